Background: an optimization exercise with open tools, aiming at small area and a short achievable clock period. Do not read the settings as production practice.
Where RTL was checked, it was by simulation tests only, not by an equivalence proof against the original.
The runs stand in the order in which they began. Some may have run side by side, so a run need not build on the results above it, and the first need not be the original design.
The series may have gaps, and a smaller design here may also do less where the tests do not look.
The RTL of run 3 was laid out without a check of its function.
Power figures rest on the tool's default switching activity, not on a simulated workload.

==> design/flow/design.v <==
typedef logic [32-1:0] addr_t;
typedef logic [32-1:0] instr_t;
typedef logic [32-1:0] imm_t;
typedef logic [32-1:0] word_t;
typedef logic [32-1:0] reg_data_t;
typedef logic [$clog2(32)-1:0] arf_id_t;
typedef logic [$clog2(16)-1:0] rob_id_t;
typedef logic [$clog2(4)-1:0] st_buf_id_t;
typedef logic [64-1:0] block_data_t;
typedef logic [$clog2((2**(32-$clog2(64 / 8))))-1:0] main_mem_block_addr_t;
typedef logic [$clog2(64 / 8)-1:0] main_mem_block_offset_t;
typedef logic [(32 - $clog2(64/8) - $clog2(64))-1:0] dcache_tag_t;
typedef logic [$clog2(64)-1:0] dcache_index_t;
typedef logic [$clog2(64/8)-1:0] dcache_offset_t;
typedef enum bit {ICACHE = 1'b0, DCACHE = 1'b1} cache_type_t;
typedef enum bit {READ = 1'b0, WRITE = 1'b1} req_type_t;
typedef enum bit [1:0] {BYTE = 2'b00, HALFWORD = 2'b01, WORD = 2'b10} req_width_t;
typedef struct packed {
    dcache_tag_t tag;
    dcache_index_t index;
    dcache_offset_t offset;
} dcache_addr_t;
typedef struct packed {
    logic valid;
    req_type_t req_type;
    logic [1:0] wmask;
} dcache_tag_array_req_t;
typedef logic [$clog2(64/8)-1:0] icache_offset_t;
typedef logic [$clog2(64)-1:0] icache_index_t;
typedef logic [(32 - $clog2(64/8) - $clog2(64))-1:0] icache_tag_t;
typedef struct packed {
    instr_t instr;
    addr_t pc;
    logic is_cond_br;
    logic br_dir_pred;
    addr_t br_target_pred;
} ififo_entry_t;
typedef struct packed {
    logic dst_valid;
    arf_id_t dst_arf_id;
    addr_t pc_npc;  
    logic br_mispred;
    logic reg_ready;
    logic is_executed;
    reg_data_t reg_data;
} rob_entry_t;
typedef struct packed {
    logic dst_valid;
    arf_id_t dst_arf_id;
    addr_t pc;
} rob_dispatch_data_t;
typedef struct packed {
    logic src1_valid;  
    rob_id_t src1_rob_id;
    logic src1_ready;  
    reg_data_t src1_data;
    logic src2_valid;
    rob_id_t src2_rob_id;
    logic src2_ready;
    reg_data_t src2_data;
    logic dst_valid;
    rob_id_t instr_rob_id;
    imm_t imm;
    addr_t pc;
    logic [2:0] funct3;  
    logic is_r_type;
    logic is_i_type;
    logic is_u_type;  
    logic is_b_type;
    logic is_j_type;  
    logic is_sub;  
    logic is_sra_srai;  
    logic is_lui;  
    logic is_jalr;  
    logic br_dir_pred;  
    addr_t br_target_pred;
} iiq_entry_t;
typedef struct packed {
    logic ld_st;  
    rob_id_t base_addr_rob_id;
    logic base_addr_ready;
    addr_t base_addr;
    imm_t imm;
    rob_id_t st_data_rob_id;
    logic st_data_ready;
    reg_data_t st_data;
    rob_id_t instr_rob_id;
    logic [1:0] width;  
    logic ld_sign;  
    logic [$clog2(4)-1:0] st_buf_id;  
} lsq_entry_t;
typedef struct packed {
    logic ld_st;  
    rob_id_t base_addr_rob_id;
    logic base_addr_ready;
    addr_t base_addr;
    imm_t imm;
    rob_id_t st_data_rob_id;
    logic st_data_ready;
    reg_data_t st_data;
    rob_id_t instr_rob_id;
    req_width_t width;
    logic ld_sign;  
} lsq_simple_entry_t;
typedef struct packed {
    logic entry_valid;
    reg_data_t src1_data;
    reg_data_t src2_data;
    rob_id_t instr_rob_id;  
    imm_t imm;
    addr_t pc;
    logic [2:0] funct3;  
    logic is_r_type;
    logic is_i_type;
    logic is_u_type;  
    logic is_b_type;
    logic is_j_type;  
    logic is_sub;  
    logic is_sra_srai;  
    logic is_lui;  
    logic is_jalr;  
    logic br_dir_pred;  
} iiq_issue_data_t;
typedef struct packed {
    addr_t eff_addr;
    logic [1:0] ld_width;
    logic is_dcache_initiated;  
    rob_id_t instr_rob_id;
    reg_data_t ld_data;  
} ld_buf_entry_t;
typedef struct packed {
    addr_t eff_addr;
    reg_data_t st_data;
    logic [2:0] st_width;
} st_buf_entry_t;
typedef struct packed {
    logic valid;
    logic rd_wr;  
    addr_t addr;
    logic [1:0] width;
    reg_data_t data;  
} lsu_dcache_req_t;
typedef struct packed {
    logic valid;
    reg_data_t data;
} dcache_lsu_resp_t;  
typedef struct packed {
    logic valid;
    addr_t addr;
} ifu_icache_req_t;
typedef struct packed {
    logic valid;
    instr_t instr;
} icache_ifu_resp_t;
typedef struct packed {
    logic valid;
    logic rd_wr;
    main_mem_block_addr_t addr;
    block_data_t data;
} dcache_main_mem_req_t;
typedef struct packed {
    logic valid;
    main_mem_block_addr_t addr;
    block_data_t data;
} icache_main_mem_req_t;
typedef struct packed {
    logic valid;
    logic i_d;  
    main_mem_block_addr_t addr;
    block_data_t data;
} main_mem_req_t;
typedef struct packed {
    logic valid;
    logic i_d;  
    block_data_t data;
} main_mem_resp_t;
typedef struct packed {
    logic valid;
    block_data_t data;
} main_mem_dcache_resp_t;
typedef struct packed {
    logic valid;
    block_data_t data;
} main_mem_icache_resp_t;
typedef enum {POSEDGE, NEGEDGE} edge_t;
typedef logic [6:0] opcode_t;
typedef logic [2:0] funct3_t;
typedef logic [6:0] funct7_t;
module INV_X1 (input wire A, output wire ZN);
    assign ZN = ~A;
endmodule
module AND2_X1 (input wire A1, input wire A2, output wire ZN);
    assign ZN = A1 & A2;
endmodule
module AND3_X1 (input wire A1, input wire A2, input wire A3, output wire ZN);
    assign ZN = A1 & A2 & A3;
endmodule
module AND4_X1 (input wire A1, input wire A2, input wire A3, input wire A4, output wire ZN);
    assign ZN = A1 & A2 & A3 & A4;
endmodule
module OR2_X1 (input wire A1, input wire A2, output wire ZN);
    assign ZN = A1 | A2;
endmodule
module OR3_X1 (input wire A1, input wire A2, input wire A3, output wire ZN);
    assign ZN = A1 | A2 | A3;
endmodule
module OR4_X1 (input wire A1, input wire A2, input wire A3, input wire A4, output wire ZN);
    assign ZN = A1 | A2 | A3 | A4;
endmodule
module XOR2_X1 (input wire A, input wire B, output wire Z);
    assign Z = A ^ B;
endmodule
module XNOR2_X1 (input wire A, input wire B, output wire ZN);
    assign ZN = ~(A ^ B);
endmodule
module FA_X1 (input wire A, input wire B, input wire CI, output wire S, output wire CO);
    assign S = A ^ B ^ CI;
    assign CO = (A & B) | (A & CI) | (B & CI);
endmodule
module ff1 #(
    parameter WIDTH = 8
) (
    input wire [WIDTH-1:0] a,
    output reg [WIDTH-1:0] y
);
    assign y[0] = a[0];
    for (genvar i = 1; i < WIDTH; i++) begin
        assign y[i] = ~|a[i-1:0] & a[i];
    end
endmodule
module unsigned_cmp #(
    parameter WIDTH
) (
    input wire [WIDTH-1:0] a,
    input wire [WIDTH-1:0] b,
    output wire eq,
    output wire lt,
    output wire ge
);
    assign eq = (a == b);
    assign lt = (a < b);
    assign ge = (a >= b);
endmodule
module reg_ #(
    parameter WIDTH = 1
) (
    input wire clk,
    input wire rst_aL,
    input wire we,
    input wire [WIDTH-1:0] din,
    output wire [WIDTH-1:0] dout,
    input wire flush,
    input wire init,
    input wire [WIDTH-1:0] init_state
);
    logic [WIDTH-1:0] reg_r;
    always_ff @(posedge clk or negedge rst_aL) begin
        if (!rst_aL) begin
            reg_r <= 0;
        end else if (flush) begin
            reg_r <= 0;
        end else if (we) begin
            reg_r <= din;
        end
    end
    assign dout = reg_r;
endmodule
module adder #(
    parameter WIDTH
) (
    input wire [WIDTH-1:0] a,
    input wire [WIDTH-1:0] b,
    output wire [WIDTH-1:0] sum
);
    wire [WIDTH-2:0] C;
    wire cout;  
    for (genvar i = 0; i < WIDTH; i = i + 1) begin : fa_gen
        if (i == 0) begin
            FA_X1 fa_first (.A(a[0]), .B(b[0]), .CI(1'b0), .S(sum[0]), .CO(C[0]));
        end else if (i < WIDTH-1) begin
            FA_X1 fa_middle (.A(a[i]), .B(b[i]), .CI(C[i-1]), .S(sum[i]), .CO(C[i]));
        end else begin
            FA_X1 fa_last (.A(a[WIDTH-1]), .B(b[WIDTH-1]), .CI(C[WIDTH-2]), .S(sum[WIDTH-1]), .CO(cout));
        end
    end
endmodule
module up_down_counter #(
    parameter WIDTH = 1
) (
    input wire clk,
    input wire rst_aL,
    input wire inc,
    input wire dec,
    output wire [WIDTH-1:0] count,
    input wire flush,
    input wire init,
    input wire [WIDTH-1:0] init_state
);
    wire [WIDTH-1:0] next_count;
    reg_ #(.WIDTH(WIDTH)) ctr (
        .flush(flush),
        .clk(clk),
        .rst_aL(rst_aL),
        .we(inc ^ dec),  
        .din(next_count),
        .dout(count),
        .init(init),
        .init_state(init_state)
    );
    wire [WIDTH-1:0] one = 'b1;
    wire [WIDTH-1:0] minus_one = {WIDTH{1'b1}};
    wire [WIDTH-1:0] b = inc ? one : minus_one;  
    adder #(.WIDTH(WIDTH)) inc_adder (
        .a(count),
        .b(b),
        .sum(next_count)
    );
endmodule
module onehot_mux #(
    parameter WIDTH,
    parameter N_INS
) (
    input wire clk,
    input wire [N_INS-1:0] [WIDTH-1:0] ins,
    input wire [N_INS-1:0] sel,
    output logic [WIDTH-1:0] out  
);
    always_comb begin
        out = {WIDTH{1'b0}};
        for (int i = N_INS-1; i >= 0; i--) begin
            if (sel[i]) begin
                out = ins[i];
            end
        end
    end
endmodule
module dec_ #(
    parameter IN_WIDTH = 1,
    localparam OUT_WIDTH = 2**IN_WIDTH
) (
    input wire [IN_WIDTH-1:0] in,
    output wire [OUT_WIDTH-1:0] out
);
    assign out = 1 << in;
endmodule
module and8 (
    input wire [7:0] a,
    output wire y
);
    wire and0;
    wire and1;
    AND4_X1 _and0(.A1(a[0]), .A2(a[1]), .A3(a[2]), .A4(a[3]), .ZN(and0));
    AND4_X1 _and1(.A1(a[4]), .A2(a[5]), .A3(a[6]), .A4(a[7]), .ZN(and1));
    AND2_X1 _and_y(.A1(and0), .A2(and1), .ZN(y));
endmodule
module and16 (
    input wire [15:0] a,
    output wire y
);
    wire and0;
    wire and1;
    and8 _and0(.a(a[7:0]), .y(and0));
    and8 _and1(.a(a[15:8]), .y(and1));
    AND2_X1 _and_y(.A1(and0), .A2(and1), .ZN(y));
endmodule
module and32 (
    input wire [31:0] a,
    output wire y
);
    wire and0;
    wire and1;
    and16 _and0(.a(a[15:0]), .y(and0));
    and16 _and1(.a(a[31:16]), .y(and1));
    AND2_X1 _and_y(.A1(and0), .A2(and1), .ZN(y));
endmodule
module and_ #(
    parameter N_INS
) (
    input wire [N_INS-1:0] a,
    output wire y
);
    case (N_INS)
        2: AND2_X1 and_gate (
            .A1(a[0]),
            .A2(a[1]),
            .ZN(y)
        );
        3: AND3_X1 and_gate (
            .A1(a[0]),
            .A2(a[1]),
            .A3(a[2]),
            .ZN(y)
        );
        4: AND4_X1 and_gate (
            .A1(a[0]),
            .A2(a[1]),
            .A3(a[2]),
            .A4(a[3]),
            .ZN(y)
        );
        5: and8 and_gate (
            .a({a, 3'b111}),
            .y(y)
        );
        6: and8 and_gate (
            .a({a, 2'b11}),
            .y(y)
        );
        7: and8 and_gate (
            .a({a, 1'b1}),
            .y(y)
        );
        8: and8 and_gate (
            .a(a),
            .y(y)
        );
        9: and16 and_gate (
            .a({a, 7'b1111111}),
            .y(y)
        );
        10: and16 and_gate (
            .a({a, 6'b111111}),
            .y(y)
        );
        11: and16 and_gate (
            .a({a, 5'b11111}),
            .y(y)
        );
        12: and16 and_gate (
            .a({a, 4'b1111}),
            .y(y)
        );
        13: and16 and_gate (
            .a({a, 3'b111}),
            .y(y)
        );
        14: and16 and_gate (
            .a({a, 2'b11}),
            .y(y)
        );
        15: and16 and_gate (
            .a({a, 1'b1}),
            .y(y)
        );
        16: and16 and_gate (
            .a(a),
            .y(y)
        );
        17: and32 and_gate (
            .a({a, 15'b111111111111111}),
            .y(y)
        );
        18: and32 and_gate (
            .a({a, 14'b11111111111111}),
            .y(y)
        );
        19: and32 and_gate (
            .a({a, 13'b1111111111111}),
            .y(y)
        );
        20: and32 and_gate (
            .a({a, 12'b111111111111}),
            .y(y)
        );
        21: and32 and_gate (
            .a({a, 11'b11111111111}),
            .y(y)
        );
        22: and32 and_gate (
            .a({a, 10'b1111111111}),
            .y(y)
        );
        23: and32 and_gate (
            .a({a, 9'b111111111}),
            .y(y)
        );
        24: and32 and_gate (
            .a({a, 8'b11111111}),
            .y(y)
        );
        25: and32 and_gate (
            .a({a, 7'b1111111}),
            .y(y)
        );
        26: and32 and_gate (
            .a({a, 6'b111111}),
            .y(y)
        );
        27: and32 and_gate (
            .a({a, 5'b11111}),
            .y(y)
        );
        28: and32 and_gate (
            .a({a, 4'b1111}),
            .y(y)
        );
        29: and32 and_gate (
            .a({a, 3'b111}),
            .y(y)
        );
        30: and32 and_gate (
            .a({a, 2'b11}),
            .y(y)
        );
        31: and32 and_gate (
            .a({a, 1'b1}),
            .y(y)
        );
        32: and32 and_gate (
            .a(a),
            .y(y)
        );
        default: begin
            assign y = 1'b0;
        end
    endcase
endmodule
module or8 (
    input wire [7:0] a,
    output wire y
);
    wire or0;
    wire or1;
    OR4_X1 _or0(.A1(a[0]), .A2(a[1]), .A3(a[2]), .A4(a[3]), .ZN(or0));
    OR4_X1 _or1(.A1(a[4]), .A2(a[5]), .A3(a[6]), .A4(a[7]), .ZN(or1));
    OR2_X1 _or_y(.A1(or0), .A2(or1), .ZN(y));
endmodule
module or16 (
    input wire [15:0] a,
    output wire y
);
    wire or0;
    wire or1;
    or8 _or0(.a(a[7:0]), .y(or0));
    or8 _or1(.a(a[15:8]), .y(or1));
    OR2_X1 _or_y(.A1(or0), .A2(or1), .ZN(y));
endmodule
module or32 (
    input wire [31:0] a,
    output wire y
);
    wire or0;
    wire or1;
    or16 _or0(.a(a[15:0]), .y(or0));
    or16 _or1(.a(a[31:16]), .y(or1));
    OR2_X1 _or_y(.A1(or0), .A2(or1), .ZN(y));
endmodule
module or_ #(
    parameter N_INS
) (
    input wire [N_INS-1:0] a,
    output wire y
);
    case (N_INS)
        2: OR2_X1 _or (
            .A1(a[0]),
            .A2(a[1]),
            .ZN(y)
        );
        3: OR3_X1 _or (
            .A1(a[0]),
            .A2(a[1]),
            .A3(a[2]),
            .ZN(y)
        );
        4: OR4_X1 _or (
            .A1(a[0]),
            .A2(a[1]),
            .A3(a[2]),
            .A4(a[3]),
            .ZN(y)
        );
        5: or8 _or (
            .a({a, 3'b000}),
            .y(y)
        );
        6: or8 _or (
            .a({a, 2'b00}),
            .y(y)
        );
        7: or8 _or (
            .a({a, 1'b0}),
            .y(y)
        );
        8: or8 _or (
            .a(a),
            .y(y)
        );
        9: or16 _or (
            .a({a, 7'b0000_000}),
            .y(y)
        );
        10: or16 _or (
            .a({a, 6'b0000_00}),
            .y(y)
        );
        11: or16 _or (
            .a({a, 5'b0000_0}),
            .y(y)
        );
        12: or16 _or (
            .a({a, 4'b0000}),
            .y(y)
        );
        13: or16 _or (
            .a({a, 3'b000}),
            .y(y)
        );
        14: or16 _or (
            .a({a, 2'b00}),
            .y(y)
        );
        15: or16 _or (
            .a({a, 1'b0}),
            .y(y)
        );
        16: or16 _or (
            .a(a),
            .y(y)
        );
        17: or32 _or (
            .a({a, 15'b0000_0000_0000_000}),
            .y(y)
        );
        18: or32 _or (
            .a({a, 14'b0000_0000_0000_00}),
            .y(y)
        );
        19: or32 _or (
            .a({a, 13'b0000_0000_0000_0}),
            .y(y)
        );
        20: or32 _or (
            .a({a, 12'b0000_0000_0000}),
            .y(y)
        );
        21: or32 _or (
            .a({a, 11'b0000_0000_000}),
            .y(y)
        );
        22: or32 _or (
            .a({a, 10'b0000_0000_00}),
            .y(y)
        );
        23: or32 _or (
            .a({a, 9'b0000_0000_0}),
            .y(y)
        );
        24: or32 _or (
            .a({a, 8'b0000_0000}),
            .y(y)
        );
        25: or32 _or (
            .a({a, 7'b0000_000}),
            .y(y)
        );
        26: or32 _or (
            .a({a, 6'b0000_00}),
            .y(y)
        );
        27: or32 _or (
            .a({a, 5'b0000_0}),
            .y(y)
        );
        28: or32 _or (
            .a({a, 4'b0000}),
            .y(y)
        );
        29: or32 _or (
            .a({a, 3'b000}),
            .y(y)
        );
        30: or32 _or (
            .a({a, 2'b00}),
            .y(y)
        );
        31: or32 _or (
            .a({a, 1'b0}),
            .y(y)
        );
        32: or32 _or (
            .a(a),
            .y(y)
        );
        default: begin
            assign y = 1'b0;
        end
    endcase
endmodule
module extend_first1 #(
    parameter WIDTH = 1
) (
    input wire [WIDTH-1:0] a,
    output wire [WIDTH-1:0] y
);
    assign y[0] = a[0];
    for (genvar i = 1; i < WIDTH; i++) begin
        or_ #(.N_INS(2)) or_gate (
            .a({a[i], y[i-1]}),
            .y(y[i])
        );
    end
endmodule
module shift_queue #(
    parameter N_ENTRIES = 8,
    parameter ENTRY_WIDTH = 190,
    localparam PTR_WIDTH = $clog2(N_ENTRIES),
    localparam CTR_WIDTH = PTR_WIDTH + 1
) (
    input wire clk,
    input wire rst_aL,
    output wire enq_ready,
    input wire enq_valid,
    input wire [ENTRY_WIDTH-1:0] enq_data,
    input wire deq_ready,
    input wire [N_ENTRIES-1:0] deq_sel_onehot,  
    output wire deq_valid,
    output wire [ENTRY_WIDTH-1:0] deq_data,
    input wire [N_ENTRIES-1:0] wr_en,
    input wire [N_ENTRIES-1:0] [ENTRY_WIDTH-1:0] wr_data,
    output wire [N_ENTRIES-1:0] [ENTRY_WIDTH-1:0] entry_douts,
    output wire [CTR_WIDTH-1:0] enq_ctr_dout,
    input wire flush,
    input wire init,
    input wire [N_ENTRIES-1:0] [ENTRY_WIDTH-1:0] init_entry_reg_state,
    input wire [CTR_WIDTH-1:0] init_enq_up_down_counter_state,
    output wire [N_ENTRIES-1:0] [ENTRY_WIDTH-1:0] current_entry_reg_state,
    output wire [CTR_WIDTH-1:0] current_enq_up_down_counter_state
);
    wire [CTR_WIDTH-1:0] enq_ctr;  
    wire [PTR_WIDTH-1:0] enq_ptr = enq_ctr[PTR_WIDTH-1:0];  
    wire queue_full = enq_ctr[PTR_WIDTH];  
    wire enq;
    and_ #(.N_INS(2)) enq_and (
        .a({enq_ready, enq_valid}),
        .y(enq)
    );
    wire deq;
    and_ #(.N_INS(2)) deq_and (
        .a({deq_ready, deq_valid}),
        .y(deq)
    );
    wire [N_ENTRIES-1:0] shift_we_pre;
    extend_first1 #(.WIDTH(N_ENTRIES)) shift_we_pre_extf1 (
        .a(deq_sel_onehot),
        .y(shift_we_pre)
    );
    wire [N_ENTRIES-1:0] shift_we;
    for (genvar i = 0; i < N_ENTRIES; i++) begin
        and_ #(.N_INS(2)) shift_we_and (
            .a({shift_we_pre[i], deq}),
            .y(shift_we[i])
        );
    end
    wire [N_ENTRIES:0] enq_we_ext_pre;
    wire [2**CTR_WIDTH-1:0] enq_ctr_decoder_out;
    dec_ #(.IN_WIDTH(CTR_WIDTH)) enq_ctr_decoder (
        .in(enq_ctr),
        .out(enq_ctr_decoder_out)
    );
    assign enq_we_ext_pre = enq_ctr_decoder_out[N_ENTRIES:0];  
    wire [N_ENTRIES:0] enq_we_ext;
    for (genvar i = 0; i <= N_ENTRIES; i++) begin
        and_ #(.N_INS(2)) enq_we_and (
            .a({enq_we_ext_pre[i], enq}),
            .y(enq_we_ext[i])
        );
    end
    wire [N_ENTRIES:0] wr_en_ext = {1'b0, wr_en};  
    wire [N_ENTRIES-1:0] shift_we_not;
    wire [N_ENTRIES:0] enq_we_ext_not;
    wire [N_ENTRIES:0] wr_en_ext_not;
    for (genvar i = 0; i < N_ENTRIES; i++) begin
        INV_X1 shift_we_inv (
            .A(shift_we[i]),
            .ZN(shift_we_not[i])
        );
        INV_X1 enq_we_ext_inv (
            .A(enq_we_ext[i]),
            .ZN(enq_we_ext_not[i])
        );
        INV_X1 wr_en_ext_inv (
            .A(wr_en_ext[i]),
            .ZN(wr_en_ext_not[i])
        );
    end
    INV_X1 enq_we_ext_last_inv (
        .A(enq_we_ext[N_ENTRIES]),
        .ZN(enq_we_ext_not[N_ENTRIES])
    );
    INV_X1 wr_en_ext_last_inv (
        .A(wr_en_ext[N_ENTRIES]),
        .ZN(wr_en_ext_not[N_ENTRIES])
    );
    wire [N_ENTRIES-1:0] sel_data_behind;  
    for (genvar i = 0; i < N_ENTRIES; i++) begin
        and_ #(.N_INS(3)) sel_data_behind_and (
            .a({shift_we[i], enq_we_ext_not[i+1], wr_en_ext_not[i+1]}),
            .y(sel_data_behind[i])
        );
    end
    wire [N_ENTRIES-1:0] sel_enq_data_pre_from_this;  
    wire [N_ENTRIES-1:0] sel_enq_data_pre_from_behind;  
    wire [N_ENTRIES-1:0] sel_enq_data;  
    for (genvar i = 0; i < N_ENTRIES; i++) begin
        and_ #(.N_INS(2)) sel_enq_data_pre_from_this_and (
            .a({enq_we_ext[i], shift_we_not[i]}),
            .y(sel_enq_data_pre_from_this[i])
        );
        and_ #(.N_INS(2)) sel_enq_data_pre_from_behind_and (
            .a({enq_we_ext[i+1], shift_we[i]}),
            .y(sel_enq_data_pre_from_behind[i])
        );
        or_ #(.N_INS(2)) sel_enq_data_or (
            .a({sel_enq_data_pre_from_this[i], sel_enq_data_pre_from_behind[i]}),
            .y(sel_enq_data[i])
        );
    end
    wire [N_ENTRIES-1:0] sel_wr_data;  
    for (genvar i = 0; i < N_ENTRIES; i++) begin
        and_ #(.N_INS(2)) sel_wr_data_and (
            .a({wr_en_ext[i], shift_we_not[i]}),
            .y(sel_wr_data[i])
        );
    end
    wire [N_ENTRIES-1:0] sel_wr_data_behind;  
    for (genvar i = 0; i < N_ENTRIES; i++) begin
        and_ #(.N_INS(2)) sel_wr_data_behind_and (
            .a({wr_en_ext[i+1], shift_we[i]}),
            .y(sel_wr_data_behind[i])
        );
    end
    wire [N_ENTRIES-1:0] [ENTRY_WIDTH-1:0] entry_din;
    for (genvar i = 0; i < N_ENTRIES-1; i++) begin
        onehot_mux #(.WIDTH(ENTRY_WIDTH), .N_INS(4)) entry_din_mux (
            .clk(clk),
            .ins({entry_douts[i+1], enq_data, wr_data[i], wr_data[i+1]}),
            .sel({sel_data_behind[i], sel_enq_data[i], sel_wr_data[i], sel_wr_data_behind[i]}),
            .out(entry_din[i])
        );
    end
    onehot_mux #(.WIDTH(ENTRY_WIDTH), .N_INS(4)) entry_din_last_mux (
        .clk(clk),
        .ins({{ENTRY_WIDTH{1'b0}}, enq_data, wr_data[N_ENTRIES-1], {ENTRY_WIDTH{1'b0}}}),
        .sel({sel_data_behind[N_ENTRIES-1], sel_enq_data[N_ENTRIES-1], sel_wr_data[N_ENTRIES-1], sel_wr_data_behind[N_ENTRIES-1]}),
        .out(entry_din[N_ENTRIES-1])
    );
    wire [N_ENTRIES-1:0] entry_we;
    for (genvar i = 0; i < N_ENTRIES; i++) begin
        or_ #(.N_INS(4)) entry_we_or (
            .a({sel_data_behind[i], sel_enq_data[i], sel_wr_data[i], sel_wr_data_behind[i]}),
            .y(entry_we[i])
        );
    end
    wire enq_ctr_inc;
    wire enq_ctr_dec;
    wire enq_not;
    wire deq_not;
    INV_X1 enq_inv (
        .A(enq),
        .ZN(enq_not)
    );
    INV_X1 deq_inv (
        .A(deq),
        .ZN(deq_not)
    );
    and_ #(.N_INS(2)) enq_ctr_inc_and (
        .a({enq, deq_not}),
        .y(enq_ctr_inc)
    );
    and_ #(.N_INS(2)) enq_ctr_dec_and (
        .a({enq_not, deq}),
        .y(enq_ctr_dec)
    );
    wire queue_not_full;
    INV_X1 inv (
        .A(queue_full),
        .ZN(queue_not_full)
    );
    or_ #(.N_INS(2)) enq_ready_or (
        .a({queue_not_full, deq}),
        .y(enq_ready)
    );
    or_ #(.N_INS(N_ENTRIES)) deq_valid_or (
        .a(deq_sel_onehot),
        .y(deq_valid)
    );
    onehot_mux #(.WIDTH(ENTRY_WIDTH), .N_INS(N_ENTRIES)) deq_data_mux (
        .clk(clk),
        .sel(deq_sel_onehot),
        .ins(entry_douts),
        .out(deq_data)
    );
    up_down_counter #(.WIDTH(CTR_WIDTH)) enq_up_down_counter (  
        .clk(clk),
        .rst_aL(rst_aL),
        .inc(enq_ctr_inc),
        .dec(enq_ctr_dec),
        .count(enq_ctr),
        .flush(flush),
        .init(init),
        .init_state(init_enq_up_down_counter_state)
    );
    assign enq_ctr_dout = enq_ctr;
    for (genvar i = 0; i < N_ENTRIES; i++) begin : queue
        reg_ #(.WIDTH(ENTRY_WIDTH)) entry_reg (  
            .flush(flush),
            .clk(clk),
            .rst_aL(rst_aL),
            .we(entry_we[i]),
            .din(entry_din[i]),
            .dout(entry_douts[i]),
            .init(init),
            .init_state(init_entry_reg_state[i])
        );
    end
    assign current_entry_reg_state = entry_douts;
    assign current_enq_up_down_counter_state = enq_ctr;
endmodule
module inv (
    input wire a,
    output wire y
);
    INV_X1 _inv (
        .A(a),
        .ZN(y)
    );
endmodule
module nor_ #(
    parameter N_INS
) (
    input wire [N_INS-1:0] a,
    output wire y
);
    wire or_y;
    or_ #(.N_INS(N_INS)) _or (
        .a(a),
        .y(or_y)
    );
    inv _inv (
        .a(or_y),
        .y(y)
    );
endmodule
module integer_issue (
    input wire clk,
    input wire init,
    input wire rst_aL,
    output wire dispatch_ready,
    input wire dispatch_valid,
    input wire iiq_entry_t dispatch_data,
    output wire issue_valid,
    output wire rob_id_t issue_rob_id,
    output wire iiq_issue_data_t issue_data,
    input wire alu_broadcast_valid,
    input wire rob_id_t alu_broadcast_rob_id,
    input wire reg_data_t alu_broadcast_reg_data,
    input wire ld_broadcast_valid,
    input wire rob_id_t ld_broadcast_rob_id,  
    input wire reg_data_t ld_broadcast_reg_data,
    input wire fetch_redirect_valid
);
    wire [8-1:0] [190-1:0] entries;
    wire [8-1:0] scheduled_entry_idx_onehot;
    wire iiq_entry_t scheduled_entry;
    wire [8-1:0] entries_wr_en;
    wire [8-1:0] [190-1:0] entries_wr_data;
    localparam int unsigned CTR_WIDTH = $clog2(8) + 1;
    wire [CTR_WIDTH-1:0] enq_ctr;
    shift_queue #(
        .N_ENTRIES(8),
        .ENTRY_WIDTH(190)
    ) iiq (
        .clk(clk),
        .init(init),
        .rst_aL(rst_aL),
        .enq_ready(dispatch_ready),
        .enq_valid(dispatch_valid),
        .enq_data(dispatch_data),
        .deq_ready(1'b1),  
        .deq_sel_onehot(scheduled_entry_idx_onehot),  
        .deq_valid(issue_valid),
        .deq_data(scheduled_entry),
        .wr_en(entries_wr_en),
        .wr_data(entries_wr_data),
        .entry_douts(entries),
        .enq_ctr_dout(enq_ctr),
        .flush(fetch_redirect_valid),
        .init_entry_reg_state('0),
        .init_enq_up_down_counter_state('0),
        .current_enq_up_down_counter_state(),
        .current_entry_reg_state()
    );
    wire [8-1:0] entries_valid;
    wire [8-1:0] entries_ready;
    for (genvar i = 0; i < 8; i++) begin
        wire iiq_entry_t entry_i = entries[i];
        unsigned_cmp #(
            .WIDTH(CTR_WIDTH)
        ) entries_valid_cmp (
            .a(i[CTR_WIDTH-1:0]),
            .b(enq_ctr),
            .eq(),
            .lt(entries_valid[i]),
            .ge()
        );
        wire entries_src1_valid_and_ready;
        and_ #(
            .N_INS(2)
        ) entries_src1_valid_and_ready_and (
            .a({entry_i.src1_valid, entry_i.src1_ready}),
            .y(entries_src1_valid_and_ready)
        );
        wire entries_src1_not_valid;
        inv entries_src1_not_valid_inv (
            .a(entry_i.src1_valid),
            .y(entries_src1_not_valid)
        );
        wire src1_ok;
        or_ #(
            .N_INS(2)
        ) src1_ok_or (
            .a({entries_src1_not_valid, entries_src1_valid_and_ready}),
            .y(src1_ok)
        );
        wire entries_src2_valid_and_ready;
        and_ #(
            .N_INS(2)
        ) entries_src2_valid_and_ready_and (
            .a({entry_i.src2_valid, entry_i.src2_ready}),
            .y(entries_src2_valid_and_ready)
        );
        wire entries_src2_not_valid;
        inv entries_src2_not_valid_inv (
            .a(entry_i.src2_valid),
            .y(entries_src2_not_valid)
        );
        wire src2_ok;
        or_ #(
            .N_INS(2)
        ) src2_ok_or (
            .a({entries_src2_not_valid, entries_src2_valid_and_ready}),
            .y(src2_ok)
        );
        and_ #(
            .N_INS(3)
        ) entries_ready_and (
            .a({entries_valid[i], src1_ok, src2_ok}),
            .y(entries_ready[i])
        );
    end
    ff1 #(
        .WIDTH(8)
    ) issue_scheduler (
        .a(entries_ready),
        .y(scheduled_entry_idx_onehot)
    );
    wire [8-1:0] entries_src1_iiq_wakeup;  
    wire [8-1:0] entries_src1_iiq_wakeup_ok;
    wire [8-1:0] entries_src2_iiq_wakeup;
    wire [8-1:0] entries_src2_iiq_wakeup_ok;
    wire [8-1:0] entries_src1_alu_capture;
    wire [8-1:0] entries_src1_alu_capture_ok;
    wire [8-1:0] entries_src2_alu_capture;
    wire [8-1:0] entries_src2_alu_capture_ok;
    wire [8-1:0] entries_src1_ld_capture;
    wire [8-1:0] entries_src1_ld_capture_ok;
    wire [8-1:0] entries_src2_ld_capture;
    wire [8-1:0] entries_src2_ld_capture_ok;
    for (genvar i = 0; i < 8; i++) begin
        wire iiq_entry_t entry_i = entries[i];
        unsigned_cmp #(
            .WIDTH($clog2(16))
        ) entries_src1_int_wakeup_cmp (
            .a(scheduled_entry.src1_rob_id),
            .b(entry_i.src1_rob_id),
            .eq(entries_src1_iiq_wakeup[i]),
            .ge(),
            .lt()
        );
        wire entries_src1_not_ready;
        inv entries_src1_not_ready_inv (
            .a(entry_i.src1_ready),
            .y(entries_src1_not_ready)
        );
        and_ #(
            .N_INS(5)
        ) entries_src1_iiq_wakeup_ok_and (
            .a({issue_valid, entries_valid[i], entry_i.src1_valid, entries_src1_not_ready, entries_src1_iiq_wakeup[i]}),
            .y(entries_src1_iiq_wakeup_ok[i])
        );
        unsigned_cmp #(
            .WIDTH($clog2(16))
        ) entries_src2_int_wakeup_cmp (
            .a(scheduled_entry.src2_rob_id),
            .b(entry_i.src2_rob_id),
            .eq(entries_src2_iiq_wakeup[i]),
            .ge(),
            .lt()
        );
        wire entries_src2_not_ready;
        inv entries_src2_not_ready_inv (
            .a(entry_i.src2_ready),
            .y(entries_src2_not_ready)
        );
        and_ #(
            .N_INS(5)
        ) entries_src2_iiq_wakeup_ok_and (
            .a({issue_valid, entries_valid[i], entry_i.src2_valid, entries_src2_not_ready, entries_src2_iiq_wakeup[i]}),
            .y(entries_src2_iiq_wakeup_ok[i])
        );
        unsigned_cmp #(
            .WIDTH($clog2(16))
        ) entries_src1_alu_capture_cmp (
            .a(alu_broadcast_rob_id),
            .b(entry_i.src1_rob_id),
            .eq(entries_src1_alu_capture[i]),
            .ge(),
            .lt()
        );
        and_ #(
            .N_INS(5)
        ) entries_src1_alu_capture_ok_and (
            .a({
                alu_broadcast_valid,
                entries_valid[i],
                entry_i.src1_valid,
                entry_i.src1_ready,
                entries_src1_alu_capture[i]
            }),
            .y(entries_src1_alu_capture_ok[i])
        );
        unsigned_cmp #(
            .WIDTH($clog2(16))
        ) entries_src2_alu_capture_cmp (
            .a(alu_broadcast_rob_id),
            .b(entry_i.src2_rob_id),
            .eq(entries_src2_alu_capture[i]),
            .ge(),
            .lt()
        );
        and_ #(
            .N_INS(5)
        ) entries_src2_alu_capture_ok_and (
            .a({
                alu_broadcast_valid,
                entries_valid[i],
                entry_i.src2_valid,
                entry_i.src2_ready,
                entries_src2_alu_capture[i]
            }),
            .y(entries_src2_alu_capture_ok[i])
        );
        unsigned_cmp #(
            .WIDTH($clog2(16))
        ) entries_src1_ld_capture_cmp (
            .a(ld_broadcast_rob_id),
            .b(entry_i.src1_rob_id),
            .eq(entries_src1_ld_capture[i]),
            .ge(),
            .lt()
        );
        and_ #(
            .N_INS(5)
        ) entries_src1_ld_capture_ok_and (
            .a({
                ld_broadcast_valid,
                entries_valid[i],
                entry_i.src1_valid,
                entries_src1_not_ready,
                entries_src1_ld_capture[i]
            }),
            .y(entries_src1_ld_capture_ok[i])
        );
        unsigned_cmp #(
            .WIDTH($clog2(16))
        ) entries_src2_ld_capture_cmp (
            .a(ld_broadcast_rob_id),
            .b(entry_i.src2_rob_id),
            .eq(entries_src2_ld_capture[i]),
            .ge(),
            .lt()
        );
        and_ #(
            .N_INS(5)
        ) entries_src2_ld_capture_ok_and (
            .a({
                ld_broadcast_valid,
                entries_valid[i],
                entry_i.src2_valid,
                entries_src2_not_ready,
                entries_src2_ld_capture[i]
            }),
            .y(entries_src2_ld_capture_ok[i])
        );
    end
    for (genvar i = 0; i < 8; i++) begin
        wire iiq_entry_t entry_i = entries[i];
        or_ #(
            .N_INS(6)
        ) entries_wr_en_or (
            .a({
                entries_src1_iiq_wakeup_ok[i],
                entries_src2_iiq_wakeup_ok[i],
                entries_src1_alu_capture_ok[i],
                entries_src2_alu_capture_ok[i],
                entries_src1_ld_capture_ok[i],
                entries_src2_ld_capture_ok[i]
            }),
            .y(entries_wr_en[i])
        );
    end
    for (genvar i = 0; i < 8; i++) begin
        wire iiq_entry_t entry_i = entries[i];
        wire entries_wr_src1_ready;
        or_ #(
            .N_INS(3)
        ) entries_wr_src1_ready_or (
            .a({entries_src1_iiq_wakeup_ok[i], entries_src1_ld_capture_ok[i], entry_i.src1_ready}),
            .y(entries_wr_src1_ready)
        );
        wire sel_src1_data;
        nor_ #(
            .N_INS(2)
        ) sel_src1_data_nor (
            .a({entries_src1_alu_capture_ok[i], entries_src1_ld_capture_ok[i]}),
            .y(sel_src1_data)
        );
        wire reg_data_t entries_wr_src1_data;
        onehot_mux #(
            .WIDTH(32),
            .N_INS(3)
        ) entries_wr_src1_data_mux (
            .clk(clk),
            .ins({alu_broadcast_reg_data,         ld_broadcast_reg_data,         entry_i.src1_data}),
            .sel({entries_src1_alu_capture_ok[i], entries_src1_ld_capture_ok[i], sel_src1_data}),
            .out(entries_wr_src1_data)
        );
        wire entries_wr_src2_ready;
        or_ #(
            .N_INS(3)
        ) entries_wr_src2_ready_or (
            .a({entries_src2_iiq_wakeup_ok[i], entries_src2_ld_capture_ok[i], entry_i.src2_ready}),
            .y(entries_wr_src2_ready)
        );
        wire sel_src2_data;
        nor_ #(
            .N_INS(2)
        ) sel_src2_data_nor (
            .a({entries_src2_alu_capture_ok[i], entries_src2_ld_capture_ok[i]}),
            .y(sel_src2_data)
        );
        wire reg_data_t entries_wr_src2_data;
        onehot_mux #(
            .WIDTH(32),
            .N_INS(3)
        ) entries_wr_src2_data_mux (
            .clk(clk),
            .ins({alu_broadcast_reg_data,         ld_broadcast_reg_data,         entry_i.src2_data}),
            .sel({entries_src2_alu_capture_ok[i], entries_src2_ld_capture_ok[i], sel_src2_data}),
            .out(entries_wr_src2_data)
        );
        assign entries_wr_data[i] = {
        entry_i.src1_valid,
        entry_i.src1_rob_id,
        entries_wr_src1_ready,
        entries_wr_src1_data,
        entry_i.src2_valid,
        entry_i.src2_rob_id,
        entries_wr_src2_ready,
        entries_wr_src2_data,
        entry_i.dst_valid,
        entry_i.instr_rob_id,
        entry_i.imm,
        entry_i.pc,
        entry_i.funct3,
        entry_i.is_r_type,
        entry_i.is_i_type,
        entry_i.is_u_type,
        entry_i.is_b_type,
        entry_i.is_j_type,
        entry_i.is_sub,
        entry_i.is_sra_srai,
        entry_i.is_lui,
        entry_i.is_jalr,
        entry_i.br_dir_pred,
        entry_i.br_target_pred
    };
    end
    wire src1_alu_broadcast_match;
    wire src1_ld_broadcast_match;
    wire src2_alu_broadcast_match;
    wire src2_ld_broadcast_match;
    unsigned_cmp #(
        .WIDTH($clog2(16))
    ) src1_alu_broadcast_cmp (
        .a(alu_broadcast_rob_id),
        .b(scheduled_entry.src1_rob_id),
        .eq(src1_alu_broadcast_match),
        .ge(),
        .lt()
    );
    unsigned_cmp #(
        .WIDTH($clog2(16))
    ) src1_ld_broadcast_cmp (
        .a(ld_broadcast_rob_id),
        .b(scheduled_entry.src1_rob_id),
        .eq(src1_ld_broadcast_match),
        .ge(),
        .lt()
    );
    unsigned_cmp #(
        .WIDTH($clog2(16))
    ) src2_alu_broadcast_cmp (
        .a(alu_broadcast_rob_id),
        .b(scheduled_entry.src2_rob_id),
        .eq(src2_alu_broadcast_match),
        .ge(),
        .lt()
    );
    unsigned_cmp #(
        .WIDTH($clog2(16))
    ) src2_ld_broadcast_cmp (
        .a(ld_broadcast_rob_id),
        .b(scheduled_entry.src2_rob_id),
        .eq(src2_ld_broadcast_match),
        .ge(),
        .lt()
    );
    wire src1_alu_broadcast_bypass;
    wire src1_ld_broadcast_bypass;
    wire src2_alu_broadcast_bypass;
    wire src2_ld_broadcast_bypass;
    and_ #(
        .N_INS(2)
    ) src1_alu_broadcast_bypass_and (
        .a({alu_broadcast_valid, src1_alu_broadcast_match}),
        .y(src1_alu_broadcast_bypass)
    );
    and_ #(
        .N_INS(2)
    ) src1_ld_broadcast_bypass_and (
        .a({ld_broadcast_valid, src1_ld_broadcast_match}),
        .y(src1_ld_broadcast_bypass)
    );
    and_ #(
        .N_INS(2)
    ) src2_alu_broadcast_bypass_and (
        .a({alu_broadcast_valid, src2_alu_broadcast_match}),
        .y(src2_alu_broadcast_bypass)
    );
    and_ #(
        .N_INS(2)
    ) src2_ld_broadcast_bypass_and (
        .a({ld_broadcast_valid, src2_ld_broadcast_match}),
        .y(src2_ld_broadcast_bypass)
    );
    wire sel_iiq_src1_data;
    wire sel_iiq_src2_data;
    nor_ #(
        .N_INS(2)
    ) sel_iiq_src1_data_nor (
        .a({src1_alu_broadcast_bypass, src1_ld_broadcast_bypass}),
        .y(sel_iiq_src1_data)
    );
    nor_ #(
        .N_INS(2)
    ) sel_iiq_src2_data_nor (
        .a({src2_alu_broadcast_bypass, src2_ld_broadcast_bypass}),
        .y(sel_iiq_src2_data)
    );
    wire reg_data_t integer_issue_buffer_din_src1_data;
    wire reg_data_t integer_issue_buffer_din_src2_data;
    onehot_mux #(
        .WIDTH(32),
        .N_INS(3)
    ) integer_issue_buffer_din_src1_data_mux (
        .clk(clk),
        .ins({alu_broadcast_reg_data,         ld_broadcast_reg_data,         scheduled_entry.src1_data}),
        .sel({src1_alu_broadcast_bypass,      src1_ld_broadcast_bypass,      sel_iiq_src1_data}),
        .out(integer_issue_buffer_din_src1_data)
    );
    onehot_mux #(
        .WIDTH(32),
        .N_INS(3)
    ) integer_issue_buffer_din_src2_data_mux (
        .clk(clk),
        .ins({alu_broadcast_reg_data,         ld_broadcast_reg_data,         scheduled_entry.src2_data}),
        .sel({src2_alu_broadcast_bypass,      src2_ld_broadcast_bypass,      sel_iiq_src2_data}),
        .out(integer_issue_buffer_din_src2_data)
    );
    wire iiq_issue_data_t integer_issue_buffer_din;
    assign integer_issue_buffer_din = {
        issue_valid,
        integer_issue_buffer_din_src1_data,
        integer_issue_buffer_din_src2_data,
        scheduled_entry.instr_rob_id,
        scheduled_entry.imm,
        scheduled_entry.pc,
        scheduled_entry.funct3,
        scheduled_entry.is_r_type,
        scheduled_entry.is_i_type,
        scheduled_entry.is_u_type,
        scheduled_entry.is_b_type,
        scheduled_entry.is_j_type,
        scheduled_entry.is_sub,
        scheduled_entry.is_sra_srai,
        scheduled_entry.is_lui,
        scheduled_entry.is_jalr,
        scheduled_entry.br_dir_pred
    };
    reg_ #(.WIDTH(146))
    integer_issue_buffer (
        .clk(clk),
        .init(init),
        .rst_aL(rst_aL),
        .we(1'b1),
        .din(integer_issue_buffer_din),
        .dout(issue_data),
        .flush(fetch_redirect_valid),
        .init_state('0)
    );
    assign issue_rob_id = scheduled_entry.instr_rob_id;
endmodule
module signed_cmp #(
    parameter WIDTH
) (
    input wire [WIDTH-1:0] a,
    input wire [WIDTH-1:0] b,
    output wire eq,
    output wire lt,
    output wire ge
);
    assign eq = ($signed(a) == $signed(b));
    assign lt = ($signed(a) < $signed(b));
    assign ge = ($signed(a) >= $signed(b));
endmodule
module bitwise_and #(
    parameter WIDTH = 1
) (
    input wire [WIDTH-1:0] a,
    input wire [WIDTH-1:0] b,
    output wire [WIDTH-1:0] y
);
    for (genvar i = 0; i < WIDTH; i++) begin
        and_ #(.N_INS(2)) and_i (
            .a({a[i], b[i]}),
            .y(y[i])
        );
    end
endmodule
module bitwise_or #(
    parameter WIDTH = 1
) (
    input wire [WIDTH-1:0] a,
    input wire [WIDTH-1:0] b,
    output wire [WIDTH-1:0] y
);
    for (genvar i = 0; i < WIDTH; i++) begin
        or_ #(.N_INS(2)) or_i (
            .a({a[i], b[i]}),
            .y(y[i])
        );
    end
endmodule
module xor_ #(
    parameter N_INS
) (
    input wire [N_INS-1:0] a,
    output wire y
);
    assign y = ^a;
endmodule
module bitwise_xor #(
    parameter WIDTH
) (
    input wire [WIDTH-1:0] a,
    input wire [WIDTH-1:0] b,
    output wire [WIDTH-1:0] y
);
    for (genvar i = 0; i < WIDTH; i++) begin
        xor_ #(.N_INS(2)) xor_i (
            .a({a[i], b[i]}),
            .y(y[i])
        );
    end
endmodule
module mux_ #(
    parameter WIDTH,
    parameter N_INS,
    localparam SEL_WIDTH = $clog2(N_INS)
) (
    input wire [N_INS-1:0][WIDTH-1:0] ins,
    input wire [SEL_WIDTH-1:0] sel,
    output wire [WIDTH-1:0] out
);
    wire [SEL_WIDTH-1:0] inv_sel;
    for (genvar i = 0; i < SEL_WIDTH; i = i + 1) begin
        INV_X1 inv(
            .A(sel[i]),
            .ZN(inv_sel[i])
        );
    end
    wire [N_INS-1:0][WIDTH-1:0] gated_ins;
    genvar i,j,k;
    generate
        for (i = 0; i < WIDTH; i = i + 1) begin
            wire [N_INS-1:0] gated_ins_i;
            for(j = 0; j < N_INS; j = j + 1) begin
                wire [(SEL_WIDTH+1)-1:0] and_in;
                assign and_in[0] = ins[j][i];
                for(k = 0; k < SEL_WIDTH; k = k + 1) begin
                    assign and_in[k+1] = (j & (1'b1 << k)) ? sel[k] : inv_sel[k];
                end
                and_ #(.N_INS(SEL_WIDTH+1)) and_gate(
                    .a(and_in),
                    .y(gated_ins[j][i])
                );
                assign gated_ins_i[j] = gated_ins[j][i];
            end
            or_ #(.N_INS(N_INS)) or_gate(.a(gated_ins_i), .y(out[i]));
        end
    endgenerate
endmodule
module bitwise_inv #(
    parameter WIDTH
) (
    input wire [WIDTH-1:0] a,
    output wire [WIDTH-1:0] y
);
    for (genvar i = 0; i < WIDTH; i = i + 1) begin
        inv _inv (
            .a(a[i]),
            .y(y[i])
        );
    end
endmodule
module integer_execute (
    input wire clk,
    input wire rst_aL,
    input wire iiq_issue_data_t iiq_issue_data,
    output wire rob_id_t instr_rob_id_out,  
    output wire execute_valid,  
    output wire alu_broadcast_valid,
    output wire reg_data_t dst,
    output wire npc_wb_valid,  
    output wire npc_mispred,  
    output wire addr_t npc  
);
    wire entry_valid = iiq_issue_data.entry_valid;
    wire reg_data_t src1 = iiq_issue_data.src1_data;
    wire reg_data_t src2 = iiq_issue_data.src2_data;
    wire rob_id_t instr_rob_id_in = iiq_issue_data.instr_rob_id;
    wire imm_t imm = iiq_issue_data.imm;
    wire addr_t pc = iiq_issue_data.pc;
    wire funct3_t funct3 = iiq_issue_data.funct3;  
    wire is_r_type = iiq_issue_data.is_r_type;
    wire is_i_type = iiq_issue_data.is_i_type;
    wire is_u_type = iiq_issue_data.is_u_type;  
    wire is_b_type = iiq_issue_data.is_b_type;
    wire is_j_type = iiq_issue_data.is_j_type;  
    wire is_sub = iiq_issue_data.is_sub;  
    wire is_sra_srai = iiq_issue_data.is_sra_srai;  
    wire is_lui = iiq_issue_data.is_lui;  
    wire is_jalr = iiq_issue_data.is_jalr;  
    wire br_dir_pred = iiq_issue_data.br_dir_pred;  
    wire word_t main_adder_op1 = (is_r_type || is_i_type) ?
                                    src1 :
                                    (is_lui) ?
                                        32'b0:
                                        pc;
    wire word_t inv_src2;
    bitwise_inv #(
        .WIDTH(32)
    ) src2_inv (
        .a(src2),
        .y(inv_src2)
    );
    wire word_t minus_src2;
    adder #(
        .WIDTH(32)
    ) minus_src2_adder (
        .a(inv_src2),
        .b(32'b1),
        .sum(minus_src2)
    );
    wire word_t main_adder_op2 = (!is_r_type) ?
                                    imm :
                                    is_sub ?
                                        minus_src2 :
                                        src2;
    wire word_t main_adder_sum;
    adder #(
        .WIDTH(32)
    ) main_adder (
        .a(main_adder_op1),
        .b(main_adder_op2),
        .sum(main_adder_sum)
    );
    wire addr_t pc_plus_4;
    adder #(
        .WIDTH(32)
    ) pc_plus_4_adder (
        .a(pc),
        .b(32'd4),
        .sum(pc_plus_4)
    );
    wire word_t cmp_op1 = src1;
    wire word_t cmp_op2;
    mux_ #(
        .WIDTH(32),
        .N_INS(2)
    ) cmp_op2_mux (
        .ins({imm, src2}),
        .sel(is_i_type),
        .out(cmp_op2)
    );
    wire unsigned_cmp_eq_w;
    wire unsigned_cmp_lt_w;
    wire unsigned_cmp_ge_w;
    wire word_t unsigned_cmp_eq;
    wire word_t unsigned_cmp_lt;
    wire word_t unsigned_cmp_ge;
    wire word_t signed_cmp_eq;
    wire word_t signed_cmp_lt;
    wire word_t signed_cmp_ge;
    unsigned_cmp #(
        .WIDTH(32)
    ) unsigned_cmp (
        .a(cmp_op1),
        .b(cmp_op2),
        .eq(unsigned_cmp_eq_w),
        .lt(unsigned_cmp_lt_w),
        .ge(unsigned_cmp_ge_w)
    );
    assign unsigned_cmp_eq = {31'b0, unsigned_cmp_eq_w};
    assign unsigned_cmp_lt = {31'b0, unsigned_cmp_lt_w};
    assign unsigned_cmp_ge = {31'b0, unsigned_cmp_ge_w};
    signed_cmp #(
        .WIDTH(32)
    ) signed_cmp (
        .a(cmp_op1),
        .b(cmp_op2),
        .eq(),
        .lt(),
        .ge()
    );
    assign signed_cmp_eq = {31'b0, unsigned_cmp_eq_w};
    assign signed_cmp_lt = {31'b0, unsigned_cmp_lt_w};
    assign signed_cmp_ge = {31'b0, unsigned_cmp_ge_w};
    wire word_t and_op1 = src1;
    wire word_t and_op2;
    mux_ #(
        .WIDTH(32),
        .N_INS(2)
    ) and_op2_mux (
        .ins({imm, src2}),
        .sel(is_i_type),
        .out(and_op2)
    );
    wire word_t and_out;
    bitwise_and #(
        .WIDTH(32)
    ) _bitwise_and (
        .a(and_op1),
        .b(and_op2),
        .y(and_out)
    );
    wire word_t or_op1 = src1;
    wire word_t or_op2;
    mux_ #(
        .WIDTH(32),
        .N_INS(2)
    ) or_op2_mux (
        .ins({imm, src2}),
        .sel(is_i_type),
        .out(or_op2)
    );
    wire word_t or_out;
    bitwise_or #(
        .WIDTH(32)
    ) _bitwise_or (
        .a(or_op1),
        .b(or_op2),
        .y(or_out)
    );
    wire word_t xor_op1 = src1;
    wire word_t xor_op2;
    mux_ #(
        .WIDTH(32),
        .N_INS(2)
    ) xor_op2_mux (
        .ins({imm, src2}),
        .sel(is_i_type),
        .out(xor_op2)
    );
    wire word_t xor_out;
    bitwise_xor #(
        .WIDTH(32)
    ) _bitwise_xor (
        .a(xor_op1),
        .b(xor_op2),
        .y(xor_out)
    );
    wire word_t sll_op1 = src1;
    wire [4:0] sll_op2;
    mux_ #(
        .WIDTH(5),
        .N_INS(2)
    ) sll_op2_mux (
        .ins({imm[4:0], src2[4:0]}),
        .sel(is_i_type),
        .out(sll_op2)
    );
    wire word_t sll_out = sll_op1 << sll_op2;
    wire word_t srl_op1 = src1;
    wire [4:0] srl_op2;
    mux_ #(
        .WIDTH(5),
        .N_INS(2)
    ) srl_op2_mux (
        .ins({imm[4:0], src2[4:0]}),
        .sel(is_i_type),
        .out(srl_op2)
    );
    wire word_t srl_out = srl_op1 >> srl_op2;
    wire word_t sra_op1 = src1;
    wire [4:0] sra_op2;
    mux_ #(
        .WIDTH(5),
        .N_INS(2)
    ) sra_op2_mux (
        .ins({imm[4:0], src2[4:0]}),
        .sel(is_i_type),
        .out(sra_op2)
    );
    wire word_t sra_out = sra_op1 >>> sra_op2;
    assign instr_rob_id_out = instr_rob_id_in;
    assign execute_valid = entry_valid;
    wire dst_valid;
    inv dst_valid_inv (
        .a(is_b_type),
        .y(dst_valid)
    );
    and_ #(
        .N_INS(2)
    ) alu_broadcast_valid_and (
        .a({entry_valid, dst_valid}),
        .y(alu_broadcast_valid)
    );
    wire funct3_nor;
    nor_ #(
        .N_INS(3)
    ) _funct3_nor (
        .a(funct3),
        .y(funct3_nor)
    );
    wire sel_main_adder_sum;
    or_ #(
        .N_INS(2)
    ) sel_main_adder_sum_or (
        .a({is_u_type, funct3_nor}),
        .y(sel_main_adder_sum)
    );
    wire not_funct3_2;
    wire not_funct3_1;
    wire not_funct3_0;
    inv not_funct3_2_inv (
        .a(funct3[2]),
        .y(not_funct3_2)
    );
    inv not_funct3_1_inv (
        .a(funct3[1]),
        .y(not_funct3_1)
    );
    inv not_funct3_0_inv (
        .a(funct3[0]),
        .y(not_funct3_0)
    );
    wire sel_sll_out;
    and_ #(
        .N_INS(3)
    ) sel_sll_out_and (
        .a({not_funct3_2, not_funct3_1, funct3[0]}),
        .y(sel_sll_out)
    );
    wire not_is_sra_srai;
    inv not_is_sra_srai_inv (
        .a(is_sra_srai),
        .y(not_is_sra_srai)
    );
    wire sel_srl_out;
    and_ #(
        .N_INS(4)
    ) sel_srl_out_and (
        .a({funct3[2], not_funct3_1, funct3[0], not_is_sra_srai}),
        .y(sel_srl_out)
    );
    wire sel_sra_out;
    and_ #(
        .N_INS(4)
    ) sel_sra_out_and (
        .a({funct3[2], not_funct3_1, funct3[0], is_sra_srai}),
        .y(sel_sra_out)
    );
    wire sel_unsigned_cmp_lt;
    and_ #(
        .N_INS(3)
    ) sel_unsigned_cmp_lt_and (
        .a({not_funct3_2, funct3[1], funct3[0]}),
        .y(sel_unsigned_cmp_lt)
    );
    wire sel_signed_cmp_lt;
    and_ #(
        .N_INS(3)
    ) sel_signed_cmp_lt_and (
        .a({not_funct3_2, funct3[1], not_funct3_0}),
        .y(sel_signed_cmp_lt)
    );
    wire sel_and_out;
    and_ #(
        .N_INS(3)
    ) sel_and_out_and (
        .a(funct3),
        .y(sel_and_out)
    );
    wire sel_or_out;
    and_ #(
        .N_INS(3)
    ) sel_or_out_and (
        .a({funct3[2], funct3[1], not_funct3_0}),
        .y(sel_or_out)
    );
    wire sel_xor_out;
    and_ #(
        .N_INS(3)
    ) sel_xor_out_and (
        .a({funct3[2], not_funct3_1, not_funct3_0}),
        .y(sel_xor_out)
    );
    wire sel_pc_plus_4;
    or_ #(
        .N_INS(2)
    ) sel_pc_plus_4_or (
        .a({is_j_type, is_jalr}),
        .y(sel_pc_plus_4)
    );
    onehot_mux #(
        .WIDTH(32),
        .N_INS(10)
    ) dst_mux (
        .clk(clk),
        .ins({
            main_adder_sum,
            sll_out,
            srl_out,
            sra_out,
            unsigned_cmp_lt,
            signed_cmp_lt,
            and_out,
            or_out,
            xor_out,
            pc_plus_4
        }),
        .sel({
            sel_main_adder_sum,
            sel_sll_out,
            sel_srl_out,
            sel_sra_out,
            sel_unsigned_cmp_lt,
            sel_signed_cmp_lt,
            sel_and_out,
            sel_or_out,
            sel_xor_out,
            sel_pc_plus_4
        }),
        .out(dst)
    );
    wire sel_beq_taken;
    nor_ #(
        .N_INS(3)
    ) sel_beq_taken_nor (
        .a(funct3),
        .y(sel_beq_taken)
    );
    wire sel_bne_taken;
    and_ #(
        .N_INS(3)
    ) sel_bne_taken_and (
        .a({not_funct3_2, not_funct3_1, funct3[0]}),
        .y(sel_bne_taken)
    );
    wire sel_blt_taken;
    and_ #(
        .N_INS(3)
    ) sel_blt_taken_and (
        .a({funct3[2], not_funct3_1, not_funct3_0}),
        .y(sel_blt_taken)
    );
    wire sel_bge_taken;
    and_ #(
        .N_INS(3)
    ) sel_bge_taken_and (
        .a({funct3[2], not_funct3_1, funct3[0]}),
        .y(sel_bge_taken)
    );
    wire sel_bltu_taken;
    and_ #(
        .N_INS(3)
    ) sel_bltu_taken_and (
        .a({funct3[2], funct3[1], not_funct3_0}),
        .y(sel_bltu_taken)
    );
    wire sel_bgeu_taken;
    and_ #(
        .N_INS(3)
    ) sel_bgeu_taken_and (
        .a(funct3),
        .y(sel_bgeu_taken)
    );
    wire unsigned_cmp_eq_or;
    wire unsigned_cmp_eq_nor;
    wire signed_cmp_lt_or;
    wire signed_cmp_ge_or;
    wire unsigned_cmp_lt_or;
    wire unsigned_cmp_ge_or;
    or_ #(
        .N_INS(32)
    ) _unsigned_cmp_eq_or (
        .a(unsigned_cmp_eq),
        .y(unsigned_cmp_eq_or)
    );
    nor_ #(
        .N_INS(32)
    ) _unsigned_cmp_eq_nor (
        .a(unsigned_cmp_eq),
        .y(unsigned_cmp_eq_nor)
    );
    or_ #(
        .N_INS(32)
    ) _signed_cmp_lt_or (
        .a(signed_cmp_lt),
        .y(signed_cmp_lt_or)
    );
    or_ #(
        .N_INS(32)
    ) _signed_cmp_ge_or (
        .a(signed_cmp_ge),
        .y(signed_cmp_ge_or)
    );
    or_ #(
        .N_INS(32)
    ) _unsigned_cmp_lt_or (
        .a(unsigned_cmp_lt),
        .y(unsigned_cmp_lt_or)
    );
    or_ #(
        .N_INS(32)
    ) _unsigned_cmp_ge_or (
        .a(unsigned_cmp_ge),
        .y(unsigned_cmp_ge_or)
    );
    wire br_taken;
    onehot_mux #(
        .WIDTH(1),
        .N_INS(6)
    ) br_taken_mux (
        .clk(clk),
        .ins({
            unsigned_cmp_eq_or,
            unsigned_cmp_eq_nor,
            signed_cmp_lt_or,
            signed_cmp_ge_or,
            unsigned_cmp_lt_or,
            unsigned_cmp_ge_or
        }),
        .sel({
            sel_beq_taken,
            sel_bne_taken,
            sel_blt_taken,
            sel_bge_taken,
            sel_bltu_taken,
            sel_bgeu_taken
        }),
        .out(br_taken)
    );
    or_ #(
        .N_INS(2)
    ) npc_wb_valid_or (
        .a({is_b_type, is_jalr}),
        .y(npc_wb_valid)
    );
    mux_ #(
        .WIDTH(1),
        .N_INS(2)
    ) npc_0_mux (
        .ins({1'b0, main_adder_sum[0]}),
        .sel(is_jalr),
        .out(npc[0])
    );
    assign npc[31:1] = main_adder_sum[31:1];
    wire br_dir_pred_xor_br_taken;
    xor_ #(
        .N_INS(2)
    ) _br_dir_pred_xor_br_taken (
        .a({br_dir_pred, br_taken}),
        .y(br_dir_pred_xor_br_taken)
    );
    or_ #(
        .N_INS(2)
    ) npc_mispred_or (
        .a({br_dir_pred_xor_br_taken, is_jalr}),
        .y(npc_mispred)
    );
endmodule
module int_backend (
    input  wire        clk,
    input  wire        rst_aL,
    input  wire        flush,
    output wire        dispatch_ready,
    input  wire        dispatch_valid,
    input  wire [190-1:0] dispatch_data,
    input  wire        ld_broadcast_valid,
    input  wire [$clog2(16)-1:0] ld_broadcast_rob_id,
    input  wire [32-1:0] ld_broadcast_reg_data,
    output wire        issue_valid,
    output wire [$clog2(16)-1:0] issue_rob_id,
    output wire        execute_valid,
    output wire        alu_broadcast_valid,
    output wire [$clog2(16)-1:0] alu_broadcast_rob_id,
    output wire [32-1:0] alu_broadcast_reg_data,
    output wire        alu_npc_wb_valid,
    output wire        alu_npc_mispred,
    output wire [32-1:0] alu_npc
);
    iiq_issue_data_t iiq_issue_data;
    rob_id_t         iiq_issue_rob_id;
    rob_id_t         alu_rob_id;
    reg_data_t       alu_dst;
    addr_t           npc;
    wire             alu_bc_valid;
    wire [190-1:0] dispatch_entry = {dispatch_data[189:114], 1'b0,
                                                  dispatch_data[112:32], 32'b0};
    integer_issue _integer_issue (
        .clk(clk),
        .init(1'b0),
        .rst_aL(rst_aL),
        .fetch_redirect_valid(flush),
        .dispatch_ready(dispatch_ready),
        .dispatch_valid(dispatch_valid),
        .dispatch_data(dispatch_entry),
        .issue_valid(issue_valid),
        .issue_rob_id(iiq_issue_rob_id),
        .issue_data(iiq_issue_data),
        .alu_broadcast_valid(alu_bc_valid),
        .alu_broadcast_rob_id(alu_rob_id),
        .alu_broadcast_reg_data(alu_dst),
        .ld_broadcast_valid(ld_broadcast_valid),
        .ld_broadcast_rob_id(ld_broadcast_rob_id),
        .ld_broadcast_reg_data(ld_broadcast_reg_data)
    );
    integer_execute _integer_execute (
        .clk(clk),
        .rst_aL(rst_aL),
        .iiq_issue_data(iiq_issue_data),
        .instr_rob_id_out(alu_rob_id),
        .execute_valid(execute_valid),
        .alu_broadcast_valid(alu_bc_valid),
        .dst(alu_dst),
        .npc_wb_valid(alu_npc_wb_valid),
        .npc_mispred(alu_npc_mispred),
        .npc(npc)
    );
    assign issue_rob_id           = iiq_issue_rob_id;
    assign alu_broadcast_valid    = alu_bc_valid;
    assign alu_broadcast_rob_id   = alu_rob_id;
    assign alu_broadcast_reg_data = alu_dst;
    assign alu_npc                = npc;
endmodule
==> design/flow/run.sh <==
#!/bin/bash
# synth_recipe.tcl (not shown) runs the flow's synth.tcl, then flattens the netlist and writes it again
# the make line also repeats each setting of config.mk as NAME=value (left out here)
make -C /OpenROAD-flow-scripts/flow DESIGN_CONFIG=/design/flow/config.mk WORK_HOME=/design/flow/orfs CLKGATE_MAP_FILE= SYNTH_SCRIPT=/design/flow/synth_recipe.tcl finish
==> design/flow/config.mk <==
export PLATFORM = sky130hd
export DESIGN_NAME = int_backend
export DESIGN_NICKNAME = int_backend
export VERILOG_FILES = /design/flow/design.v
export SDC_FILE = /design/flow/constraint.sdc
export NUM_CORES = 4
export LEC_CHECK = 0
export CAP_MARGIN = 20
export CELL_PAD_IN_SITES_DETAIL_PLACEMENT = 2
export CELL_PAD_IN_SITES_GLOBAL_PLACEMENT = 4
export CORE_MARGIN = 2
export CORE_UTILIZATION = 20
export GPL_ROUTABILITY_DRIVEN = 1
export PLACE_DENSITY = 0.35
export SLEW_MARGIN = 20
==> design/flow/constraint.sdc <==
create_clock -name core_clock -period 24.0 [get_ports {clk}]
set_input_delay 4.8000 -clock core_clock [delete_from_list [all_inputs] [get_ports {clk}]]
set_output_delay 4.8000 -clock core_clock [all_outputs]
set_load 0.01 [all_outputs]
==> impl_metrics.json, run 1 <==
{
  "status": "complete, no violations",
  "synth_top_family_by_area": "compound AO/OA/AOI/OAI gates",
  "yosysSeqAreaShare": 0.365,
  "global_route.usage.met2": 0.515,
  "synth_ff_type": "dfrtp_1",
  "synthAdderAreaFrac": 0.0272,
  "use_met1": 0.466,
  "antenna_found_initial": 129,
  "die_y_um": 696,
  "slowest_delay_ns": 0.76,
  "synth_xor_area_frac": 0.0154,
  "instances_no_fill": 17800,
  "finalSetupViolations": 0,
  "clkLatencyLatePin_ns": 0.97,
  "yosys.area_share.simple": 0.107,
  "grt_pass1_vias": 114000,
  "grt_pass1_wl_mm": 1110,
  "p_per_area_nw_per_um2": 158,
  "fin_worst_skew_ns": 0.101,
  "placed_cells": 17300,
  "critical_path_class": "flip-flop to primary output",
  "cts_resized": 0,
  "setup_tns_ns": 0,
  "via_count": 109000,
  "synth_edf_count": 0,
  "worst_path_most_repeated_cell": "fa_1",
  "met3_usage": 0.0609,
  "hpwl_mm": 518,
  "syn-num-nets": 12100,
  "clkSinkCount": 1397,
  "critical_path.endpoint_type": "primary output",
  "min_period_ns": 23.14,
  "portBuffers": 274,
  "ant_nets": 0,
  "cts_buffers": 210,
  "vias_per_cell": 6.15,
  "area_delta_synth_final_pct": 17.6,
  "worst_pin_slew_ns": 1.28,
  "p_leak_nw": 41.9,
  "hold_class": "flip-flop to flip-flop",
  "top_usage_layer": "met2",
  "wirelength_mm": 837,
  "async_flop_share": 1.00,
  "dr.pass1.iters": 8,
  "start_util": 0.201,
  "worst_path_dominant_cell_family": "adder cells",
  "postSynthAreaPerCell_um2": 8.17,
  "post_cts_buffers": 0,
  "arrival_ns": 18.34,
  "yosysUniqueCellTypes": 101,
  "place.gp.congestion": 0.874,
  "die_width_um": 696,
  "layout-drive-gt1-share": 0.0958,
  "cap_viol_max_count": 0,
  "crit_fanout": 34,
  "synth_cells": 11700,
  "dieArea_um2": 485000,
  "rows": 254,
  "critPathSlowestCell": "a22oi_2",
  "grt_overflow_total": 0,
  "grt_use_total": 0.335,
  "clock_path_buffers": 4,
  "grt_max_degree": 132,
  "start_kind": "flip-flop",
  "finalHoldViolations": 0,
  "routedWlPerCell_um": 47.1,
  "clk_pin_slew_ns": 0.06,
  "slew_violations": 0,
  "peakVddDrop_v": 0.000166,
  "synthMuxAreaShare": 0.0233,
  "synth_compound_area_frac": 0.390,
  "ctsHoldBuffers": 0,
  "drt_iter0_markers": 12100,
  "clock.fmax_mhz": 43.2,
  "netlist_area_um2": 95800,
  "relSlewSlack": 0.142,
  "fin_crit_sh": 0.964,
  "boundaryPins": 309,
  "cts_tree": "built",
  "drc_errors": 0,
  "ys_ff_latch": 1397,
  "core_um2": 478000,
  "ys_warn_count": 16,
  "ctsRootBufferMaster": "clkbuf_16",
  "rsz0062_at_grt": "no",
  "crit_buf_inv": 5,
  "cp.required_ns": 19.20,
  "fin_util": 0.236,
  "final_net_count": 11600,
  "htreeDepth": 4
}
-- final cells by class --
type,count,area [um^2]
fill,54000,365000
inverter,192,726
clock inverter,37,404
sequential,1397,35000
multi-input combinational,8576,55200
clock buffer,334,6400
timing repair buffer,757,6820
antenna,76,190
tap,6400,8010
-- Yosys cell counts (35+ instances only) --
master	count	area, um^2
a21oi_1	1542	7720
nand2_1	1413	5300
dfrtp_1	1397	35000
clkbuf_1	1155	4340
o21ai_0	956	4780
a22oi_1	870	6530
nor2_1	585	2200
o22ai_1	477	2980
a221o_1	352	3520
a221oi_1	320	2800
buf_1	231	867
inv_1	188	706
ha_1	157	1960
mux2i_1	142	1420
a211oi_1	129	968
a22o_1	128	1120
a222oi_1	127	1270
nor3_1	118	591
buf_2	108	541
xnor2_1	97	850
o31ai_1	89	668
a311oi_1	86	753
o221ai_1	72	631
xor2_1	71	622
nand3_1	67	335
nand2b_1	66	413
a21o_1	51	383
buf_4	49	368
o21a_1	45	338
a31oi_1	42	263
o211ai_1	37	278
a32oi_1	35	307
-- tightest hold or removal path: cells and delay by family, from the launching register on --
family          cells  cell delay [ns]
flops               1             0.34
compound gates      1             0.05
simple gates        1             0.05
-- final timing paths --
| kind | slack (ns) | to | cells after the start | start |
|---|---|---|---|---|
| setup / recovery | 0.86 | alu_broadcast_reg_data[30] | 42 | _integer_issue.integer_issue_buffer.reg_r[9] |
| hold / removal | 0.48 | _integer_issue.iiq.queue[0].entry_reg.reg_r[175] | 2 | _integer_issue.iiq.queue[0].entry_reg.reg_r[175] |
| setup reg to reg | 5.91 | _integer_issue.iiq.queue[1].entry_reg.reg_r[144] | 44 | _integer_issue.integer_issue_buffer.reg_r[9] |
| hold reg to reg | 0.48 | _integer_issue.iiq.queue[0].entry_reg.reg_r[175] | 2 | _integer_issue.iiq.queue[0].entry_reg.reg_r[175] |
| max in group asynchronous | 16.37 | _integer_issue.iiq.queue[4].entry_reg.reg_r[100] | 5 | rst_aL |
| min in group asynchronous | 3.79 | _integer_issue.iiq.queue[7].entry_reg.reg_r[130] | 1 | rst_aL |
-- kinds of logic after synthesis --
family,count (synthesis)
adder cells (fa/ha/maj),189
XOR/XNOR,168
multiplexers,187
AO/OA/AOI/OAI,5576
flip-flops,1397
AND/OR/NAND/NOR,2456
buffers and inverters,1745
-- where the power goes --
| part | switching [mW] | internal [mW] | total (mW) |
|---|---|---|---|
| sequential | 0.401 | 2.66 | 3.06 |
| combinational | 8.99 | 2.52 | 11.5 |
| clock | 1.39 | 1.86 | 3.25 |
-- routing by layer --
metal | routed length, um | vias up
li1 | - | 43300
met1 | 382000 | 59800
met2 | 366000 | 4889
met3 | 55400 | 1225
met4 | 32800 | 46
met5 | 644 | -
-- flip-flops by register name (all words and copies together) (netlist names) --
signal	flops
_integer_issue.iiq.enq_up_down_counter.ctr.reg_r	4
_integer_issue.integer_issue_buffer.reg_r	145
_integer_issue.iiq.queue.entry_reg.reg_r	1248
-- metrics by stage --
step / power [mW] / cell area [um^2] / hold slack, ns / setup slack (ns)
2_1_floorplan: 7.60 / 95800 / 0.443 / 2.73
3_3_place_gp: 14.4 / 106000 / 0.460 / 1.61
3_5_place_dp: 14.5 / 106000 / 0.469 / 1.70
4_1_cts: 17.8 / 112000 / 0.484 / 0.645
5_1_grt: 18.2 / 113000 / 0.513 / 0.199
6_report: 17.8 / 113000 / 0.485 / 0.865
-- cells in the final DEF (no fill, tap or decap), types with 76 or more instances in the layout --
cell type        instances
o21ai_0                954
a21oi_1               1530
ha_1                   157
clkbuf_16              212
buf_4                  447
inv_1                  186
diode_2                 76
o22ai_1                475
a22oi_1                869
a221oi_1               314
mux2i_1                139
a311oi_1                86
a22o_1                 128
o31ai_1                 87
nand2_1               1402
clkdlybuf4s50_1        267
xnor2_1                 97
dfrtp_1               1392
nor3_1                  95
a221o_1                352
a211oi_1               123
nor2_1                 558
a222oi_1               127
==> run 2, diff against run 1 <==
--- a/design/flow/design.v
+++ b/design/flow/design.v
@@ -2020,60 +2020,244 @@
     output wire        dispatch_ready,
     input  wire        dispatch_valid,
-    input  wire [190-1:0] dispatch_data,
+    input  wire [189:0] dispatch_data,
     input  wire        ld_broadcast_valid,
-    input  wire [$clog2(16)-1:0] ld_broadcast_rob_id,
-    input  wire [32-1:0] ld_broadcast_reg_data,
+    input  wire [3:0]  ld_broadcast_rob_id,
+    input  wire [31:0] ld_broadcast_reg_data,
     output wire        issue_valid,
-    output wire [$clog2(16)-1:0] issue_rob_id,
+    output wire [3:0]  issue_rob_id,
     output wire        execute_valid,
     output wire        alu_broadcast_valid,
-    output wire [$clog2(16)-1:0] alu_broadcast_rob_id,
-    output wire [32-1:0] alu_broadcast_reg_data,
+    output wire [3:0]  alu_broadcast_rob_id,
+    output wire [31:0] alu_broadcast_reg_data,
     output wire        alu_npc_wb_valid,
     output wire        alu_npc_mispred,
-    output wire [32-1:0] alu_npc
+    output wire [31:0] alu_npc
 );
-    iiq_issue_data_t iiq_issue_data;
-    rob_id_t         iiq_issue_rob_id;
-    rob_id_t         alu_rob_id;
-    reg_data_t       alu_dst;
-    addr_t           npc;
-    wire             alu_bc_valid;
-    wire [190-1:0] dispatch_entry = {dispatch_data[189:114], 1'b0,
-                                                  dispatch_data[112:32], 32'b0};
-    integer_issue _integer_issue (
-        .clk(clk),
-        .init(1'b0),
-        .rst_aL(rst_aL),
-        .fetch_redirect_valid(flush),
-        .dispatch_ready(dispatch_ready),
-        .dispatch_valid(dispatch_valid),
-        .dispatch_data(dispatch_entry),
-        .issue_valid(issue_valid),
-        .issue_rob_id(iiq_issue_rob_id),
-        .issue_data(iiq_issue_data),
-        .alu_broadcast_valid(alu_bc_valid),
-        .alu_broadcast_rob_id(alu_rob_id),
-        .alu_broadcast_reg_data(alu_dst),
-        .ld_broadcast_valid(ld_broadcast_valid),
-        .ld_broadcast_rob_id(ld_broadcast_rob_id),
-        .ld_broadcast_reg_data(ld_broadcast_reg_data)
-    );
-    integer_execute _integer_execute (
-        .clk(clk),
-        .rst_aL(rst_aL),
-        .iiq_issue_data(iiq_issue_data),
-        .instr_rob_id_out(alu_rob_id),
-        .execute_valid(execute_valid),
-        .alu_broadcast_valid(alu_bc_valid),
-        .dst(alu_dst),
-        .npc_wb_valid(alu_npc_wb_valid),
-        .npc_mispred(alu_npc_mispred),
-        .npc(npc)
-    );
-    assign issue_rob_id           = iiq_issue_rob_id;
-    assign alu_broadcast_valid    = alu_bc_valid;
-    assign alu_broadcast_rob_id   = alu_rob_id;
-    assign alu_broadcast_reg_data = alu_dst;
-    assign alu_npc                = npc;
+    localparam N = 8;
+    wire        d_s1v   = dispatch_data[189];
+    wire [3:0]  d_s1id  = dispatch_data[188:185];
+    wire        d_s1r   = dispatch_data[184];
+    wire [31:0] d_s1d   = dispatch_data[183:152];
+    wire        d_s2v   = dispatch_data[151];
+    wire [3:0]  d_s2id  = dispatch_data[150:147];
+    wire        d_s2r   = dispatch_data[146];
+    wire [31:0] d_s2d   = dispatch_data[145:114];
+    wire [3:0]  d_rob   = dispatch_data[112:109];
+    wire [31:0] d_imm   = dispatch_data[108:77];
+    wire [31:0] d_pc    = dispatch_data[76:45];
+    wire [2:0]  d_f3    = dispatch_data[44:42];
+    wire [7:0]  d_fl    = {dispatch_data[41],    
+                           dispatch_data[40],    
+                           dispatch_data[38],    
+                           dispatch_data[37],    
+                           dispatch_data[36],    
+                           dispatch_data[34],    
+                           dispatch_data[33],    
+                           dispatch_data[32]};   
+    reg [N-1:0]  valid;
+    reg [N-1:0]          s1v;
+    reg [N-1:0] [3:0]    s1id;
+    reg [N-1:0]          s1r;
+    reg [N-1:0] [31:0]   s1d;
+    reg [N-1:0]          s2v;
+    reg [N-1:0] [3:0]    s2id;
+    reg [N-1:0]          s2r;
+    reg [N-1:0] [31:0]   s2d;
+    reg [N-1:0] [3:0]    rob;
+    reg [N-1:0] [31:0]   imm;
+    reg [N-1:0] [31:0]   pc;
+    reg [N-1:0] [2:0]    f3;
+    reg [N-1:0] [7:0]    fl;
+    reg [N*N-1:0] older;
+    reg          ex_valid_q;
+    reg          bc_valid_q;
+    reg [3:0]    rob_q;
+    reg [31:0]   dst_q;
+    reg          wb_valid_q;
+    reg          mispred_q;
+    reg [31:0]   npc_q;
+    wire [N-1:0] rdy;
+    for (genvar s = 0; s < N; s++) begin : g_rdy
+        assign rdy[s] = valid[s] & (~s1v[s] | s1r[s]) & (~s2v[s] | s2r[s]);
+    end
+    wire [N-1:0] sel;
+    for (genvar s = 0; s < N; s++) begin : g_sel
+        wire [N-1:0] blk;
+        for (genvar o = 0; o < N; o++) begin : g_o
+            if (o < s)      assign blk[o] = rdy[o] & older[o*N+s];
+            else if (o > s) assign blk[o] = rdy[o] & ~older[s*N+o];
+            else            assign blk[o] = 1'b0;
+        end
+        assign sel[s] = rdy[s] & ~|blk;
+    end
+    assign issue_valid = |rdy;
+    reg        q_s1v, q_s2v;
+    reg [3:0]  q_s1id, q_s2id, q_rob;
+    reg [31:0] q_s1d, q_s2d, q_imm, q_pc;
+    reg [2:0]  q_f3;
+    reg [7:0]  q_fl;
+    always_comb begin
+        q_s1v = 1'b0; q_s1id = 4'b0; q_s1d = 32'b0;
+        q_s2v = 1'b0; q_s2id = 4'b0; q_s2d = 32'b0;
+        q_rob = 4'b0; q_imm = 32'b0; q_pc = 32'b0; q_f3 = 3'b0; q_fl = 8'b0;
+        for (int s = 0; s < N; s++) begin
+            q_s1id = q_s1id | ({4{sel[s]}}  & s1id[s]);
+            q_s1d  = q_s1d  | ({32{sel[s]}} & s1d[s]);
+            q_s2id = q_s2id | ({4{sel[s]}}  & s2id[s]);
+            q_s2d  = q_s2d  | ({32{sel[s]}} & s2d[s]);
+            q_rob  = q_rob  | ({4{sel[s]}}  & rob[s]);
+            q_imm  = q_imm  | ({32{sel[s]}} & imm[s]);
+            q_pc   = q_pc   | ({32{sel[s]}} & pc[s]);
+            q_f3   = q_f3   | ({3{sel[s]}}  & f3[s]);
+            q_fl   = q_fl   | ({8{sel[s]}}  & fl[s]);
+        end
+    end
+    assign issue_rob_id = q_rob;
+    wire full = &valid;
+    assign dispatch_ready = ~full | issue_valid;
+    wire enq = dispatch_valid & dispatch_ready;
+    wire [N-1:0] free = ~valid;
+    wire [N-1:0] free_first;
+    for (genvar s = 0; s < N; s++) begin : g_ff
+        if (s == 0) assign free_first[s] = free[0];
+        else        assign free_first[s] = free[s] & ~|free[s-1:0];
+    end
+    wire [N-1:0] tgt = full ? sel : free_first;
+    wire        alu_bc_v  = bc_valid_q;
+    wire [3:0]  alu_bc_id = rob_q;
+    wire [31:0] alu_bc_d  = dst_q;
+    always_ff @(posedge clk or negedge rst_aL) begin
+        if (!rst_aL) begin
+            valid <= '0;
+        end else if (flush) begin
+            valid <= '0;
+        end else begin
+            valid <= (valid & ~sel) | (tgt & {N{enq}});
+        end
+    end
+    for (genvar s = 0; s < N; s++) begin : g_slot
+        wire wake1 = issue_valid & s1v[s] & ~s1r[s] & (q_s1id == s1id[s]);
+        wire wake2 = issue_valid & s2v[s] & ~s2r[s] & (q_s2id == s2id[s]);
+        wire ld1   = ld_broadcast_valid & s1v[s] & ~s1r[s] & (ld_broadcast_rob_id == s1id[s]);
+        wire ld2   = ld_broadcast_valid & s2v[s] & ~s2r[s] & (ld_broadcast_rob_id == s2id[s]);
+        wire alu1  = alu_bc_v & s1v[s] & s1r[s] & (alu_bc_id == s1id[s]);
+        wire alu2  = alu_bc_v & s2v[s] & s2r[s] & (alu_bc_id == s2id[s]);
+        always_ff @(posedge clk) begin
+            if (tgt[s]) begin
+                s1v[s]  <= d_s1v;
+                s1id[s] <= d_s1id;
+                s1r[s]  <= d_s1r;
+                s1d[s]  <= d_s1d;
+                s2v[s]  <= d_s2v;
+                s2id[s] <= d_s2id;
+                s2r[s]  <= d_s2r;
+                s2d[s]  <= d_s2d;
+                rob[s]  <= d_rob;
+                imm[s]  <= d_imm;
+                pc[s]   <= d_pc;
+                f3[s]   <= d_f3;
+                fl[s]   <= d_fl;
+            end else begin
+                if (wake1 | ld1) s1r[s] <= 1'b1;
+                if (wake2 | ld2) s2r[s] <= 1'b1;
+                if (ld1)       s1d[s] <= ld_broadcast_reg_data;
+                else if (alu1) s1d[s] <= alu_bc_d;
+                if (ld2)       s2d[s] <= ld_broadcast_reg_data;
+                else if (alu2) s2d[s] <= alu_bc_d;
+            end
+        end
+        for (genvar o = s + 1; o < N; o++) begin : g_age
+            always_ff @(posedge clk) begin
+                if (tgt[s])      older[s*N+o] <= 1'b0;
+                else if (tgt[o]) older[s*N+o] <= 1'b1;
+            end
+        end
+    end
+    wire b1_ld  = ld_broadcast_valid & (ld_broadcast_rob_id == q_s1id);
+    wire b1_alu = alu_bc_v & (alu_bc_id == q_s1id);
+    wire b2_ld  = ld_broadcast_valid & (ld_broadcast_rob_id == q_s2id);
+    wire b2_alu = alu_bc_v & (alu_bc_id == q_s2id);
+    wire [31:0] src1 = b1_ld ? ld_broadcast_reg_data : b1_alu ? alu_bc_d : q_s1d;
+    wire [31:0] src2 = b2_ld ? ld_broadcast_reg_data : b2_alu ? alu_bc_d : q_s2d;
+    wire is_r    = q_fl[7];
+    wire is_i    = q_fl[6];
+    wire is_b    = q_fl[5];
+    wire is_j    = q_fl[4];
+    wire is_sub  = q_fl[3];
+    wire is_lui  = q_fl[2];
+    wire is_jalr = q_fl[1];
+    wire bdp     = q_fl[0];
+    wire [31:0] op1  = (is_r | is_i) ? src1 : is_lui ? 32'b0 : q_pc;
+    wire        cin  = is_r & is_sub;
+    wire [31:0] op2  = ~is_r ? q_imm : is_sub ? ~src2 : src2;
+    wire [32:0] sum_x = {op1, 1'b1} + {op2, cin};
+    wire [31:0] sum  = sum_x[32:1];
+    wire [31:0] pc4  = q_pc + 32'd4;
+    wire [31:0] opb  = is_i ? q_imm : src2;
+    wire        eq   = (src1 == opb);
+    wire        lt   = (src1 < opb);
+    wire [31:0] sll  = src1 << opb[4:0];
+    wire [31:0] srl  = src1 >> opb[4:0];
+    reg [31:0] res;
+    always_comb begin
+        case (q_f3)
+            3'd0: res = sum;
+            3'd1: res = sll;
+            3'd2: res = {31'b0, lt};
+            3'd3: res = {31'b0, lt};
+            3'd4: res = src1 ^ opb;
+            3'd5: res = srl;
+            3'd6: res = src1 | opb;
+            default: res = src1 & opb;
+        endcase
+    end
+    wire [31:0] dst = (is_j | is_jalr) ? pc4 : res;
+    reg br_taken;
+    always_comb begin
+        case (q_f3)
+            3'd0: br_taken = eq;
+            3'd1: br_taken = ~eq;
+            3'd4: br_taken = lt;
+            3'd5: br_taken = ~lt;
+            3'd6: br_taken = lt;
+            3'd7: br_taken = ~lt;
+            default: br_taken = 1'b0;
+        endcase
+    end
+    wire mispred = (bdp ^ br_taken) | is_jalr;
+    wire [31:0] npc = {sum[31:1], sum[0] & ~is_jalr};
+    always_ff @(posedge clk or negedge rst_aL) begin
+        if (!rst_aL) begin
+            ex_valid_q <= 1'b0;
+            bc_valid_q <= 1'b0;
+            rob_q      <= 4'b0;
+            dst_q      <= 32'b0;
+            wb_valid_q <= 1'b0;
+            mispred_q  <= 1'b1;
+            npc_q      <= 32'b0;
+        end else if (flush) begin
+            ex_valid_q <= 1'b0;
+            bc_valid_q <= 1'b0;
+            rob_q      <= 4'b0;
+            dst_q      <= 32'b0;
+            wb_valid_q <= 1'b0;
+            mispred_q  <= 1'b1;
+            npc_q      <= 32'b0;
+        end else begin
+            ex_valid_q <= issue_valid;
+            bc_valid_q <= issue_valid & ~is_b;
+            rob_q      <= q_rob;
+            dst_q      <= dst;
+            wb_valid_q <= is_b | is_jalr;
+            mispred_q  <= mispred;
+            npc_q      <= npc;
+        end
+    end
+    assign execute_valid          = ex_valid_q;
+    assign alu_broadcast_valid    = bc_valid_q;
+    assign alu_broadcast_rob_id   = rob_q;
+    assign alu_broadcast_reg_data = dst_q;
+    assign alu_npc_wb_valid       = wb_valid_q;
+    assign alu_npc_mispred        = mispred_q;
+    assign alu_npc                = npc_q;
 endmodule
==> impl_metrics.json, run 2 <==
{
  "status": "complete, no violations",
  "grt_pass1_wl_mm": 621,
  "combPwrFrac": 0.244,
  "clock_path_buffers": 4,
  "grt_pass1_vias": 63900,
  "dr.pass1.iters": 5,
  "slew_violations": 0,
  "p_clk_frac": 0.379,
  "worstRegToRegCells": 35,
  "yosysUniqueCellTypes": 120,
  "cts_resized": 0,
  "synth.area.top_cells": "edfxtp_1 (50%), mux2i_1 (8.1%), a22oi_1 (5.0%)",
  "rsz0062_at_grt": "no",
  "wirelength_mm": 465,
  "arrival_ns": 13.67,
  "crit_fanout": 27,
  "worst_pin_slew_ns": 1.29,
  "cp.required_ns": 24.70,
  "final_net_count": 7220,
  "postSynthAreaPerCell_um2": 11.0,
  "core_um2": 372000,
  "power_frac_seq": 0.377,
  "start_kind": "input port",
  "synth_ff_type": "edfxtp_1",
  "swShare": 0.345,
  "portBuffers": 273,
  "synth_common_cells": "edfxtp_1 (1240), o21ai_0 (695), nand2_1 (691), mux2i_1 (605), a22oi_1 (492)",
  "worst-r2r-setup-slack_ns": 12.53,
  "critical_path.endpoint_type": "flip-flop",
  "clkLatencyLatePin_ns": 0.91,
  "layout_setup_ws_ns": 11.03,
  "ctsHoldBuffers": 0,
  "area_delta_synth_final_pct": 19.9,
  "p_sw_mw": 2.52,
  "start_util": 0.201,
  "vias_per_cell": 4.95,
  "place.gp.congestion": 0.857,
  "htreeDepth": 4,
  "peakVddDrop_v": 0.0000523,
  "synth_cells": 6755,
  "fin_crit_sh": 0.540,
  "grt_max_degree": 94,
  "antenna_found_initial": 105,
  "endpoint": "dst_q[24]",
  "async_flop_share": 0.0593,
  "drc_errors": 0,
  "ctsRootBufferMaster": "clkbuf_16",
  "p_per_area_nw_per_um2": 81.9,
  "finalSetupViolations": 0,
  "timing.rr.start": "s2r[1]",
  "grt_overflow_total": 0,
  "yosysSeqAreaShare": 0.534,
  "ys_ff_latch": 1348,
  "boundaryPins": 309,
  "relSlewSlack": 0.137,
  "reg2reg_to": "dst_q[24]",
  "dieArea_um2": 377000,
  "cap_viol_max_count": 0,
  "ys_warn_count": 1,
  "final_cell_mix": "edfxtp_1 (1240), o21ai_0 (693), nand2_1 (690)",
  "fin_worst_skew_ns": 0.0648,
  "min_period_ns": 12.97,
  "setup_tns_ns": 0,
  "clock.fmax_mhz": 77.1,
  "syn-num-nets": 7116,
  "clk_pin_slew_ns": 0.06,
  "finalHoldViolations": 0,
  "post_cts_buffers": 0,
  "synth_edf_count": 1240,
  "yosys.area.top_type": "edfxtp_1",
  "layout-drive-gt1-share": 0.107,
  "p_int_mw": 4.79,
  "netlist_area_um2": 74500,
  "hold_class": "flip-flop to flip-flop",
  "cts_tree": "built",
  "final_common_cell": "edfxtp_1",
  "die_y_um": 614,
  "drt_iter0_markers": 4010,
  "clkSinkCount": 1348,
  "critical_path_class": "input port to flip-flop",
  "rows": 224,
  "synthMostInstantiatedCell": "edfxtp_1",
  "dp_slack_ns": 9.90,
  "cp-startpoint": "ld_broadcast_rob_id[2]",
  "p_leak_nw": 32.6,
  "netlist.area_leader.share": 0.500,
  "cts_buffers": 189,
  "routedWlPerCell_um": 38.7,
  "hpwl_mm": 313,
  "die_width_um": 614,
  "fill_cells": 40800,
  "grt_use_total": 0.240,
  "via_count": 59500,
  "ant_nets": 0
}
-- run 2: cell types whose count changed after synthesis, sizes merged, moves of 468 or more --
cell	previous run	this run
dfrtp	1397	79
clkbuf	1161	459
nand2	1414	691
mux2i	142	610
a21oi	1543	175
edfxtp	0	1240
-- run 2: power by group through the flow --
stage	Sequential [mW]	Clock (mW)	Combinational (mW)
floorplan	2.79	0	0.852
global placement	2.80	0	1.79
detailed placement	2.81	0	1.80
CTS	2.76	2.88	1.81
global route	2.76	2.95	1.90
finish	2.76	2.77	1.78
-- run 2: worst min path at each step --
stage          startpoint  slack (ns)        end  depth (start not counted)
6_report        older[15]        0.50  older[15]                          2
5_1_grt          older[3]        0.53   older[3]                          2
4_1_cts          older[3]        0.51   older[3]                          2
3_5_place_dp    older[13]        0.49  older[13]                          2
3_3_place_gp    older[11]        0.48  older[11]                          2
2_1_floorplan   older[46]        0.44  older[46]                          2
-- run 2: cells by family (layout without fill, tap and decap cells) --
logic type      count (synthesis)  after routing  synth area share
mux                           626            626            0.0848
xor+xnor                      282            282            0.0335
buf+inv                       805           1060            0.0462
simple gates                 1719           1719             0.114
other cells                     0             36                 0
compound gates               1845           1845             0.165
flops                        1348           1348             0.534
fa+ha+maj                     130            130            0.0219
-- run 2: routing by layer --
layer | up-vias | wire, um | track usage
met5 | - | 68 | 0
met1 | 32200 | 214000 | 0.326
met3 | 417 | 14400 | 0.0210
met2 | 1145 | 226000 | 0.415
met4 | 10 | 10600 | 0.0509
li1 | 25800 | - | -
-- run 2: layout make-up --
type | count | area [um^2] | area share
multi-input combinational | 4602 | 31600 | 0.354
inverter | 128 | 533 | 0.00597
clock buffer | 245 | 5030 | 0.0563
tap | 4972 | 6220 | 0.0696
antenna | 36 | 90.1 | 0.00101
sequential | 1348 | 39800 | 0.446
clock inverter | 97 | 816 | 0.00913
timing repair buffer | 590 | 5220 | 0.0584
-- run 2: per-stage QoR --
stage | hold slack, ns | utilization | cell area, um^2 | power [mW] | instances
4_1_cts | 0.506 | 0.240 | 89300 | 7.44 | 12000
5_1_grt | 0.529 | 0.240 | 89300 | 7.61 | 12000
3_5_place_dp | 0.491 | 0.224 | 83400 | 4.61 | 11600
6_report | 0.500 | 0.240 | 89300 | 7.31 | 12000
2_1_floorplan | 0.439 | - | 74500 | 3.65 | 6755
3_3_place_gp | 0.478 | 0.224 | 83400 | 4.59 | 11600
-- run 2: critical path: stages --
cell and delay (ns):
clkdlybuf4s50_1 0.45, buf_4 0.40, inv_1 0.24, nand3_1 0.12, a211o_1 0.18, buf_4 0.39
or3_2 0.55, buf_4 0.47, mux2i_2 0.25, buf_4 0.27, o21ai_0 0.13, ha_1 0.40
a21o_1 0.21, a21o_1 0.21, a21o_1 0.18, a21o_1 0.17, a21oi_1 0.15, nor2_1 0.07
a211oi_1 0.45, o21bai_1 0.18, o21ai_0 0.69, a21oi_1 0.16, buf_4 0.22, o31ai_1 0.49
mux2i_1 0.62, o211ai_1 0.19, nor4bb_1 0.72, o22ai_1 0.18
==> run 3, diff against run 2 <==
--- a/design/flow/design.v
+++ b/design/flow/design.v
@@ -2070,26 +2070,10 @@
     reg [N-1:0] [7:0]    fl;
     reg [N*N-1:0] older;
-    reg          ex_valid_q;
-    reg          bc_valid_q;
+    reg          ex_valid_q, bc_valid_q, wb_valid_q;
     reg [3:0]    rob_q;
-    reg [31:0]   dst_q;
-    reg          wb_valid_q;
-    reg          mispred_q;
-    reg [31:0]   npc_q;
-    wire [N-1:0] rdy;
-    for (genvar s = 0; s < N; s++) begin : g_rdy
-        assign rdy[s] = valid[s] & (~s1v[s] | s1r[s]) & (~s2v[s] | s2r[s]);
-    end
-    wire [N-1:0] sel;
-    for (genvar s = 0; s < N; s++) begin : g_sel
-        wire [N-1:0] blk;
-        for (genvar o = 0; o < N; o++) begin : g_o
-            if (o < s)      assign blk[o] = rdy[o] & older[o*N+s];
-            else if (o > s) assign blk[o] = rdy[o] & ~older[s*N+o];
-            else            assign blk[o] = 1'b0;
-        end
-        assign sel[s] = rdy[s] & ~|blk;
-    end
-    assign issue_valid = |rdy;
+    wire [31:0]  dst;
+    reg  [N-1:0] sel;           
+    reg          issue_valid_q;
+    assign issue_valid = issue_valid_q;
     reg        q_s1v, q_s2v;
     reg [3:0]  q_s1id, q_s2id, q_rob;
@@ -2126,14 +2110,8 @@
     wire        alu_bc_v  = bc_valid_q;
     wire [3:0]  alu_bc_id = rob_q;
-    wire [31:0] alu_bc_d  = dst_q;
-    always_ff @(posedge clk or negedge rst_aL) begin
-        if (!rst_aL) begin
-            valid <= '0;
-        end else if (flush) begin
-            valid <= '0;
-        end else begin
-            valid <= (valid & ~sel) | (tgt & {N{enq}});
-        end
-    end
+    wire [31:0] alu_bc_d  = dst;
+    wire [N-1:0] valid_d = flush ? {N{1'b0}} : ((valid & ~sel) | (tgt & {N{enq}}));
+    wire [N-1:0] s1v_d, s1r_d, s2v_d, s2r_d;
+    wire [N*N-1:0] older_d;
     for (genvar s = 0; s < N; s++) begin : g_slot
         wire wake1 = issue_valid & s1v[s] & ~s1r[s] & (q_s1id == s1id[s]);
@@ -2143,13 +2121,17 @@
         wire alu1  = alu_bc_v & s1v[s] & s1r[s] & (alu_bc_id == s1id[s]);
         wire alu2  = alu_bc_v & s2v[s] & s2r[s] & (alu_bc_id == s2id[s]);
+        assign s1v_d[s] = tgt[s] ? d_s1v : s1v[s];
+        assign s2v_d[s] = tgt[s] ? d_s2v : s2v[s];
+        assign s1r_d[s] = tgt[s] ? d_s1r : (s1r[s] | wake1 | ld1);
+        assign s2r_d[s] = tgt[s] ? d_s2r : (s2r[s] | wake2 | ld2);
         always_ff @(posedge clk) begin
+            s1v[s] <= s1v_d[s];
+            s2v[s] <= s2v_d[s];
+            s1r[s] <= s1r_d[s];
+            s2r[s] <= s2r_d[s];
             if (tgt[s]) begin
-                s1v[s]  <= d_s1v;
                 s1id[s] <= d_s1id;
-                s1r[s]  <= d_s1r;
                 s1d[s]  <= d_s1d;
-                s2v[s]  <= d_s2v;
                 s2id[s] <= d_s2id;
-                s2r[s]  <= d_s2r;
                 s2d[s]  <= d_s2d;
                 rob[s]  <= d_rob;
@@ -2159,6 +2141,4 @@
                 fl[s]   <= d_fl;
             end else begin
-                if (wake1 | ld1) s1r[s] <= 1'b1;
-                if (wake2 | ld2) s2r[s] <= 1'b1;
                 if (ld1)       s1d[s] <= ld_broadcast_reg_data;
                 else if (alu1) s1d[s] <= alu_bc_d;
@@ -2168,8 +2148,31 @@
         end
         for (genvar o = s + 1; o < N; o++) begin : g_age
-            always_ff @(posedge clk) begin
-                if (tgt[s])      older[s*N+o] <= 1'b0;
-                else if (tgt[o]) older[s*N+o] <= 1'b1;
-            end
+            assign older_d[s*N+o] = tgt[s] ? 1'b0 : tgt[o] ? 1'b1 : older[s*N+o];
+            always_ff @(posedge clk) older[s*N+o] <= older_d[s*N+o];
+        end
+    end
+    wire [N-1:0] rdy_d;
+    for (genvar s = 0; s < N; s++) begin : g_rdy
+        assign rdy_d[s] = valid_d[s] & (~s1v_d[s] | s1r_d[s]) & (~s2v_d[s] | s2r_d[s]);
+    end
+    wire [N-1:0] sel_d;
+    for (genvar s = 0; s < N; s++) begin : g_sel
+        wire [N-1:0] blk;
+        for (genvar o = 0; o < N; o++) begin : g_o
+            if (o < s)      assign blk[o] = rdy_d[o] & older_d[o*N+s];
+            else if (o > s) assign blk[o] = rdy_d[o] & ~older_d[s*N+o];
+            else            assign blk[o] = 1'b0;
+        end
+        assign sel_d[s] = rdy_d[s] & ~|blk;
+    end
+    always_ff @(posedge clk or negedge rst_aL) begin
+        if (!rst_aL) begin
+            valid         <= '0;
+            sel           <= '0;
+            issue_valid_q <= 1'b0;
+        end else begin
+            valid         <= valid_d;
+            sel           <= sel_d;
+            issue_valid_q <= |rdy_d;
         end
     end
@@ -2193,4 +2196,5 @@
     wire [32:0] sum_x = {op1, 1'b1} + {op2, cin};
     wire [31:0] sum  = sum_x[32:1];
+    wire        pc4sel = is_j | is_jalr;
     wire [31:0] pc4  = q_pc + 32'd4;
     wire [31:0] opb  = is_i ? q_imm : src2;
@@ -2199,18 +2203,18 @@
     wire [31:0] sll  = src1 << opb[4:0];
     wire [31:0] srl  = src1 >> opb[4:0];
-    reg [31:0] res;
+    reg [31:0] m_d;
     always_comb begin
-        case (q_f3)
-            3'd0: res = sum;
-            3'd1: res = sll;
-            3'd2: res = {31'b0, lt};
-            3'd3: res = {31'b0, lt};
-            3'd4: res = src1 ^ opb;
-            3'd5: res = srl;
-            3'd6: res = src1 | opb;
-            default: res = src1 & opb;
+        if (pc4sel) m_d = pc4;
+        else case (q_f3)
+            3'd1:    m_d = sll;
+            3'd2:    m_d = {31'b0, lt};
+            3'd3:    m_d = {31'b0, lt};
+            3'd4:    m_d = src1 ^ opb;
+            3'd5:    m_d = srl;
+            3'd6:    m_d = src1 | opb;
+            default: m_d = src1 & opb;    
         endcase
     end
-    wire [31:0] dst = (is_j | is_jalr) ? pc4 : res;
+    wire use_sum = ~pc4sel & (q_f3 == 3'd0);
     reg br_taken;
     always_comb begin
@@ -2226,38 +2230,46 @@
     end
     wire mispred = (bdp ^ br_taken) | is_jalr;
-    wire [31:0] npc = {sum[31:1], sum[0] & ~is_jalr};
+    reg [31:0] sum_q, m_q;
+    reg        use_sum_q, jalr_q, mispred_q;
     always_ff @(posedge clk or negedge rst_aL) begin
         if (!rst_aL) begin
             ex_valid_q <= 1'b0;
             bc_valid_q <= 1'b0;
-            rob_q      <= 4'b0;
-            dst_q      <= 32'b0;
             wb_valid_q <= 1'b0;
+            rob_q      <= 4'b0;
+            sum_q      <= 32'b0;
+            m_q        <= 32'b0;
+            use_sum_q  <= 1'b1;
+            jalr_q     <= 1'b0;
             mispred_q  <= 1'b1;
-            npc_q      <= 32'b0;
         end else if (flush) begin
             ex_valid_q <= 1'b0;
             bc_valid_q <= 1'b0;
-            rob_q      <= 4'b0;
-            dst_q      <= 32'b0;
             wb_valid_q <= 1'b0;
+            rob_q      <= 4'b0;
+            sum_q      <= 32'b0;
+            m_q        <= 32'b0;
+            use_sum_q  <= 1'b1;
+            jalr_q     <= 1'b0;
             mispred_q  <= 1'b1;
-            npc_q      <= 32'b0;
         end else begin
             ex_valid_q <= issue_valid;
             bc_valid_q <= issue_valid & ~is_b;
-            rob_q      <= q_rob;
-            dst_q      <= dst;
             wb_valid_q <= is_b | is_jalr;
+            rob_q      <= q_rob;
+            sum_q      <= sum;
+            m_q        <= m_d;
+            use_sum_q  <= use_sum;
+            jalr_q     <= is_jalr;
             mispred_q  <= mispred;
-            npc_q      <= npc;
         end
     end
+    assign dst = use_sum_q ? sum_q : m_q;
     assign execute_valid          = ex_valid_q;
     assign alu_broadcast_valid    = bc_valid_q;
     assign alu_broadcast_rob_id   = rob_q;
-    assign alu_broadcast_reg_data = dst_q;
+    assign alu_broadcast_reg_data = dst;
     assign alu_npc_wb_valid       = wb_valid_q;
     assign alu_npc_mispred        = mispred_q;
-    assign alu_npc                = npc_q;
+    assign alu_npc                = {sum_q[31:1], sum_q[0] & ~jalr_q};
 endmodule
==> design/flow/flow/run.sh (new file) <==
#!/bin/bash
# The standard layout (standard.sh: standard synthesis and ORFS), with
# two changes to how the layout is made:
#  - timing repair aims past the clock (setup over-fix margin), so the tools
#    size and buffer the design for speed instead of stopping at 24 ns;
#  - the port buffers are plain buffer cells instead of delay cells.
# The SDC (clock period, I/O delays, loads) is the standard flow's, unchanged.
# Each tool's full log is under orfs/logs/; make's output is in make_standard.log.
set -euo pipefail
export SETUP_SLACK_MARGIN=17
export BUFFER_PORTS_ARGS="-buffer_cell sky130_fd_sc_hd__buf_2"
bash standard.sh > make_standard.log 2>&1
==> design/flow/standard.sh (new file) <==
#!/bin/bash
# synth_recipe.tcl (not shown) runs the flow's synth.tcl, then flattens the netlist and writes it again
# the make line also repeats each setting of config.mk as NAME=value (left out here)
make -C /OpenROAD-flow-scripts/flow DESIGN_CONFIG=/design/flow/config.mk WORK_HOME=/design/flow/orfs CLKGATE_MAP_FILE= SYNTH_SCRIPT=/design/flow/synth_recipe.tcl "${@:-finish}"
==> design/flow/config.mk (replaced) <==
export PLATFORM = sky130hd
export DESIGN_NAME = int_backend
export DESIGN_NICKNAME = int_backend
export VERILOG_FILES = /design/flow/design.v
export SDC_FILE = /design/flow/constraint.sdc
export NUM_CORES = 4
export LEC_CHECK = 0
export CAP_MARGIN = 20
export CELL_PAD_IN_SITES_DETAIL_PLACEMENT = 1
export CELL_PAD_IN_SITES_GLOBAL_PLACEMENT = 2
export CORE_MARGIN = 2
export CORE_UTILIZATION = 40
export CTS_BUF_LIST = sky130_fd_sc_hd__clkbuf_8
export CTS_CLUSTER_SIZE = 24
export GPL_ROUTABILITY_DRIVEN = 1
export GPL_TIMING_DRIVEN = 1
export PLACE_DENSITY = 0.55
export SLEW_MARGIN = 20
removed: design/flow/run.sh
==> impl_metrics.json, run 3 <==
{
  "slew_violations": 0,
  "start_kind": "input port",
  "dieArea_um2": 185000,
  "final_common_cell": "edfxtp_1",
  "cp_cell_sequence": "buf_16, xor2_4, nor4_4, buf_6, nand2_8, buf_12, buf_16, buf_4, buf_4, a21oi_2, mux2_2, ha_1, nor4_1, nand2_1, nor3_2, and4_1, nand2_1, a32oi_2, xnor2_1, nand3b_1",
  "ctsRootBufferMaster": "clkbuf_8",
  "hp-start": "older[37]",
  "die_width_um": 430,
  "netlist.area_leader.share": 0.499,
  "dr.pass1.iters": 5,
  "setup_tns_ns": 0,
  "synth_edf_count": 1208,
  "grt_overflow_total": 0,
  "grt_use_total": 0.387,
  "finalHoldViolations": 0,
  "peakVddDrop_v": 0.0000577,
  "synth_xor_area_frac": 0.0350,
  "postSynthAreaPerCell_um2": 10.2,
  "critPathSlowestCell": "and4_1",
  "timing.rr.start": "sel[3]",
  "routedWlPerCell_um": 37.8,
  "fin_util": 0.490,
  "clock_path_buffers": 3,
  "power_frac_seq": 0.384,
  "drt_iter0_markers": 7277,
  "p_int_mw": 4.67,
  "ys_warn_count": 1,
  "worstHoldPathCells": 2,
  "worst-r2r-setup-slack_ns": 16.14,
  "clock.fmax_mhz": 120,
  "async_flop_share": 0.0670,
  "placedInstanceArea_um2": 76200,
  "synth.area.top_cells": "edfxtp_1 (50%), o21ai_0 (7.4%), a22oi_1 (5.6%)",
  "cp.required_ns": 24.94,
  "hold_class": "flip-flop to flip-flop",
  "boundaryPins": 309,
  "layout_setup_ws_ns": 15.64,
  "grt_pass1_wl_mm": 505,
  "rows": 156,
  "yosysSeqAreaShare": 0.547,
  "syn-num-nets": 7489,
  "cts_buffers": 239,
  "drc_errors": 0,
  "portBuffers": 273,
  "yosys.area.top_type": "edfxtp_1",
  "rsz0062_at_grt": "yes",
  "area_delta_synth_final_pct": 21.8,
  "slowest_delay_ns": 0.49,
  "fill_cells": 19300,
  "hpwl_mm": 216,
  "cts_tree": "built",
  "relSlewSlack": 0.104,
  "arrival_ns": 9.30,
  "netlist_area_um2": 72700,
  "fin_crit_sh": 0.348,
  "htreeDepth": 4,
  "synthMuxAreaShare": 0.0358,
  "layout-drive-gt1-share": 0.217,
  "reg2reg_to": "mispred_q",
  "min_period_ns": 8.36,
  "final_net_count": 7866,
  "grt_pass1_vias": 62500,
  "grt_max_degree": 132,
  "die_y_um": 430,
  "vias_per_cell": 6.41,
  "placed_cells": 9229,
  "via_count": 64800,
  "wirelength_mm": 381,
  "final_cell_mix": "edfxtp_1 (1208), nand2_1 (1051), o21ai_0 (1047)",
  "cap_viol_max_count": 0,
  "ys_ff_latch": 1359,
  "swShare": 0.364,
  "p_leak_nw": 34.0,
  "ant_nets": 0,
  "instances_no_fill": 10100,
  "hold_slack_ns": 0.506,
  "synth_cells": 7128,
  "worst_pin_slew_ns": 1.34,
  "status": "complete, no violations",
  "clk_pin_slew_ns": 0.06,
  "synth_ff_type": "edfxtp_1",
  "critical_path.endpoint_type": "flip-flop",
  "p_per_area_nw_per_um2": 82.9,
  "fin_worst_skew_ns": 0.0987,
  "yosysUniqueCellTypes": 93,
  "finalSetupViolations": 0,
  "crit_fanout": 7,
  "synth_compound_area_frac": 0.194,
  "synth_common_cells": "edfxtp_1 (1208), o21ai_0 (1072), nand2_1 (1065), a22oi_1 (541), clkbuf_1 (450)",
  "critical_path_class": "input port to flip-flop",
  "synthAdderAreaFrac": 0.0225,
  "core_um2": 181000,
  "place.gp.congestion": 0.990,
  "p_sw_mw": 2.67,
  "antenna_found_initial": 72,
  "design_area_um2": 88500,
  "combPwrFrac": 0.325,
  "yosys.area_share.simple": 0.114,
  "p_total_mw": 7.34,
  "clkLatencyLatePin_ns": 1.06,
  "synthMostInstantiatedCell": "edfxtp_1",
  "start_util": 0.402,
  "worstRegToRegCells": 20,
  "dp_slack_ns": 12.86,
  "worstHoldEndpoint": "older[37]",
  "synth_top_family_by_area": "compound AO/OA/AOI/OAI gates",
  "clkSinkCount": 1359,
  "p_clk_frac": 0.292,
  "ctsHoldBuffers": 0
}
run 3: cell types whose count changed in the layout (fill, tap and decap cells not counted), sizes merged, moves of 43 or more:
cell           change
nor2             +133
nand3             -79
nor3              -43
nand4             +67
a22oi             +49
buf              +486
o21ai            +384
mux2i            -414
and4              -62
a21oi            +125
inv              +111
clkdlybuf4s50    -264
nand2            +374
run 3: kinds of logic (layout without fill, tap and decap cells):
family | after synthesis | count (layout)
fa+ha+maj | 130 | 130
buf+inv | 867 | 1431
mux | 251 | 251
xor+xnor | 290 | 290
simple gates | 1930 | 1940
flops | 1359 | 1359
compound gates | 2301 | 2301
other cells | 0 | 33
run 3: power groups by stage:
stage | clock [mW] | sequential [mW] | combinational, mW
6_report | 2.14 | 2.82 | 2.39
3_3_place_gp | 0 | 2.85 | 1.75
2_1_floorplan | 0 | 2.82 | 1.07
5_1_grt | 2.27 | 2.82 | 2.50
4_1_cts | 2.17 | 2.80 | 2.15
3_5_place_dp | 0 | 2.86 | 1.78
run 3: per-layer routing:
layer  GRT usage  routed length (um)
met1       0.508              152000
met2       0.609              172000
met5           0                 336
met4       0.201               23900
met3      0.0751               33600
run 3: cell type report:
cell class                 instances  area (um^2)  share of cell area
timing repair buffer             830         7730              0.0873
clock buffer                     250         3440              0.0389
multi-input combinational       4912        32500               0.367
tap                             2370         2970              0.0335
clock inverter                   188         1230              0.0139
sequential                      1359        39800               0.449
antenna                           33         82.6            0.000933
timing repair inverter             2         22.5            0.000254
inverter                         161          800             0.00903
run 3: how the worst max path moves through the flow:
| stage | to | depth (start not counted) | startpoint | slack, ns |
|---|---|---|---|---|
| after CTS | sum_q[31] | 24 | ld_broadcast_rob_id[2] | 15.76 |
| after global routing | sum_q[31] | 24 | ld_broadcast_rob_id[2] | 15.62 |
| after floorplan | sum_q[31] | 23 | ld_broadcast_rob_id[3] | 15.37 |
| after detailed placement | mispred_q | 23 | ld_broadcast_rob_id[1] | 12.86 |
| final | mispred_q | 20 | ld_broadcast_rob_id[2] | 15.64 |
| after global placement | sum_q[30] | 22 | ld_broadcast_rob_id[3] | 12.92 |
run 3: timing repair:
action / CTS / global route
buffers inserted: 255 / 110
cloned: 26 / 13
pin swaps: 99 / 97
resized for setup: 515 / 243
setup endpoints to repair: 157 / 187
run 3: worst max-delay path: cells and delay by family:
kind / cells / cell delay, ns
simple gates: 8 / 2.00
mux: 1 / 0.29
compound gates: 2 / 0.65
xor+xnor: 2 / 0.34
fa+ha+maj: 1 / 0.27
buf+inv: 6 / 0.91
==> run 4, diff against run 3 <==
--- a/design/flow/design.v
+++ b/design/flow/design.v
@@ -2166,4 +2166,13 @@
         assign sel_d[s] = rdy_d[s] & ~|blk;
     end
+    wire         bc_valid_d = ~flush & issue_valid & ~q_fl[5];
+    wire [N-1:0] eqa1, eqa2;
+    for (genvar s = 0; s < N; s++) begin : g_eqa
+        wire [3:0] id1_d = tgt[s] ? d_s1id : s1id[s];
+        wire [3:0] id2_d = tgt[s] ? d_s2id : s2id[s];
+        assign eqa1[s] = (id1_d == q_rob);
+        assign eqa2[s] = (id2_d == q_rob);
+    end
+    reg b1_alu_q, b2_alu_q;
     always_ff @(posedge clk or negedge rst_aL) begin
         if (!rst_aL) begin
@@ -2171,14 +2180,18 @@
             sel           <= '0;
             issue_valid_q <= 1'b0;
+            b1_alu_q      <= 1'b0;
+            b2_alu_q      <= 1'b0;
         end else begin
             valid         <= valid_d;
             sel           <= sel_d;
             issue_valid_q <= |rdy_d;
+            b1_alu_q      <= bc_valid_d & |(sel_d & eqa1);
+            b2_alu_q      <= bc_valid_d & |(sel_d & eqa2);
         end
     end
     wire b1_ld  = ld_broadcast_valid & (ld_broadcast_rob_id == q_s1id);
-    wire b1_alu = alu_bc_v & (alu_bc_id == q_s1id);
+    wire b1_alu = b1_alu_q;
     wire b2_ld  = ld_broadcast_valid & (ld_broadcast_rob_id == q_s2id);
-    wire b2_alu = alu_bc_v & (alu_bc_id == q_s2id);
+    wire b2_alu = b2_alu_q;
     wire [31:0] src1 = b1_ld ? ld_broadcast_reg_data : b1_alu ? alu_bc_d : q_s1d;
     wire [31:0] src2 = b2_ld ? ld_broadcast_reg_data : b2_alu ? alu_bc_d : q_s2d;
@@ -2194,11 +2207,16 @@
     wire        cin  = is_r & is_sub;
     wire [31:0] op2  = ~is_r ? q_imm : is_sub ? ~src2 : src2;
-    wire [32:0] sum_x = {op1, 1'b1} + {op2, cin};
-    wire [31:0] sum  = sum_x[32:1];
+    wire [17:0] lo_x  = {1'b0, op1[15:0], 1'b1} + {1'b0, op2[15:0], cin};
+    wire [16:0] lo    = lo_x[17:1];
+    wire [15:0] hi0   = op1[31:16] + op2[31:16];
+    wire [16:0] hi1_x = {op1[31:16], 1'b1} + {op2[31:16], 1'b1};
+    wire [15:0] hi1   = hi1_x[16:1];
     wire        pc4sel = is_j | is_jalr;
     wire [31:0] pc4  = q_pc + 32'd4;
     wire [31:0] opb  = is_i ? q_imm : src2;
-    wire        eq   = (src1 == opb);
-    wire        lt   = (src1 < opb);
+    wire        eq_hi = (src1[31:16] == opb[31:16]);
+    wire        eq_lo = (src1[15:0]  == opb[15:0]);
+    wire        lt_hi = (src1[31:16] <  opb[31:16]);
+    wire        lt_lo = (src1[15:0]  <  opb[15:0]);
     wire [31:0] sll  = src1 << opb[4:0];
     wire [31:0] srl  = src1 >> opb[4:0];
@@ -2208,28 +2226,24 @@
         else case (q_f3)
             3'd1:    m_d = sll;
-            3'd2:    m_d = {31'b0, lt};
-            3'd3:    m_d = {31'b0, lt};
             3'd4:    m_d = src1 ^ opb;
             3'd5:    m_d = srl;
             3'd6:    m_d = src1 | opb;
-            default: m_d = src1 & opb;    
+            3'd7:    m_d = src1 & opb;
+            default: m_d = 32'b0;         
         endcase
     end
     wire use_sum = ~pc4sel & (q_f3 == 3'd0);
-    reg br_taken;
-    always_comb begin
-        case (q_f3)
-            3'd0: br_taken = eq;
-            3'd1: br_taken = ~eq;
-            3'd4: br_taken = lt;
-            3'd5: br_taken = ~lt;
-            3'd6: br_taken = lt;
-            3'd7: br_taken = ~lt;
-            default: br_taken = 1'b0;
-        endcase
-    end
-    wire mispred = (bdp ^ br_taken) | is_jalr;
-    reg [31:0] sum_q, m_q;
-    reg        use_sum_q, jalr_q, mispred_q;
+    wire use_lt  = ~pc4sel & (q_f3[2:1] == 2'b01);
+    wire f3_none = (q_f3[2:1] == 2'b01);
+    wire mp_one  = is_jalr | (f3_none & bdp);
+    wire mp_zero = ~is_jalr & f3_none & ~bdp;
+    wire mp_inv  = bdp ^ ((q_f3 == 3'd1) | (q_f3 == 3'd5) | (q_f3 == 3'd7));
+    wire mp_eq   = ~q_f3[2];
+    reg [15:0] lo_q, hi0_q, hi1_q;
+    reg        c16_q;
+    reg [31:0] m_q;
+    reg        use_sum_q, use_lt_q, jalr_q;
+    reg        eq_hi_q, eq_lo_q, lt_hi_q, lt_lo_q;
+    reg        mp_one_q, mp_zero_q, mp_inv_q, mp_eq_q;
     always_ff @(posedge clk or negedge rst_aL) begin
         if (!rst_aL) begin
@@ -2238,9 +2252,20 @@
             wb_valid_q <= 1'b0;
             rob_q      <= 4'b0;
-            sum_q      <= 32'b0;
+            lo_q       <= 16'd0;
+            c16_q      <= 1'b0;
+            hi0_q      <= 16'd0;
+            hi1_q      <= 16'd1;
             m_q        <= 32'b0;
             use_sum_q  <= 1'b1;
+            use_lt_q   <= 1'b0;
             jalr_q     <= 1'b0;
-            mispred_q  <= 1'b1;
+            eq_hi_q    <= 1'b1;
+            eq_lo_q    <= 1'b1;
+            lt_hi_q    <= 1'b0;
+            lt_lo_q    <= 1'b0;
+            mp_one_q   <= 1'b0;
+            mp_zero_q  <= 1'b0;
+            mp_inv_q   <= 1'b0;
+            mp_eq_q    <= 1'b1;
         end else if (flush) begin
             ex_valid_q <= 1'b0;
@@ -2248,9 +2273,20 @@
             wb_valid_q <= 1'b0;
             rob_q      <= 4'b0;
-            sum_q      <= 32'b0;
+            lo_q       <= 16'd0;
+            c16_q      <= 1'b0;
+            hi0_q      <= 16'd0;
+            hi1_q      <= 16'd1;
             m_q        <= 32'b0;
             use_sum_q  <= 1'b1;
+            use_lt_q   <= 1'b0;
             jalr_q     <= 1'b0;
-            mispred_q  <= 1'b1;
+            eq_hi_q    <= 1'b1;
+            eq_lo_q    <= 1'b1;
+            lt_hi_q    <= 1'b0;
+            lt_lo_q    <= 1'b0;
+            mp_one_q   <= 1'b0;
+            mp_zero_q  <= 1'b0;
+            mp_inv_q   <= 1'b0;
+            mp_eq_q    <= 1'b1;
         end else begin
             ex_valid_q <= issue_valid;
@@ -2258,12 +2294,26 @@
             wb_valid_q <= is_b | is_jalr;
             rob_q      <= q_rob;
-            sum_q      <= sum;
+            lo_q       <= lo[15:0];
+            c16_q      <= lo[16];
+            hi0_q      <= hi0;
+            hi1_q      <= hi1;
             m_q        <= m_d;
             use_sum_q  <= use_sum;
+            use_lt_q   <= use_lt;
             jalr_q     <= is_jalr;
-            mispred_q  <= mispred;
+            eq_hi_q    <= eq_hi;
+            eq_lo_q    <= eq_lo;
+            lt_hi_q    <= lt_hi;
+            lt_lo_q    <= lt_lo;
+            mp_one_q   <= mp_one;
+            mp_zero_q  <= mp_zero;
+            mp_inv_q   <= mp_inv;
+            mp_eq_q    <= mp_eq;
         end
     end
-    assign dst = use_sum_q ? sum_q : m_q;
+    wire [31:0] sum = {c16_q ? hi1_q : hi0_q, lo_q};
+    wire eq = eq_hi_q & eq_lo_q;
+    wire lt = lt_hi_q | (eq_hi_q & lt_lo_q);
+    assign dst = use_sum_q ? sum : {m_q[31:1], m_q[0] | (use_lt_q & lt)};
     assign execute_valid          = ex_valid_q;
     assign alu_broadcast_valid    = bc_valid_q;
@@ -2271,5 +2321,5 @@
     assign alu_broadcast_reg_data = dst;
     assign alu_npc_wb_valid       = wb_valid_q;
-    assign alu_npc_mispred        = mispred_q;
-    assign alu_npc                = {sum_q[31:1], sum_q[0] & ~jalr_q};
+    assign alu_npc_mispred        = mp_one_q | (~mp_zero_q & (mp_inv_q ^ (mp_eq_q ? eq : lt)));
+    assign alu_npc                = {sum[31:1], sum[0] & ~jalr_q};
 endmodule
==> design/flow/flow/run.sh (replaced) <==
#!/bin/bash
# The standard layout (standard.sh: the standard flow's synthesis script and ORFS),
# with three changes to how the layout is made:
#  - synthesis leaves adders to Yosys's parallel-prefix mapping and abc
#    instead of extracting full/half-adder cells (ADDER_MAP_FILE empty);
#    registers, their names and cell types are unchanged;
#  - timing repair aims past the clock (setup over-fix margin), so the tools
#    size and buffer the design for speed instead of stopping at 24 ns;
#  - the port buffers are plain buffer cells instead of delay cells.
# The SDC (clock period, I/O delays, loads) is the standard flow's, unchanged.
# Each tool's full log is under orfs/logs/; make's output is in make_standard.log.
set -euo pipefail
export ADDER_MAP_FILE=
export SETUP_SLACK_MARGIN=17
export BUFFER_PORTS_ARGS="-buffer_cell sky130_fd_sc_hd__buf_2"
bash standard.sh > make_standard.log 2>&1
--- a/design/flow/config.mk
+++ b/design/flow/config.mk
@@ -11,8 +11,10 @@
 export CORE_MARGIN = 2
 export CORE_UTILIZATION = 40
-export CTS_BUF_LIST = sky130_fd_sc_hd__clkbuf_8
-export CTS_CLUSTER_SIZE = 24
+export CTS_BUF_LIST = sky130_fd_sc_hd__clkbuf_16
+export CTS_CLUSTER_DIAMETER = 50
+export CTS_CLUSTER_SIZE = 16
 export GPL_ROUTABILITY_DRIVEN = 1
 export GPL_TIMING_DRIVEN = 1
 export PLACE_DENSITY = 0.55
 export SLEW_MARGIN = 20
+export TNS_END_PERCENT = 3
==> impl_metrics.json, run 4 <==
{
  "worst_path_dominant_cell_family": "compound AO/OA/AOI/OAI gates",
  "grt_max_degree": 144,
  "fin_util": 0.459,
  "worst_path_most_repeated_cell": "buf_12",
  "yosys.area.top_type": "edfxtp_1",
  "synthMostInstantiatedCell": "edfxtp_1",
  "hold_class": "flip-flop to flip-flop",
  "worstRegToRegCells": 16,
  "dr.pass1.iters": 8,
  "peakVddDrop_v": 0.0000585,
  "timing.rr.start": "sel[2]",
  "start_kind": "input port",
  "final_cell_mix": "edfxtp_1 (1144), nand2_1 (1033), o21ai_0 (671)",
  "via_count": 62100,
  "hpwl_mm": 214,
  "drt_iter0_markers": 6105,
  "rows": 159,
  "core_um2": 187000,
  "status": "complete, no violations",
  "vias_per_cell": 6.27,
  "synth_top_family_by_area": "compound AO/OA/AOI/OAI gates",
  "synth.area.top_cells": "edfxtp_1 (46%), a22oi_1 (6.2%), mux2i_1 (5.5%)",
  "grt_pass1_wl_mm": 488,
  "place.gp.congestion": 0.925,
  "die_width_um": 438,
  "area_delta_synth_final_pct": 14.1,
  "clock_path_buffers": 3,
  "cp.depth": 17,
  "crit_fanout": 8,
  "worst_pin_slew_ns": 1.13,
  "synth_edf_count": 1144,
  "crit_buf_inv": 6,
  "fin_crit_sh": 0.323,
  "synth_compound_area_frac": 0.173,
  "p_leak_nw": 33.0,
  "clk_pin_slew_ns": 0.05,
  "yosysSeqAreaShare": 0.528,
  "reg2reg_to": "lo_q[13]",
  "grt_use_total": 0.357,
  "min_period_ns": 7.75,
  "cp-startpoint": "ld_broadcast_rob_id[2]",
  "ctsRootBufferMaster": "clkbuf_16",
  "portBuffers": 273,
  "synthAdderAreaFrac": 0.00427,
  "start_util": 0.402,
  "finalSetupViolations": 0,
  "fin_worst_skew_ns": 0.0372,
  "finalHoldViolations": 0,
  "yosys.area_share.simple": 0.127,
  "relSlewSlack": 0.245,
  "ys_ff_latch": 1386,
  "critical_path_class": "input port to flip-flop",
  "final_common_cell": "edfxtp_1",
  "routedWlPerCell_um": 35.2,
  "rsz0062_at_grt": "yes",
  "slew_violations": 0,
  "postSynthAreaPerCell_um2": 10.3,
  "cap_viol_max_count": 0,
  "endpoint": "m_q[25]",
  "grt_overflow_total": 0,
  "p_per_area_nw_per_um2": 84.4,
  "critical_path.endpoint_type": "flip-flop",
  "netlist.area_leader.share": 0.456,
  "ctsHoldBuffers": 0,
  "drc_errors": 0,
  "instances_no_fill": 9907,
  "setup_tns_ns": 0,
  "synth_common_cells": "edfxtp_1 (1144), nand2_1 (1036), o21ai_0 (681), a22oi_1 (623), nor2_1 (496)",
  "final_net_count": 7477,
  "ant_nets": 0,
  "critPathSlowestCell": "or3_4",
  "htreeDepth": 4,
  "arrival_ns": 8.42,
  "cp.required_ns": 24.66,
  "yosysUniqueCellTypes": 116,
  "placed_cells": 9501,
  "dieArea_um2": 192000,
  "clkLatencyLatePin_ns": 0.86,
  "cp_cell_sequence": "buf_12, buf_12, or3_4, a211oi_4, buf_12, buf_16, nand2_8, mux2i_4, buf_12, buf_4, mux2i_1, mux2i_2, mux2i_1, a22oi_1, nor2_1, o21ai_0, o221ai_1",
  "async_flop_share": 0.0851,
  "cts_buffers": 170,
  "grt_pass1_vias": 61900,
  "clkSinkCount": 1386,
  "synth_cells": 7325,
  "netlist_area_um2": 75300,
  "design_area_um2": 85900,
  "die_y_um": 438,
  "boundaryPins": 309,
  "placedInstanceArea_um2": 78100,
  "hold_slack_ns": 0.512,
  "slowest_delay_ns": 0.41,
  "synth_xor_area_frac": 0.0447,
  "synth_ff_type": "edfxtp_1",
  "antenna_found_initial": 74,
  "wirelength_mm": 349,
  "syn-num-nets": 7556,
  "clock.fmax_mhz": 129,
  "ys_warn_count": 1,
  "worst-r2r-setup-slack_ns": 17.93,
  "synthMuxAreaShare": 0.0687,
  "layout-drive-gt1-share": 0.163,
  "cts_tree": "built"
}
[run 4: cell types whose count changed after synthesis, moves of 82 or more]
cell | previous run | this run
a22oi_1 | 541 | 623
ha_1 | 129 | 0
mux2i_1 | 193 | 416
nor2_1 | 394 | 496
o21ai_0 | 1072 | 681
xor2_1 | 108 | 193
[run 4: worst min-delay path by stage]
stage              start  slack [ns]         to  cells past startpoint
6_report        older[1]        0.51   older[1]                      2
2_1_floorplan  older[39]        0.46  older[39]                      2
4_1_cts         older[7]        0.51   older[7]                      2
3_5_place_dp    older[5]        0.49   older[5]                      2
5_1_grt         older[6]        0.53   older[6]                      2
3_3_place_gp    older[5]        0.49   older[5]                      2
[run 4: area by class of cell]
| cell class | count | area [um^2] |
|---|---|---|
| Fill cell | 20200 | 101000 |
| Sequential cell | 1386 | 39800 |
| Multi-Input combinational cell | 5066 | 32700 |
| Clock buffer | 171 | 4280 |
| Timing Repair Buffer | 530 | 4010 |
| Tap cell | 2495 | 3120 |
| Clock inverter | 144 | 1530 |
| Inverter | 92 | 400 |
| Antenna cell | 23 | 57.6 |
[run 4: stage by stage]
stage / setup slack [ns] / power, mW
finish: 16.25 / 7.25
global route: 16.24 / 7.49
CTS: 16.41 / 7.24
detailed placement: 14.27 / 4.47
global placement: 14.18 / 4.44
floorplan: 16.36 / 3.86
[run 4: what timing repair did]
item,CTS,global route
gates cloned,9,0
gates resized for setup,198,25
setup endpoints to repair,145,124
buffers inserted,52,6
pin swaps,27,3
[run 4: worst register-to-register path: cells and delay by family (launching register included)]
family                     cells  cell delay [ns]
buffers and inverters          4             1.46
adders and majority gates      2             0.73
and+or+nand+nor                4             1.78
DFF                            1             0.66
AOI/OAI and AO/OA              5             1.03
muxes                          1             0.31
[run 4: metal layers]
layer | GRT usage | up-vias | wire, um
met5 | 0 | - | 208
met4 | 0.141 | 30 | 14200
met3 | 0.0545 | 624 | 23900
met2 | 0.573 | 2451 | 162000
met1 | 0.485 | 32200 | 149000
li1 | - | 26800 | -
[run 4: where the power goes]
| part | internal, mW | leakage [nW] | switching [mW] |
|---|---|---|---|
| clock network | 1.53 | 2.84 | 1.16 |
| logic | 0.555 | 17.0 | 1.17 |
| registers | 2.77 | 13.2 | 0.0797 |
| total | 4.85 | 33.0 | 2.41 |
[run 4: cells by family after synthesis]
logic type | Yosys count
and+or+nand+nor | 2132
AOI/OAI and AO/OA | 2020
DFF | 1386
buffers and inverters | 877
muxes | 503
xor gates and xnor gates | 377
adders and majority gates | 30
==> run 5, diff against run 4 <==
--- a/design/flow/config.mk
+++ b/design/flow/config.mk
@@ -11,10 +11,9 @@
 export CORE_MARGIN = 2
 export CORE_UTILIZATION = 40
-export CTS_BUF_LIST = sky130_fd_sc_hd__clkbuf_16
-export CTS_CLUSTER_DIAMETER = 50
-export CTS_CLUSTER_SIZE = 16
+export CTS_BUF_LIST = sky130_fd_sc_hd__clkbuf_8
+export CTS_CLUSTER_SIZE = 24
 export GPL_ROUTABILITY_DRIVEN = 1
 export GPL_TIMING_DRIVEN = 1
 export PLACE_DENSITY = 0.55
 export SLEW_MARGIN = 20
-export TNS_END_PERCENT = 3
+export TNS_END_PERCENT = 10
==> impl_metrics.json, run 5 <==
{
  "final_common_cell": "edfxtp_1",
  "worst_pin_slew_ns": 1.17,
  "cp_cell_sequence": "buf_12, buf_12, or3_4, buf_6, a211o_4, buf_4, or3_1, nand2_2, mux2i_1, mux2i_1, mux2i_1, mux2i_1, o32ai_1, a21oi_1, o21ai_0",
  "start_kind": "input port",
  "synth_ff_type": "edfxtp_1",
  "slowest_delay_ns": 0.45,
  "boundaryPins": 309,
  "clkSinkCount": 1386,
  "hpwl_mm": 212,
  "yosys.area.top_type": "edfxtp_1",
  "ctsHoldBuffers": 0,
  "finalHoldViolations": 0,
  "placedInstanceArea_um2": 78100,
  "ys_ff_latch": 1386,
  "synth_common_cells": "edfxtp_1 (1144), nand2_1 (1036), o21ai_0 (681), a22oi_1 (623), nor2_1 (496)",
  "netlist.area_leader.share": 0.456,
  "postSynthAreaPerCell_um2": 10.3,
  "grt_pass1_wl_mm": 505,
  "finalSetupViolations": 0,
  "slew_violations": 0,
  "setup_tns_ns": 0,
  "yosysSeqAreaShare": 0.528,
  "crit_fanout": 8,
  "arrival_ns": 8.58,
  "clkLatencyLatePin_ns": 1.06,
  "cts_tree": "built",
  "dr.pass1.iters": 6,
  "clock.fmax_mhz": 130,
  "antenna_found_initial": 78,
  "worst_path_dominant_cell_family": "compound AO/OA/AOI/OAI gates",
  "final_net_count": 7683,
  "critical_path_class": "input port to flip-flop",
  "worst_path_most_repeated_cell": "mux2i_1",
  "routedWlPerCell_um": 35.9,
  "final_cell_mix": "edfxtp_1 (1144), nand2_1 (1032), o21ai_0 (663)",
  "multiInputGateArea_um2": 33100,
  "critPathSlowestCell": "a211o_4",
  "min_period_ns": 7.71,
  "relSlewSlack": 0.220,
  "p_leak_nw": 34.1,
  "place.gp.congestion": 0.923,
  "clk_pin_slew_ns": 0.06,
  "status": "complete, no violations",
  "portBuffers": 273,
  "ys_warn_count": 1,
  "synth_edf_count": 1144,
  "peakVddDrop_v": 0.0000487,
  "core_um2": 187000,
  "p_per_area_nw_per_um2": 78.5,
  "wirelength_mm": 365,
  "die_width_um": 438,
  "grt_pass1_vias": 63300,
  "rows": 159,
  "area_delta_synth_final_pct": 15.7,
  "die_y_um": 438,
  "cts_buffers": 240,
  "rsz0062_at_grt": "yes",
  "synth.area.top_cells": "edfxtp_1 (46%), a22oi_1 (6.2%), mux2i_1 (5.5%)",
  "via_count": 64300,
  "synth_cells": 7325,
  "cap_viol_max_count": 0,
  "cp.required_ns": 24.87,
  "layout.area.seq_um2": 39800,
  "fin_worst_skew_ns": 0.0730,
  "grt_overflow_total": 0,
  "ant_nets": 0,
  "crit_buf_inv": 4,
  "fill_cells": 20400,
  "dieArea_um2": 192000,
  "grt_use_total": 0.370,
  "design_area_um2": 87100,
  "start_util": 0.402,
  "fin_crit_sh": 0.321,
  "grt_max_degree": 144,
  "synthMostInstantiatedCell": "edfxtp_1",
  "critical_path.endpoint_type": "flip-flop",
  "drc_errors": 0,
  "vias_per_cell": 6.32,
  "async_flop_share": 0.0851,
  "yosysUniqueCellTypes": 116,
  "drt_iter0_markers": 6791,
  "netlist_area_um2": 75300,
  "clock_path_buffers": 3,
  "htreeDepth": 4,
  "hold_class": "flip-flop to flip-flop",
  "layout-drive-gt1-share": 0.181,
  "syn-num-nets": 7556,
  "ctsRootBufferMaster": "clkbuf_8"
}
-- run 5: cell count changes in the layout (fill, tap and decap cells not counted), sizes merged --
| cell | change |
|---|---|
| a211o | +2 |
| buf | +128 |
| bufbuf | +3 |
| bufinv | -14 |
| clkbuf | +90 |
| clkinv | +5 |
| clkinvlp | -20 |
| diode | +4 |
| inv | +72 |
| nand2 | -2 |
-- run 5: per-layer routing --
layer | up-vias | wire (um) | GRT usage | part of all wire
li1 | 27200 | - | - | -
met4 | 26 | 15300 | 0.158 | 0.042
met3 | 687 | 30600 | 0.0689 | 0.084
met5 | - | 165 | 0 | 0.00045
met2 | 2995 | 167000 | 0.584 | 0.46
met1 | 33400 | 151000 | 0.499 | 0.42
-- run 5: final timing paths --
path	from	to	slack (ns)	cells past startpoint
min in group asynchronous	rst_aL	hi1_q[15]	3.72	1
setup reg to reg	sel[3]	m_q[12]	17.95	20
max in group asynchronous	rst_aL	sel[7]	18.67	2
setup / recovery	ld_broadcast_rob_id[2]	m_q[12]	16.29	15
hold / removal	older[6]	older[6]	0.51	2
hold reg to reg	older[6]	older[6]	0.51	2
-- run 5: cell type report --
cell class / count / area share
diodes: 27 / 0.000775
clock buffers: 256 / 0.0404
clock inverters: 187 / 0.0110
inverters: 92 / 0.00478
multi-input cells: 5066 / 0.380
flip-flops and latches: 1386 / 0.457
well taps: 2495 / 0.0358
repair buffers: 666 / 0.0697
-- run 5: tightest hold or removal path, stage by stage (launching register included) --
cell and delay, ns:
dfxtp_1 0.30, nor2_1 0.09, nor2_1 0.07
-- run 5: per-stage QoR --
stage | instances | setup WS [ns] | utilization | total power, mW | hold slack, ns
6_report | 10200 | 16.29 | 0.465 | 6.84 | 0.506
5_1_grt | 10200 | 16.40 | 0.465 | 7.08 | 0.527
4_1_cts | 10100 | 16.37 | 0.460 | 6.76 | 0.505
3_5_place_dp | 9491 | 14.04 | 0.417 | 4.47 | 0.494
3_3_place_gp | 9491 | 14.08 | 0.417 | 4.43 | 0.492
2_1_floorplan | 7325 | 16.36 | - | 3.86 | 0.462
-- run 5: timing repair --
action / in CTS / in global routing
buffers inserted: 143 / 49
pin swaps: 52 / 14
setup endpoints to repair: 146 / 126
cloned: 17 / 4
gates resized for setup: 397 / 62
-- run 5: power by group --
group / total [mW] / internal, mW / switching, mW
Sequential: 2.84 / 2.77 / 0.0742
Clock: 2.08 / 1.03 / 1.06
Combinational: 1.91 / 0.664 / 1.25
-- run 5: kinds of logic after synthesis --
family / count (synthesis) / share of synthesized area
adder cells (fa/ha/maj): 30 / 0.00427
flip-flops: 1386 / 0.528
XOR/XNOR: 377 / 0.0447
multiplexers: 503 / 0.0687
AO/OA/AOI/OAI: 2020 / 0.173
AND/OR/NAND/NOR: 2132 / 0.127
buffers and inverters: 877 / 0.0544
==> run 6, diff against run 5 <==
--- a/design/flow/design.v
+++ b/design/flow/design.v
@@ -2219,6 +2219,6 @@
     wire        lt_hi = (src1[31:16] <  opb[31:16]);
     wire        lt_lo = (src1[15:0]  <  opb[15:0]);
-    wire [31:0] sll  = src1 << opb[4:0];
-    wire [31:0] srl  = src1 >> opb[4:0];
+    wire [31:0] sll  = src1 << {opb[4:1], 1'b0};
+    wire [31:0] srl  = src1 >> {opb[4:1], 1'b0};
     reg [31:0] m_d;
     always_comb begin
@@ -2235,4 +2235,9 @@
     wire use_sum = ~pc4sel & (q_f3 == 3'd0);
     wire use_lt  = ~pc4sel & (q_f3[2:1] == 2'b01);
+    wire pk_hi1  = use_sum & lo[16];                          
+    wire pk_hi0  = use_sum & ~lo[16];                         
+    wire pk_l1   = ~pc4sel & (q_f3 == 3'd1) & opb[0];         
+    wire pk_r1   = ~pc4sel & (q_f3 == 3'd5) & opb[0];         
+    wire pk_m    = ~use_sum & ~pk_l1 & ~pk_r1;                
     wire f3_none = (q_f3[2:1] == 2'b01);
     wire mp_one  = is_jalr | (f3_none & bdp);
@@ -2244,4 +2249,5 @@
     reg [31:0] m_q;
     reg        use_sum_q, use_lt_q, jalr_q;
+    reg        pk_hi1_q, pk_hi0_q, pk_l1_q, pk_r1_q, pk_m_q;
     reg        eq_hi_q, eq_lo_q, lt_hi_q, lt_lo_q;
     reg        mp_one_q, mp_zero_q, mp_inv_q, mp_eq_q;
@@ -2259,4 +2265,9 @@
             use_sum_q  <= 1'b1;
             use_lt_q   <= 1'b0;
+            pk_hi1_q   <= 1'b0;
+            pk_hi0_q   <= 1'b1;
+            pk_l1_q    <= 1'b0;
+            pk_r1_q    <= 1'b0;
+            pk_m_q     <= 1'b0;
             jalr_q     <= 1'b0;
             eq_hi_q    <= 1'b1;
@@ -2280,4 +2291,9 @@
             use_sum_q  <= 1'b1;
             use_lt_q   <= 1'b0;
+            pk_hi1_q   <= 1'b0;
+            pk_hi0_q   <= 1'b1;
+            pk_l1_q    <= 1'b0;
+            pk_r1_q    <= 1'b0;
+            pk_m_q     <= 1'b0;
             jalr_q     <= 1'b0;
             eq_hi_q    <= 1'b1;
@@ -2301,4 +2317,9 @@
             use_sum_q  <= use_sum;
             use_lt_q   <= use_lt;
+            pk_hi1_q   <= pk_hi1;
+            pk_hi0_q   <= pk_hi0;
+            pk_l1_q    <= pk_l1;
+            pk_r1_q    <= pk_r1;
+            pk_m_q     <= pk_m;
             jalr_q     <= is_jalr;
             eq_hi_q    <= eq_hi;
@@ -2315,5 +2336,11 @@
     wire eq = eq_hi_q & eq_lo_q;
     wire lt = lt_hi_q | (eq_hi_q & lt_lo_q);
-    assign dst = use_sum_q ? sum : {m_q[31:1], m_q[0] | (use_lt_q & lt)};
+    wire [15:0] hi_pick = ({16{pk_hi1_q}} & hi1_q) | ({16{pk_hi0_q}} & hi0_q);
+    wire [31:0] sum_pick = {hi_pick, {16{use_sum_q}} & lo_q};
+    assign dst = sum_pick
+               | ({32{pk_l1_q}} & {m_q[30:0], 1'b0})
+               | ({32{pk_r1_q}} & {1'b0, m_q[31:1]})
+               | ({32{pk_m_q}}  & m_q)
+               | {31'b0, use_lt_q & lt};
     assign execute_valid          = ex_valid_q;
     assign alu_broadcast_valid    = bc_valid_q;
==> design/flow/flow/run.sh (replaced) <==
#!/bin/bash
# The standard layout (standard.sh: the standard flow's synthesis script and ORFS),
# with these changes to how the layout is made:
#  - synthesis leaves adders to Yosys's parallel-prefix mapping and abc
#    instead of extracting full/half-adder cells (ADDER_MAP_FILE empty);
#    registers, their names and cell types are unchanged;
#  - timing repair aims past the clock (setup over-fix margin), so the tools
#    size and buffer the design for speed instead of stopping at 24 ns;
#  - the port buffers are plain buffer cells instead of delay cells;
#  - clock tree: larger sink clusters on clkbuf_8, no dummy loads.
# The SDC (clock period, I/O delays, loads) is the standard flow's, unchanged.
# Each tool's full log is under orfs/logs/; make's output is in make_standard.log.
set -euo pipefail
export ADDER_MAP_FILE=
export SETUP_SLACK_MARGIN=17
export BUFFER_PORTS_ARGS="-buffer_cell sky130_fd_sc_hd__buf_2"
export CTS_ARGS="-sink_clustering_enable -repair_clock_nets -sink_clustering_size 14 -sink_clustering_max_diameter 60 -buf_list sky130_fd_sc_hd__clkbuf_8 -dont_use_dummy_load"
bash standard.sh > make_standard.log 2>&1
--- a/design/flow/config.mk
+++ b/design/flow/config.mk
@@ -11,9 +11,7 @@
 export CORE_MARGIN = 2
 export CORE_UTILIZATION = 40
-export CTS_BUF_LIST = sky130_fd_sc_hd__clkbuf_8
-export CTS_CLUSTER_SIZE = 24
 export GPL_ROUTABILITY_DRIVEN = 1
 export GPL_TIMING_DRIVEN = 1
 export PLACE_DENSITY = 0.55
 export SLEW_MARGIN = 20
-export TNS_END_PERCENT = 10
+export TNS_END_PERCENT = 3
==> impl_metrics.json, run 6 <==
{
  "power_frac_seq": 0.478,
  "clock_path_buffers": 3,
  "synth.area.top_cells": "edfxtp_1 (47%), a22oi_1 (6.6%), nand2_1 (5.6%)",
  "status": "complete, no violations",
  "dieArea_um2": 188000,
  "grt_use_total": 0.368,
  "start_kind": "input port",
  "ys_ff_latch": 1391,
  "cp-startpoint": "ld_broadcast_rob_id[3]",
  "arrival_ns": 8.26,
  "fin_util": 0.454,
  "clk_pin_slew_ns": 0.09,
  "finalSetupViolations": 0,
  "ant_nets": 0,
  "postSynthAreaPerCell_um2": 9.81,
  "critical_path_class": "input port to flip-flop",
  "clkLatencyLatePin_ns": 0.97,
  "via_count": 64500,
  "yosysUniqueCellTypes": 88,
  "routedWlPerCell_um": 36.6,
  "p_leak_nw": 30.8,
  "p_clk_frac": 0.236,
  "wirelength_mm": 366,
  "clock.fmax_mhz": 132,
  "placedInstanceArea_um2": 76800,
  "synthMostInstantiatedCell": "edfxtp_1",
  "clkSinkCount": 1391,
  "cp.required_ns": 24.71,
  "syn-num-nets": 7749,
  "design_area_um2": 83200,
  "die_y_um": 433,
  "finalHoldViolations": 0,
  "area_delta_synth_final_pct": 12.9,
  "start_util": 0.403,
  "boundaryPins": 309,
  "hold_class": "flip-flop to flip-flop",
  "synth_common_cells": "edfxtp_1 (1144), nand2_1 (1095), o21ai_0 (757), nor2_1 (650), a22oi_1 (645)",
  "p_per_area_nw_per_um2": 71.7,
  "setup_tns_ns": 0,
  "cts_tree": "built",
  "final_net_count": 7760,
  "vias_per_cell": 6.44,
  "async_flop_share": 0.0884,
  "layout-drive-gt1-share": 0.160,
  "netlist.area_leader.share": 0.466,
  "cap_viol_max_count": 0,
  "slew_violations": 0,
  "htreeDepth": 4,
  "grt_pass1_wl_mm": 490,
  "hp-start": "s1v[4]",
  "antenna_found_initial": 58,
  "p_sw_mw": 2.09,
  "p_total_mw": 5.96,
  "grt_max_degree": 140,
  "drt_iter0_markers": 7896,
  "synth_cells": 7518,
  "p_int_mw": 3.88,
  "portBuffers": 273,
  "peakVddDrop_v": 0.0000509,
  "worst_pin_slew_ns": 1.18,
  "swShare": 0.350,
  "ctsRootBufferMaster": "clkbuf_8",
  "rsz0062_at_grt": "yes",
  "fin_worst_skew_ns": 0.131,
  "ys_warn_count": 1,
  "critical_path.endpoint_type": "flip-flop",
  "netlist_area_um2": 73700,
  "fin_crit_sh": 0.315,
  "drc_errors": 0,
  "yosys.area.top_type": "edfxtp_1",
  "dr.pass1.iters": 7,
  "min_period_ns": 7.55,
  "final_cell_mix": "edfxtp_1 (1144), nand2_1 (1086), o21ai_0 (741)",
  "timing.rr.start": "sel[1]",
  "rows": 157,
  "relSlewSlack": 0.215,
  "synth_edf_count": 1144,
  "crit_fanout": 45,
  "place.gp.congestion": 0.920,
  "grt_pass1_vias": 62300,
  "yosysSeqAreaShare": 0.541,
  "hold_slack_ns": 0.498,
  "hpwl_mm": 216,
  "die_width_um": 433,
  "grt_overflow_total": 0,
  "core_um2": 183000,
  "synth_ff_type": "edfxtp_1",
  "final_common_cell": "edfxtp_1",
  "combPwrFrac": 0.286,
  "cts_buffers": 148
}
-- run 6: cell types whose count changed after synthesis, sizes merged, moves of 21 or more --
| cell | change |
|---|---|
| o221ai | -21 |
| a31oi | -22 |
| mux2i | -280 |
| o22ai | +42 |
| buf | -89 |
| nor2 | +151 |
| mux2 | -33 |
| a21oi | +178 |
| clkbuf | +119 |
| nand2 | +53 |
| nand3 | -46 |
| o21ai | +66 |
-- run 6: kinds of logic (layout without fill, tap and decap cells) --
group | count (synthesis) | count (layout) | share of synthesized area
AND/OR/NAND/NOR | 2305 | 2307 | 0.137
AO/OA/AOI/OAI | 2304 | 2304 | 0.193
flip-flops | 1391 | 1391 | 0.541
buffers and inverters | 901 | 908 | 0.0512
XOR/XNOR | 395 | 395 | 0.0469
multiplexers | 190 | 190 | 0.0269
adder cells (fa/ha/maj) | 32 | 32 | 0.00434
other | 0 | 18 | 0
-- run 6: what timing repair did --
action | 4_1_cts | 5_1_grt
hold buffers | 0 | 0
gates cloned | 13 | 17
setup endpoints to repair | 278 | 221
pin swaps | 53 | 33
setup buffers | 114 | 67
resized for setup | 324 | 113
-- run 6: critical path, stage by stage --
cell	delay, ns
buf_16	0.13
nand2b_4	0.15
mux2i_4	0.17
nand4_4	0.14
buf_12	0.20
buf_12	0.15
buf_16	0.16
mux2i_1	0.13
nand2_1	0.16
o21a_1	0.15
buf_4	0.47
nand2_1	0.30
o22ai_1	0.28
nand3_1	0.18
a221oi_1	0.63
-- run 6: power by group through the flow --
stage	Combinational [mW]	Sequential (mW)	Clock [mW]
floorplan	0.941	2.85	0
CTS	1.63	2.85	1.43
detailed placement	1.49	2.90	0
global route	1.81	2.86	1.50
finish	1.71	2.85	1.41
global placement	1.47	2.90	0
-- run 6: final timing paths --
| check | end | slack [ns] | cells after the start |
|---|---|---|---|
| worst max-delay path | m_q[26] | 16.45 | 15 |
| worst min-delay path | s1v[4] | 0.50 | 2 |
| worst max register to register | hi1_q[14] | 17.16 | 17 |
| worst min register to register | s1v[4] | 0.50 | 2 |
| max in group asynchronous | sel[3] | 18.68 | 2 |
| min in group asynchronous | lo_q[2] | 3.94 | 1 |
-- run 6: through the flow --
step / instances / setup WS, ns
2_1_floorplan: 7518 / 16.14
3_3_place_gp: 9632 / 14.04
3_5_place_dp: 9632 / 14.03
4_1_cts: 9907 / 16.47
5_1_grt: 9998 / 16.47
6_report: 10000 / 16.45
-- run 6: area by class of cell --
type	count	area, um^2
antenna	18	45.0
clock buffer	148	2040
fill	20000	99900
inverter	86	387
multi-input combinational	5228	31900
sequential	1391	40000
tap	2464	3080
timing repair buffer	674	5760
-- run 6: per-layer routing --
| layer | share of wire | GRT usage |
|---|---|---|
| met1 | 0.42 | 0.504 |
| met2 | 0.46 | 0.590 |
| met3 | 0.086 | 0.0576 |
| met4 | 0.042 | 0.133 |
| met5 | 0.00077 | 0 |
==> run 7, diff against run 6 <==
--- a/design/flow/flow/run.sh
+++ b/design/flow/flow/run.sh
@@ -15,4 +15,4 @@
 export SETUP_SLACK_MARGIN=17
 export BUFFER_PORTS_ARGS="-buffer_cell sky130_fd_sc_hd__buf_2"
-export CTS_ARGS="-sink_clustering_enable -repair_clock_nets -sink_clustering_size 14 -sink_clustering_max_diameter 60 -buf_list sky130_fd_sc_hd__clkbuf_8 -dont_use_dummy_load"
+export CTS_ARGS="-sink_clustering_enable -repair_clock_nets -sink_clustering_size 18 -sink_clustering_max_diameter 70 -buf_list sky130_fd_sc_hd__clkbuf_8 -dont_use_dummy_load"
 bash standard.sh > make_standard.log 2>&1
--- a/design/flow/config.mk
+++ b/design/flow/config.mk
@@ -11,7 +11,7 @@
 export CORE_MARGIN = 2
 export CORE_UTILIZATION = 40
-export GPL_ROUTABILITY_DRIVEN = 1
+export GPL_ROUTABILITY_DRIVEN = 0
 export GPL_TIMING_DRIVEN = 1
 export PLACE_DENSITY = 0.55
 export SLEW_MARGIN = 20
-export TNS_END_PERCENT = 3
+export TNS_END_PERCENT = 0
==> impl_metrics.json, run 7 <==
{
  "clock_path_buffers": 3,
  "ctsRootBufferMaster": "clkbuf_8",
  "status": "complete, no violations",
  "worst_pin_slew_ns": 1.22,
  "boundaryPins": 309,
  "cp.required_ns": 19.20,
  "yosysUniqueCellTypes": 88,
  "synth.area.top_cells": "edfxtp_1 (47%), a22oi_1 (6.6%), nand2_1 (5.6%)",
  "via_count": 62000,
  "final_common_cell": "edfxtp_1",
  "clkSinkCount": 1391,
  "drt_iter0_markers": 6291,
  "p_total_mw": 5.69,
  "rsz0062_at_grt": "yes",
  "hpwl_mm": 215,
  "highest_layer": "met5",
  "grt_max_degree": 152,
  "yosysSeqAreaShare": 0.541,
  "clkLatencyLatePin_ns": 0.97,
  "grt_pass1_wl_mm": 476,
  "critical_path.endpoint_type": "primary output",
  "dr.pass1.iters": 6,
  "final_net_count": 7580,
  "start_util": 0.403,
  "antenna_found_initial": 46,
  "fin_crit_sh": 0.320,
  "fin_worst_skew_ns": 0.121,
  "wl_met1_mm": 143,
  "synth_common_cells": "edfxtp_1 (1144), nand2_1 (1095), o21ai_0 (757), nor2_1 (650), a22oi_1 (645)",
  "synthMostInstantiatedCell": "edfxtp_1",
  "htreeDepth": 3,
  "hold_class": "flip-flop to flip-flop",
  "wl_met2_mm": 158,
  "ctsHoldBuffers": 0,
  "grt_overflow_total": 0,
  "vias_per_cell": 6.30,
  "core_um2": 183000,
  "cts_tree": "built",
  "netlist_area_um2": 73700,
  "ys_ff_latch": 1391,
  "arrival_ns": 2.89,
  "area_delta_synth_final_pct": 8.96,
  "layout-drive-gt1-share": 0.128,
  "grt_use_total": 0.356,
  "wl_met3_mm": 24.7,
  "yosys.area.top_type": "edfxtp_1",
  "critical_path_class": "flip-flop to primary output",
  "routedWlPerCell_um": 34.7,
  "synth_edf_count": 1144,
  "wirelength_mm": 342,
  "grt_pass1_vias": 61200,
  "final_cell_mix": "edfxtp_1 (1144), nand2_1 (1090), o21ai_0 (742)",
  "slew_violations": 0,
  "cts_buffers": 119,
  "ant_nets": 0,
  "die_width_um": 433,
  "finalSetupViolations": 0,
  "ys_warn_count": 1,
  "rows": 157,
  "die_y_um": 433,
  "netlist.area_leader.share": 0.466,
  "setup_tns_ns": 0,
  "crit_fanout": 6,
  "finalHoldViolations": 0,
  "clock.fmax_mhz": 130,
  "p_per_area_nw_per_um2": 70.8,
  "syn-num-nets": 7749,
  "p_leak_nw": 29.3,
  "relSlewSlack": 0.185,
  "peakVddDrop_v": 0.0000487,
  "async_flop_share": 0.0884,
  "clk_pin_slew_ns": 0.11,
  "cap_viol_max_count": 0,
  "portBuffers": 273,
  "synth_cells": 7518,
  "dieArea_um2": 188000,
  "postSynthAreaPerCell_um2": 9.81,
  "start_kind": "flip-flop",
  "min_period_ns": 7.69,
  "drc_errors": 0,
  "synth_ff_type": "edfxtp_1"
}
==> run 7: cell type report <==
| type | instances | area, um^2 |
|---|---|---|
| antenna | 25 | 62.6 |
| clock buffer | 119 | 1640 |
| fill | 20300 | 103000 |
| inverter | 86 | 364 |
| multi-input combinational | 5226 | 31300 |
| sequential | 1391 | 40000 |
| tap | 2464 | 3080 |
| timing repair buffer | 525 | 3890 |
==> run 7: path summary, 6_finish.rpt <==
path | start | endpoint | slack, ns | depth (start not counted)
worst min-delay path | older[5] | older[5] | 0.51 | 2
min in group asynchronous | rst_aL | lo_q[4] | 3.86 | 1
max in group asynchronous | rst_aL | b1_alu_q | 18.59 | 2
worst min register to register | older[5] | older[5] | 0.51 | 2
worst max register to register | sel[0] | m_q[31] | 17.23 | 16
worst max-delay path | pk_r1_q | alu_broadcast_reg_data[0] | 16.31 | 6
==> run 7: routing by layer <==
metal,GRT usage,vias to the layer above
met5,0,-
met4,0.150,22
met3,0.0549,595
met2,0.572,2379
met1,0.479,32000
li1,-,27000
==> run 7: metrics by stage <==
| stage | cells | hold WS [ns] | area (um^2) | setup slack, ns | utilization |
|---|---|---|---|---|---|
| 5_1_grt | 9826 | 0.534 | 80300 | 16.32 | 0.439 |
| 2_1_floorplan | 7518 | 0.445 | 73900 | 16.14 | - |
| 3_5_place_dp | 9633 | 0.491 | 76800 | 13.73 | 0.420 |
| 3_3_place_gp | 9633 | 0.478 | 76800 | 13.75 | 0.419 |
| 6_report | 9836 | 0.509 | 80300 | 16.31 | 0.439 |
| 4_1_cts | 9784 | 0.504 | 79300 | 16.29 | 0.433 |
==> run 7: critical path: stages, from the launching register on <==
cell      delay [ns]
dfrtp_2         0.45
buf_12          0.15
a222oi_1        0.76
o21a_1          0.27
buf_12          0.15
inv_4           0.04
buf_6           0.11
==> run 7: cell families (layout without fill, tap and decap cells) <==
logic type	after synthesis	count (layout)	share of synthesized area
adder cells (fa/ha/maj)	32	32	0.00434
XOR/XNOR	395	395	0.0469
other	0	25	0
AO/OA/AOI/OAI	2304	2304	0.193
flip-flops	1391	1391	0.541
multiplexers	190	190	0.0269
buffers and inverters	901	730	0.0512
AND/OR/NAND/NOR	2305	2305	0.137
==> run 7: repair_timing <==
| action | in CTS | in global routing |
|---|---|---|
| endpoints found under the setup margin | 258 | 241 |
| gates resized for setup | 115 | 150 |
| pin swaps | 4 | 13 |
| setup buffers | 31 | 25 |
| cloned | 1 | 2 |
==> run 7: where the power goes <==
part | switching [mW] | internal (mW) | leakage (nW)
logic | 1.09 | 0.492 | 15.2
clock network | 0.815 | 0.438 | 0.856
registers | 0.0855 | 2.77 | 13.3
total | 1.99 | 3.70 | 29.3
==> run 8, diff against run 7 <==
--- a/design/flow/design.v
+++ b/design/flow/design.v
@@ -2125,4 +2125,18 @@
         assign s1r_d[s] = tgt[s] ? d_s1r : (s1r[s] | wake1 | ld1);
         assign s2r_d[s] = tgt[s] ? d_s2r : (s2r[s] | wake2 | ld2);
+        wire p1_t = tgt[s];
+        wire p1_l = ~tgt[s] & ld1;
+        wire p1_a = ~tgt[s] & ~ld1 & alu1;
+        wire p1_h = ~tgt[s] & ~ld1 & ~alu1;
+        wire p2_t = tgt[s];
+        wire p2_l = ~tgt[s] & ld2;
+        wire p2_a = ~tgt[s] & ~ld2 & alu2;
+        wire p2_h = ~tgt[s] & ~ld2 & ~alu2;
+        always_ff @(posedge clk) begin
+            s1d[s] <= ({32{p1_t}} & d_s1d) | ({32{p1_l}} & ld_broadcast_reg_data)
+                    | ({32{p1_a}} & alu_bc_d) | ({32{p1_h}} & s1d[s]);
+            s2d[s] <= ({32{p2_t}} & d_s2d) | ({32{p2_l}} & ld_broadcast_reg_data)
+                    | ({32{p2_a}} & alu_bc_d) | ({32{p2_h}} & s2d[s]);
+        end
         always_ff @(posedge clk) begin
             s1v[s] <= s1v_d[s];
@@ -2132,7 +2146,5 @@
             if (tgt[s]) begin
                 s1id[s] <= d_s1id;
-                s1d[s]  <= d_s1d;
                 s2id[s] <= d_s2id;
-                s2d[s]  <= d_s2d;
                 rob[s]  <= d_rob;
                 imm[s]  <= d_imm;
@@ -2140,9 +2152,4 @@
                 f3[s]   <= d_f3;
                 fl[s]   <= d_fl;
-            end else begin
-                if (ld1)       s1d[s] <= ld_broadcast_reg_data;
-                else if (alu1) s1d[s] <= alu_bc_d;
-                if (ld2)       s2d[s] <= ld_broadcast_reg_data;
-                else if (alu2) s2d[s] <= alu_bc_d;
             end
         end
--- a/design/flow/flow/run.sh
+++ b/design/flow/flow/run.sh
@@ -15,4 +15,4 @@
 export SETUP_SLACK_MARGIN=17
 export BUFFER_PORTS_ARGS="-buffer_cell sky130_fd_sc_hd__buf_2"
-export CTS_ARGS="-sink_clustering_enable -repair_clock_nets -sink_clustering_size 18 -sink_clustering_max_diameter 70 -buf_list sky130_fd_sc_hd__clkbuf_8 -dont_use_dummy_load"
+export CTS_ARGS="-sink_clustering_enable -repair_clock_nets -sink_clustering_size 14 -sink_clustering_max_diameter 60 -buf_list sky130_fd_sc_hd__clkbuf_8 -dont_use_dummy_load"
 bash standard.sh > make_standard.log 2>&1
--- a/design/flow/config.mk
+++ b/design/flow/config.mk
@@ -11,7 +11,7 @@
 export CORE_MARGIN = 2
 export CORE_UTILIZATION = 40
-export GPL_ROUTABILITY_DRIVEN = 0
+export GPL_ROUTABILITY_DRIVEN = 1
 export GPL_TIMING_DRIVEN = 1
 export PLACE_DENSITY = 0.55
 export SLEW_MARGIN = 20
-export TNS_END_PERCENT = 0
+export TNS_END_PERCENT = 3
==> impl_metrics.json, run 8 <==
{
  "clkSinkCount": 1391,
  "hp-start": "s1v[4]",
  "worstHoldPathCells": 2,
  "fin_crit_sh": 0.317,
  "critical_path_class": "input port to flip-flop",
  "cap_viol_max_count": 0,
  "ctsRootBufferMaster": "clkbuf_8",
  "p_leak_nw": 28.7,
  "slew_violations": 0,
  "cts_tree": "built",
  "arrival_ns": 8.42,
  "netlist_area_um2": 73500,
  "ctsHoldBuffers": 0,
  "synth_cells": 8281,
  "layout-drive-gt1-share": 0.136,
  "layout_setup_ws_ns": 16.40,
  "hold_class": "flip-flop to flip-flop",
  "grt_pass1_vias": 67600,
  "relSlewSlack": 0.211,
  "core_um2": 183000,
  "final_cell_mix": "nor2_1 (1193), a21oi_1 (1012), nand2_1 (701)",
  "finalSetupViolations": 0,
  "synthMostInstantiatedCell": "nor2_1",
  "crit_fanout": 8,
  "reg2reg_to": "m_q[17]",
  "min_period_ns": 7.60,
  "ys_warn_count": 1,
  "drt_iter0_markers": 6329,
  "grt_max_degree": 139,
  "timing.rr.start": "sel[6]",
  "async_flop_share": 0.0884,
  "dr.pass1.iters": 6,
  "place.gp.congestion": 0.955,
  "rows": 157,
  "clock.fmax_mhz": 132,
  "via_count": 68300,
  "vias_per_cell": 6.43,
  "finalHoldViolations": 0,
  "layout.area.seq_um2": 34800,
  "synth.area.top_cells": "edfxtp_1 (26%), dfxtp_1 (17%), a21oi_1 (6.9%)",
  "htreeDepth": 4,
  "yosysUniqueCellTypes": 119,
  "hpwl_mm": 222,
  "netlist.area_leader.share": 0.258,
  "start_kind": "input port",
  "dieArea_um2": 187000,
  "drc_errors": 0,
  "final_common_cell": "nor2_1",
  "ys_ff_latch": 1391,
  "die_width_um": 433,
  "status": "complete, no violations",
  "postSynthAreaPerCell_um2": 8.88,
  "dp_slack_ns": 13.84,
  "grt_pass1_wl_mm": 506,
  "peakVddDrop_v": 0.0000553,
  "worst_pin_slew_ns": 1.18,
  "grt_use_total": 0.375,
  "synth_edf_count": 632,
  "start_util": 0.402,
  "worstHoldEndpoint": "s1v[4]",
  "worstRegToRegCells": 19,
  "cp.required_ns": 24.82,
  "rsz0062_at_grt": "yes",
  "syn-num-nets": 8512,
  "worst-r2r-setup-slack_ns": 17.92,
  "synth_common_cells": "nor2_1 (1200), a21oi_1 (1021), nand2_1 (706), a22oi_1 (636), dfxtp_1 (636)",
  "area_delta_synth_final_pct": 10.1,
  "clkLatencyLatePin_ns": 0.98,
  "die_y_um": 433,
  "p_per_area_nw_per_um2": 73.9,
  "synth_ff_type": "dfxtp_1",
  "grt_overflow_total": 0,
  "fin_worst_skew_ns": 0.105,
  "final_net_count": 8334,
  "clk_pin_slew_ns": 0.08,
  "portBuffers": 273,
  "routedWlPerCell_um": 34.3,
  "cts_buffers": 151,
  "fill_cells": 20800,
  "yosysSeqAreaShare": 0.473,
  "clock_path_buffers": 3,
  "wirelength_mm": 364,
  "setup_tns_ns": 0,
  "yosys.area.top_type": "edfxtp_1",
  "ant_nets": 0,
  "multiInputGateArea_um2": 35700,
  "boundaryPins": 309,
  "antenna_found_initial": 78,
  "critical_path.endpoint_type": "flip-flop"
}
run 8: cell types whose count changed in the layout (fill, tap and decap cells not counted), moves of 58 or more:
cell	change
nor2_1	+547
a21oi_1	+529
dfxtp_1	+512
edfxtp_1	-512
o21ai_0	-444
a211oi_1	+411
nand2_1	-389
buf_4	+58
run 8: cell type report:
cell class                      instances  share of cell area
Inverter                               95             0.00516
Multi-Input combinational cell       5871               0.441
Clock buffer                          151              0.0257
Antenna cell                           43             0.00133
Timing Repair Buffer                  593              0.0583
Tap cell                             2464              0.0381
Sequential cell                      1391               0.430
run 8: worst max-delay path: stages:
cell and delay (ns):
buf_16 0.13, xor2_4 0.18, nor4_4 0.40, buf_12 0.21, buf_4 0.22, a211oi_1 0.08
a21oi_2 0.69, o21ai_2 0.19, and2_4 0.23, maj3_4 0.36, a31oi_1 0.29, o21ai_1 0.19
a21oi_1 0.18, xor2_1 0.17, nor2_1 0.07
run 8: how the worst max path moves through the flow:
| stage | endpoint | startpoint |
|---|---|---|
| 3_5_place_dp | pk_hi1_q | ld_broadcast_rob_id[3] |
| 5_1_grt | hi1_q[10] | ld_broadcast_rob_id[3] |
| 6_report | hi1_q[9] | ld_broadcast_rob_id[0] |
| 3_3_place_gp | pk_hi1_q | ld_broadcast_valid |
| 2_1_floorplan | pk_hi1_q | ld_broadcast_rob_id[3] |
| 4_1_cts | alu_broadcast_reg_data[26] | pk_m_q |
run 8: power breakdown:
group          internal [mW]  switching, mW
logic                  0.587           1.13
registers               2.69          0.153
clock network          0.557          0.862
run 8: per-layer routing:
metal,track usage,part of all wire,vias to the layer above
met4,0.181,0.047,34
met5,0,0.00061,-
met3,0.0638,0.069,723
met1,0.488,0.42,35100
met2,0.603,0.46,2719
li1,-,-,29600
run 8: stage by stage:
stage	utilization	instances	power (mW)	area [um^2]	hold slack [ns]
after CTS	0.436	10500	5.94	79800	0.494
after global placement	0.416	10300	4.41	76000	0.479
final	0.443	10600	5.98	80900	0.503
after detailed placement	0.416	10300	4.45	76000	0.479
after global routing	0.442	10600	6.22	80900	0.519
after floorplan	-	8281	3.87	73600	0.444
run 8: cell families after synthesis:
logic type / count (synthesis) / synth area share
adders and majority gates: 30 / 0.00427
DFF: 1391 / 0.473
muxes: 142 / 0.0203
and+or+nand+nor: 2489 / 0.147
xor gates and xnor gates: 388 / 0.0472
buffers and inverters: 1019 / 0.0599
AOI/OAI and AO/OA: 2822 / 0.248
run 8: repair_timing:
action / 4_1_cts / 5_1_grt
pin swaps: 30 / 30
buffers inserted: 51 / 55
endpoints found under the setup margin: 155 / 138
resized for setup: 202 / 91
gates cloned: 9 / 6
==> run 9, diff against run 8 <==
--- a/design/flow/design.v
+++ b/design/flow/design.v
@@ -2125,18 +2125,4 @@
         assign s1r_d[s] = tgt[s] ? d_s1r : (s1r[s] | wake1 | ld1);
         assign s2r_d[s] = tgt[s] ? d_s2r : (s2r[s] | wake2 | ld2);
-        wire p1_t = tgt[s];
-        wire p1_l = ~tgt[s] & ld1;
-        wire p1_a = ~tgt[s] & ~ld1 & alu1;
-        wire p1_h = ~tgt[s] & ~ld1 & ~alu1;
-        wire p2_t = tgt[s];
-        wire p2_l = ~tgt[s] & ld2;
-        wire p2_a = ~tgt[s] & ~ld2 & alu2;
-        wire p2_h = ~tgt[s] & ~ld2 & ~alu2;
-        always_ff @(posedge clk) begin
-            s1d[s] <= ({32{p1_t}} & d_s1d) | ({32{p1_l}} & ld_broadcast_reg_data)
-                    | ({32{p1_a}} & alu_bc_d) | ({32{p1_h}} & s1d[s]);
-            s2d[s] <= ({32{p2_t}} & d_s2d) | ({32{p2_l}} & ld_broadcast_reg_data)
-                    | ({32{p2_a}} & alu_bc_d) | ({32{p2_h}} & s2d[s]);
-        end
         always_ff @(posedge clk) begin
             s1v[s] <= s1v_d[s];
@@ -2146,5 +2132,7 @@
             if (tgt[s]) begin
                 s1id[s] <= d_s1id;
+                s1d[s]  <= d_s1d;
                 s2id[s] <= d_s2id;
+                s2d[s]  <= d_s2d;
                 rob[s]  <= d_rob;
                 imm[s]  <= d_imm;
@@ -2152,4 +2140,9 @@
                 f3[s]   <= d_f3;
                 fl[s]   <= d_fl;
+            end else begin
+                if (ld1)       s1d[s] <= ld_broadcast_reg_data;
+                else if (alu1) s1d[s] <= alu_bc_d;
+                if (ld2)       s2d[s] <= ld_broadcast_reg_data;
+                else if (alu2) s2d[s] <= alu_bc_d;
             end
         end
--- a/design/flow/flow/run.sh
+++ b/design/flow/flow/run.sh
@@ -14,5 +14,5 @@
 export ADDER_MAP_FILE=
 export SETUP_SLACK_MARGIN=17
-export BUFFER_PORTS_ARGS="-buffer_cell sky130_fd_sc_hd__buf_2"
-export CTS_ARGS="-sink_clustering_enable -repair_clock_nets -sink_clustering_size 14 -sink_clustering_max_diameter 60 -buf_list sky130_fd_sc_hd__clkbuf_8 -dont_use_dummy_load"
+export BUFFER_PORTS_ARGS="-buffer_cell sky130_fd_sc_hd__buf_1"
+export CTS_ARGS="-sink_clustering_enable -repair_clock_nets -sink_clustering_size 18 -sink_clustering_max_diameter 70 -buf_list sky130_fd_sc_hd__clkbuf_8 -dont_use_dummy_load"
 bash standard.sh > make_standard.log 2>&1
==> design/flow/config.mk (replaced) <==
export PLATFORM = sky130hd
export DESIGN_NAME = int_backend
export DESIGN_NICKNAME = int_backend
export VERILOG_FILES = /design/flow/design.v
export SDC_FILE = /design/flow/constraint.sdc
export NUM_CORES = 4
export LEC_CHECK = 0
export CAP_MARGIN = 10
export CELL_PAD_IN_SITES_DETAIL_PLACEMENT = 1
export CELL_PAD_IN_SITES_GLOBAL_PLACEMENT = 2
export CORE_MARGIN = 2
export CORE_UTILIZATION = 40
export GPL_ROUTABILITY_DRIVEN = 0
export GPL_TIMING_DRIVEN = 1
export PLACE_DENSITY = 0.55
export SLEW_MARGIN = 10
export TNS_END_PERCENT = 0
==> impl_metrics.json, run 9 <==
{
  "hp-start": "s2v[1]",
  "arrival_ns": 8.37,
  "finalHoldViolations": 0,
  "layout_setup_ws_ns": 16.35,
  "layout-drive-gt1-share": 0.0969,
  "rsz0062_at_grt": "yes",
  "fin_worst_skew_ns": 0.132,
  "portBuffers": 273,
  "ctsRootBufferMaster": "clkbuf_8",
  "worstHoldPathCells": 2,
  "ys_warn_count": 1,
  "setup_tns_ns": 0,
  "drt_iter0_markers": 6471,
  "boundaryPins": 309,
  "p_sw_mw": 2.01,
  "swShare": 0.349,
  "routedWlPerCell_um": 34.8,
  "netlist.area_leader.share": 0.466,
  "p_per_area_nw_per_um2": 71.5,
  "min_period_ns": 7.65,
  "wirelength_mm": 344,
  "hpwl_mm": 215,
  "hold_slack_ns": 0.498,
  "final_net_count": 7639,
  "async_flop_share": 0.0884,
  "worstHoldEndpoint": "s2v[1]",
  "drc_errors": 0,
  "area_delta_synth_final_pct": 9.15,
  "worst_pin_slew_ns": 1.32,
  "critical_path.endpoint_type": "flip-flop",
  "postSynthAreaPerCell_um2": 9.81,
  "fin_crit_sh": 0.319,
  "die_width_um": 433,
  "p_int_mw": 3.75,
  "cts_buffers": 130,
  "synth_common_cells": "edfxtp_1 (1144), nand2_1 (1095), o21ai_0 (757), nor2_1 (650), a22oi_1 (645)",
  "clkSinkCount": 1391,
  "dp_slack_ns": 13.93,
  "power_frac_seq": 0.496,
  "clk_pin_slew_ns": 0.09,
  "p_leak_nw": 28.8,
  "start_util": 0.403,
  "ant_nets": 0,
  "grt_pass1_wl_mm": 480,
  "die_y_um": 433,
  "final_cell_mix": "edfxtp_1 (1144), nand2_1 (1091), o21ai_0 (744)",
  "cp-startpoint": "ld_broadcast_rob_id[0]",
  "via_count": 63000,
  "dr.pass1.iters": 6,
  "combPwrFrac": 0.275,
  "synth.area.top_cells": "edfxtp_1 (47%), a22oi_1 (6.6%), nand2_1 (5.6%)",
  "worst-r2r-setup-slack_ns": 16.83,
  "grt_max_degree": 138,
  "core_um2": 183000,
  "yosys.area.top_type": "edfxtp_1",
  "synth_edf_count": 1144,
  "relSlewSlack": 0.121,
  "crit_fanout": 10,
  "cp.required_ns": 24.73,
  "status": "complete, no violations",
  "critical_path_class": "input port to flip-flop",
  "antenna_found_initial": 39,
  "htreeDepth": 4,
  "timing.rr.start": "sel[6]",
  "syn-num-nets": 7749,
  "yosysSeqAreaShare": 0.541,
  "reg2reg_to": "m_q[31]",
  "netlist_area_um2": 73700,
  "worstRegToRegCells": 16,
  "start_kind": "input port",
  "vias_per_cell": 6.37,
  "grt_use_total": 0.360,
  "slew_violations": 0,
  "ys_ff_latch": 1391,
  "ctsHoldBuffers": 0,
  "p_clk_frac": 0.228,
  "synth_ff_type": "edfxtp_1",
  "hold_class": "flip-flop to flip-flop",
  "rows": 157,
  "clock.fmax_mhz": 131,
  "grt_pass1_vias": 61800,
  "grt_overflow_total": 0,
  "clock_path_buffers": 3,
  "clkLatencyLatePin_ns": 0.99,
  "synth_cells": 7518,
  "yosysUniqueCellTypes": 88,
  "final_common_cell": "edfxtp_1",
  "synthMostInstantiatedCell": "edfxtp_1",
  "peakVddDrop_v": 0.0000570,
  "cap_viol_max_count": 0,
  "dieArea_um2": 188000,
  "cts_tree": "built",
  "finalSetupViolations": 0
}
-- run 9: changes by cell type in the layout (fill, tap and decap cells not counted), sizes merged, moves of 34 or more --
cell    change
a211oi    -415
nor2      -551
dfxtp     -512
nand2     +388
o21ai     +402
nand3      -56
mux2i      +34
edfxtp    +512
a21oi     -543
-- run 9: how the worst max path moves through the flow --
stage               slack (ns)  depth (start not counted)                         to
floorplan                16.14                         14                    lt_hi_q
global placement         13.96                         16                   b1_alu_q
detailed placement       13.93                         15                  hi0_q[14]
CTS                      16.42                          6  alu_broadcast_reg_data[0]
global route             16.33                         17                    lt_hi_q
finish                   16.35                         14                     m_q[7]
-- run 9: kinds of logic after synthesis --
| kind of cell | after synthesis | share of synthesized area |
|---|---|---|
| xor+xnor | 395 | 0.0469 |
| fa+ha+maj | 32 | 0.00434 |
| flops | 1391 | 0.541 |
| buf+inv | 901 | 0.0512 |
| compound gates | 2304 | 0.193 |
| mux | 190 | 0.0269 |
| simple gates | 2305 | 0.137 |
-- run 9: metrics by stage --
| step | cell area [um^2] | std cells | util | total power [mW] |
|---|---|---|---|---|
| 2_1_floorplan | 73900 | 7518 | - | 3.79 |
| 3_3_place_gp | 76600 | 9655 | 0.418 | 4.34 |
| 3_5_place_dp | 76600 | 9655 | 0.418 | 4.37 |
| 4_1_cts | 79800 | 9846 | 0.436 | 5.72 |
| 5_1_grt | 80500 | 9880 | 0.439 | 5.97 |
| 6_report | 80500 | 9887 | 0.440 | 5.75 |
-- run 9: layer usage --
metal / share of wire / GRT usage
met5: 0.00040 / 0
met4: 0.041 / 0.144
met3: 0.073 / 0.0563
met2: 0.46 / 0.566
met1: 0.43 / 0.497
-- run 9: area by class of cell --
type | count | area (um^2)
Inverter | 86 | 378
Timing Repair Buffer | 572 | 3950
Multi-Input combinational cell | 5227 | 31300
Fill cell | 20200 | 103000
Sequential cell | 1391 | 40000
Clock buffer | 130 | 1790
Antenna cell | 17 | 42.5
Tap cell | 2464 | 3080
-- run 9: timing repair --
item | 4_1_cts | 5_1_grt
gates resized for setup | 163 | 70
setup endpoints to repair | 293 | 311
hold endpoints to repair | 0 | 0
setup buffers | 57 | 21
pin swaps | 10 | 5
gates cloned | 4 | 2
-- run 9: critical path: stages --
cell	delay (ns)
buf_1	0.13
buf_12	0.17
inv_2	0.04
or3_1	0.34
and3_4	0.20
buf_12	0.15
a21oi_1	0.69
nor2_1	0.24
o21ai_0	0.41
mux2i_1	0.18
nor2_1	0.12
a31oi_1	0.06
a221oi_1	0.63
o22ai_1	0.19
-- run 9: power by group through the flow --
stage	registers, mW	clock network [mW]	logic (mW)
finish	2.86	1.31	1.58
global route	2.87	1.41	1.69
CTS	2.85	1.34	1.53
detailed placement	2.91	0	1.47
global placement	2.91	0	1.43
floorplan	2.85	0	0.940
==> run 10, diff against run 9 <==
--- a/design/flow/design.v
+++ b/design/flow/design.v
@@ -2125,4 +2125,18 @@
         assign s1r_d[s] = tgt[s] ? d_s1r : (s1r[s] | wake1 | ld1);
         assign s2r_d[s] = tgt[s] ? d_s2r : (s2r[s] | wake2 | ld2);
+        wire p1_t = tgt[s];
+        wire p1_l = ~tgt[s] & ld1;
+        wire p1_a = ~tgt[s] & ~ld1 & alu1;
+        wire p1_h = ~tgt[s] & ~ld1 & ~alu1;
+        wire p2_t = tgt[s];
+        wire p2_l = ~tgt[s] & ld2;
+        wire p2_a = ~tgt[s] & ~ld2 & alu2;
+        wire p2_h = ~tgt[s] & ~ld2 & ~alu2;
+        always_ff @(posedge clk) begin
+            s1d[s] <= ({32{p1_t}} & d_s1d) | ({32{p1_l}} & ld_broadcast_reg_data)
+                    | ({32{p1_a}} & alu_bc_d) | ({32{p1_h}} & s1d[s]);
+            s2d[s] <= ({32{p2_t}} & d_s2d) | ({32{p2_l}} & ld_broadcast_reg_data)
+                    | ({32{p2_a}} & alu_bc_d) | ({32{p2_h}} & s2d[s]);
+        end
         always_ff @(posedge clk) begin
             s1v[s] <= s1v_d[s];
@@ -2132,7 +2146,5 @@
             if (tgt[s]) begin
                 s1id[s] <= d_s1id;
-                s1d[s]  <= d_s1d;
                 s2id[s] <= d_s2id;
-                s2d[s]  <= d_s2d;
                 rob[s]  <= d_rob;
                 imm[s]  <= d_imm;
@@ -2140,9 +2152,4 @@
                 f3[s]   <= d_f3;
                 fl[s]   <= d_fl;
-            end else begin
-                if (ld1)       s1d[s] <= ld_broadcast_reg_data;
-                else if (alu1) s1d[s] <= alu_bc_d;
-                if (ld2)       s2d[s] <= ld_broadcast_reg_data;
-                else if (alu2) s2d[s] <= alu_bc_d;
             end
         end
@@ -2166,13 +2173,4 @@
         assign sel_d[s] = rdy_d[s] & ~|blk;
     end
-    wire         bc_valid_d = ~flush & issue_valid & ~q_fl[5];
-    wire [N-1:0] eqa1, eqa2;
-    for (genvar s = 0; s < N; s++) begin : g_eqa
-        wire [3:0] id1_d = tgt[s] ? d_s1id : s1id[s];
-        wire [3:0] id2_d = tgt[s] ? d_s2id : s2id[s];
-        assign eqa1[s] = (id1_d == q_rob);
-        assign eqa2[s] = (id2_d == q_rob);
-    end
-    reg b1_alu_q, b2_alu_q;
     always_ff @(posedge clk or negedge rst_aL) begin
         if (!rst_aL) begin
@@ -2180,18 +2178,14 @@
             sel           <= '0;
             issue_valid_q <= 1'b0;
-            b1_alu_q      <= 1'b0;
-            b2_alu_q      <= 1'b0;
         end else begin
             valid         <= valid_d;
             sel           <= sel_d;
             issue_valid_q <= |rdy_d;
-            b1_alu_q      <= bc_valid_d & |(sel_d & eqa1);
-            b2_alu_q      <= bc_valid_d & |(sel_d & eqa2);
         end
     end
     wire b1_ld  = ld_broadcast_valid & (ld_broadcast_rob_id == q_s1id);
-    wire b1_alu = b1_alu_q;
+    wire b1_alu = alu_bc_v & (alu_bc_id == q_s1id);
     wire b2_ld  = ld_broadcast_valid & (ld_broadcast_rob_id == q_s2id);
-    wire b2_alu = b2_alu_q;
+    wire b2_alu = alu_bc_v & (alu_bc_id == q_s2id);
     wire [31:0] src1 = b1_ld ? ld_broadcast_reg_data : b1_alu ? alu_bc_d : q_s1d;
     wire [31:0] src2 = b2_ld ? ld_broadcast_reg_data : b2_alu ? alu_bc_d : q_s2d;
--- a/design/flow/flow/run.sh
+++ b/design/flow/flow/run.sh
@@ -14,5 +14,5 @@
 export ADDER_MAP_FILE=
 export SETUP_SLACK_MARGIN=17
-export BUFFER_PORTS_ARGS="-buffer_cell sky130_fd_sc_hd__buf_1"
+export BUFFER_PORTS_ARGS="-buffer_cell sky130_fd_sc_hd__buf_2"
 export CTS_ARGS="-sink_clustering_enable -repair_clock_nets -sink_clustering_size 18 -sink_clustering_max_diameter 70 -buf_list sky130_fd_sc_hd__clkbuf_8 -dont_use_dummy_load"
 bash standard.sh > make_standard.log 2>&1
--- a/design/flow/config.mk
+++ b/design/flow/config.mk
@@ -6,5 +6,5 @@
 export NUM_CORES = 4
 export LEC_CHECK = 0
-export CAP_MARGIN = 10
+export CAP_MARGIN = 20
 export CELL_PAD_IN_SITES_DETAIL_PLACEMENT = 1
 export CELL_PAD_IN_SITES_GLOBAL_PLACEMENT = 2
@@ -14,4 +14,4 @@
 export GPL_TIMING_DRIVEN = 1
 export PLACE_DENSITY = 0.55
-export SLEW_MARGIN = 10
+export SLEW_MARGIN = 20
 export TNS_END_PERCENT = 0
==> impl_metrics.json, run 10 <==
{
  "endpoint": "m_q[8]",
  "crit_fanout": 18,
  "instances_no_fill": 10300,
  "vias_per_cell": 6.49,
  "slew_violations": 0,
  "ys_ff_latch": 1389,
  "ys_warn_count": 1,
  "start_util": 0.401,
  "p_per_area_nw_per_um2": 78.2,
  "ant_nets": 0,
  "yosys.area.top_type": "edfxtp_1",
  "worst-r2r-setup-slack_ns": 17.18,
  "cp.required_ns": 24.78,
  "die_width_um": 432,
  "layout_setup_ws_ns": 16.38,
  "routedWlPerCell_um": 35.1,
  "yosysUniqueCellTypes": 112,
  "grt_pass1_wl_mm": 505,
  "core_um2": 182000,
  "fin_crit_sh": 0.318,
  "synth_cells": 7993,
  "finalSetupViolations": 0,
  "peakVddDrop_v": 0.0000525,
  "grt_overflow_total": 0,
  "dr.pass1.iters": 7,
  "yosysSeqAreaShare": 0.483,
  "min_period_ns": 7.62,
  "status": "complete, no violations",
  "ctsRootBufferMaster": "clkbuf_8",
  "layout-drive-gt1-share": 0.133,
  "clk_pin_slew_ns": 0.08,
  "syn-num-nets": 8224,
  "hold_class": "flip-flop to flip-flop",
  "cp-startpoint": "ld_broadcast_rob_id[1]",
  "placed_cells": 9990,
  "dp_slack_ns": 14.10,
  "p_total_mw": 6.29,
  "grt_max_degree": 152,
  "fill_cells": 20600,
  "arrival_ns": 8.40,
  "critical_path.endpoint_type": "flip-flop",
  "p_leak_nw": 30.1,
  "clock.fmax_mhz": 131,
  "drt_iter0_markers": 6608,
  "timing.rr.start": "sel[0]",
  "relSlewSlack": 0.170,
  "rsz0062_at_grt": "yes",
  "synth_common_cells": "nor2_1 (958), a21oi_1 (831), nand2_1 (763), edfxtp_1 (696), a22oi_1 (616)",
  "clkSinkCount": 1389,
  "worstRegToRegCells": 16,
  "finalHoldViolations": 0,
  "final_cell_mix": "nor2_1 (949), a21oi_1 (815), nand2_1 (759)",
  "grt_pass1_vias": 66500,
  "synth.area.top_cells": "edfxtp_1 (29%), dfxtp_1 (16%), a22oi_1 (6.3%)",
  "synthMostInstantiatedCell": "nor2_1",
  "cts_buffers": 134,
  "start_kind": "input port",
  "setup_tns_ns": 0,
  "antenna_found_initial": 69,
  "clkLatencyLatePin_ns": 0.97,
  "netlist_area_um2": 73200,
  "synth_edf_count": 696,
  "die_y_um": 432,
  "hpwl_mm": 220,
  "boundaryPins": 309,
  "drc_errors": 0,
  "htreeDepth": 4,
  "fin_util": 0.441,
  "grt_use_total": 0.378,
  "final_common_cell": "nor2_1",
  "area_delta_synth_final_pct": 9.84,
  "netlist.area_leader.share": 0.285,
  "cts_tree": "built",
  "critical_path_class": "input port to flip-flop",
  "reg2reg_to": "pk_hi1_q",
  "dieArea_um2": 187000,
  "fin_worst_skew_ns": 0.0975,
  "wirelength_mm": 362,
  "worst_pin_slew_ns": 1.24,
  "cap_viol_max_count": 0,
  "portBuffers": 273,
  "async_flop_share": 0.0871,
  "clock_path_buffers": 3,
  "final_net_count": 8128,
  "postSynthAreaPerCell_um2": 9.16,
  "synth_ff_type": "edfxtp_1",
  "rows": 157,
  "via_count": 67000
}
==> run 10: cell types whose count changed after synthesis, sizes merged, moves of 27 or more <==
cell,change
dfxtp,+448
buf,+27
o21ai,-155
edfxtp,-448
mux2i,+195
nand3,+30
a211oi,+143
nor2,+307
nand2,-332
a21oi,+332
xnor2,-34
xor2,-50
o31ai,+32
==> run 10: worst min path at each step <==
stage / cells after the start / start / slack, ns / endpoint
final: 2 / older[55] / 0.51 / older[55]
after global routing: 2 / older[55] / 0.52 / older[55]
after CTS: 2 / older[55] / 0.50 / older[55]
after detailed placement: 2 / older[55] / 0.48 / older[55]
after global placement: 2 / older[19] / 0.49 / older[19]
after floorplan: 2 / older[55] / 0.46 / older[55]
==> run 10: kinds of logic (layout without fill, tap and decap cells) <==
family,after synthesis,in the layout,synth area share
AO/OA/AOI/OAI,2658,2658,0.230
AND/OR/NAND/NOR,2290,2290,0.136
flip-flops,1389,1389,0.483
multiplexers,372,372,0.0524
buffers and inverters,944,846,0.0564
adder cells (fa/ha/maj),29,29,0.00403
XOR/XNOR,311,311,0.0376
other,0,36,0
==> run 10: through the flow <==
stage | instance area [um^2] | hold slack, ns
after global routing | 80400 | 0.524
after floorplan | 73400 | 0.455
after CTS | 79300 | 0.502
after detailed placement | 75700 | 0.480
after global placement | 75700 | 0.489
final | 80500 | 0.505
==> run 10: critical path, stage by stage <==
cell and delay [ns]:
buf_8 0.17, xor2_2 0.22, nor4_4 0.35, buf_12 0.20, and2_4 0.24, buf_12 0.12, buf_16 0.20, o31ai_4 0.09
buf_4 0.17, buf_4 0.14, buf_4 0.15, inv_1 0.13, a211oi_1 0.09, a21oi_1 0.31, mux2i_1 0.26, a221oi_2 0.56
o22ai_1 0.14
==> run 10: cell type report <==
cell class	count	area, um^2	area share
flip-flops and latches	1389	35400	0.440
inverters	112	497	0.00617
well taps	2385	2980	0.0371
multi-input cells	5660	34900	0.434
clock buffers	134	1840	0.0229
repair buffers	600	4720	0.0587
diodes	36	90.1	0.00112
==> run 10: timing repair <==
item,CTS,global route
endpoints found under the setup margin,153,142
hold buffers,0,0
pin swaps,44,32
buffers inserted,85,58
gates resized for setup,177,89
gates cloned,8,4
==> run 10: routing by layer <==
metal  part of all wire  vias to the layer above  track usage
li1                   -                    28900            -
met1               0.42                    34600        0.501
met2               0.45                     2787        0.590
met3              0.070                      725       0.0582
met4              0.060                       32        0.209
met5            0.00059                        -            0
==> run 10: power breakdown <==
part / switching, mW / internal, mW
combinational: 1.29 / 0.688
clock: 0.840 / 0.498
sequential: 0.182 / 2.80
==> run 11, diff against run 10 <==
--- a/design/flow/design.v
+++ b/design/flow/design.v
@@ -2173,4 +2173,13 @@
         assign sel_d[s] = rdy_d[s] & ~|blk;
     end
+    wire         bc_valid_d = ~flush & issue_valid & ~q_fl[5];
+    wire [N-1:0] eqa1, eqa2;
+    for (genvar s = 0; s < N; s++) begin : g_eqa
+        wire [3:0] id1_d = tgt[s] ? d_s1id : s1id[s];
+        wire [3:0] id2_d = tgt[s] ? d_s2id : s2id[s];
+        assign eqa1[s] = (id1_d == q_rob);
+        assign eqa2[s] = (id2_d == q_rob);
+    end
+    reg b1_alu_q, b2_alu_q;
     always_ff @(posedge clk or negedge rst_aL) begin
         if (!rst_aL) begin
@@ -2178,14 +2187,18 @@
             sel           <= '0;
             issue_valid_q <= 1'b0;
+            b1_alu_q      <= 1'b0;
+            b2_alu_q      <= 1'b0;
         end else begin
             valid         <= valid_d;
             sel           <= sel_d;
             issue_valid_q <= |rdy_d;
+            b1_alu_q      <= bc_valid_d & |(sel_d & eqa1);
+            b2_alu_q      <= bc_valid_d & |(sel_d & eqa2);
         end
     end
     wire b1_ld  = ld_broadcast_valid & (ld_broadcast_rob_id == q_s1id);
-    wire b1_alu = alu_bc_v & (alu_bc_id == q_s1id);
+    wire b1_alu = b1_alu_q;
     wire b2_ld  = ld_broadcast_valid & (ld_broadcast_rob_id == q_s2id);
-    wire b2_alu = alu_bc_v & (alu_bc_id == q_s2id);
+    wire b2_alu = b2_alu_q;
     wire [31:0] src1 = b1_ld ? ld_broadcast_reg_data : b1_alu ? alu_bc_d : q_s1d;
     wire [31:0] src2 = b2_ld ? ld_broadcast_reg_data : b2_alu ? alu_bc_d : q_s2d;
==> impl_metrics.json, run 11 <==
{
  "p_sw_mw": 2.13,
  "hpwl_mm": 221,
  "yosys.area_share.simple": 0.147,
  "cp.required_ns": 19.20,
  "grt_pass1_vias": 67500,
  "drt_iter0_markers": 6472,
  "placed_cells": 10300,
  "clk_pin_slew_ns": 0.06,
  "final_common_cell": "nor2_1",
  "start_util": 0.402,
  "worstRegToRegCells": 16,
  "antenna_found_initial": 86,
  "drc_errors": 0,
  "cap_viol_max_count": 0,
  "finalSetupViolations": 0,
  "worst_pin_slew_ns": 1.21,
  "ys_ff_latch": 1391,
  "synth.area.top_cells": "edfxtp_1 (26%), dfxtp_1 (17%), a21oi_1 (6.9%)",
  "boundaryPins": 309,
  "swShare": 0.360,
  "synthMuxAreaShare": 0.0203,
  "dieArea_um2": 187000,
  "worstHoldPathCells": 2,
  "power_frac_seq": 0.482,
  "synth_common_cells": "nor2_1 (1200), a21oi_1 (1021), nand2_1 (706), a22oi_1 (636), dfxtp_1 (636)",
  "combPwrFrac": 0.289,
  "postSynthAreaPerCell_um2": 8.88,
  "cts_buffers": 135,
  "netlist_area_um2": 73500,
  "area_delta_synth_final_pct": 9.01,
  "wirelength_mm": 358,
  "clkSinkCount": 1391,
  "yosys.area.top_type": "edfxtp_1",
  "layout_setup_ws_ns": 16.31,
  "worst_path_most_repeated_cell": "buf_12",
  "via_count": 68200,
  "relSlewSlack": 0.196,
  "p_leak_nw": 28.3,
  "cp_cell_sequence": "buf_12, a222oi_1, a21boi_2, buf_12, inv_4, buf_6",
  "cts_tree": "built",
  "htreeDepth": 4,
  "ys_warn_count": 1,
  "routedWlPerCell_um": 33.9,
  "synth_compound_area_frac": 0.248,
  "syn-num-nets": 8512,
  "ant_nets": 0,
  "instances_no_fill": 10600,
  "start_kind": "flip-flop",
  "crit_buf_inv": 4,
  "arrival_ns": 2.89,
  "portBuffers": 273,
  "cp.depth": 6,
  "ctsRootBufferMaster": "clkbuf_8",
  "grt_use_total": 0.369,
  "finalHoldViolations": 0,
  "hold_class": "flip-flop to flip-flop",
  "core_um2": 183000,
  "min_period_ns": 7.69,
  "yosysUniqueCellTypes": 119,
  "critPathSlowestCell": "a222oi_1",
  "slew_violations": 0,
  "worst_path_dominant_cell_family": "compound AO/OA/AOI/OAI gates",
  "fin_crit_sh": 0.320,
  "fin_util": 0.438,
  "synthMostInstantiatedCell": "nor2_1",
  "synth_top_family_by_area": "compound AO/OA/AOI/OAI gates",
  "clock.fmax_mhz": 130,
  "dr.pass1.iters": 6,
  "p_per_area_nw_per_um2": 73.6,
  "status": "complete, no violations",
  "grt_pass1_wl_mm": 500,
  "async_flop_share": 0.0884,
  "critical_path.endpoint_type": "primary output",
  "peakVddDrop_v": 0.0000519,
  "vias_per_cell": 6.46,
  "critical_path_class": "flip-flop to primary output",
  "grt_max_degree": 129,
  "netlist.area_leader.share": 0.258,
  "final_net_count": 8276,
  "synthAdderAreaFrac": 0.00427,
  "setup_tns_ns": 0,
  "rows": 157,
  "p_int_mw": 3.77,
  "rsz0062_at_grt": "yes",
  "slowest_delay_ns": 0.66,
  "layout-drive-gt1-share": 0.128,
  "synth_cells": 8281,
  "die_width_um": 433,
  "final_cell_mix": "nor2_1 (1192), a21oi_1 (1013), nand2_1 (703)",
  "grt_overflow_total": 0,
  "synth_edf_count": 632,
  "clock_path_buffers": 3,
  "crit_fanout": 7,
  "die_y_um": 433,
  "synth_ff_type": "dfxtp_1",
  "p_clk_frac": 0.229,
  "fin_worst_skew_ns": 0.115,
  "yosysSeqAreaShare": 0.473,
  "dp_slack_ns": 13.88,
  "clkLatencyLatePin_ns": 1.02,
  "synth_xor_area_frac": 0.0472
}
run 11: cell types whose count changed in the layout (fill, tap and decap cells not counted), sizes merged, moves of 64 or more:
cell    delta
a211oi   +272
edfxtp    -64
a21oi    +211
nor2     +244
mux2i    -229
o21ai    -247
xor2      +76
dfxtp     +64
run 11: logic make-up (layout without fill, tap and decap cells):
kind of cell | Yosys count | in the layout
other cells | 0 | 48
mux | 142 | 142
fa+ha+maj | 30 | 30
buf+inv | 1019 | 781
compound gates | 2822 | 2822
flops | 1391 | 1391
simple gates | 2489 | 2489
xor+xnor | 388 | 388
run 11: final timing paths:
kind | from | endpoint | slack, ns
worst max-delay path | pk_m_q | alu_broadcast_reg_data[0] | 16.31
worst min-delay path | s1v[4] | s1v[4] | 0.50
worst max register to register | sel[5] | m_q[31] | 17.48
worst min register to register | s1v[4] | s1v[4] | 0.50
max in group asynchronous | rst_aL | sel[2] | 18.43
min in group asynchronous | rst_aL | m_q[4] | 3.88
run 11: area by class of cell:
cell class	count	area, um^2
fill	20900	103000
multi-input combinational	5871	35500
sequential	1391	34800
timing repair buffer	551	4340
tap	2464	3080
clock buffer	135	1860
inverter	95	420
antenna	48	120
run 11: tightest hold or removal path, delay by kind of cell, from the launching register on:
| kind | cells | cell delay [ns] |
|---|---|---|
| AND/OR/NAND/NOR | 2 | 0.12 |
| flip-flops | 1 | 0.34 |
run 11: power groups by stage:
stage	Combinational, mW	Clock, mW	Sequential [mW]
2_1_floorplan	1.05	0	2.82
3_3_place_gp	1.51	0	2.89
3_5_place_dp	1.55	0	2.89
4_1_cts	1.62	1.38	2.83
5_1_grt	1.82	1.45	2.86
6_report	1.71	1.35	2.84
run 11: what timing repair did:
| action | in CTS | in global routing |
|---|---|---|
| buffers inserted | 34 | 44 |
| gates resized for setup | 140 | 107 |
| hold buffers | 0 | 0 |
| pin swaps | 8 | 24 |
| setup endpoints to repair | 155 | 146 |
| gates cloned | 5 | 9 |
run 11: metal layers:
metal / share of wire / wire length [um] / track usage
met5: 0.00073 / 263 / 0
met2: 0.46 / 164000 / 0.591
met3: 0.066 / 23600 / 0.0549
met4: 0.051 / 18400 / 0.176
met1: 0.43 / 152000 / 0.489
run 11: per-stage QoR:
stage	hold slack, ns	area, um^2	power (mW)
after floorplan	0.444	73600	3.87
after global placement	0.475	76000	4.40
after detailed placement	0.475	76000	4.44
after CTS	0.484	78900	5.83
after global routing	0.516	80100	6.13
final	0.496	80200	5.90
==> run 12, diff against run 11 <==
--- a/design/flow/config.mk
+++ b/design/flow/config.mk
@@ -15,3 +15,3 @@
 export PLACE_DENSITY = 0.55
 export SLEW_MARGIN = 20
-export TNS_END_PERCENT = 0
+export TNS_END_PERCENT = 1
==> impl_metrics.json, run 12 <==
{
  "critical_path.endpoint_type": "flip-flop",
  "worstHoldPathCells": 2,
  "p_clk_frac": 0.226,
  "wirelength_mm": 361,
  "final_net_count": 8273,
  "boundaryPins": 309,
  "p_total_mw": 5.87,
  "via_count": 68000,
  "setup_tns_ns": 0,
  "synth_edf_count": 632,
  "arrival_ns": 8.35,
  "final_cell_mix": "nor2_1 (1195), a21oi_1 (1012), nand2_1 (703)",
  "grt_pass1_wl_mm": 500,
  "min_period_ns": 7.59,
  "cts_tree": "built",
  "ctsRootBufferMaster": "clkbuf_8",
  "yosys.area.top_type": "edfxtp_1",
  "fill_cells": 20800,
  "synthMostInstantiatedCell": "nor2_1",
  "start_kind": "input port",
  "dp_slack_ns": 13.94,
  "drc_errors": 0,
  "finalSetupViolations": 0,
  "hold_class": "flip-flop to flip-flop",
  "synth.area.top_cells": "edfxtp_1 (26%), dfxtp_1 (17%), a21oi_1 (6.9%)",
  "status": "complete, no violations",
  "ctsHoldBuffers": 0,
  "highest_layer": "met5",
  "cap_viol_max_count": 0,
  "hold_slack_ns": 0.506,
  "grt_overflow_total": 0,
  "fin_crit_sh": 0.316,
  "ys_warn_count": 1,
  "peakVddDrop_v": 0.0000619,
  "power_frac_seq": 0.484,
  "finalHoldViolations": 0,
  "grt_pass1_vias": 67100,
  "grt_use_total": 0.370,
  "worst_pin_slew_ns": 1.21,
  "postSynthAreaPerCell_um2": 8.88,
  "ant_nets": 0,
  "clkLatencyLatePin_ns": 0.96,
  "syn-num-nets": 8512,
  "vias_per_cell": 6.45,
  "combPwrFrac": 0.290,
  "design_area_um2": 80100,
  "p_per_area_nw_per_um2": 73.2,
  "critical_path_class": "input port to flip-flop",
  "netlist_area_um2": 73500,
  "async_flop_share": 0.0884,
  "die_y_um": 433,
  "swShare": 0.360,
  "rows": 157,
  "wl_met2_mm": 165,
  "wl_met3_mm": 24.6,
  "slew_violations": 0,
  "rsz0062_at_grt": "yes",
  "fin_worst_skew_ns": 0.107,
  "dr.pass1.iters": 6,
  "clk_pin_slew_ns": 0.10,
  "yosysSeqAreaShare": 0.473,
  "ys_ff_latch": 1391,
  "netlist.area_leader.share": 0.258,
  "hpwl_mm": 223,
  "portBuffers": 273,
  "p_leak_nw": 28.3,
  "start_util": 0.402,
  "synth_cells": 8281,
  "grt_max_degree": 127,
  "drt_iter0_markers": 6599,
  "core_um2": 183000,
  "dieArea_um2": 187000,
  "die_width_um": 433,
  "clock_path_buffers": 3,
  "worst-r2r-setup-slack_ns": 17.60,
  "relSlewSlack": 0.193,
  "area_delta_synth_final_pct": 9.00,
  "cts_buffers": 131,
  "p_int_mw": 3.75,
  "final_common_cell": "nor2_1",
  "worstRegToRegCells": 16,
  "routedWlPerCell_um": 34.3,
  "layout_setup_ws_ns": 16.41,
  "p_sw_mw": 2.11,
  "clock.fmax_mhz": 132,
  "synth_ff_type": "dfxtp_1",
  "cp.required_ns": 24.76,
  "antenna_found_initial": 85,
  "crit_fanout": 18,
  "synth_common_cells": "nor2_1 (1200), a21oi_1 (1021), nand2_1 (706), a22oi_1 (636), dfxtp_1 (636)",
  "htreeDepth": 4,
  "wl_met1_mm": 153,
  "yosysUniqueCellTypes": 119,
  "placedInstanceArea_um2": 76100,
  "clkSinkCount": 1391,
  "layout-drive-gt1-share": 0.127
}
[run 12: cell types whose count changed in the layout (fill, tap and decap cells not counted), moves of 4 or more]
| cell | previous run | this run |
|---|---|---|
| diode_2 | 48 | 37 |
| o21ai_4 | 8 | 12 |
| buf_8 | 2 | 7 |
| clkbuf_8 | 136 | 132 |
| buf_6 | 21 | 17 |
| buf_4 | 210 | 204 |
| buf_12 | 31 | 39 |
[run 12: worst max-delay path: stages]
cell and delay (ns):
buf_2 0.11, buf_8 0.18, xor2_1 0.22, nor4_4 0.32, buf_12 0.23, buf_16 0.18, mux2_4 0.34, a22oi_2 0.26
nor2_1 0.09, maj3_2 0.34, a22o_4 0.27, a41oi_4 0.26, nor4b_4 0.36, nor3_2 0.08, o21ai_2 0.21, nor3_1 0.07
[run 12: cell type report]
class                      count  area [um^2]  area share
multi-input combinational   5871        35500       0.443
sequential                  1391        34800       0.435
timing repair buffer         552         4400      0.0549
tap                         2464         3080      0.0385
clock buffer                 131         1800      0.0225
inverter                      95          409     0.00510
antenna                       37         92.6     0.00116
[run 12: through the flow]
stage | utilization | std cells
after floorplan | - | 8281
after global placement | 0.416 | 10300
after detailed placement | 0.416 | 10300
after CTS | 0.432 | 10500
after global routing | 0.438 | 10500
final | 0.438 | 10500
[run 12: final timing paths]
path	to	start
min	s1v[4]	s1v[4]
max reg2reg	m_q[31]	sel[4]
min in group asynchronous	m_q[6]	rst_aL
max in group asynchronous	sel[1]	rst_aL
max	pk_hi1_q	ld_broadcast_rob_id[1]
min reg2reg	s1v[4]	s1v[4]
[run 12: power groups by stage]
| stage | Combinational [mW] | Clock (mW) | Sequential [mW] |
|---|---|---|---|
| 2_1_floorplan | 1.05 | 0 | 2.82 |
| 3_3_place_gp | 1.52 | 0 | 2.88 |
| 3_5_place_dp | 1.55 | 0 | 2.89 |
| 4_1_cts | 1.61 | 1.36 | 2.84 |
| 5_1_grt | 1.81 | 1.43 | 2.86 |
| 6_report | 1.70 | 1.32 | 2.84 |
[run 12: per-layer routing]
metal	up-vias	global-route usage
li1	29500	-
met1	35000	0.492
met2	2812	0.588
met3	712	0.0580
met4	40	0.177
met5	-	0
[run 12: repair_timing]
item                       CTS  global route
gates resized for setup    127           120
setup endpoints to repair  155           145
setup buffers               34            30
pin swaps                    8            30
gates cloned                 2            11
[run 12: cells by family after synthesis]
family | share of synthesized area
muxes | 0.0203
AOI/OAI and AO/OA | 0.248
adders and majority gates | 0.00427
and+or+nand+nor | 0.147
buffers and inverters | 0.0599
DFF | 0.473
xor gates and xnor gates | 0.0472
==> run 13, diff against run 12 <==
--- a/design/flow/config.mk
+++ b/design/flow/config.mk
@@ -15,3 +15,3 @@
 export PLACE_DENSITY = 0.55
 export SLEW_MARGIN = 20
-export TNS_END_PERCENT = 1
+export TNS_END_PERCENT = 2
==> impl_metrics.json, run 13 <==
{
  "boundaryPins": 309,
  "hold_class": "flip-flop to flip-flop",
  "synth_ff_type": "dfxtp_1",
  "critical_path.endpoint_type": "primary output",
  "grt_max_degree": 128,
  "hp-start": "s1v[4]",
  "slew_violations": 0,
  "synth_xor_area_frac": 0.0472,
  "finalSetupViolations": 0,
  "grt_pass1_wl_mm": 500,
  "cp_cell_sequence": "buf_12, a222oi_1, and3_1, buf_12, clkinvlp_4, buf_6",
  "cp.required_ns": 19.20,
  "worstHoldPathCells": 2,
  "cap_viol_max_count": 0,
  "wl_met3_mm": 23.6,
  "routedWlPerCell_um": 33.9,
  "netlist.area_leader.share": 0.258,
  "antenna_found_initial": 81,
  "worst_path_dominant_cell_family": "buffers and inverters",
  "wl_met1_mm": 151,
  "yosysSeqAreaShare": 0.473,
  "p_per_area_nw_per_um2": 73.7,
  "synth.area.top_cells": "edfxtp_1 (26%), dfxtp_1 (17%), a21oi_1 (6.9%)",
  "synth_cells": 8281,
  "hold_slack_ns": 0.500,
  "final_net_count": 8305,
  "portBuffers": 273,
  "reg2reg_to": "m_q[31]",
  "start_kind": "flip-flop",
  "synth_top_family_by_area": "compound AO/OA/AOI/OAI gates",
  "dieArea_um2": 187000,
  "clk_pin_slew_ns": 0.09,
  "dr.pass1.iters": 6,
  "ys_warn_count": 1,
  "area_delta_synth_final_pct": 9.36,
  "worstHoldEndpoint": "s1v[4]",
  "drc_errors": 0,
  "crit_fanout": 11,
  "peakVddDrop_v": 0.0000528,
  "cp.depth": 6,
  "die_width_um": 433,
  "status": "complete, no violations",
  "yosys.area_share.simple": 0.147,
  "arrival_ns": 2.86,
  "worstRegToRegCells": 18,
  "yosys.area.top_type": "edfxtp_1",
  "synth_common_cells": "nor2_1 (1200), a21oi_1 (1021), nand2_1 (706), a22oi_1 (636), dfxtp_1 (636)",
  "final_cell_mix": "nor2_1 (1193), a21oi_1 (1012), nand2_1 (702)",
  "ctsHoldBuffers": 0,
  "worst_pin_slew_ns": 1.19,
  "cts_tree": "built",
  "synth_compound_area_frac": 0.248,
  "grt_pass1_vias": 67400,
  "worst_path_most_repeated_cell": "buf_12",
  "synth_edf_count": 632,
  "fill_cells": 20800,
  "finalHoldViolations": 0,
  "critical_path_class": "flip-flop to primary output",
  "p_leak_nw": 28.4,
  "rsz0062_at_grt": "yes",
  "synthMostInstantiatedCell": "nor2_1",
  "cts_buffers": 131,
  "critPathSlowestCell": "dfrtp_4",
  "syn-num-nets": 8512,
  "htreeDepth": 4,
  "clkLatencyLatePin_ns": 0.97,
  "slowest_delay_ns": 0.53,
  "via_count": 67800,
  "ctsRootBufferMaster": "clkbuf_8",
  "layout-drive-gt1-share": 0.131,
  "synthAdderAreaFrac": 0.00427,
  "clock_path_buffers": 3,
  "hpwl_mm": 222,
  "cp-startpoint": "pk_m_q",
  "ys_ff_latch": 1391,
  "netlist_area_um2": 73500,
  "setup_tns_ns": 0,
  "fin_crit_sh": 0.319,
  "highest_layer": "met5",
  "synthMuxAreaShare": 0.0203,
  "drt_iter0_markers": 6925,
  "fin_worst_skew_ns": 0.123,
  "grt_overflow_total": 0,
  "rows": 157,
  "postSynthAreaPerCell_um2": 8.88,
  "wirelength_mm": 358,
  "timing.rr.start": "sel[1]",
  "wl_met2_mm": 165,
  "min_period_ns": 7.66,
  "core_um2": 183000,
  "start_util": 0.402,
  "grt_use_total": 0.370,
  "ant_nets": 0,
  "crit_buf_inv": 4,
  "yosysUniqueCellTypes": 119,
  "relSlewSlack": 0.206,
  "die_y_um": 433,
  "vias_per_cell": 6.41,
  "fin_util": 0.440,
  "worst-r2r-setup-slack_ns": 17.67,
  "async_flop_share": 0.0884,
  "final_common_cell": "nor2_1",
  "clock.fmax_mhz": 131,
  "clkSinkCount": 1391
}
-- run 13: cell families (layout without fill, tap and decap cells) --
| logic type | Yosys count | count (layout) |
|---|---|---|
| compound gates | 2822 | 2822 |
| xor+xnor | 388 | 388 |
| fa+ha+maj | 30 | 30 |
| buf+inv | 1019 | 810 |
| flops | 1391 | 1391 |
| mux | 142 | 142 |
| other cells | 0 | 37 |
| simple gates | 2489 | 2489 |
-- run 13: layout make-up --
cell class | instances | area (um^2) | area share
antenna | 37 | 92.6 | 0.00115
tap | 2464 | 3080 | 0.0383
sequential | 1391 | 34800 | 0.433
multi-input combinational | 5871 | 35500 | 0.441
inverter | 95 | 414 | 0.00515
timing repair buffer | 584 | 4700 | 0.0584
clock buffer | 131 | 1800 | 0.0224
-- run 13: worst register-to-register path, stage by stage (launching register included) --
cell and delay (ns):
dfrtp_4 0.66, buf_4 0.44, buf_4 0.56, buf_4 0.54, buf_4 0.44, a22oi_1 0.16, and4_1 0.28, inv_1 0.17
nand4_1 0.15, nand4b_1 0.28, nand2b_1 0.29, and4b_1 0.40, nand4_1 0.26, and4bb_2 0.46, nand2_1 0.13, nor3_2 0.32
nand3_1 0.16, xor2_1 0.21, a211oi_1 0.25
-- run 13: metrics by stage --
stage / instance area (um^2) / std cells / setup WS [ns] / total power, mW
3_5_place_dp: 76000 / 10300 / 13.89 / 4.45
3_3_place_gp: 76000 / 10300 / 13.95 / 4.41
5_1_grt: 80400 / 10600 / 16.33 / 6.15
6_report: 80400 / 10600 / 16.34 / 5.93
4_1_cts: 79200 / 10500 / 16.25 / 5.83
2_1_floorplan: 73600 / 8281 / 15.97 / 3.87
-- run 13: power by group --
group | switching [mW] | internal [mW]
clock | 0.843 | 0.487
combinational | 1.15 | 0.607
sequential | 0.152 | 2.69
-- run 13: worst max-delay path by stage --
stage | to | slack, ns
floorplan | pk_hi1_q | 15.97
global placement | pk_hi1_q | 13.95
detailed placement | pk_hi1_q | 13.89
CTS | alu_broadcast_reg_data[26] | 16.25
global route | alu_broadcast_reg_data[17] | 16.33
finish | alu_broadcast_reg_data[26] | 16.34
-- run 13: metal layers --
layer  up-vias  global-route usage
met3       715              0.0574
met2      2597               0.589
met5         -                   0
met4        44               0.186
met1     34800               0.487
li1      29600                   -
-- run 13: timing repair --
action,CTS,global route
pin swaps,22,16
endpoints found under the setup margin,154,140
gates cloned,5,6
gates resized for setup,149,119
setup buffers,59,52
==> run 14, diff against run 13 <==
--- a/design/flow/flow/run.sh
+++ b/design/flow/flow/run.sh
@@ -13,5 +13,5 @@
 set -euo pipefail
 export ADDER_MAP_FILE=
-export SETUP_SLACK_MARGIN=17
+export SETUP_SLACK_MARGIN=18
 export BUFFER_PORTS_ARGS="-buffer_cell sky130_fd_sc_hd__buf_2"
 export CTS_ARGS="-sink_clustering_enable -repair_clock_nets -sink_clustering_size 18 -sink_clustering_max_diameter 70 -buf_list sky130_fd_sc_hd__clkbuf_8 -dont_use_dummy_load"
--- a/design/flow/config.mk
+++ b/design/flow/config.mk
@@ -15,3 +15,3 @@
 export PLACE_DENSITY = 0.55
 export SLEW_MARGIN = 20
-export TNS_END_PERCENT = 2
+export TNS_END_PERCENT = 1
==> impl_metrics.json, run 14 <==
{
  "worst_path_dominant_cell_family": "compound AO/OA/AOI/OAI gates",
  "synth_ff_type": "dfxtp_1",
  "ant_nets": 0,
  "clock_path_buffers": 3,
  "rsz0062_at_grt": "yes",
  "ctsRootBufferMaster": "clkbuf_8",
  "synthMostInstantiatedCell": "nor2_1",
  "htreeDepth": 4,
  "synthAdderAreaFrac": 0.00427,
  "synth.area.top_cells": "edfxtp_1 (26%), dfxtp_1 (17%), a21oi_1 (6.9%)",
  "antenna_found_initial": 80,
  "grt_pass1_wl_mm": 509,
  "final_cell_mix": "nor2_1 (1193), a21oi_1 (1013), nand2_1 (700)",
  "finalHoldViolations": 0,
  "die_y_um": 433,
  "ys_warn_count": 1,
  "cts_buffers": 133,
  "critical_path.endpoint_type": "primary output",
  "clkLatencyLatePin_ns": 0.98,
  "finalSetupViolations": 0,
  "p_per_area_nw_per_um2": 73.4,
  "drt_iter0_markers": 6953,
  "ys_ff_latch": 1391,
  "min_period_ns": 7.68,
  "grt_max_degree": 90,
  "boundaryPins": 309,
  "synth_common_cells": "nor2_1 (1200), a21oi_1 (1021), nand2_1 (706), a22oi_1 (636), dfxtp_1 (636)",
  "die_width_um": 433,
  "cp_cell_sequence": "buf_12, a222oi_1, a21boi_2, buf_12, inv_4, buf_6",
  "grt_pass1_vias": 67900,
  "critPathSlowestCell": "a222oi_1",
  "cap_viol_max_count": 0,
  "synthMuxAreaShare": 0.0203,
  "synth_cells": 8281,
  "setup_tns_ns": 0,
  "arrival_ns": 2.88,
  "vias_per_cell": 6.41,
  "rows": 157,
  "fin_worst_skew_ns": 0.115,
  "core_um2": 183000,
  "crit_fanout": 3,
  "cp.required_ns": 19.20,
  "final_common_cell": "nor2_1",
  "start_kind": "flip-flop",
  "via_count": 67900,
  "portBuffers": 273,
  "hpwl_mm": 224,
  "area_delta_synth_final_pct": 9.44,
  "worst_pin_slew_ns": 1.20,
  "routedWlPerCell_um": 34.2,
  "slew_violations": 0,
  "p_total_mw": 5.91,
  "clk_pin_slew_ns": 0.07,
  "wirelength_mm": 362,
  "synth_xor_area_frac": 0.0472,
  "dieArea_um2": 187000,
  "clkSinkCount": 1391,
  "yosys.area.top_type": "edfxtp_1",
  "yosysUniqueCellTypes": 119,
  "syn-num-nets": 8512,
  "grt_overflow_total": 0,
  "async_flop_share": 0.0884,
  "cts_tree": "built",
  "yosysSeqAreaShare": 0.473,
  "crit_buf_inv": 4,
  "netlist.area_leader.share": 0.258,
  "worst_path_most_repeated_cell": "buf_12",
  "status": "complete, no violations",
  "netlist_area_um2": 73500,
  "critical_path_class": "flip-flop to primary output",
  "hold_class": "flip-flop to flip-flop",
  "drc_errors": 0,
  "synth_compound_area_frac": 0.248,
  "clock.fmax_mhz": 130,
  "design_area_um2": 80500,
  "final_net_count": 8309,
  "layout_setup_ws_ns": 16.32,
  "yosys.area_share.simple": 0.147,
  "dp_slack_ns": 13.87,
  "synth_top_family_by_area": "compound AO/OA/AOI/OAI gates",
  "fill_cells": 20800,
  "fin_util": 0.440,
  "dr.pass1.iters": 6,
  "postSynthAreaPerCell_um2": 8.88,
  "placedInstanceArea_um2": 76000,
  "start_util": 0.402,
  "p_leak_nw": 28.5,
  "fin_crit_sh": 0.320,
  "synth_edf_count": 632,
  "peakVddDrop_v": 0.0000567,
  "relSlewSlack": 0.201,
  "layout-drive-gt1-share": 0.131,
  "grt_use_total": 0.377,
  "slowest_delay_ns": 0.72
}
[run 14: layout make-up]
type	count	area [um^2]	area share
well taps	2464	3080	0.0383
repair buffers	586	4770	0.0592
inverters	95	423	0.00526
clock buffers	133	1830	0.0227
diodes	49	123	0.00152
multi-input cells	5871	35400	0.440
flip-flops and latches	1391	34800	0.433
[run 14: layer usage]
layer,up-vias,part of all wire,global-route usage
li1,29600,-,-
met4,24,0.054,0.191
met5,-,0.00043,0
met2,2685,0.46,0.599
met1,34900,0.43,0.501
met3,665,0.064,0.0517
[run 14: stage by stage]
step / hold slack [ns] / instances
final: 0.502 / 10600
after global routing: 0.523 / 10600
after detailed placement: 0.484 / 10300
after global placement: 0.469 / 10300
after CTS: 0.491 / 10500
after floorplan: 0.444 / 8281
[run 14: logic make-up after synthesis]
| logic type | count (synthesis) |
|---|---|
| buf+inv | 1019 |
| xor+xnor | 388 |
| flops | 1391 |
| fa+ha+maj | 30 |
| compound gates | 2822 |
| mux | 142 |
| simple gates | 2489 |
[run 14: worst min-delay path, cell delays in order, from the launching register on]
cell and delay, ns:
dfxtp_1 0.35, nand2_1 0.07, nand2_1 0.04
[run 14: path summary, 6_finish.rpt]
check                           startpoint                        end  slack (ns)  cells past startpoint
worst min-delay path                s1v[1]                     s1v[1]        0.50                      2
max in group asynchronous           rst_aL                     sel[7]       18.87                      2
worst min register to register      s1v[1]                     s1v[1]        0.50                      2
worst max-delay path                pk_m_q  alu_broadcast_reg_data[0]       16.32                      6
worst max register to register      sel[4]                    m_q[31]       17.13                     17
min in group asynchronous           rst_aL                   use_lt_q        3.76                      1
[run 14: power breakdown]
part / internal [mW] / switching (mW) / total, mW
clock network: 0.495 / 0.845 / 1.34
logic: 0.595 / 1.13 / 1.73
registers: 2.69 / 0.150 / 2.84
total: 3.78 / 2.13 / 5.91
[run 14: timing repair]
| action | in CTS | in global routing |
|---|---|---|
| pin swaps | 35 | 10 |
| resized for setup | 236 | 23 |
| gates cloned | 11 | 1 |
| hold buffers | 0 | 0 |
| setup buffers | 91 | 14 |
| endpoints found under the setup margin | 656 | 583 |
==> run 15, diff against run 14 <==
--- a/design/flow/design.v
+++ b/design/flow/design.v
@@ -2173,13 +2173,4 @@
         assign sel_d[s] = rdy_d[s] & ~|blk;
     end
-    wire         bc_valid_d = ~flush & issue_valid & ~q_fl[5];
-    wire [N-1:0] eqa1, eqa2;
-    for (genvar s = 0; s < N; s++) begin : g_eqa
-        wire [3:0] id1_d = tgt[s] ? d_s1id : s1id[s];
-        wire [3:0] id2_d = tgt[s] ? d_s2id : s2id[s];
-        assign eqa1[s] = (id1_d == q_rob);
-        assign eqa2[s] = (id2_d == q_rob);
-    end
-    reg b1_alu_q, b2_alu_q;
     always_ff @(posedge clk or negedge rst_aL) begin
         if (!rst_aL) begin
@@ -2187,18 +2178,14 @@
             sel           <= '0;
             issue_valid_q <= 1'b0;
-            b1_alu_q      <= 1'b0;
-            b2_alu_q      <= 1'b0;
         end else begin
             valid         <= valid_d;
             sel           <= sel_d;
             issue_valid_q <= |rdy_d;
-            b1_alu_q      <= bc_valid_d & |(sel_d & eqa1);
-            b2_alu_q      <= bc_valid_d & |(sel_d & eqa2);
         end
     end
     wire b1_ld  = ld_broadcast_valid & (ld_broadcast_rob_id == q_s1id);
-    wire b1_alu = b1_alu_q;
+    wire b1_alu = alu_bc_v & (alu_bc_id == q_s1id);
     wire b2_ld  = ld_broadcast_valid & (ld_broadcast_rob_id == q_s2id);
-    wire b2_alu = b2_alu_q;
+    wire b2_alu = alu_bc_v & (alu_bc_id == q_s2id);
     wire [31:0] src1 = b1_ld ? ld_broadcast_reg_data : b1_alu ? alu_bc_d : q_s1d;
     wire [31:0] src2 = b2_ld ? ld_broadcast_reg_data : b2_alu ? alu_bc_d : q_s2d;
--- a/design/flow/flow/run.sh
+++ b/design/flow/flow/run.sh
@@ -13,5 +13,5 @@
 set -euo pipefail
 export ADDER_MAP_FILE=
-export SETUP_SLACK_MARGIN=18
+export SETUP_SLACK_MARGIN=17
 export BUFFER_PORTS_ARGS="-buffer_cell sky130_fd_sc_hd__buf_2"
 export CTS_ARGS="-sink_clustering_enable -repair_clock_nets -sink_clustering_size 18 -sink_clustering_max_diameter 70 -buf_list sky130_fd_sc_hd__clkbuf_8 -dont_use_dummy_load"
==> impl_metrics.json, run 15 <==
{
  "syn-num-nets": 8224,
  "netlist.area_leader.share": 0.285,
  "synthMostInstantiatedCell": "nor2_1",
  "synth_common_cells": "nor2_1 (958), a21oi_1 (831), nand2_1 (763), edfxtp_1 (696), a22oi_1 (616)",
  "dieArea_um2": 187000,
  "yosysUniqueCellTypes": 112,
  "cp_cell_sequence": "buf_8, xor2_2, nor4_4, buf_12, and2_4, buf_12, buf_16, o31ai_4, buf_4, buf_4, buf_4, inv_1, a211oi_1, a21oi_1, mux2i_1, a221oi_2, o22ai_1",
  "ctsRootBufferMaster": "clkbuf_8",
  "vias_per_cell": 6.49,
  "ys_ff_latch": 1389,
  "synth_cells": 7993,
  "hold_slack_ns": 0.505,
  "grt_overflow_total": 0,
  "postSynthAreaPerCell_um2": 9.16,
  "grt_use_total": 0.378,
  "wirelength_mm": 362,
  "worst-r2r-setup-slack_ns": 17.18,
  "relSlewSlack": 0.170,
  "critical_path.endpoint_type": "flip-flop",
  "p_leak_nw": 30.1,
  "netlist_area_um2": 73200,
  "grt_max_degree": 152,
  "critical_path_class": "input port to flip-flop",
  "core_um2": 182000,
  "htreeDepth": 4,
  "drt_iter0_markers": 6608,
  "grt_pass1_wl_mm": 505,
  "yosys.area.top_type": "edfxtp_1",
  "slowest_delay_ns": 0.56,
  "synth_edf_count": 696,
  "antenna_found_initial": 69,
  "layout_setup_ws_ns": 16.38,
  "via_count": 67000,
  "cap_viol_max_count": 0,
  "async_flop_share": 0.0871,
  "start_util": 0.401,
  "crit_fanout": 18,
  "ys_warn_count": 1,
  "cts_buffers": 134,
  "dp_slack_ns": 14.10,
  "ctsHoldBuffers": 0,
  "finalSetupViolations": 0,
  "final_common_cell": "nor2_1",
  "boundaryPins": 309,
  "layout-drive-gt1-share": 0.133,
  "die_y_um": 432,
  "hold_class": "flip-flop to flip-flop",
  "finalHoldViolations": 0,
  "p_total_mw": 6.29,
  "ant_nets": 0,
  "fin_crit_sh": 0.318,
  "clk_pin_slew_ns": 0.08,
  "area_delta_synth_final_pct": 9.84,
  "synth_ff_type": "edfxtp_1",
  "crit_buf_inv": 8,
  "critPathSlowestCell": "a221oi_2",
  "synth.area.top_cells": "edfxtp_1 (29%), dfxtp_1 (16%), a22oi_1 (6.3%)",
  "setup_tns_ns": 0,
  "dr.pass1.iters": 7,
  "start_kind": "input port",
  "arrival_ns": 8.40,
  "drc_errors": 0,
  "worst_path_dominant_cell_family": "buffers and inverters",
  "worst_pin_slew_ns": 1.24,
  "min_period_ns": 7.62,
  "fin_worst_skew_ns": 0.0975,
  "clock.fmax_mhz": 131,
  "multiInputGateArea_um2": 34900,
  "final_net_count": 8128,
  "portBuffers": 273,
  "slew_violations": 0,
  "cp.required_ns": 24.78,
  "fill_cells": 20600,
  "clkLatencyLatePin_ns": 0.97,
  "routedWlPerCell_um": 35.1,
  "p_per_area_nw_per_um2": 78.2,
  "rsz0062_at_grt": "yes",
  "worst_path_most_repeated_cell": "buf_4",
  "final_cell_mix": "nor2_1 (949), a21oi_1 (815), nand2_1 (759)",
  "rows": 157,
  "clock_path_buffers": 3,
  "grt_pass1_vias": 66500,
  "yosysSeqAreaShare": 0.483,
  "peakVddDrop_v": 0.0000525,
  "clkSinkCount": 1389,
  "cts_tree": "built",
  "layout.area.seq_um2": 35400,
  "die_width_um": 432,
  "hpwl_mm": 220,
  "status": "complete, no violations"
}
==> run 15: changes by cell type in the layout (fill, tap and decap cells not counted), sizes merged, moves of 40 or more <==
cell	change
xor2	-76
o21ai	+247
a21oi	-211
nor3	+40
nor2	-244
mux2i	+229
edfxtp	+64
a211oi	-272
dfxtp	-64
nand2	+56
==> run 15: through the flow <==
step	std cells	area (um^2)	util
2_1_floorplan	7993	73400	-
3_3_place_gp	9990	75700	0.415
3_5_place_dp	9990	75700	0.415
4_1_cts	10200	79300	0.435
5_1_grt	10300	80400	0.441
6_report	10300	80500	0.441
==> run 15: path summary, 6_finish.rpt <==
kind                                         from  depth (start not counted)         to
max in group asynchronous                  rst_aL                          2     sel[6]
setup / recovery           ld_broadcast_rob_id[1]                         17     m_q[8]
hold reg to reg                         older[55]                          2  older[55]
hold / removal                          older[55]                          2  older[55]
min in group asynchronous                  rst_aL                          1   hi1_q[7]
setup reg to reg                           sel[0]                         16   pk_hi1_q
==> run 15: cells by family after synthesis <==
kind of cell	synth area share
AND/OR/NAND/NOR	0.136
AO/OA/AOI/OAI	0.230
buffers and inverters	0.0564
XOR/XNOR	0.0376
multiplexers	0.0524
adder cells (fa/ha/maj)	0.00403
flip-flops	0.483
==> run 15: worst register-to-register path, stage by stage, from the launching register on <==
cell and delay (ns):
dfrtp_4 0.55, buf_4 0.23, buf_12 0.21, a22oi_1 0.33, nand4_1 0.83, xnor2_2 0.59
nand4_4 0.82, mux2i_1 0.90, o211ai_1 0.17, a31oi_2 0.32, xnor2_2 0.14, or3_4 0.41
a211oi_4 0.17, buf_6 0.17, a211oi_4 0.08, or4b_4 0.58, a211oi_2 0.23
==> run 15: power breakdown <==
group          switching, mW  total (mW)  internal, mW
registers              0.182        2.98          2.80
clock network          0.840        1.34         0.498
logic                   1.29        1.97         0.688
total                   2.31        6.29          3.98
==> run 15: area by class of cell <==
class / instances / share of cell area
multi-input combinational: 5660 / 0.434
clock buffer: 134 / 0.0229
tap: 2385 / 0.0371
antenna: 36 / 0.00112
timing repair buffer: 600 / 0.0587
inverter: 112 / 0.00617
sequential: 1389 / 0.440
==> run 15: repair_timing <==
item | in CTS | in global routing
endpoints found under the setup margin | 153 | 142
setup buffers | 85 | 58
endpoints found under the hold margin | 0 | 0
gates cloned | 8 | 4
resized for setup | 177 | 89
pin swaps | 44 | 32
==> run 15: metal layers <==
layer / up-vias / track usage / wire (um)
li1: 28900 / - / -
met1: 34600 / 0.501 / 152000
met2: 2787 / 0.590 / 162000
met3: 725 / 0.0582 / 25400
met4: 32 / 0.209 / 21900
met5: - / 0 / 213

==> what the ideal ports hide <==
No port has a modelled driver above. Below, the same layouts with a new extraction and two added sets of constraints. Step 1 (the two cells are an assumption about what drives the block):
set clk [get_ports {clk}]
set_driving_cell -lib_cell sky130_fd_sc_hd__clkbuf_16 $clk
set_driving_cell -lib_cell sky130_fd_sc_hd__buf_2 [delete_from_list [all_inputs] $clk]
Step 2, shift: input delay + t, output delay - t, t = (earliest + latest rising clock arrival at the registers) / 2. This alone moves slack from input paths to output paths. Three values: ideal, step 1, step 2; two values: the first two.
run	t (ns)	setup WS [ns]	worst setup path at the end	pins driven straight from the clock port
run 1	1.040	0.865 / 0.746 / 1.786	register to output	1
run 2	0.990	11.034 / 11.115 / 10.126	input to register	1
run 3	1.105	15.641 / 15.675 / 14.570	input to register	1
run 4	0.933	16.246 / 16.286 / 15.353	input to register	1
run 5	1.105	16.295 / 16.332 / 15.227	input to register	1
run 6	1.002	16.449 / 16.416 / 15.413	input to register	1
run 7	0.994	16.314 / 16.229 / 15.419	input to register	1
run 8	1.018	16.401 / 16.332 / 15.314	input to register	1
run 9	1.009	16.355 / 16.354 / 15.399	input to register	1
run 10	1.016	16.380 / 16.389 / 15.409	input to register	1
run 11	1.051	16.314 / 16.222 / 15.308	input to register	1
run 12	0.997	16.409 / 16.338 / 15.467	input to register	1
run 13	1.011	16.342 / 16.244 / 15.410	input to register	1
run 14	1.008	16.321 / 16.231 / 15.310	input to register	1
run 15	1.016	16.380 / 16.389 / 15.409	input to register	1
After both steps every run listed still meets setup and hold. For run 8, which loses most, drivers alone change the setup slack by -0.069 ns; drivers and shift together by -1.087 ns.
